What follows belongs to an exercise in optimizing a design on an open flow for small area, a short achievable clock period and few clock cycles per item; a production flow would make more cautious choices. RTL that was checked went through simulation tests only; none was proved equivalent to the original. Order is by start time. A run may have started before the one above it ended, and the first run may already hold edits. Some runs may be left out. An edit can pass the tests and still lose a function that they never use. The RTL of runs 3, 8, 9 and 11 was laid out without a check of its function.

[flow/config.mk]
export PLATFORM = sky130hd
export DESIGN_NAME = JAM
export DESIGN_NICKNAME = JAM
export VERILOG_FILES = /design/flow/design.v
export SDC_FILE = /design/flow/constraint.sdc
export NUM_CORES = 4
export LEC_CHECK = 0
export CAP_MARGIN = 20
export CORE_MARGIN = 2
export CORE_UTILIZATION = 40
export SLEW_MARGIN = 20
[flow/constraint.sdc]
create_clock -name core_clock -period 10.0 [get_ports {CLK}]
set_input_delay 2.0000 -clock core_clock [delete_from_list [all_inputs] [get_ports {CLK}]]
set_output_delay 2.0000 -clock core_clock [all_outputs]
set_load 0.01 [all_outputs]
[flow/design.v]
module JAM (
input              CLK,
input              RST,
output logic [2:0] W,
output logic [2:0] J,
input        [6:0] Cost,
output logic [3:0] MatchCount,
output logic [8:0] MinCost,
output logic       Valid
);
logic [3:0] count_read;   
logic [2:0] arr [7:0];     
logic [9:0] roundCost;    
logic [2:0] P1;
logic [2:0] P2;
logic [2:0] P1_reg;
logic [2:0] P2_reg;
logic [2:0] beforeSort [7:0];
logic [2:0] afterSort [7:0];
logic [2:0] sortMin;
logic [9:0] roundCost_add_Cost;
logic LoopFinish;
assign roundCost_add_Cost = roundCost + Cost;
assign LoopFinish = (arr[0] == 3'd7) &&
                    (arr[1] == 3'd6) &&
                    (arr[2] == 3'd5) &&
                    (arr[3] == 3'd4) &&
                    (arr[4] == 3'd3) &&
                    (arr[5] == 3'd2) &&
                    (arr[6] == 3'd1) &&
                    (arr[7] == 3'd0) ;
genvar idx;
generate
    for(idx=0;idx<8;idx=idx+1)begin:instanceSomething
        setNumber setNumber(
            .selfIdx   (idx[2:0]),
            .self_value(arr[idx]),
            .P1_i      (P1),
            .P1_value  (arr[P1]),
            .number_o  (beforeSort[idx])
        );
    end
endgenerate
sort8 sort8(
  .in1 (beforeSort[0]),
  .in2 (beforeSort[1]),
  .in3 (beforeSort[2]),
  .in4 (beforeSort[3]),
  .in5 (beforeSort[4]),
  .in6 (beforeSort[5]),
  .in7 (beforeSort[6]),
  .in8 (beforeSort[7]),
  .out1( afterSort[0]),
  .out2( afterSort[1]),
  .out3( afterSort[2]),
  .out4( afterSort[3]),
  .out5( afterSort[4]),
  .out6( afterSort[5]),
  .out7( afterSort[6]),
  .out8( afterSort[7])
);
assign sortMin = afterSort[0];
typedef enum logic [2:0] {
    RESET, SWITCH, LIST, READ, FINISH
} fsm;
fsm state;
always_ff @(posedge CLK or posedge RST) begin
    if (RST) begin
        arr[0] <= 3'd0;
        arr[1] <= 3'd1;
        arr[2] <= 3'd2;
        arr[3] <= 3'd3;
        arr[4] <= 3'd4;
        arr[5] <= 3'd5;
        arr[6] <= 3'd6;
        arr[7] <= 3'd7;
    end
    else if (state == SWITCH) begin
        arr[P1] <= arr[P2];
        arr[P2] <= arr[P1];
    end
    else if (state == LIST) begin
        case (P1_reg)
            'd0: begin
                arr[1] <= arr[7];
                arr[7] <= arr[1];
                arr[2] <= arr[6];
                arr[6] <= arr[2];
                arr[3] <= arr[5];
                arr[5] <= arr[3];
            end
            'd1: begin
                arr[2] <= arr[7];
                arr[7] <= arr[2];
                arr[3] <= arr[6];
                arr[6] <= arr[3];
                arr[4] <= arr[5];
                arr[5] <= arr[4];
            end
            'd2: begin
                arr[3] <= arr[7];
                arr[7] <= arr[3];
                arr[4] <= arr[6];
                arr[6] <= arr[4];
            end
            'd3: begin
                arr[4] <= arr[7];
                arr[7] <= arr[4];
                arr[5] <= arr[6];
                arr[6] <= arr[5];
            end
            'd4: begin
                arr[5] <= arr[7];
                arr[7] <= arr[5];
            end
            'd5: begin
                arr[6] <= arr[7];
                arr[7] <= arr[6];
            end
        endcase
    end
    else begin
        arr[0] <= arr[0];
        arr[1] <= arr[1];
        arr[2] <= arr[2];
        arr[3] <= arr[3];
        arr[4] <= arr[4];
        arr[5] <= arr[5];
        arr[6] <= arr[6];
        arr[7] <= arr[7];
    end
end
always_comb begin
    if (arr[7] > arr[6])      P1 = 3'd6;
    else if (arr[6] > arr[5]) P1 = 3'd5;
    else if (arr[5] > arr[4]) P1 = 3'd4;
    else if (arr[4] > arr[3]) P1 = 3'd3;
    else if (arr[3] > arr[2]) P1 = 3'd2;
    else if (arr[2] > arr[1]) P1 = 3'd1;
    else if (arr[1] > arr[0]) P1 = 3'd0;
    else                      P1 = 3'd0;
end
always_comb begin
    if      (arr[7] == sortMin) P2 = 3'd7;
    else if (arr[6] == sortMin) P2 = 3'd6;
    else if (arr[5] == sortMin) P2 = 3'd5;
    else if (arr[4] == sortMin) P2 = 3'd4;
    else if (arr[3] == sortMin) P2 = 3'd3;
    else if (arr[2] == sortMin) P2 = 3'd2;
    else if (arr[1] == sortMin) P2 = 3'd1;
    else                        P2 = 3'd0;
end
always_ff @(posedge CLK or posedge RST) begin
    if (RST)
        state <= RESET;
    else begin
        case (state)
            RESET:
                state <= READ;
            SWITCH:
                state <= LIST;
            LIST:
                state <= READ;
            READ:
                if(count_read == 4'd8 || (roundCost_add_Cost > MinCost && count_read > 4'd1) )begin
                    if(LoopFinish)state <= FINISH;
                    else          state <= SWITCH;
                end
                else state <= READ;
            FINISH:
                state <= RESET;
            default:
                state <= RESET;
        endcase
    end
end
always_ff @(posedge CLK or posedge RST) begin
    if (RST)
        count_read <= 4'd0;
    else if (state == SWITCH)
        count_read <= 4'd0;
    else if (state == READ)
        count_read <= count_read + 4'd1;
    else
        count_read <= count_read;
end
always_ff @(posedge CLK or posedge RST) begin
    if (RST)P1_reg <= 3'd0;
    else if(state == SWITCH)P1_reg <= P1;
end
always_ff @(posedge CLK or posedge RST) begin
    if (RST)P2_reg <= 3'd0;
    else if(state == SWITCH)P2_reg <= P2;
end
always_comb begin
    if (state == READ) begin
        W = count_read;
        J = (count_read == 4'd8)?(3'd0):(arr[count_read]);
    end
    else begin
        W = 3'd0;
        J = 3'd0;
    end
end
always_ff @(posedge CLK or posedge RST) begin
    if (RST)
        roundCost <= 10'd0;
    else if (count_read == 4'd1 && state == READ)
        roundCost <= Cost;
    else if (state == READ)
        roundCost <= roundCost_add_Cost;
    else
        roundCost <= roundCost;
end
always_ff @(posedge CLK or posedge RST) begin
    if (RST)MinCost <= 9'd511;
    else if(state == RESET)MinCost <= 9'd511;
    else if (count_read == 4'd8 && state == READ && roundCost_add_Cost < MinCost)MinCost <= roundCost_add_Cost; 
end
always_ff @(posedge CLK or posedge RST) begin
    if (RST)MatchCount <= 4'd0;
    else if(state == RESET)MatchCount <= 4'd0;
    else if (count_read == 4'd8 && state == READ)begin
        if(roundCost_add_Cost < MinCost)MatchCount <= 4'd1;
        else if(roundCost_add_Cost == MinCost)MatchCount <= MatchCount + 4'd1;
    end 
end
assign Valid = (state == FINISH);
endmodule
module setNumber(
    input  [2:0] selfIdx,
    input  [2:0] self_value,
    input  [2:0] P1_i,
    input  [2:0] P1_value,
    output logic [2:0] number_o
);
always_comb begin
    if(selfIdx <= P1_i)number_o = 3'd7;
    else begin
        if(self_value > P1_value)number_o = self_value;
        else                     number_o = 3'd7;
    end
end
endmodule
module sort2(
  input         [2:0] in1 ,
  input         [2:0] in2 ,
  output logic  [2:0] out1,
  output logic  [2:0] out2
);
always_comb begin
    if(in1 < in2)begin
        out1 = in1;
        out2 = in2;
    end
    else begin
        out1 = in2;
        out2 = in1;
    end
end
endmodule
module sort4(
  input         [2:0] in1 ,
  input         [2:0] in2 ,
  input         [2:0] in3 ,
  input         [2:0] in4 ,
  output logic  [2:0] out1,
  output logic  [2:0] out2,
  output logic  [2:0] out3,
  output logic  [2:0] out4
);
logic  [2:0] stage1_1;
logic  [2:0] stage1_2;
logic  [2:0] stage1_3;
logic  [2:0] stage1_4;
sort2 S1_1(
    .in1 (in1),
    .in2 (in2),
    .out1(stage1_1),
    .out2(stage1_2)
);
sort2 S1_2(
    .in1 (in3),
    .in2 (in4),
    .out1(stage1_3),
    .out2(stage1_4)
);
logic  [2:0] stage2_1;
logic  [2:0] stage2_2;
logic  [2:0] stage2_3;
logic  [2:0] stage2_4;
sort2 S2_1(
    .in1 (stage1_1),
    .in2 (stage1_3),
    .out1(stage2_1),
    .out2(stage2_2)
);
sort2 S2_2(
    .in1 (stage1_2),
    .in2 (stage1_4),
    .out1(stage2_3),
    .out2(stage2_4)
);
logic  [2:0] stage3_1;
logic  [2:0] stage3_2;
sort2 S3_1(
    .in1 (stage2_2),
    .in2 (stage2_3),
    .out1(stage3_1),
    .out2(stage3_2)
);
assign out1 = stage2_1;
assign out2 = stage3_1;
assign out3 = stage3_2;
assign out4 = stage2_4;
endmodule
module sort8(
  input         [2:0] in1 ,
  input         [2:0] in2 ,
  input         [2:0] in3 ,
  input         [2:0] in4 ,
  input         [2:0] in5 ,
  input         [2:0] in6 ,
  input         [2:0] in7 ,
  input         [2:0] in8 ,
  output logic  [2:0] out1,
  output logic  [2:0] out2,
  output logic  [2:0] out3,
  output logic  [2:0] out4,
  output logic  [2:0] out5,
  output logic  [2:0] out6,
  output logic  [2:0] out7,
  output logic  [2:0] out8
);
logic  [2:0] stage1_1;
logic  [2:0] stage1_2;
logic  [2:0] stage1_3;
logic  [2:0] stage1_4;
logic  [2:0] stage1_5;
logic  [2:0] stage1_6;
logic  [2:0] stage1_7;
logic  [2:0] stage1_8;
sort2 S1_1(
    .in1 (in1),
    .in2 (in2),
    .out1(stage1_1),
    .out2(stage1_2)
);
sort2 S1_2(
    .in1 (in3),
    .in2 (in4),
    .out1(stage1_3),
    .out2(stage1_4)
);
sort2 S1_3(
    .in1 (in5),
    .in2 (in6),
    .out1(stage1_5),
    .out2(stage1_6)
);
sort2 S1_4(
    .in1 (in7),
    .in2 (in8),
    .out1(stage1_7),
    .out2(stage1_8)
);
logic  [2:0] stage2_1;
logic  [2:0] stage2_2;
logic  [2:0] stage2_3;
logic  [2:0] stage2_4;
logic  [2:0] stage2_5;
logic  [2:0] stage2_6;
logic  [2:0] stage2_7;
logic  [2:0] stage2_8;
sort4 S2_1(
    .in1 (stage1_1),
    .in2 (stage1_3),
    .in3 (stage1_5),
    .in4 (stage1_7),
    .out1(stage2_1),
    .out2(stage2_2),
    .out3(stage2_3),
    .out4(stage2_4)
);
sort4 S2_2(
    .in1 (stage1_2),
    .in2 (stage1_4),
    .in3 (stage1_6),
    .in4 (stage1_8),
    .out1(stage2_5),
    .out2(stage2_6),
    .out3(stage2_7),
    .out4(stage2_8)
);
logic  [2:0] stage3_1;
logic  [2:0] stage3_2;
logic  [2:0] stage3_3;
logic  [2:0] stage3_4;
logic  [2:0] stage3_5;
logic  [2:0] stage3_6;
sort2 S3_1(
    .in1 (stage2_2),
    .in2 (stage2_5),
    .out1(stage3_1),
    .out2(stage3_2)
);
sort2 S3_2(
    .in1 (stage2_3),
    .in2 (stage2_6),
    .out1(stage3_3),
    .out2(stage3_4)
);
sort2 S3_3(
    .in1 (stage2_4),
    .in2 (stage2_7),
    .out1(stage3_5),
    .out2(stage3_6)
);
logic  [2:0] stage4_1;
logic  [2:0] stage4_2;
logic  [2:0] stage4_3;
logic  [2:0] stage4_4;
sort4 S4_1(
    .in1 (stage2_2),
    .in2 (stage2_3),
    .in3 (stage2_4),
    .in4 (stage2_5),
    .out1(stage4_1),
    .out2(stage4_2),
    .out3(stage4_3),
    .out4(stage4_4)
);
assign out1 = stage2_1;
assign out2 = stage3_1;
assign out3 = stage4_1;
assign out4 = stage4_2;
assign out5 = stage4_3;
assign out6 = stage4_4;
assign out7 = stage3_6;
assign out8 = stage2_8;
endmodule
[flow/run.sh]
#!/bin/bash
# synth_recipe.tcl (not shown) runs the flow's synth.tcl, then flattens the netlist and writes it again
# the make line also repeats each setting of config.mk as NAME=value (left out here)
make -C /OpenROAD-flow-scripts/flow DESIGN_CONFIG=/design/flow/config.mk WORK_HOME=/design/flow/orfs CLKGATE_MAP_FILE= SYNTH_SCRIPT=/design/flow/synth_recipe.tcl finish
==> results of run 1 <==
[placed cells by master, fill, tap and decap left out, drive strengths merged, types with 10 or more instances in the layout]
cell type	n
o22ai	17
dfstp	21
buf	112
nand2b	14
dfrtp	36
clkbuf	11
o211ai	13
a31oi	16
or2	12
nor3	23
a21oi	56
or3	15
ha	84
o21ai	103
nor2b	12
nand3	26
nand2	83
a211oi	15
xnor2	16
inv	68
mux2i	24
o31ai	10
nor4	12
clkdlybuf4s50	28
nor2	89
[cell type report]
type                            instances  area [um2]  share of cell area, %
Antenna cell                            1        2.50                 0.0268
Clock buffer                           11         243                   2.60
Clock inverter                          5        78.8                  0.843
Inverter                               72         270                   2.89
Multi-Input combinational cell        815        5880                   62.9
Sequential cell                        57        1450                   15.5
Tap cell                              234         293                   3.13
Timing Repair Buffer                  140        1120                   12.0
[how the worst max path moves through the flow]
stage                    from        end  slack (ns)  cells after the start
floorplan           arr[3][1]  arr[6][0]        0.32                     42
global placement    arr[4][1]  arr[2][0]        0.14                     41
detailed placement  arr[4][1]  arr[6][0]       -0.08                     38
CTS                 arr[5][2]  arr[2][2]        0.04                     40
global route        arr[6][1]  arr[2][2]       -0.11                     44
finish              arr[6][1]  arr[6][0]        0.18                     43
[timing repair]
| action | CTS | global route |
|---|---|---|
| buffers inserted | 0 | 15 |
| pin swaps | 0 | 14 |
| gates cloned | 0 | 1 |
| endpoints found under the setup margin | 20 | 24 |
| gates resized for setup | 3 | 51 |
[layer usage]
layer  routed length [um]  up-vias  track usage [%]  share of wire [%]
li1                     -     3919                -                  -
met1                12700     4047             39.8                 44
met2                12400      407             42.0                 43
met3                 2930       82             7.15                 10
met4                 1010        0             11.2                3.5
met5                    0        -                0                  0
[cell families (layout without fill, tap and decap cells)]
logic type / count (synthesis) / after routing / share of synthesized area (%)
AO/OA/AOI/OAI: 339 / 339 / 30.5
AND/OR/NAND/NOR: 336 / 336 / 22.9
buffers and inverters: 125 / 228 / 6.41
adder cells (fa/ha/maj): 85 / 85 / 14.2
flip-flops: 57 / 57 / 19.3
multiplexers: 31 / 32 / 4.30
XOR/XNOR: 20 / 20 / 2.32
other: 1 / 4 / 0.0498
[metrics by stage]
step | utilization, % | hold WS [ns] | setup TNS, ns | cells | setup WS (ns)
3_5_place_dp | 46.5 | 0.489 | -0.320 | 1302 | -0.0819
4_1_cts | 48.3 | 0.501 | 0 | 1318 | 0.0379
3_3_place_gp | 46.5 | 0.474 | 0 | 1302 | 0.140
6_report | 50.3 | 0.497 | 0 | 1335 | 0.183
5_1_grt | 50.3 | 0.521 | -0.670 | 1334 | -0.113
2_1_floorplan | - | 0.454 | 0 | 996 | 0.318
[cell usage after synthesis, types with 10 or more instances]
cell	count
dfstp_2	21
clkbuf_1	45
a31oi_1	15
nor3_1	22
mux2i_1	22
nor4_1	10
nor2_1	86
xnor2_1	16
nand3_1	26
inv_1	68
o211ai_1	12
nand2_1	83
nand2b_1	14
o21ai_0	95
a21oi_1	54
ha_1	84
dfrtp_1	36
or3_1	15
o22ai_1	16
nor2b_1	12
a211oi_1	14
[worst min-delay path: stages, from the launching register on]
cell and delay [ns]:
dfrtp_1 0.34, nand2_1 0.05, o21ai_0 0.07
==> impl_metrics.tcl, run 1 <==
set metrics [dict create \
    outcome "finished clean" \
    synth.top_cells.by_area "ha_1, dfrtp_1, dfstp_2" \
    viasPerCell 6.33 \
    synth_warnings 7 \
    clock.fmax_mhz 102 \
    wl_um 29000 \
    synth.avg_cell_area_um2 7.58 \
    io_buffers 28 \
    maxSlewViolCount 0 \
    cts_tree "built" \
    path_common_cell "ha_1" \
    syn_inst 994 \
    path_buf_inv 5 \
    numCtsBuffers 9 \
    worst_pin_slew_ns 0.983 \
    cpPeakStageDelay_ns 0.59 \
    core_um2 18600 \
    antenna_found_initial 1 \
    critPathKind "reg2reg" \
    hold_viol_final 0 \
    dieArea_um2 20000 \
    regMostFlops "arr" \
    synth_ff_type "dfrtp_1" \
    synthArstFlopShare_pct 100 \
    h-tree-depth 3 \
    crit_path_start_kind "flop" \
    die_y_um 141 \
    required_ns 10.16 \
    grt_pass1_vias 7861 \
    track_usage_pct 28.4 \
    cts-root-buf "clkbuf_16" \
    synth_edf_count 0 \
    relSlewSlack_pct 34.5 \
    fp-row-count 50 \
    timing.final.crit_share_pct 98.2 \
    drc 0 \
    ff2ff_path_depth 43 \
    overflow 0 \
    gp_congestion 1.03 \
    hp-start "roundCost[3]" \
    timing.rr.end "arr[6][0]" \
    synth_seq_area_share_pct 19.3 \
    period_needed_ns 9.82 \
    setup-violations-final 0 \
    synth_cell_types 101 \
    path_clk_slew_ns 0.06 \
    dpl.hpwl_um 21500 \
    synth_top_area_share_pct 13.9 \
    whs_endpoint "roundCost[3]" \
    layout-drive-gt1-share_pct 21.1 \
    grt_max_degree 58 \
    critical-path-top-delay-family "compound AO/OA/AOI/OAI gates" \
    largest_register_ffs 24 \
    cp.arrival_ns 9.98 \
    min_path_type "reg2reg" \
    synth_area_um2 7540 \
    crit_fanout 7 \
    cts.path.max_buffers 2 \
    dieWidth_um 141 \
    firstDrtPassIters 9 \
    rrSetupSlack_ns 0.18 \
    avgRoutedWirePerCell_um 21.8 \
    drv_cap 0 \
    area_growth_pct 24.1 \
    min_delay_path_depth 2 \
    io_pins 29 \
    r2r-start "arr[6][1]" \
    final_area_um2 9350 \
    yosysTopAreaCell "ha_1" \
    fillers 1778 \
    vias 8455 \
    drt_iter0_markers 1002 \
    clk_latency_ns 0.34 \
    postCtsHoldBufs 0 \
    fin_skew_ns 0.00959 \
    placed_area_um2 8640 \
    start_util_pct 40.6 \
    grt_pass1_wl_um 44000 \
    ant_nets 0 \
    clock-sinks 57 \
    synth_seq_cells 57 \
    num-nets-final 1189 \
    cp-end-kind "flop" \
    cp_slowest_cell "dfstp_2" \
]
Testbench counts, summed over its fixed seeds: cycles 9,385,536, jobs 24.
Power of run 1 is not shown: default switching activity piles up to over one toggle a cycle in this logic, so the estimate is an artifact.
==> inputs of run 2 (changes only) <==
==> flow/design.v (replaced) <==
module JAM (
input              CLK,
input              RST,
output logic [2:0] W,
output logic [2:0] J,
input        [6:0] Cost,
output logic [3:0] MatchCount,
output logic [8:0] MinCost,
output logic       Valid
);
localparam logic [1:0] PRE  = 2'd0,
                       DFS  = 2'd1,
                       DONE = 2'd2;
logic [1:0] ph;
logic       p2;           
logic       ev_p2;        
logic       iv;
logic [7:0] mask;         
logic [2:0] col [0:6];    
logic [8:0] R   [1:7];    
logic       ev;
logic [2:0] ew, ej;
logic [9:0] T;            
logic [10:0] Kr;          
logic [6:0] u [0:7];
logic [6:0] v [0:7];
logic [6:0] m;            
logic [9:0] LB;           
logic [8:0] B;            
logic [9:0] nextB;
logic       found;
logic [3:0] cnt;
function automatic logic [2:0] ffs_above(input logic [7:0] used, input logic [2:0] aft, input logic incl);
    logic [2:0] r;
    r = 3'd0;
    for (int k = 7; k >= 0; k--)
        if (!used[k] && ((k > aft) || (incl && k == aft))) r = k;
    ffs_above = r;
endfunction
function automatic logic any_above(input logic [7:0] used, input logic [2:0] aft);
    logic r;
    r = 1'b0;
    for (int k = 0; k < 8; k++)
        if (!used[k] && k > aft) r = 1'b1;
    any_above = r;
endfunction
logic [8:0] Rcur;
assign Rcur = (W == 3'd0) ? 9'd0 : R[W];
logic [9:0] T_iss;
logic [10:0] Kr_iss;
assign T_iss  = {1'b0, B - Rcur} + {3'd0, u[W]} + {3'd0, v[J]};
assign Kr_iss = {2'b0, Rcur} - {4'b0, u[W]} - {4'b0, v[J]};
logic pass_e;
logic [9:0] ns;
assign pass_e = ({3'd0, Cost} <= T);
logic [10:0] ns_w;
assign ns_w   = Kr + {4'b0, Cost};
assign ns     = ns_w[9:0];
logic descend;
assign descend = ph == DFS && ev && pass_e && ew != 3'd7;
logic [7:0] mask_d;
assign mask_d = mask | (8'd1 << ej);
logic       sib_ok;
logic [2:0] sib;
assign sib_ok = any_above(mask, J);
assign sib    = ffs_above(mask, J, 1'b0);
logic [2:0] pcol;
logic [7:0] mask_p;
assign pcol   = col[W - 3'd1];
assign mask_p = mask & ~(8'd1 << pcol);
logic [6:0] rmin;
assign rmin = (ej == 3'd0 || Cost < m) ? Cost : m;
logic [6:0] cr;
assign cr = Cost - u[ew];
always_ff @(posedge CLK or posedge RST) begin
    if (RST) begin
        ph    <= PRE;
        p2    <= 1'b0;
        ev_p2 <= 1'b0;
        W     <= 3'd0;
        J     <= 3'd0;
        iv    <= 1'b1;
        mask  <= 8'd0;
        ev    <= 1'b0;
        ew    <= 3'd0;
        ej    <= 3'd0;
        T     <= 10'd0;
        Kr    <= 11'd0;
        m     <= 7'd0;
        LB    <= 10'd0;
        B     <= 9'd0;
        nextB <= 10'h3ff;
        found <= 1'b0;
        cnt   <= 4'd0;
        MinCost <= 9'd0;
        for (int k = 0; k < 7; k++) col[k] <= 3'd0;
        for (int k = 1; k < 8; k++) R[k] <= 9'd0;
        for (int k = 0; k < 8; k++) begin u[k] <= 7'd0; v[k] <= 7'd0; end
    end else begin
        case (ph)
        PRE: begin
            if (ev) begin
                if (!ev_p2) begin
                    m <= rmin;
                    if (ej == 3'd7) begin
                        u[ew] <= rmin;
                        LB    <= LB + {3'd0, rmin};
                    end
                end else begin
                    if (ew == 3'd0 || cr < v[ej]) v[ej] <= cr;
                    if (ew == 3'd7)
                        LB <= LB + {3'd0, (cr < v[ej]) ? cr : v[ej]};
                end
            end
            ev_p2 <= p2;
            ew    <= W;
            ej    <= J;
            if (p2 && W == 3'd7 && J == 3'd7) begin
                ph <= DFS;
                ev <= 1'b0;
                W  <= 3'd0;
                J  <= 3'd0;
                iv <= 1'b1;
            end else begin
                ev <= 1'b1;
                {W, J} <= {W, J} + 6'd1;
                if (W == 3'd7 && J == 3'd7) p2 <= 1'b1;
            end
        end
        DFS: begin
            if (ev_p2) begin
                ev_p2 <= 1'b0;
                if (cr < v[ej]) v[ej] <= cr;
                LB <= LB + {3'd0, (cr < v[ej]) ? cr : v[ej]};
            end
            if (ev && !ev_p2) begin
                if (pass_e) begin
                    if (ew == 3'd7) begin
                        found <= 1'b1;
                        cnt   <= cnt + 4'd1;
                    end
                end else if (ns < nextB) begin
                    nextB <= ns;
                end
            end
            if (descend) begin
                col[ew]      <= ej;
                R[ew + 3'd1] <= ns[8:0];
                mask         <= mask_d;
                W            <= ew + 3'd1;
                J            <= ffs_above(mask_d, 3'd0, 1'b1);
                iv           <= 1'b1;
                ev           <= 1'b0;
            end else if (iv) begin
                ev <= 1'b1;
                ew <= W;
                ej <= J;
                T  <= T_iss;
                Kr <= Kr_iss;
                iv <= sib_ok;
                J  <= sib;
            end else begin
                ev <= 1'b0;
                if (W != 3'd0) begin
                    W    <= W - 3'd1;
                    mask <= mask_p;
                    J    <= ffs_above(mask_p, pcol, 1'b0);
                    iv   <= any_above(mask_p, pcol);
                end else if (found || (ev && pass_e && ew == 3'd7)) begin
                    ph <= DONE;
                    MinCost <= 9'(LB + {1'b0, B});
                end else begin
                    B     <= ((!pass_e && ev && ns < nextB) ? ns[8:0] : nextB[8:0]);
                    nextB <= 10'h3ff;
                    mask  <= 8'd0;
                    J     <= 3'd0;
                    iv    <= 1'b1;
                end
            end
        end
        default: ;
        endcase
    end
end
assign Valid = (ph == DONE);
always_comb MatchCount = cnt;
endmodule
==> run 2 against run 1 <==
  * Still clean
  * Sequential cell count rose by 234
  * Count of clock-buffer cells in the layout rose by 37
  * Worst hold slack worse by 0.028 ns
  * Register-to-register slack improved by 2.1 ns
  * Cell area up 110%
  * Clock skew up 0.0088 ns
  * Maximum frequency grew 28%
  * Die area increased by 130%
  * Routed wire length is 75% higher
  * Utilization decreased by 5.4 points
  * Worst setup slack better by 2.1 ns
  * Final cell count grew 82%
==> impl_metrics.tcl, run 2 <==
set metrics [dict create \
    period_needed_ns 7.69 \
    ant_nets 0 \
    busiest_layer "met2" \
    setup_tns_ns 0 \
    num-nets-final 1947 \
    overflow 0 \
    ys_top_cells_by_count "dfrtp_1, nand2_1, o21ai_0, a21oi_1, mux2_2" \
    drt_iter0_markers 1267 \
    path_common_cell "ha_1" \
    regMostFlops "R" \
    antenna_found_initial 0 \
    ff2ff_path_depth 25 \
    diodes 0 \
    grt_use_met3_pct 3.01 \
    grtUsageMet1_pct 30.6 \
    min_path_type "reg2reg" \
    outcome "finished clean" \
    timing.final.crit_share_pct 76.9 \
    drv_cap 0 \
    required_ns 10.46 \
    ctsResizeCount 0 \
    cp.arrival_ns 8.15 \
    seqCellArea_um2 7300 \
    synth_ff_type "dfrtp_1" \
    post_cts_buffers 0 \
    firstDrtPassIters 7 \
    final_common_cell "dfrtp_1" \
    dpl.hpwl_um 35600 \
    fin_skew_ns 0.0184 \
    fp-row-count 77 \
    grt_pass1_wl_um 80700 \
    synth_top_area_share_pct 39.3 \
    postCtsHoldBufs 0 \
    drc 0 \
    setup-violations-final 0 \
    dieWidth_um 215 \
    gp_congestion 0.880 \
    worstSetupStartpoint "ew[2]" \
    h-tree-depth 2 \
    die_y_um 215 \
    synth_seq_cells 291 \
    crit_end "LB[7]" \
    wl_um 50900 \
    cts.path.max_buffers 3 \
    synth_edf_count 0 \
    cp-end-kind "flop" \
    yosysMostFrequentCell "dfrtp_1" \
    fillers 4234 \
    cp_slowest_cell "dfrtp_1" \
    path_clk_slew_ns 0.06 \
    synthArstFlopShare_pct 100 \
    synth_seq_area_share_pct 40.9 \
    numCtsBuffers 35 \
    avgRoutedWirePerCell_um 20.9 \
    io_pins 29 \
    clock.fmax_mhz 130 \
    grt_max_degree 143 \
    io_buffers 28 \
    core_um2 44100 \
    area_growth_pct 11.2 \
    multi_input_area_um2 9730 \
    grt_setup_unrepaired "false" \
    rrSetupSlack_ns 2.31 \
    viasPerCell 5.76 \
    vias 14003 \
    cts_tree "built" \
    crit_fanout 19 \
    syn_inst 1826 \
    critPathKind "reg2reg" \
    clock-sinks 291 \
    r2r-start "ew[2]" \
    layout_common_cells "dfrtp_1, nand2_1, o21ai_0, a21oi_1, mux2_2" \
    synth.avg_cell_area_um2 9.76 \
    grt_util_met2_pct 35.7 \
    maxSlewViolCount 0 \
    largest_register_ffs 63 \
    synth.top_cells.by_area "dfrtp_1, mux2_2, ha_1" \
    relSlewSlack_pct 24.2 \
    crit_path_start_kind "flop" \
    dieArea_um2 46300 \
    timing.rr.end "LB[7]" \
    cpPeakStageDelay_ns 0.69 \
    cts-root-buf "clkbuf_16" \
    synth_warnings 5 \
    grt_pass1_vias 13951 \
    clk_latency_ns 0.55 \
    hold_viol_final 0 \
    layout-drive-gt1-share_pct 14.2 \
    yosysTopAreaCell "dfrtp_1" \
    start_util_pct 40.4 \
    synth_cell_types 79 \
    track_usage_pct 22.0 \
    worst_pin_slew_ns 1.11 \
    synth_area_um2 17800 \
]
==> run 2: cell types whose count changed after synthesis, sizes merged, moves of 27 or more <==
cell,before,now
a21oi,56,138
nand2,83,162
a22oi,4,67
clkbuf,45,72
nor2,89,128
dfrtp,36,280
o21ai,103,153
inv,68,106
mux2,8,139
==> run 2: how the worst min path moves through the flow <==
stage | slack [ns] | endpoint | from | cells after the start
6_report | 0.47 | cnt[3] | cnt[3] | 1
3_5_place_dp | 0.46 | cnt[3] | cnt[3] | 1
4_1_cts | 0.47 | cnt[3] | cnt[3] | 1
5_1_grt | 0.50 | col[1][1] | col[1][1] | 2
2_1_floorplan | 0.44 | col[5][2] | col[5][2] | 2
3_3_place_gp | 0.46 | col[6][2] | col[6][2] | 2
==> run 2: kinds of logic after synthesis <==
logic type,Yosys count,synth area share [%]
multiplexers,178,11.4
XOR/XNOR,54,2.65
adder cells (fa/ha/maj),124,9.59
buffers and inverters,204,4.58
AO/OA/AOI/OAI,539,19.6
AND/OR/NAND/NOR,436,11.3
flip-flops,291,40.9
==> run 2: worst max-delay path, delay by kind of cell (launching register included) <==
| kind | cells | cell delay (ns) |
|---|---|---|
| XOR/XNOR | 2 | 0.82 |
| buffers and inverters | 1 | 0.35 |
| multiplexers | 2 | 0.70 |
| flip-flops | 1 | 0.69 |
| AND/OR/NAND/NOR | 3 | 0.68 |
| adder cells (fa/ha/maj) | 4 | 1.38 |
| AO/OA/AOI/OAI | 13 | 2.97 |
==> run 2: area by class of cell <==
cell class                      count  share of cell area [%]
Clock inverter                     16                    1.14
Clock buffer                       48                    4.97
Tap cell                          592                    3.74
Multi-Input combinational cell   1331                    49.1
Timing Repair Buffer               49                    2.27
Inverter                          106                    2.03
Sequential cell                   291                    36.8
==> run 2: per-stage QoR <==
stage | setup WS [ns] | utilization, % | instances | instance area [um2] | hold slack [ns]
after floorplan | 3.37 | - | 1826 | 17800 | 0.444
after global placement | 2.16 | 42.1 | 2369 | 18600 | 0.459
after detailed placement | 2.03 | 42.2 | 2369 | 18600 | 0.462
after CTS | 2.45 | 44.9 | 2433 | 19800 | 0.474
after global routing | 1.73 | 44.9 | 2433 | 19800 | 0.496
final | 2.31 | 44.9 | 2433 | 19800 | 0.469
==> run 2: metal layers <==
layer  wire (um)  part of all wire, %
met5           0                    0
met4        1290                  2.5
met3        2830                  5.6
met2       23500                   46
met1       23300                   46
Testbench counts for the RTL of run 2, summed over its fixed seeds: cycles 30,167, jobs 24.
Power of run 2 is not shown: the default activity estimate is doubtful for this run.
==> inputs of run 3 (changes only) <==
==> flow/design.v (replaced) <==
module JAM (
input              CLK,
input              RST,
output logic [2:0] W,
output logic [2:0] J,
input        [6:0] Cost,
output logic [3:0] MatchCount,
output logic [8:0] MinCost,
output logic       Valid
);
localparam logic [1:0] PRE  = 2'd0,
                       DFS  = 2'd1,
                       DONE = 2'd2;
logic [1:0] ph;
logic [7:0] c;            
logic [6:0] u  [0:7];
logic [6:0] v  [0:7];
logic [7:0] Z  [0:7];     
logic [3:0] S  [0:7];     
logic [7:0] Y  [0:7];     
logic [3:0] Tc [0:7];     
logic [6:0] dl [0:7];     
logic [6:0] m;            
logic [7:0] ya;           
logic [3:0] ta;           
logic       iv;           
logic [7:0] mask;         
logic [2:0] col [0:6];    
logic [8:0] D   [0:7];    
logic [7:0] minEx;        
logic       found;
logic [3:0] cnt;
logic       ev;
logic [2:0] ew, ej;
logic [7:0] em;
logic [9:0] E;            
logic [10:0] T;           
function automatic logic [2:0] ffs8(input logic [7:0] x);
    logic [2:0] r;
    r = 3'd0;
    for (int k = 7; k >= 0; k--)
        if (x[k]) r = k;
    ffs8 = r;
endfunction
function automatic logic [7:0] above(input logic [2:0] p);
    above = ~((8'd2 << p) - 8'd1);
endfunction
function automatic logic [3:0] sat4(input logic [6:0] x);
    sat4 = (x > 7'd15) ? 4'd15 : x[3:0];
endfunction
logic [7:0] ohJ, mc;
assign ohJ = 8'd1 << J;
assign mc  = mask | ohJ;
logic       cur_zero;
assign cur_zero = Z[W][J];
logic [7:0] rows_after;        
assign rows_after = above(W);
logic [6:0] lb_row, lb_col, LBc;
always_comb begin
    lb_row = 7'd0;
    lb_col = 7'd0;
    for (int i = 0; i < 8; i++) begin
        if (rows_after[i] && ((Z[i] & ~mc) == 8'd0)) lb_row = lb_row + {3'd0, S[i]};
        if (!mc[i] && ((Y[i] & rows_after) == 8'd0))  lb_col = lb_col + {3'd0, Tc[i]};
    end
    LBc = (lb_row > lb_col) ? lb_row : lb_col;
end
logic [8:0] Dw;
assign Dw = D[W];
logic pass0;
assign pass0 = ({2'd0, LBc} <= Dw);
logic [9:0]  E_iss;
logic [10:0] T_iss;
assign E_iss = {1'b0, Dw} + {3'd0, u[W]} + {3'd0, v[J]};
assign T_iss = {1'b0, E_iss} - {4'd0, LBc};
logic [7:0] sib_v;
assign sib_v = ~mask & above(J);
logic [2:0] pc;
logic [7:0] pmask, pop_v;
assign pc    = col[W - 3'd1];
assign pmask = mask & ~(8'd1 << pc);
assign pop_v = ~mask & above(pc);
logic pass_e;
assign pass_e = !T[10] && ({3'd0, Cost} <= T[9:0]);
logic [10:0] ex_e;
assign ex_e = {4'd0, Cost} - T;
logic [9:0] Dn;
assign Dn = E - {3'd0, Cost};
logic [7:0] emd;
assign emd = em | (8'd1 << ej);
logic e_desc, e_leaf;
assign e_desc = ph == DFS && ev && pass_e && ew != 3'd7;
assign e_leaf = ph == DFS && ev && pass_e && ew == 3'd7;
logic [6:0] rmin;      
logic [6:0] r;         
logic [6:0] cmin;
logic [6:0] red;       
logic [7:0] d1, d2, d3;
assign d1 = c - 8'd1;      
assign d2 = c - 8'd65;     
assign d3 = c - 8'd73;     
assign rmin = (d1[2:0] == 3'd0 || Cost < m) ? Cost : m;
assign r    = Cost - u[d2[2:0]];
assign cmin = (d2[2:0] == 3'd0 || r < m) ? r : m;
assign red  = dl[7] - v[d3[5:3]];
logic [7:0] ex_i, ex_ev, ex_min;
assign ex_i  = (ph == DFS && iv && !e_desc && cur_zero && !pass0) ? 8'(LBc - Dw[6:0]) : 8'hff;
assign ex_ev = (ph == DFS && ev && !pass_e) ? ((ex_e[10:8] != 3'd0) ? 8'hff : ex_e[7:0]) : 8'hff;
always_comb begin
    ex_min = minEx;
    if (ex_i  < ex_min) ex_min = ex_i;
    if (ex_ev < ex_min) ex_min = ex_ev;
end
always_ff @(posedge CLK or posedge RST) begin
    if (RST) begin
        ph      <= PRE;
        c       <= 8'd0;
        W       <= 3'd0;
        J       <= 3'd0;
        iv      <= 1'b0;
        ev      <= 1'b0;
        mask    <= 8'd0;
        minEx   <= 8'hff;
        found   <= 1'b0;
        cnt     <= 4'd0;
        MinCost <= 9'd0;
    end else begin
        case (ph)
        PRE: begin
            c <= c + 8'd1;
            if (c < 8'd63) begin
                {W, J} <= 6'(c + 8'd1);
            end else begin
                W <= 3'(c + 8'd1);
                J <= 3'((c + 8'd1) >> 3);
            end
            if (c >= 8'd1 && c <= 8'd64) begin
                m <= rmin;
                if (d1[2:0] == 3'd7) begin
                    u[d1[5:3]] <= rmin;
                    MinCost    <= MinCost + {2'd0, rmin};
                end
            end
            if (c >= 8'd65 && c <= 8'd128) begin
                m <= cmin;
                if (d2[2:0] == 3'd7) begin
                    v[d2[5:3]] <= cmin;
                    MinCost    <= MinCost + {2'd0, cmin};
                end
            end
            for (int k = 7; k > 0; k--) dl[k] <= dl[k-1];
            dl[0] <= r;
            if (c >= 8'd73) begin
                Z[d3[2:0]][d3[5:3]] <= (red == 7'd0);
                if (d3[5:3] == 3'd0)
                    S[d3[2:0]] <= (red == 7'd0) ? 4'd15 : sat4(red);
                else if (red != 7'd0 && sat4(red) < S[d3[2:0]])
                    S[d3[2:0]] <= sat4(red);
                ya[d3[2:0]] <= (red == 7'd0);
                if (d3[2:0] == 3'd0)
                    ta <= (red == 7'd0) ? 4'd15 : sat4(red);
                else if (red != 7'd0 && sat4(red) < ta)
                    ta <= sat4(red);
                if (d3[2:0] == 3'd7) begin
                    Y[d3[5:3]]  <= {(red == 7'd0), ya[6:0]};
                    Tc[d3[5:3]] <= (red != 7'd0 && sat4(red) < ta) ? sat4(red) : ta;
                end
            end
            if (c == 8'd136) begin
                ph    <= DFS;
                W     <= 3'd0;
                J     <= 3'd0;
                mask  <= 8'd0;
                iv    <= 1'b1;
                D[0]  <= 9'd0;
            end
        end
        DFS: begin
            minEx <= ex_min;
            if (e_leaf) begin
                found <= 1'b1;
                cnt   <= cnt + 4'd1;
            end
            if (e_desc) begin
                col[ew]      <= ej;
                D[ew + 3'd1] <= Dn[8:0];
                mask         <= emd;
                W            <= ew + 3'd1;
                J            <= ffs8(~emd);
                iv           <= 1'b1;
                ev           <= 1'b0;
            end else begin
                ev <= iv && !cur_zero;
                ew <= W;
                ej <= J;
                em <= mask;
                E  <= E_iss;
                T  <= T_iss;
                if (iv && cur_zero && pass0 && W != 3'd7) begin
                    col[W]      <= J;
                    D[W + 3'd1] <= Dw;
                    mask        <= mc;
                    W           <= W + 3'd1;
                    J           <= ffs8(~mc);
                end else begin
                    if (iv && cur_zero && pass0) begin
                        found <= 1'b1;
                        cnt   <= cnt + 4'd1;
                    end
                    if (iv && sib_v != 8'd0) begin
                        J <= ffs8(sib_v);
                    end else if (W != 3'd0) begin
                        W    <= W - 3'd1;
                        mask <= pmask;
                        J    <= ffs8(pop_v);
                        iv   <= (pop_v != 8'd0);
                    end else if (iv) begin
                        iv <= 1'b0;    
                    end else if (found || e_leaf) begin
                        ph <= DONE;
                    end else begin
                        MinCost <= MinCost + {1'b0, ex_min};
                        D[0]    <= D[0] + {1'b0, ex_min};
                        minEx   <= 8'hff;
                        mask    <= 8'd0;
                        J       <= 3'd0;
                        iv      <= 1'b1;
                    end
                end
            end
        end
        default: ;
        endcase
    end
end
assign Valid = (ph == DONE);
assign MatchCount = cnt;
endmodule
==> run 3 against run 2 <==
  * The layout now fails its checks (setup timing)
  * Non-clock buffer count rose by 512
  * Final cell count rose by 88%
  * Utilization rose by 6.9 points
  * Count of clock-buffer cells in the layout rose by 28
  * Critical endpoint is now D[0][8]
  * Critical path depth rose by 48
  * Largest cell class unchanged
  * Routed wire length rose by 120%
  * Cell area rose by 110%
==> impl_metrics.tcl, run 3 <==
set metrics [dict create \
    outcome "failed layout checks" \
    violatedChecks "setup timing" \
    maxSlewViolCount 0 \
    setup-violations-final 150 \
    cpPeakStageDelay_ns 0.44 \
    gp_congestion 0.961 \
    yosysTopAreaCell "edfxtp_1" \
    crit_path_start_kind "flop" \
    path_common_cell "a21o_1" \
    vias 27054 \
    timing.final.crit_share_pct 156 \
    diodes 0 \
    syn_inst 2975 \
    crit_fanout 5 \
    firstDrtPassIters 8 \
    start_util_pct 40.4 \
    dieArea_um2 83700 \
    required_ns 10.37 \
    preCtsSetupSlack_ns -6.00 \
    synth_area_um2 32600 \
    cp_slowest_cell "dfrtp_2" \
    layout-drive-gt1-share_pct 27.0 \
    worst_pin_slew_ns 1.17 \
    fillers 6920 \
    fp-row-count 104 \
    cp-end-kind "flop" \
    grt_pass1_wl_um 166000 \
    relSlewSlack_pct 20.8 \
    stdcell_count 4580 \
    synth_warnings 10 \
    cp.arrival_ns 15.98 \
    grt_max_degree 60 \
    grt_setup_unrepaired "true" \
    clock.fmax_mhz 64.0 \
    synth_seq_cells 544 \
    layout_common_cells "edfxtp_1, buf_4, nand2_1, inv_1, ha_1" \
    synth_seq_area_share_pct 49.5 \
    regMostFlops "D" \
    drc 0 \
    synth.avg_cell_area_um2 10.9 \
    die_y_um 289 \
    grt_pass1_vias 27053 \
    path_clk_slew_ns 0.06 \
    dpl.hpwl_um 82400 \
    viasPerCell 5.91 \
    min_path_type "reg2reg" \
    seqCellArea_um2 16100 \
    synthArstFlopShare_pct 8.82 \
    dieWidth_um 289 \
    drt_iter0_markers 2916 \
    setup_tns_ns -394.13 \
    synth_top_area_share_pct 45.7 \
    synth_edf_count 496 \
    largest_register_ffs 72 \
    dp.cells 4400 \
    core_um2 80500 \
    ant_nets 0 \
    io_buffers 28 \
    critPathKind "reg2reg" \
    avgRoutedWirePerCell_um 24.5 \
    whs_ns 0.418 \
    num-nets-final 3718 \
    yosysMostFrequentCell "edfxtp_1" \
    cts.path.max_buffers 3 \
    multi_input_area_um2 16700 \
    cts_tree "built" \
    clk_latency_ns 0.65 \
    fin_skew_ns 0.0331 \
    synth_cell_types 93 \
    setup_ws_ns -5.61 \
    hold_viol_final 0 \
    drv_cap 0 \
    period_needed_ns 15.61 \
    track_usage_pct 26.4 \
    h-tree-depth 2 \
    ys_top_cells_by_count "edfxtp_1, nand2_1, ha_1, inv_1, nor2_1" \
    synth.top_cells.by_area "edfxtp_1, ha_1, nand2_1" \
    clock-sinks 544 \
    antenna_found_initial 5 \
    synth_ff_type "edfxtp_1" \
    numCtsBuffers 59 \
    overflow 0 \
    io_pins 29 \
    cts-root-buf "clkbuf_16" \
    wl_um 112000 \
    final_common_cell "edfxtp_1" \
    area_growth_pct 28.1 \
]
==> run 3: cell types whose count changed in the layout (fill, tap and decap cells not counted), sizes merged, moves of 54 or more <==
cell | before | now
edfxtp | 0 | 496
mux2 | 139 | 75
xnor2 | 36 | 90
nor2 | 128 | 188
dfrtp | 280 | 40
inv | 106 | 201
nand2 | 162 | 268
a21o | 24 | 97
buf | 21 | 533
ha | 103 | 207
==> run 3: kinds of logic after synthesis <==
logic type,synth area share (%)
compound gates,17.9
simple gates,11.2
flops,49.5
buf+inv,3.80
fa+ha+maj,9.86
xor+xnor,3.51
mux,4.23
==> run 3: repair_timing <==
item,in CTS,in global routing
setup endpoints to repair,150,150
gates cloned,5,0
hold buffers,0,0
pin swaps,126,76
setup buffers,65,29
gates resized for setup,207,70
==> run 3: final cells by class <==
| class | count | share of cell area (%) |
|---|---|---|
| clock inverters | 34 | 1.02 |
| well taps | 1060 | 3.18 |
| flip-flops and latches | 544 | 38.6 |
| multi-input cells | 2106 | 40.1 |
| inverters | 199 | 1.82 |
| repair buffers | 561 | 11.5 |
| clock buffers | 76 | 3.76 |
==> run 3: final timing paths <==
path / startpoint / end / slack [ns] / depth (start not counted)
hold / removal: dl[4][5] / dl[5][5] / 0.42 / 0
setup / recovery: W[1] / D[0][8] / -5.61 / 73
hold reg to reg: dl[4][5] / dl[5][5] / 0.42 / 0
setup reg to reg: W[1] / D[0][8] / -5.61 / 73
min in group asynchronous: RST / cnt[0] / 2.55 / 3
max in group asynchronous: RST / W[0] / 6.87 / 3
==> run 3: layer usage <==
layer  part of all wire [%]  vias to the layer above  wire, um  track usage, %
met5                      0                        -         0               0
met4                    4.5                        0      5040            10.7
met3                    7.4                      275      8320            3.85
met2                     48                     1216     53800            44.9
met1                     40                    13366     44900            33.7
li1                       -                    12197         -               -
==> run 3: through the flow <==
| step | util, % | instance area, um2 |
|---|---|---|
| 2_1_floorplan | - | 33200 |
| 3_3_place_gp | 46.9 | 37800 |
| 3_5_place_dp | 46.9 | 37800 |
| 4_1_cts | 51.2 | 41300 |
| 5_1_grt | 51.8 | 41700 |
| 6_report | 51.8 | 41700 |
==> run 3: worst max-delay path: cells and delay by family (launching register included) <==
family / cells / cell delay, ns
xor+xnor: 5 / 0.65
mux: 5 / 1.50
fa+ha+maj: 15 / 4.37
compound gates: 30 / 5.28
simple gates: 9 / 1.89
buf+inv: 9 / 1.19
flops: 1 / 0.44
Power of run 3 is left out: the tool's default activity adds up to more than one toggle a clock period on the data nets, which glitch-free logic cannot reach.
==> inputs of run 4 (changes only) <==
==> flow/design.v (replaced) <==
module JAM (
input              CLK,
input              RST,
output logic [2:0] W,
output logic [2:0] J,
input        [6:0] Cost,
output logic [3:0] MatchCount,
output logic [8:0] MinCost,
output logic       Valid
);
localparam logic [1:0] PRE  = 2'd0,
                       DFS  = 2'd1,
                       DONE = 2'd2;
logic [1:0] ph;
logic [7:0] c;            
logic       srch;
assign srch = (ph == DFS);
logic [6:0] u  [0:7];
logic [6:0] v  [0:7];
logic [7:0] Z  [0:7];     
logic [3:0] S  [0:7];     
logic [3:0] Tc [0:7];     
logic [6:0] dl [0:7];     
logic [6:0] m;            
logic [3:0] ta;           
logic       iv;           
logic [7:0] mask;         
logic [2:0] col [0:6];    
logic [8:0] D   [0:7];    
logic [7:0] minEx;        
logic       found;
logic [3:0] cnt;
logic       ev;
logic [2:0] ew, ej;
logic [7:0] em;
logic [9:0] E;            
logic [6:0] LBr, LBk;     
function automatic logic [2:0] ffs8(input logic [7:0] x);
    logic [2:0] r;
    r = 3'd0;
    for (int k = 7; k >= 0; k--)
        if (x[k]) r = k;
    ffs8 = r;
endfunction
function automatic logic [7:0] above(input logic [2:0] p);
    above = ~((8'd2 << p) - 8'd1);
endfunction
function automatic logic [3:0] sat4(input logic [6:0] x);
    sat4 = (x > 7'd15) ? 4'd15 : x[3:0];
endfunction
logic [7:0] d1, d3;
assign d1 = c - 8'd1;      
assign d3 = c - 8'd73;     
logic [2:0] ui, vj;
logic [6:0] u_s, v_s;
assign u_s = u[ui];
assign v_s = v[vj];
logic [7:0] mc;
assign mc = mask | (8'd1 << J);
logic [7:0] Zt [0:7];          
always_comb
    for (int i = 0; i < 8; i++)
        for (int j = 0; j < 8; j++)
            Zt[j][i] = Z[i][j];
logic [7:0] rows_after;        
assign rows_after = above(W);
logic [3:0] gr [0:7];          
logic [3:0] gc [0:7];          
always_comb
    for (int i = 0; i < 8; i++) begin
        gr[i] = (rows_after[i] && ((Z[i] & ~mc) == 8'd0))  ? S[i]  : 4'd0;
        gc[i] = (!mc[i] && ((Zt[i] & rows_after) == 8'd0)) ? Tc[i] : 4'd0;
    end
logic [8:0] Dw;
assign Dw = D[W];
logic [9:0] E_iss;
logic [6:0] LBr_iss, LBk_iss;
logic [4:0] sr01, sr23, sr45, sr67, sk01, sk23, sk45, sk67;
logic [5:0] sr03, sr47, sk03, sk47;
assign E_iss = {1'b0, Dw} + {3'd0, u_s} + {3'd0, v_s};
assign sr01 = {1'b0, gr[0]} + {1'b0, gr[1]};
assign sr23 = {1'b0, gr[2]} + {1'b0, gr[3]};
assign sr45 = {1'b0, gr[4]} + {1'b0, gr[5]};
assign sr67 = {1'b0, gr[6]} + {1'b0, gr[7]};
assign sr03 = {1'b0, sr01} + {1'b0, sr23};
assign sr47 = {1'b0, sr45} + {1'b0, sr67};
assign LBr_iss = {1'b0, sr03} + {1'b0, sr47};
assign sk01 = {1'b0, gc[0]} + {1'b0, gc[1]};
assign sk23 = {1'b0, gc[2]} + {1'b0, gc[3]};
assign sk45 = {1'b0, gc[4]} + {1'b0, gc[5]};
assign sk67 = {1'b0, gc[6]} + {1'b0, gc[7]};
assign sk03 = {1'b0, sk01} + {1'b0, sk23};
assign sk47 = {1'b0, sk45} + {1'b0, sk67};
assign LBk_iss = {1'b0, sk03} + {1'b0, sk47};
logic       skipw, skipp;
logic [7:0] okw, okp;
assign skipw = ({5'd0, S[W]} > Dw);
assign okw   = skipw ? Z[W] : 8'hff;
logic [7:0] sib_v, skipped;
assign sib_v   = ~mask & above(J) & okw;
assign skipped = ~mask & above(J) & ~okw;
logic [2:0] pc, Wp;
logic [8:0] Dp;
logic [7:0] pmask, pop_v;
assign Wp    = W - 3'd1;
assign pc    = col[Wp];
assign Dp    = D[Wp];
assign skipp = ({5'd0, S[Wp]} > Dp);
assign okp   = 8'hff;
assign pmask = mask & ~(8'd1 << pc);
assign pop_v = ~mask & above(pc) & okp;
logic [10:0] Tr, Tk, Tm, ex_e;
assign Tr = {1'b0, E} - {4'd0, LBr};
assign Tk = {1'b0, E} - {4'd0, LBk};
assign Tm = (LBr > LBk) ? Tr : Tk;
logic pass_e;
assign pass_e = !Tr[10] && !Tk[10] && ({3'd0, Cost} <= Tr[9:0]) && ({3'd0, Cost} <= Tk[9:0]);
assign ex_e = {4'd0, Cost} - Tm;
logic [9:0] Dn;
assign Dn = E - {3'd0, Cost};
logic [7:0] emd;
assign emd = em | (8'd1 << ej);
logic e_desc, e_leaf;
assign e_desc = srch && ev && pass_e && ew != 3'd7;
assign e_leaf = srch && ev && pass_e && ew == 3'd7;
logic       p1;            
assign p1 = (c <= 8'd64);
logic [6:0] r;             
assign r = Cost - u_s;
logic [6:0] x, mn;
assign x  = p1 ? Cost : r;
assign mn = (d1[2:0] == 3'd0 || x < m) ? x : m;
logic [6:0] red;           
assign red = dl[7] - v_s;
logic       rz;
logic [3:0] rs;            
assign rz = (red == 7'd0);
assign rs = rz ? 4'd15 : sat4(red);
logic [7:0] ex_ev, exr, ex_s, exs, ex_min;
assign ex_ev = (srch && ev && !ex_e[10] && ex_e != 11'd0) ? ((ex_e[9:8] != 2'd0) ? 8'hff : ex_e[7:0]) : 8'hff;
assign ex_s  = (srch && iv && !e_desc && skipped != 8'd0) ? 8'({5'd0, S[W]} - Dw) : 8'hff;
always_comb begin
    ex_min = minEx;
    if (exr  < ex_min) ex_min = exr;
    if (exs  < ex_min) ex_min = exs;
end
logic pre_last, pass_end, fin, acc;
assign pre_last = (ph == PRE) && (c == 8'd136);
assign pass_end = srch && !iv && !ev && W == 3'd0;
assign fin      = pass_end && found;
assign acc      = (ph == PRE) && c >= 8'd9 && c <= 8'd129 && c[2:0] == 3'd1;
logic step_sib, step_pop;
assign step_sib = iv && sib_v != 8'd0;
assign step_pop = !step_sib && W != 3'd0;
logic [2:0] W_nx, J_nx;
always_comb begin
    W_nx = W;
    J_nx = J;
    if (ph == PRE) begin
        if (pre_last) begin
            W_nx = 3'd0;
            J_nx = 3'd0;
        end else if (c < 8'd63) begin
            {W_nx, J_nx} = 6'(c + 8'd1);
        end else begin
            W_nx = 3'(c + 8'd1);
            J_nx = 3'((c + 8'd1) >> 3);
        end
    end else if (srch) begin
        if (e_desc) begin
            W_nx = ew + 3'd1;
            J_nx = ffs8(~emd);
        end else if (step_sib) begin
            J_nx = ffs8(sib_v);
        end else if (step_pop) begin
            W_nx = Wp;
            J_nx = ffs8(pop_v);
        end else if (!iv && !ev && !found) begin
            J_nx = 3'd0;
        end
    end
end
always_ff @(posedge CLK) begin
    ui <= (ph == PRE && !pre_last) ? W : W_nx;
    vj <= (ph == PRE && !pre_last) ? 3'((d3 + 8'd1) >> 3) : J_nx;
end
always_ff @(posedge CLK or posedge RST) begin
    if (RST) begin
        ph      <= PRE;
        c       <= 8'd0;
        W       <= 3'd0;
        J       <= 3'd0;
        iv      <= 1'b0;
        ev      <= 1'b0;
        mask    <= 8'd0;
        minEx   <= 8'hff;
        exr     <= 8'hff;
        exs     <= 8'hff;
        found   <= 1'b0;
        cnt     <= 4'd0;
        MinCost <= 9'd0;
    end else begin
        W <= W_nx;
        J <= J_nx;
        if (acc || fin)
            MinCost <= MinCost + (fin ? D[0] : {2'd0, m});
        case (ph)
        PRE: begin
            c <= c + 8'd1;
            if (pre_last) begin
                ph   <= DFS;
                mask <= 8'd0;
                iv   <= 1'b1;
            end
        end
        DFS: begin
            minEx <= ex_min;
            exr   <= ex_ev;
            exs   <= ex_s;
            if (e_leaf) begin
                found <= 1'b1;
                cnt   <= cnt + 4'd1;
            end
            ev <= !e_desc && iv;
            if (e_desc) begin
                mask <= emd;
                iv   <= 1'b1;
            end else if (step_sib) begin
            end else if (step_pop) begin
                mask <= pmask;
                iv   <= (pop_v != 8'd0);
            end else if (iv || ev) begin
                iv <= 1'b0;    
            end else if (fin) begin
                ph <= DONE;
            end else begin
                minEx <= 8'hff;
                mask  <= 8'd0;
                iv    <= 1'b1;
            end
        end
        default: ;
        endcase
    end
end
always_ff @(posedge CLK) begin
    ew <= W;
    ej <= J;
    em <= mask;
    E  <= E_iss;
    LBr <= LBr_iss;
    LBk <= LBk_iss;
    m  <= mn;
    for (int k = 7; k > 0; k--) dl[k] <= dl[k-1];
    dl[0] <= r;
    if (ph == PRE && c <= 8'd128 && d1[2:0] == 3'd7) begin
        if (p1) u[d1[5:3]] <= mn;
        else    v[d1[5:3]] <= mn;
    end
    if (ph == PRE && c >= 8'd73) begin
        Z[d3[2:0]][d3[5:3]] <= rz;
        if (d3[5:3] == 3'd0 || rs < S[d3[2:0]])
            S[d3[2:0]] <= rs;
        if (d3[2:0] == 3'd7)
            Tc[d3[5:3]] <= (rs < ta) ? rs : ta;
    end
    ta <= (d3[2:0] == 3'd0 || rs < ta) ? rs : ta;
    if (pre_last)
        D[0] <= 9'd0;
    else if (pass_end && !fin)
        D[0] <= D[0] + {1'b0, ex_min};
    if (e_desc) begin
        col[ew]      <= ej;
        D[ew + 3'd1] <= Dn[8:0];
    end
end
assign Valid = (ph == DONE);
assign MatchCount = cnt;
endmodule
==> run 4 against run 3 <==
  * Now clean on timing, DRC and antenna
  * Utilization fell by 6.7 points
  * Clock skew rose by 0.0093 ns
  * Sequential share of layout area rose by 7.2 points
  * Synthesized cell count fell by 24%
  * Worst setup slack improved by 7.7 ns
  * Non-clock buffer count fell by 514
  * Global-route usage fell by 5.6 points
==> impl_metrics.tcl, run 4 <==
set metrics [dict create \
    final_common_cell "edfxtp_1" \
    largest_register_ffs 72 \
    path_buf_inv 4 \
    crit_path_start_kind "flop" \
    synth.avg_cell_area_um2 12.1 \
    ys_top_cells_by_count "edfxtp_1, nor2_1, inv_1, ha_1, nand2_1" \
    post_cts_buffers 0 \
    crit_fanout 21 \
    hp-start "dl[1][5]" \
    synth_edf_count 336 \
    synth_cell_types 86 \
    firstDrtPassIters 8 \
    start_util_pct 40.5 \
    regMostFlops "D" \
    io_buffers 28 \
    path_common_cell "fa_1" \
    synth_warnings 5 \
    yosysMostFrequentCell "edfxtp_1" \
    fin_skew_ns 0.0424 \
    grt_pass1_wl_um 112000 \
    viasPerCell 5.72 \
    drt_iter0_markers 1771 \
    area_growth_pct 11.3 \
    drc 0 \
    synth_top_area_share_pct 37.1 \
    grt_pass1_vias 18590 \
    fp-row-count 95 \
    timing.final.crit_share_pct 79.2 \
    worst_pin_slew_ns 1.15 \
    clock-sinks 507 \
    layout-drive-gt1-share_pct 11.5 \
    clock.fmax_mhz 126 \
    setup_tns_ns 0 \
    numCtsBuffers 56 \
    cp_slowest_cell "nor2b_1" \
    path_clk_slew_ns 0.07 \
    hold_viol_final 0 \
    cp-end-kind "flop" \
    synth.top_cells.by_area "edfxtp_1, dfxtp_1, ha_1" \
    grt_setup_unrepaired "false" \
    postCtsHoldBufs 0 \
    overflow 0 \
    critical-path-top-delay-family "adder cells" \
    worstSetupStartpoint "W[1]" \
    track_usage_pct 20.8 \
    io_pins 29 \
    h-tree-depth 2 \
    setup-violations-final 0 \
    num-nets-final 2503 \
    gp_congestion 0.945 \
    cts.path.max_buffers 3 \
    maxSlewViolCount 0 \
    core_um2 67300 \
    ant_nets 0 \
    path_cells "inv_1, ha_1, nor2b_1, clkinv_1, ha_1, xor2_1, a22oi_1, a221o_1, a221oi_1, and2_1, fa_1, fa_1, fa_1, inv_1, fa_1, inv_1, ha_1, fa_1, a21o_1, a21o_1" \
    outcome "finished clean" \
    vias 18341 \
    grt_max_degree 65 \
    yosysTopAreaCell "edfxtp_1" \
    dpl.hpwl_um 55000 \
    relSlewSlack_pct 22.8 \
    antenna_found_initial 2 \
    r2r-start "W[1]" \
    synth_area_um2 27200 \
    synth_seq_area_share_pct 50.9 \
    critPathKind "reg2reg" \
    dieWidth_um 265 \
    synth_seq_cells 507 \
    cts_tree "built" \
    die_y_um 265 \
    cp.arrival_ns 8.43 \
    syn_inst 2257 \
    cp_num_cells 20 \
    min_delay_path_depth 0 \
    layout_common_cells "edfxtp_1, nor2_1, inv_1, ha_1, nand2_1" \
    dieArea_um2 70200 \
    avgRoutedWirePerCell_um 22.7 \
    clk_latency_ns 0.66 \
    fillers 6081 \
    wl_um 72900 \
    cpPeakStageDelay_ns 0.81 \
    period_needed_ns 7.92 \
    ff2ff_path_depth 20 \
    synthArstFlopShare_pct 12.6 \
    diodes 0 \
    cts-root-buf "clkbuf_16" \
    drv_cap 0 \
    synth_ff_type "edfxtp_1" \
    required_ns 10.51 \
    ctsResizeCount 0 \
    min_path_type "reg2reg" \
]
-- run 4: final cells by class --
cell class | instances | area, um2 | share of cell area (%)
repair buffers | 47 | 423 | 1.40
clock buffers | 70 | 1470 | 4.86
multi-input cells | 1494 | 12400 | 40.8
inverters | 182 | 683 | 2.25
flip-flops and latches | 507 | 13900 | 45.8
well taps | 873 | 1090 | 3.60
clock inverters | 35 | 390 | 1.29
-- run 4: metrics by stage --
stage | hold WS (ns) | utilization [%] | cells | setup WS [ns] | area (um2)
floorplan | 0.310 | - | 2257 | 3.31 | 27200
global placement | 0.311 | 42.3 | 3103 | 2.39 | 28400
detailed placement | 0.312 | 42.3 | 3103 | 2.27 | 28400
CTS | 0.323 | 45.0 | 3208 | 2.26 | 30300
global route | 0.329 | 45.0 | 3208 | 1.70 | 30300
finish | 0.321 | 45.0 | 3208 | 2.08 | 30300
-- run 4: worst paths after layout --
kind                             to  slack (ns)
min reg2reg                dl[2][5]        0.32
min in group asynchronous    cnt[1]        1.94
max in group asynchronous      W[0]        7.34
max                          LBk[6]        2.08
max reg2reg                  LBk[6]        2.08
min                        dl[2][5]        0.32
-- run 4: worst reg2reg max path, delay by kind of cell, from the launching register on --
family | cells | cell delay (ns)
AOI/OAI and AO/OA | 5 | 1.70
buffers and inverters | 4 | 0.84
DFF | 1 | 0.60
xor gates and xnor gates | 1 | 0.18
adders and majority gates | 8 | 3.42
and+or+nand+nor | 2 | 1.06
-- run 4: routing by layer --
layer / vias to the layer above / share of wire, % / GRT usage [%]
met2: 601 / 47 / 34.4
met1: 9228 / 44 / 28.6
met3: 130 / 5.5 / 2.90
li1: 8380 / - / -
met4: 2 / 3.0 / 6.31
met5: - / 0.018 / 0
-- run 4: logic make-up after synthesis --
group           count (synthesis)  synth area share, %
buf+inv                       256                 3.65
mux                           175                 9.99
flops                         507                 50.9
xor+xnor                       94                 3.13
compound gates                426                 10.7
fa+ha+maj                     206                 11.1
simple gates                  593                 10.5
Testbench counts for the RTL of run 4, summed over its fixed seeds: cycles 8,151, jobs 24.
Power of run 4 is not shown: the default activity estimate is doubtful for this run.
==> inputs of run 5 (changes only) <==
==> flow/design.v (replaced) <==
module JAM (
input              CLK,
input              RST,
output logic [2:0] W,
output logic [2:0] J,
input        [6:0] Cost,
output logic [3:0] MatchCount,
output logic [8:0] MinCost,
output logic       Valid
);
localparam logic [1:0] PRE  = 2'd0,
                       DFS  = 2'd1,
                       DONE = 2'd2;
logic [1:0] ph;
logic [7:0] c;            
logic       srch;
assign srch = (ph == DFS);
logic [6:0] u  [0:7];     
logic [6:0] v  [0:7];     
logic [2:0] key [0:7];    
logic [2:0] perm [0:7];   
logic [7:0] rm;           
logic [7:0] Z  [0:7];     
logic [3:0] S  [0:7];     
logic [3:0] Tc [0:7];     
logic [6:0] dl [0:7];     
logic [6:0] m;            
logic [2:0] kc;           
logic [3:0] ta;           
logic [2:0] L;            
logic       iv;           
logic [7:0] mask;         
logic [2:0] col [0:6];    
logic [8:0] D   [0:7];    
logic [7:0] minEx;        
logic       found;
logic [3:0] cnt;
logic       ev;
logic [2:0] ew, ej;
logic [7:0] em;
logic [9:0] E;            
logic [6:0] LBr, LBk;     
function automatic logic [2:0] ffs8(input logic [7:0] x);
    logic [2:0] r;
    r = 3'd0;
    for (int k = 7; k >= 0; k--)
        if (x[k]) r = k;
    ffs8 = r;
endfunction
function automatic logic [7:0] above(input logic [2:0] p);
    above = ~((8'd2 << p) - 8'd1);
endfunction
function automatic logic [7:0] low1(input logic [7:0] x);
    low1 = x & ~(x - 8'd1);
endfunction
function automatic logic [3:0] sat4(input logic [6:0] x);
    sat4 = (x > 7'd15) ? 4'd15 : x[3:0];
endfunction
logic [6:0] Cost_r;
logic [2:0] wd;            
logic [5:0] a1, a2, a3;    
logic [7:0] i2;
assign i2 = c - 8'd66;     
logic p1d, p2d, dout;
assign p1d  = (c >= 8'd2)  && (c <= 8'd65);
assign p2d  = (c >= 8'd69) && (c <= 8'd132);
assign dout = (c >= 8'd77);
logic [2:0] ui, vj;
logic [6:0] u_s, v_s;
assign u_s = u[ui];
assign v_s = v[vj];
logic [3:0] kk [0:7];
always_comb
    for (int i = 0; i < 8; i++)
        kk[i] = rm[i] ? {1'b0, key[i]} : 4'd8;
logic [3:0] k01, k23, k45, k67, k03, k47;
logic [2:0] i01, i23, i45, i67, i03, i47, ipick;
assign {k01, i01} = (kk[1] < kk[0]) ? {kk[1], 3'd1} : {kk[0], 3'd0};
assign {k23, i23} = (kk[3] < kk[2]) ? {kk[3], 3'd3} : {kk[2], 3'd2};
assign {k45, i45} = (kk[5] < kk[4]) ? {kk[5], 3'd5} : {kk[4], 3'd4};
assign {k67, i67} = (kk[7] < kk[6]) ? {kk[7], 3'd7} : {kk[6], 3'd6};
assign {k03, i03} = (k23 < k01) ? {k23, i23} : {k01, i01};
assign {k47, i47} = (k67 < k45) ? {k67, i67} : {k45, i45};
assign ipick      = (k47 < k03) ? i47 : i03;
logic [7:0] Joh;               
logic [7:0] mc;
assign mc = mask | Joh;
logic [7:0] Zt [0:7];          
always_comb
    for (int i = 0; i < 8; i++)
        for (int j = 0; j < 8; j++)
            Zt[j][i] = Z[i][j];
logic [7:0] lv_after;          
logic [3:0] gr [0:7];          
logic [3:0] gc [0:7];          
always_comb
    for (int i = 0; i < 8; i++) begin
        gr[i] = (lv_after[i] && ((Z[i] & ~mc) == 8'd0))  ? S[i]  : 4'd0;
        gc[i] = (!mc[i] && ((Zt[i] & lv_after) == 8'd0)) ? Tc[i] : 4'd0;
    end
logic [8:0] Dw;
assign Dw = D[L];
logic [9:0] E_iss;
logic [6:0] LBr_iss, LBk_iss;
logic [4:0] sr01, sr23, sr45, sr67, sk01, sk23, sk45, sk67;
logic [5:0] sr03, sr47, sk03, sk47;
assign E_iss = {1'b0, Dw} + {3'd0, u_s} + {3'd0, v_s};
assign sr01 = {1'b0, gr[0]} + {1'b0, gr[1]};
assign sr23 = {1'b0, gr[2]} + {1'b0, gr[3]};
assign sr45 = {1'b0, gr[4]} + {1'b0, gr[5]};
assign sr67 = {1'b0, gr[6]} + {1'b0, gr[7]};
assign sr03 = {1'b0, sr01} + {1'b0, sr23};
assign sr47 = {1'b0, sr45} + {1'b0, sr67};
assign LBr_iss = {1'b0, sr03} + {1'b0, sr47};
assign sk01 = {1'b0, gc[0]} + {1'b0, gc[1]};
assign sk23 = {1'b0, gc[2]} + {1'b0, gc[3]};
assign sk45 = {1'b0, gc[4]} + {1'b0, gc[5]};
assign sk67 = {1'b0, gc[6]} + {1'b0, gc[7]};
assign sk03 = {1'b0, sk01} + {1'b0, sk23};
assign sk47 = {1'b0, sk45} + {1'b0, sk67};
assign LBk_iss = {1'b0, sk03} + {1'b0, sk47};
logic       skipw;
logic [7:0] okw;
assign skipw = ({5'd0, S[L]} > Dw);
assign okw   = skipw ? Z[L] : 8'hff;
logic [7:0] sib_v, skipped;
assign sib_v   = ~mask & above(J) & okw;
assign skipped = ~mask & above(J) & ~okw;
logic [2:0] pc, Lp;
logic [7:0] pmask, pop_v;
assign Lp    = L - 3'd1;
assign pc    = col[Lp];
assign pmask = mask & ~(8'd1 << pc);
assign pop_v = ~mask & above(pc);
logic [10:0] Tr, Tk, Tm, ex_e;
assign Tr = {1'b0, E} - {4'd0, LBr};
assign Tk = {1'b0, E} - {4'd0, LBk};
assign Tm = (LBr > LBk) ? Tr : Tk;
logic pass_e;
assign pass_e = !Tr[10] && !Tk[10] && ({3'd0, Cost} <= Tr[9:0]) && ({3'd0, Cost} <= Tk[9:0]);
assign ex_e = {4'd0, Cost} - Tm;
logic [9:0] Dn;
assign Dn = E - {3'd0, Cost};
logic [7:0] emd;
assign emd = em | (8'd1 << ej);
logic e_desc, e_leaf;
assign e_desc = srch && ev && pass_e && ew != 3'd7;
assign e_leaf = srch && ev && pass_e && ew == 3'd7;
logic [6:0] r;             
assign r = Cost_r - u_s;
logic [6:0] x, mn;
logic       first;
logic [2:0] kn;
assign x     = p1d ? Cost_r : r;
assign first = p1d ? (a1[2:0] == 3'd0) : (a2[2:0] == 3'd0);
assign mn    = (first || x < m) ? x : m;
assign kn    = (first || x < m) ? 3'd1 : (x == m && kc != 3'd7) ? kc + 3'd1 : kc;
logic [6:0] red;           
assign red = dl[7] - v_s;
logic       rz;
logic [3:0] rs;            
assign rz = (red == 7'd0);
assign rs = rz ? 4'd15 : sat4(red);
logic [7:0] ex_ev, exr, ex_s, exs, ex_min;
assign ex_ev = (srch && ev && !ex_e[10] && ex_e != 11'd0) ? ((ex_e[9:8] != 2'd0) ? 8'hff : ex_e[7:0]) : 8'hff;
assign ex_s  = (srch && iv && !e_desc && skipped != 8'd0) ? 8'({5'd0, S[L]} - Dw) : 8'hff;
always_comb begin
    ex_min = minEx;
    if (exr < ex_min) ex_min = exr;
    if (exs < ex_min) ex_min = exs;
end
logic pre_last, pass_end, fin, acc;
assign pre_last = (ph == PRE) && (c == 8'd140);
assign pass_end = srch && !iv && !ev && L == 3'd0;
assign fin      = pass_end && found;
logic pe;                  
assign acc      = (ph == PRE) && ((c >= 8'd10 && c <= 8'd66  && c[2:0] == 3'd2) ||
                                  (c >= 8'd77 && c <= 8'd133 && c[2:0] == 3'd5));
logic step_sib, step_pop;
assign step_sib = iv && sib_v != 8'd0;
assign step_pop = !step_sib && L != 3'd0;
logic [2:0] L_nx, J_nx, W_nx;
logic [7:0] Joh_nx, la_nx;
always_comb begin
    L_nx   = L;
    J_nx   = J;
    Joh_nx = Joh;
    la_nx  = lv_after;
    if (ph == PRE) begin
        if (pre_last) begin
            L_nx = 3'd0;
            J_nx = 3'd0;
        end else if (c < 8'd63) begin
            {L_nx, J_nx} = 6'(c + 8'd1);
        end else begin
            L_nx = i2[2:0];
            J_nx = i2[5:3];
        end
        Joh_nx = 8'd1 << J_nx;
        la_nx  = 8'hfe;
    end else if (srch) begin
        if (e_desc) begin
            L_nx   = ew + 3'd1;
            J_nx   = ffs8(~emd);
            Joh_nx = low1(~emd);
            la_nx  = above(ew + 3'd1);
        end else if (step_sib) begin
            J_nx   = ffs8(sib_v);
            Joh_nx = low1(sib_v);
        end else if (step_pop) begin
            L_nx   = Lp;
            J_nx   = ffs8(pop_v);
            Joh_nx = low1(pop_v);
            la_nx  = above(Lp);
        end else if (!iv && !ev && !found) begin
            J_nx   = 3'd0;
            Joh_nx = 8'd1;
        end
    end
    if (ph == PRE && c < 8'd63)
        W_nx = L_nx;
    else if (ph == PRE && c >= 8'd66 && c <= 8'd73)
        W_nx = ipick;            
    else
        W_nx = perm[L_nx];
end
always_ff @(posedge CLK) begin
    ui  <= (ph == PRE && !pre_last) ? wd : W_nx;
    wd  <= W;
    Cost_r <= Cost;
    Joh <= Joh_nx;
    lv_after <= la_nx;
    vj <= (ph == PRE && !pre_last) ? 3'((a3 + 6'd1) >> 3) : J_nx;
end
always_ff @(posedge CLK or posedge RST) begin
    if (RST) begin
        ph      <= PRE;
        c       <= 8'd0;
        a1      <= 6'd62;
        a2      <= 6'd59;
        a3      <= 6'd51;
        pe      <= 1'b0;
        L       <= 3'd0;
        W       <= 3'd0;
        J       <= 3'd0;
        iv      <= 1'b0;
        ev      <= 1'b0;
        mask    <= 8'd0;
        minEx   <= 8'hff;
        exr     <= 8'hff;
        exs     <= 8'hff;
        found   <= 1'b0;
        cnt     <= 4'd0;
        MinCost <= 9'd0;
    end else begin
        L <= L_nx;
        W <= W_nx;
        J <= J_nx;
        if (acc || fin)
            MinCost <= MinCost + (fin ? D[0] : {2'd0, m});
        case (ph)
        PRE: begin
            c  <= c + 8'd1;
            a1 <= a1 + 6'd1;
            a2 <= a2 + 6'd1;
            a3 <= a3 + 6'd1;
            if (pre_last) begin
                ph   <= DFS;
                mask <= 8'd0;
                iv   <= 1'b1;
            end
        end
        DFS: begin
            pe    <= pass_end && !pe;
            minEx <= ex_min;
            exr   <= ex_ev;
            exs   <= ex_s;
            if (e_leaf) begin
                found <= 1'b1;
                cnt   <= cnt + 4'd1;
            end
            ev <= !e_desc && iv;
            if (e_desc) begin
                mask <= emd;
                iv   <= 1'b1;
            end else if (step_sib) begin
            end else if (step_pop) begin
                mask <= pmask;
                iv   <= (pop_v != 8'd0);
            end else if (iv || ev) begin
                iv <= 1'b0;    
            end else if (fin) begin
                ph <= DONE;
            end else if (pe) begin
                minEx <= 8'hff;
                mask  <= 8'd0;
                iv    <= 1'b1;
            end
        end
        default: ;
        endcase
    end
end
always_ff @(posedge CLK) begin
    ew  <= L;
    ej  <= J;
    em  <= mask;
    E   <= E_iss;
    LBr <= LBr_iss;
    LBk <= LBk_iss;
    m  <= mn;
    kc <= kn;
    for (int k = 7; k > 0; k--) dl[k] <= dl[k-1];
    dl[0] <= r;
    if (p1d && a1[2:0] == 3'd7) begin
        u[a1[5:3]]   <= mn;
        key[a1[5:3]] <= kn;
    end
    if (p2d && a2[2:0] == 3'd7)
        v[a2[5:3]] <= mn;
    if (c == 8'd65)
        rm <= 8'hff;
    if (ph == PRE && c >= 8'd66 && c <= 8'd73) begin
        perm[i2[2:0]] <= ipick;
        rm[ipick]     <= 1'b0;
    end
    if (ph == PRE && dout) begin
        Z[a3[2:0]][a3[5:3]] <= rz;
        if (a3[5:3] == 3'd0 || rs < S[a3[2:0]])
            S[a3[2:0]] <= rs;
        if (a3[2:0] == 3'd7)
            Tc[a3[5:3]] <= (rs < ta) ? rs : ta;
    end
    ta <= (a3[2:0] == 3'd0 || rs < ta) ? rs : ta;
    if (pre_last)
        D[0] <= 9'd0;
    else if (pass_end && pe && !fin)
        D[0] <= D[0] + {1'b0, minEx};
    if (e_desc) begin
        col[ew]      <= ej;
        D[ew + 3'd1] <= Dn[8:0];
    end
end
assign Valid = (ph == DONE);
assign MatchCount = cnt;
endmodule
==> run 5 against run 4 <==
  * Non-clock buffer count grew 8
  * Critical path depth shrank 4
  * Register-to-register slack gained 1.6 ns
  * Synthesized cell count grew 25%
  * Maximum frequency grew 25%
  * Clock skew shrank 0.016 ns
  * First-iteration DRC count grew 34%
  * Cell area grew 21%
==> impl_metrics.tcl, run 5 <==
set metrics [dict create \
    viasPerCell 5.71 \
    synth_edf_count 392 \
    io_pins 29 \
    regMostFlops "D" \
    synthXorXnorAreaFrac_pct 2.90 \
    cp.arrival_ns 6.58 \
    clk_latency_ns 0.62 \
    dpl.hpwl_um 67700 \
    largest_register_ffs 72 \
    grt_setup_unrepaired "false" \
    worst_pin_slew_ns 1.16 \
    setup_tns_ns 0 \
    critical-path-top-delay-family "simple AND/OR/NAND/NOR gates" \
    dieWidth_um 290 \
    firstDrtPassIters 6 \
    antenna_found_initial 0 \
    timing.final.crit_share_pct 63.2 \
    period_needed_ns 6.32 \
    relSlewSlack_pct 22.4 \
    overflow 0 \
    synth_seq_cells 613 \
    layout-drive-gt1-share_pct 11.8 \
    crit_fanout 14 \
    synth_cell_types 93 \
    avgRoutedWirePerCell_um 22.8 \
    yosysMostFrequentCell "edfxtp_1" \
    setup-violations-final 0 \
    die_y_um 290 \
    track_usage_pct 21.3 \
    synth_ff_type "edfxtp_1" \
    preCtsSetupSlack_ns 3.57 \
    critPathKind "reg2reg" \
    synth.avg_cell_area_um2 11.6 \
    maxSlewViolCount 0 \
    h-tree-depth 3 \
    final_common_cell "edfxtp_1" \
    crit_path_start_kind "flop" \
    ctsResizeCount 0 \
    postCtsHoldBufs 0 \
    synth.top_cells.by_area "edfxtp_1, dfxtp_1, ha_1" \
    synth-simple-area-share_pct 11.8 \
    cpPeakStageDelay_ns 0.94 \
    post_cts_buffers 0 \
    cp_slowest_cell "dfxtp_1" \
    start_util_pct 40.5 \
    dieArea_um2 84200 \
    clock-sinks 613 \
    synth_top_area_share_pct 35.9 \
    synth_compound_area_share_pct 11.5 \
    cts.path.max_buffers 3 \
    fp-row-count 104 \
    core_um2 80800 \
    num-nets-final 3129 \
    clock.fmax_mhz 158 \
    cp-end-kind "flop" \
    synth_top_family_by_area "simple AND/OR/NAND/NOR gates" \
    path_cells "mux4_2, mux2i_1, ha_1, a21o_1, a21oi_1, o21bai_1, a21oi_1, xor3_1, or2_2, nor3b_1, nand2_1, ha_1, o211ai_1, a31oi_1, o41a_1, nor2_1" \
    layout_common_cells "edfxtp_1, nor2_1, nand2_1, inv_1, ha_1" \
    required_ns 10.27 \
    outcome "finished clean" \
    fin_skew_ns 0.0268 \
    vias 22738 \
    synth_seq_area_share_pct 50.9 \
    diodes 0 \
    setup_ws_ns 3.68 \
    synth_area_um2 32800 \
    cts_tree "built" \
    synth-adder-area-share_pct 11.2 \
    path_clk_slew_ns 0.06 \
    yosysTopAreaCell "edfxtp_1" \
    grt_pass1_wl_um 138000 \
    grt_max_degree 58 \
    area_growth_pct 11.8 \
    io_buffers 28 \
    hold_viol_final 0 \
    synth_warnings 6 \
    drv_cap 0 \
    cts-root-buf "clkbuf_16" \
    gp_congestion 0.919 \
    finish.utilization_pct 45.3 \
    ys_top_cells_by_count "edfxtp_1, nor2_1, nand2_1, inv_1, ha_1" \
    drt_iter0_markers 2374 \
    synth_mux_area_share_pct 7.98 \
    syn_inst 2829 \
    ant_nets 0 \
    wl_um 90600 \
    drc 0 \
    hp-start "dl[4][4]" \
    grt_pass1_vias 23104 \
    path_buf_inv 0 \
    synthArstFlopShare_pct 14.0 \
    min_path_type "reg2reg" \
    numCtsBuffers 70 \
]
run 5: changes by cell type after synthesis, moves of 17 or more:
cell / before / now
inv_1: 178 / 216
and3_1: 8 / 30
nor3_1: 34 / 51
a21oi_1: 83 / 123
nor2_1: 197 / 258
nand2_1: 142 / 231
clkbuf_1: 48 / 70
edfxtp_1: 336 / 392
dfxtp_1: 107 / 135
ha_1: 147 / 199
o21ai_0: 71 / 98
run 5: cell families after synthesis:
kind of cell	count (synthesis)
and+or+nand+nor	810
adders and majority gates	258
AOI/OAI and AO/OA	557
DFF	613
xor gates and xnor gates	105
buffers and inverters	316
muxes	170
run 5: worst paths after layout:
check / depth (start not counted) / slack (ns) / endpoint
worst min register to register: 0 / 0.32 / dl[5][4]
worst max register to register: 16 / 3.68 / S[6][0]
worst max-delay path: 16 / 3.68 / S[6][0]
max in group asynchronous: 3 / 7.03 / L[1]
min in group asynchronous: 2 / 1.75 / c[1]
worst min-delay path: 0 / 0.32 / dl[5][4]
run 5: area by class of cell:
cell class	count	area, um2
tap	1060	1330
fill	7277	44200
multi-input combinational	1900	14900
clock inverter	43	546
clock buffer	86	1860
inverter	222	836
sequential	613	16700
timing repair buffer	55	483
run 5: per-layer routing:
layer	vias to the layer above	track usage, %	share of wire (%)	routed length, um
met5	-	0	0	0
met2	829	34.7	47	42400
met1	11338	29.3	44	40100
li1	10406	-	-	-
met3	165	3.15	6.1	5560
met4	0	6.47	2.8	2510
run 5: worst reg2reg max path, stage by stage, from the launching register on:
cell	delay [ns]
dfxtp_1	0.94
mux4_2	0.61
mux2i_1	0.27
ha_1	0.33
a21o_1	0.19
a21oi_1	0.24
o21bai_1	0.09
a21oi_1	0.18
xor3_1	0.27
or2_2	0.28
nor3b_1	0.61
nand2_1	0.49
ha_1	0.45
o211ai_1	0.10
a31oi_1	0.06
o41a_1	0.51
nor2_1	0.36
run 5: stage by stage:
stage / hold WS [ns] / cells / area [um2]
final: 0.322 / 3979 / 36600
after global routing: 0.318 / 3979 / 36600
after CTS: 0.313 / 3979 / 36600
after detailed placement: 0.312 / 3850 / 34200
after global placement: 0.310 / 3850 / 34200
after floorplan: 0.310 / 2829 / 32800
Testbench counts for the RTL of run 5, summed over its fixed seeds: cycles 6,631, jobs 24.
Power of run 5 is not shown: the default activity estimate is doubtful for this run.
==> inputs of run 6 (changes only) <==
--- a/flow/config.mk
+++ b/flow/config.mk
@@ -8,4 +8,5 @@
 export CAP_MARGIN = 20
 export CORE_MARGIN = 2
 export CORE_UTILIZATION = 40
+export SETUP_SLACK_MARGIN = 5
 export SLEW_MARGIN = 20
==> run 6 against run 5 <==
  * Non-clock buffer count grew 70
  * Global-route usage grew 0.38 points
  * Maximum frequency grew 30%
  * Count of clock-buffer cells in the layout grew 7
  * Area after synthesis is the same
  * Still clean on timing, DRC and antenna
  * Critical endpoint is now u[1][2]
==> impl_metrics.tcl, run 6 <==
set metrics [dict create \
    synth_warnings 6 \
    fp-row-count 104 \
    whs_endpoint "dl[4][5]" \
    required_ns 10.31 \
    setup-violations-final 0 \
    cts.path.max_buffers 3 \
    setup_tns_ns 0 \
    io_buffers 28 \
    crit_fanout 17 \
    die_y_um 290 \
    layout_common_cells "edfxtp_1, nand2_1, nor2_1, inv_1, ha_1" \
    postCtsHoldBufs 0 \
    firstDrtPassIters 6 \
    ys_top_cells_by_count "edfxtp_1, nor2_1, nand2_1, inv_1, ha_1" \
    fillers 7173 \
    synth.avg_cell_area_um2 11.6 \
    multi_input_area_um2 15500 \
    fin_skew_ns 0.0303 \
    regMostFlops "D" \
    io_pins 29 \
    min_delay_path_depth 0 \
    synth_cell_types 93 \
    synth.top_cells.by_area "edfxtp_1, dfxtp_1, ha_1" \
    synth_ff_type "edfxtp_1" \
    avgRoutedWirePerCell_um 23.3 \
    crit_path_start_kind "flop" \
    grt_setup_unrepaired "true" \
    synth_top_area_share_pct 35.9 \
    yosysMostFrequentCell "edfxtp_1" \
    clock.fmax_mhz 206 \
    drt_iter0_markers 2195 \
    grt_pass1_wl_um 140000 \
    dieWidth_um 290 \
    wl_um 94300 \
    syn_inst 2829 \
    vias 23210 \
    path_cells "mux4_2, mux2i_1, ha_1, a21o_1, a21o_1, a21o_1, a21oi_1, xnor2_1, nand2_1, nand2_1, ha_1, o21ai_0, nand2b_1, a21oi_1, a311oi_4, buf_4, mux2_2" \
    diodes 0 \
    seqCellArea_um2 16700 \
    num-nets-final 3200 \
    period_needed_ns 4.85 \
    ant_nets 0 \
    maxSlewViolCount 0 \
    overflow 0 \
    track_usage_pct 21.7 \
    cp-end-kind "flop" \
    timing.rr.end "u[1][2]" \
    gp_congestion 0.911 \
    cpPeakStageDelay_ns 0.53 \
    relSlewSlack_pct 30.1 \
    clk_latency_ns 0.63 \
    final_common_cell "edfxtp_1" \
    synthArstFlopShare_pct 14.0 \
    cts-root-buf "clkbuf_16" \
    whs_ns 0.324 \
    worst_pin_slew_ns 1.05 \
    layout-drive-gt1-share_pct 17.6 \
    h-tree-depth 3 \
    rrSetupSlack_ns 5.15 \
    drc 0 \
    path_common_cell "a21o_1" \
    largest_register_ffs 72 \
    antenna_found_initial 0 \
    grt_pass1_vias 22952 \
    yosysTopAreaCell "edfxtp_1" \
    area_growth_pct 16.2 \
    core_um2 80800 \
    path_clk_slew_ns 0.06 \
    min_path_type "reg2reg" \
    synth_edf_count 392 \
    hp-start "dl[3][5]" \
    hold_viol_final 0 \
    placed_area_um2 34200 \
    critPathKind "reg2reg" \
    clock-sinks 613 \
    synth_seq_area_share_pct 50.9 \
    dpl.hpwl_um 68700 \
    grt_max_degree 54 \
    outcome "finished clean" \
    drv_cap 0 \
    cp.arrival_ns 5.16 \
    final_area_um2 38100 \
    cp_slowest_cell "mux4_2" \
    numCtsBuffers 70 \
    viasPerCell 5.73 \
    cts_tree "built" \
    dieArea_um2 84200 \
    synth_area_um2 32800 \
    timing.final.crit_share_pct 48.5 \
    start_util_pct 40.5 \
    synth_seq_cells 613 \
    ff2ff_path_depth 17 \
]
-- run 6: cell counts after synthesis --
Identical to the previous run, type by type.
-- run 6: worst max path at each step --
stage	endpoint	slack, ns	cells past startpoint
after CTS	flop	5.01	17
final	u[1][2]	5.15	17
after detailed placement	S[2][0]	3.64	16
after global placement	exs[2]	3.77	11
after floorplan	u[0][3]	5.02	23
after global routing	W[0]	4.92	26
-- run 6: cell type report --
class / count / area share (%)
flip-flops and latches: 613 / 43.9
multi-input cells: 1901 / 40.8
clock buffers: 93 / 5.18
well taps: 1060 / 3.48
repair buffers: 125 / 3.22
inverters: 222 / 2.24
clock inverters: 36 / 1.15
-- run 6: through the flow --
stage	setup WS (ns)	cells	util, %
2_1_floorplan	5.02	2829	-
3_3_place_gp	3.77	3850	42.3
3_5_place_dp	3.64	3852	42.3
4_1_cts	5.01	3993	45.9
5_1_grt	4.92	4050	47.1
6_report	5.15	4050	47.1
-- run 6: cells by family after synthesis --
family | share of synthesized area (%)
simple gates | 11.8
flops | 50.9
compound gates | 11.5
buf+inv | 3.77
fa+ha+maj | 11.2
mux | 7.98
xor+xnor | 2.90
-- run 6: metal layers --
metal	track usage, %	wire [um]	up-vias
li1	-	-	10551
met1	30.1	41000	11575
met2	35.5	44500	916
met3	3.03	6380	168
met4	6.11	2470	0
met5	0	0	-
-- run 6: timing repair --
item,in CTS,in global routing
gates cloned,0,5
buffers inserted,12,52
resized for setup,87,115
pin swaps,9,30
setup endpoints to repair,398,320
hold endpoints to repair,0,0
-- run 6: worst max-delay path, delay by kind of cell, from the launching register on --
family | cells | cell delay, ns
buffers and inverters | 1 | 0.21
AND/OR/NAND/NOR | 3 | 0.27
multiplexers | 3 | 1.57
AO/OA/AOI/OAI | 7 | 1.22
adder cells (fa/ha/maj) | 2 | 0.67
flip-flops | 1 | 0.49
XOR/XNOR | 1 | 0.11
Power of run 6 is not shown: the default activity estimate is doubtful for this run.
==> inputs of run 7 (changes only) <==
--- a/flow/config.mk
+++ b/flow/config.mk
@@ -7,6 +7,6 @@
 export LEC_CHECK = 0
 export CAP_MARGIN = 20
 export CORE_MARGIN = 2
-export CORE_UTILIZATION = 40
+export CORE_UTILIZATION = 65
 export SETUP_SLACK_MARGIN = 5
 export SLEW_MARGIN = 20
==> run 7 against run 6 <==
  * Still clean on timing, DRC and antenna
  * Clock skew down 0.011 ns
  * Count of clock-buffer cells in the layout shrank 10
  * Critical path type unchanged
  * Non-clock buffer count is 8 lower
  * Final cell count decreased by 10%
==> impl_metrics.tcl, run 7 <==
set metrics [dict create \
    setup_tns_ns 0 \
    start_util_pct 65.6 \
    required_ns 10.57 \
    grt_setup_unrepaired "false" \
    yosysMostFrequentCell "edfxtp_1" \
    ant_nets 0 \
    synth_warnings 6 \
    synth_edf_count 392 \
    fp-row-count 82 \
    overflow 0 \
    finish.utilization_pct 74.7 \
    gp_congestion 0.955 \
    dieWidth_um 229 \
    layout-drive-gt1-share_pct 17.7 \
    crit_fanout 8 \
    regMostFlops "D" \
    cts.path.max_buffers 3 \
    synth_seq_cells 613 \
    cts-root-buf "clkbuf_16" \
    preCtsSetupSlack_ns 3.44 \
    whs_ns 0.322 \
    cp.arrival_ns 5.45 \
    synth.avg_cell_area_um2 11.6 \
    dieArea_um2 52200 \
    clk_latency_ns 0.65 \
    synthArstFlopShare_pct 14.0 \
    hold_viol_final 0 \
    synth_area_um2 32800 \
    critPathKind "reg2reg" \
    yosysTopAreaCell "edfxtp_1" \
    drt_iter0_markers 2646 \
    area_growth_pct 13.9 \
    grt_max_degree 62 \
    die_y_um 229 \
    clock-sinks 613 \
    drv_cap 0 \
    worst_pin_slew_ns 1.05 \
    crit_path_start_kind "flop" \
    path_clk_slew_ns 0.06 \
    setup-violations-final 0 \
    maxSlewViolCount 0 \
    period_needed_ns 4.87 \
    setup_ws_ns 5.13 \
    layout_common_cells "edfxtp_1, nor2_1, nand2_1, inv_1, ha_1" \
    viasPerCell 6.53 \
    synth_top_area_share_pct 35.9 \
    outcome "finished clean" \
    io_buffers 28 \
    synth_ff_type "edfxtp_1" \
    ys_top_cells_by_count "edfxtp_1, nor2_1, nand2_1, inv_1, ha_1" \
    cts_tree "built" \
    fin_skew_ns 0.0190 \
    avgRoutedWirePerCell_um 24.8 \
    postCtsHoldBufs 0 \
    num-nets-final 3183 \
    min_path_type "reg2reg" \
    diodes 0 \
    cp-end-kind "flop" \
    numCtsBuffers 61 \
    track_usage_pct 34.2 \
    grt_pass1_vias 23506 \
    grt_pass1_wl_um 137000 \
    firstDrtPassIters 7 \
    antenna_found_initial 0 \
    syn_inst 2829 \
    io_pins 29 \
    synth_cell_types 93 \
    synth_seq_area_share_pct 50.9 \
    final_common_cell "edfxtp_1" \
    vias 23759 \
    drc 0 \
    synth.top_cells.by_area "edfxtp_1, dfxtp_1, ha_1" \
    dpl.hpwl_um 64400 \
    timing.final.crit_share_pct 48.7 \
    relSlewSlack_pct 29.5 \
    core_um2 50000 \
    largest_register_ffs 72 \
    h-tree-depth 2 \
    wl_um 90200 \
    clock.fmax_mhz 205 \
]
[run 7: cell count changes in the layout (fill, tap and decap cells not counted), moves of 5 or more]
cell       previous run  this run
ha_1                196       191
buf_12                9         4
clkbuf_16            77        67
clkbuf_1             12         6
nor3_2                5         0
[run 7: worst paths after layout]
kind                               start       end  slack (ns)  cells past startpoint
worst max-delay path               rm[1]     rm[3]        5.13                     22
worst min-delay path            dl[0][4]  dl[1][4]        0.32                      0
worst max register to register     rm[1]     rm[3]        5.13                     22
worst min register to register  dl[0][4]  dl[1][4]        0.32                      0
max in group asynchronous            RST     a3[3]        7.07                      3
min in group asynchronous            RST      W[2]        1.72                      2
[run 7: cell type report]
type                            count  area (um2)
Timing Repair Buffer              117        1030
Tap cell                          672         841
Inverter                          222         858
Sequential cell                   613       16700
Clock buffer                       83        1810
Multi-Input combinational cell   1901       15700
Fill cell                        3315       12600
Clock inverter                     31         340
[run 7: logic make-up after synthesis]
group / synth area share (%)
muxes: 7.98
buffers and inverters: 3.77
xor gates and xnor gates: 2.90
DFF: 50.9
adders and majority gates: 11.2
and+or+nand+nor: 11.8
AOI/OAI and AO/OA: 11.5
[run 7: what timing repair did]
action | in CTS | in global routing
endpoints found under the setup margin | 450 | 305
endpoints found under the hold margin | 0 | 0
gates cloned | 1 | 1
setup buffers | 21 | 40
resized for setup | 108 | 120
pin swaps | 8 | 39
[run 7: per-stage QoR]
stage	instance area (um2)	instances
6_report	37300	3639
5_1_grt	37300	3639
4_1_cts	36500	3598
3_5_place_dp	33700	3462
3_3_place_gp	33700	3462
2_1_floorplan	32800	2829
[run 7: worst max-delay path, stage by stage (launching register included)]
cell and delay (ns):
dfxtp_1 0.42, and2_1 0.19, ha_1 0.23, inv_1 0.06
a31oi_1 0.04, o21ai_0 0.25, a21oi_2 0.12, nor2_4 0.17
buf_4 0.16, mux2_2 0.33, o21ai_0 0.39, a21oi_4 0.12
a21o_1 0.21, ha_1 0.30, a211o_1 0.27, nor3b_2 0.18
a41oi_2 0.22, a211oi_2 0.24, a31o_2 0.21, clkinvlp_4 0.26
ha_4 0.24, nand2_2 0.06, o22a_1 0.13
[run 7: layer usage]
layer	vias to the layer above	track usage [%]	wire length [um]
li1	10533	-	-
met1	11668	48.0	36200
met2	1327	54.2	41700
met3	231	6.79	8910
met4	0	11.0	3400
met5	-	0	0
Power of run 7 is not shown: the default activity estimate is doubtful for this run.
==> inputs of run 8 (changes only) <==
--- a/flow/design.v
+++ b/flow/design.v
@@ -40,6 +40,7 @@
 logic [7:0] em;
 logic [9:0] E;            
 logic [6:0] LBr, LBk;     
+logic [3:0] Sn;           
 function automatic logic [2:0] ffs8(input logic [7:0] x);
     logic [2:0] r;
     r = 3'd0;
@@ -57,14 +58,13 @@
     sat4 = (x > 7'd15) ? 4'd15 : x[3:0];
 endfunction
 logic [6:0] Cost_r;
-logic [2:0] wd;            
 logic [5:0] a1, a2, a3;    
 logic [7:0] i2;
 assign i2 = c - 8'd66;     
 logic p1d, p2d, dout;
 assign p1d  = (c >= 8'd2)  && (c <= 8'd65);
 assign p2d  = (c >= 8'd69) && (c <= 8'd132);
-assign dout = (c >= 8'd77);
+assign dout = (c >= 8'd78);
 logic [2:0] ui, vj;
 logic [6:0] u_s, v_s;
 assign u_s = u[ui];
@@ -119,10 +119,9 @@
 assign sk03 = {1'b0, sk01} + {1'b0, sk23};
 assign sk47 = {1'b0, sk45} + {1'b0, sk67};
 assign LBk_iss = {1'b0, sk03} + {1'b0, sk47};
-logic       skipw;
+logic [7:0] skb;
 logic [7:0] okw;
-assign skipw = ({5'd0, S[L]} > Dw);
-assign okw   = skipw ? Z[L] : 8'hff;
+assign okw = skb[L] ? Z[L] : 8'hff;
 logic [7:0] sib_v, skipped;
 assign sib_v   = ~mask & above(J) & okw;
 assign skipped = ~mask & above(J) & ~okw;
@@ -141,26 +140,31 @@
 assign ex_e = {4'd0, Cost} - Tm;
 logic [9:0] Dn;
 assign Dn = E - {3'd0, Cost};
+logic [9:0] Tsk;
+logic       sk_e;
+assign Tsk  = E - {6'd0, Sn};
+assign sk_e = Tsk[9] || ({3'd0, Cost} > Tsk);
+logic [8:0] D0n;
+assign D0n = D[0] + {1'b0, minEx};
 logic [7:0] emd;
 assign emd = em | (8'd1 << ej);
 logic e_desc, e_leaf;
 assign e_desc = srch && ev && pass_e && ew != 3'd7;
 assign e_leaf = srch && ev && pass_e && ew == 3'd7;
-logic [6:0] r;             
-assign r = Cost_r - u_s;
+logic [6:0] rr;            
 logic [6:0] x, mn;
 logic       first;
 logic [2:0] kn;
-assign x     = p1d ? Cost_r : r;
+assign x     = p1d ? Cost_r : rr;
 assign first = p1d ? (a1[2:0] == 3'd0) : (a2[2:0] == 3'd0);
 assign mn    = (first || x < m) ? x : m;
 assign kn    = (first || x < m) ? 3'd1 : (x == m && kc != 3'd7) ? kc + 3'd1 : kc;
-logic [6:0] red;           
+logic [6:0] red, redr;     
 assign red = dl[7] - v_s;
 logic       rz;
 logic [3:0] rs;            
-assign rz = (red == 7'd0);
-assign rs = rz ? 4'd15 : sat4(red);
+assign rz = (redr == 7'd0);
+assign rs = rz ? 4'd15 : sat4(redr);
 logic [7:0] ex_ev, exr, ex_s, exs, ex_min;
 assign ex_ev = (srch && ev && !ex_e[10] && ex_e != 11'd0) ? ((ex_e[9:8] != 2'd0) ? 8'hff : ex_e[7:0]) : 8'hff;
 assign ex_s  = (srch && iv && !e_desc && skipped != 8'd0) ? 8'({5'd0, S[L]} - Dw) : 8'hff;
@@ -170,7 +174,7 @@
     if (exs < ex_min) ex_min = exs;
 end
 logic pre_last, pass_end, fin, acc;
-assign pre_last = (ph == PRE) && (c == 8'd140);
+assign pre_last = (ph == PRE) && (c == 8'd141);
 assign pass_end = srch && !iv && !ev && L == 3'd0;
 assign fin      = pass_end && found;
 logic pe;                  
@@ -179,6 +183,9 @@
 logic step_sib, step_pop;
 assign step_sib = iv && sib_v != 8'd0;
 assign step_pop = !step_sib && L != 3'd0;
+logic [2:0] pw_d, pw_p;
+assign pw_d = perm[ew + 3'd1];
+assign pw_p = perm[Lp];
 logic [2:0] L_nx, J_nx, W_nx;
 logic [7:0] Joh_nx, la_nx;
 always_comb begin
@@ -222,15 +229,15 @@
     else if (ph == PRE && c >= 8'd66 && c <= 8'd73)
         W_nx = ipick;            
     else
-        W_nx = perm[L_nx];
+        W_nx = (srch && e_desc) ? pw_d : (srch && step_pop && !step_sib) ? pw_p : perm[L_nx];
 end
 always_ff @(posedge CLK) begin
-    ui  <= (ph == PRE && !pre_last) ? wd : W_nx;
-    wd  <= W;
+    ui  <= (ph == PRE && !pre_last) ? W : W_nx;
+    rr  <= Cost - u_s;
     Cost_r <= Cost;
     Joh <= Joh_nx;
     lv_after <= la_nx;
-    vj <= (ph == PRE && !pre_last) ? 3'((a3 + 6'd1) >> 3) : J_nx;
+    vj <= (ph == PRE && !pre_last) ? 3'((a3 + 6'd2) >> 3) : J_nx;
 end
 always_ff @(posedge CLK or posedge RST) begin
     if (RST) begin
@@ -238,7 +245,7 @@
         c       <= 8'd0;
         a1      <= 6'd62;
         a2      <= 6'd59;
-        a3      <= 6'd51;
+        a3      <= 6'd50;
         pe      <= 1'b0;
         L       <= 3'd0;
         W       <= 3'd0;
@@ -257,7 +264,7 @@
         W <= W_nx;
         J <= J_nx;
         if (acc || fin)
-            MinCost <= MinCost + (fin ? D[0] : {2'd0, m});
+            MinCost <= MinCost + ((ph == PRE) ? {2'd0, m} : D[0]);
         case (ph)
         PRE: begin
             c  <= c + 8'd1;
@@ -307,11 +314,13 @@
     em  <= mask;
     E   <= E_iss;
     LBr <= LBr_iss;
+    Sn  <= S[L + 3'd1];
     LBk <= LBk_iss;
     m  <= mn;
+    redr <= red;
     kc <= kn;
     for (int k = 7; k > 0; k--) dl[k] <= dl[k-1];
-    dl[0] <= r;
+    dl[0] <= rr;
     if (p1d && a1[2:0] == 3'd7) begin
         u[a1[5:3]]   <= mn;
         key[a1[5:3]] <= kn;
@@ -332,13 +341,19 @@
             Tc[a3[5:3]] <= (rs < ta) ? rs : ta;
     end
     ta <= (a3[2:0] == 3'd0 || rs < ta) ? rs : ta;
-    if (pre_last)
-        D[0] <= 9'd0;
-    else if (pass_end && pe && !fin)
-        D[0] <= D[0] + {1'b0, minEx};
-    if (e_desc) begin
-        col[ew]      <= ej;
-        D[ew + 3'd1] <= Dn[8:0];
+    if (pre_last) begin
+        D[0]   <= 9'd0;
+        skb[0] <= 1'b1;
+    end else if (pass_end && pe && !fin) begin
+        D[0]   <= D0n;
+        skb[0] <= ({5'd0, S[0]} > D0n);
+    end
+    if (srch && ev) begin
+        col[ew] <= ej;
+        if (ew != 3'd7) begin
+            D[ew + 3'd1]   <= Dn[8:0];
+            skb[ew + 3'd1] <= sk_e;
+        end
     end
 end
 assign Valid = (ph == DONE);
--- a/flow/config.mk
+++ b/flow/config.mk
@@ -7,6 +7,6 @@
 export LEC_CHECK = 0
 export CAP_MARGIN = 20
 export CORE_MARGIN = 2
-export CORE_UTILIZATION = 65
+export CORE_UTILIZATION = 40
 export SETUP_SLACK_MARGIN = 5
 export SLEW_MARGIN = 20
==> run 8 against run 7 <==
  * Utilization shrank 29 points
  * Still clean on timing, DRC and antenna
  * Sequential share of layout area fell by 0.98 points
  * Sequential cell count rose by 23
  * Worst hold slack worse by 0.0027 ns
  * First-iteration DRC count decreased by 7.4%
  * Largest cell class unchanged
  * Non-clock buffer count fell by 20
  * Worst setup slack worse by 0.028 ns
  * Routed wire length increased by 1.4%
==> impl_metrics.tcl, run 8 <==
set metrics [dict create \
    gp_congestion 0.889 \
    clock-sinks 636 \
    fillers 7715 \
    grt_max_degree 52 \
    setup_tns_ns 0 \
    clock.fmax_mhz 204 \
    diodes 0 \
    avgRoutedWirePerCell_um 21.4 \
    cts.path.max_buffers 3 \
    synthArstFlopShare_pct 13.5 \
    cp.arrival_ns 5.47 \
    crit_path_start_kind "flop" \
    die_y_um 298 \
    crit_fanout 8 \
    firstDrtPassIters 6 \
    dpl.hpwl_um 67100 \
    cpPeakStageDelay_ns 0.55 \
    syn_inst 3007 \
    path_cells "nor2_2, a22o_1, a221oi_1, and4_1, and2_1, ha_1, fa_1, inv_1, fa_1, inv_1, fa_1, ha_1, inv_1, fa_1, nor2b_1, o21ai_0, nand2b_1" \
    antenna_found_initial 1 \
    cp-end-kind "flop" \
    synth_cell_types 89 \
    num-nets-final 3361 \
    synth_top_area_share_pct 34.7 \
    yosysMostFrequentCell "edfxtp_1" \
    io_pins 29 \
    synth_area_um2 34500 \
    overflow 0 \
    fin_skew_ns 0.0231 \
    layout_common_cells "edfxtp_1, nor2_1, inv_1, ha_1, nand2_1" \
    cts_tree "built" \
    grt_pass1_vias 23324 \
    synth_edf_count 399 \
    outcome "finished clean" \
    clk_latency_ns 0.64 \
    hold_viol_final 0 \
    period_needed_ns 4.90 \
    critPathKind "reg2reg" \
    synth_seq_cells 636 \
    grt_setup_unrepaired "true" \
    timing.final.crit_share_pct 49.0 \
    largest_register_ffs 72 \
    drc 0 \
    grt_pass1_wl_um 140000 \
    final_common_cell "edfxtp_1" \
    track_usage_pct 20.4 \
    yosysTopAreaCell "edfxtp_1" \
    ant_nets 0 \
    start_util_pct 40.4 \
    synth_ff_type "edfxtp_1" \
    ys_top_cells_by_count "edfxtp_1, nor2_1, inv_1, ha_1, nand2_1" \
    setup-violations-final 0 \
    path_clk_slew_ns 0.06 \
    cts-root-buf "clkbuf_16" \
    dieArea_um2 88600 \
    synth.top_cells.by_area "edfxtp_1, dfxtp_1, ha_1" \
    worst_pin_slew_ns 1.08 \
    layout-drive-gt1-share_pct 13.8 \
    synth.avg_cell_area_um2 11.5 \
    io_buffers 28 \
    drv_cap 0 \
    synth_seq_area_share_pct 49.9 \
    numCtsBuffers 74 \
    dp.cells 4117 \
    fp-row-count 107 \
    path_common_cell "fa_1" \
    core_um2 85300 \
    cp_slowest_cell "dfrtp_1" \
    vias 23772 \
    drt_iter0_markers 2449 \
    h-tree-depth 3 \
    wl_um 91500 \
    viasPerCell 5.56 \
    synth_warnings 6 \
    area_growth_pct 14.0 \
    required_ns 10.57 \
    maxSlewViolCount 0 \
    stdcell_count 4279 \
    regMostFlops "D" \
    setup_ws_ns 5.10 \
    preCtsSetupSlack_ns 3.77 \
    min_path_type "reg2reg" \
    dieWidth_um 298 \
    relSlewSlack_pct 25.9 \
]
[run 8: cell count changes after synthesis, moves of 12 or more]
cell / previous run / this run
inv_1: 216 / 236
clkbuf_1: 70 / 87
a21o_1: 45 / 33
mux2i_1: 50 / 70
mux2_2: 50 / 33
a21oi_1: 123 / 136
nor2_1: 258 / 280
nor2b_1: 30 / 46
ha_1: 199 / 219
mux4_2: 65 / 84
dfxtp_1: 135 / 151
nand2_1: 231 / 217
a22oi_1: 38 / 26
o21ai_0: 98 / 123
[run 8: worst paths after layout]
| path | start | to | slack [ns] | depth (start not counted) |
|---|---|---|---|---|
| min in group asynchronous | RST | MinCost[8] | 1.73 | 2 |
| worst max register to register | mask[6] | LBr[6] | 5.10 | 17 |
| worst min register to register | dl[3][3] | dl[4][3] | 0.32 | 0 |
| worst max-delay path | mask[6] | LBr[6] | 5.10 | 17 |
| max in group asynchronous | RST | ph[1] | 7.15 | 3 |
| worst min-delay path | dl[3][3] | dl[4][3] | 0.32 | 0 |
[run 8: routing by layer]
metal  share of wire [%]  wire length, um  GRT usage (%)
met4                 2.8             2580           6.28
met1                  46            42400           29.5
met5                   0                0              0
met3                 6.5             5920           3.21
met2                  44            40600           31.5
[run 8: cell type report]
| type | count | area, um2 | area share [%] |
|---|---|---|---|
| multi-input cells | 2023 | 16200 | 41.3 |
| repair buffers | 97 | 818 | 2.08 |
| flip-flops and latches | 636 | 17200 | 43.8 |
| clock inverters | 40 | 602 | 1.53 |
| well taps | 1144 | 1430 | 3.64 |
| clock buffers | 98 | 2090 | 5.31 |
| inverters | 241 | 920 | 2.34 |
[run 8: timing repair]
item                                   CTS  global route
buffers inserted                         8            16
resized for setup                       22            56
endpoints found under the hold margin    0             0
setup endpoints to repair               94           200
hold buffers                             0             0
pin swaps                                6            13
[run 8: metrics by stage]
| stage | hold slack (ns) | utilization (%) | area [um2] |
|---|---|---|---|
| 2_1_floorplan | 0.310 | - | 34500 |
| 3_3_place_gp | 0.311 | 42.4 | 36100 |
| 3_5_place_dp | 0.312 | 42.4 | 36200 |
| 4_1_cts | 0.323 | 45.7 | 39000 |
| 5_1_grt | 0.333 | 46.1 | 39300 |
| 6_report | 0.320 | 46.1 | 39300 |
[run 8: kinds of logic after synthesis]
logic type	Yosys count	synth area share [%]
XOR/XNOR	112	2.93
flip-flops	636	49.9
multiplexers	187	8.59
adder cells (fa/ha/maj)	279	11.4
AND/OR/NAND/NOR	853	11.9
AO/OA/AOI/OAI	592	11.4
buffers and inverters	348	3.89
[run 8: worst max-delay path: cells and delay by family, from the launching register on]
family	cells	cell delay, ns
buffers and inverters	3	0.16
adders and majority gates	6	2.41
DFF	1	0.55
AOI/OAI and AO/OA	3	0.71
and+or+nand+nor	5	0.99
Power of run 8 is not shown: the default activity estimate is doubtful for this run.
==> inputs of run 9 (changes only) <==
==> flow/flow/run.sh (new file) <==
#!/bin/bash
set -euo pipefail
bash standard.sh SETUP_SLACK_MARGIN=6 finish > layout.log 2>&1
==> flow/standard.sh (new file) <==
#!/bin/bash
# synth_recipe.tcl (not shown) runs the flow's synth.tcl, then flattens the netlist and writes it again
# the make line also repeats each setting of config.mk as NAME=value (left out here)
make -C /OpenROAD-flow-scripts/flow DESIGN_CONFIG=/design/flow/config.mk WORK_HOME=/design/flow/orfs CLKGATE_MAP_FILE= SYNTH_SCRIPT=/design/flow/synth_recipe.tcl "${@:-finish}"
removed: flow/run.sh
==> run 9 against run 8 <==
  * Clock skew rose by 0.0045 ns
  * Area after synthesis is the same
  * Sequential cell count stayed put
  * Register-to-register slack improved by 0.44 ns
  * Maximum frequency grew 9.8%
  * Via count up 6.5%
  * First-iteration DRC count is 11% lower
  * Sequential share of layout area is 3.3 points lower
  * Non-clock buffer count grew 156
  * Critical path depth grew 6
  * Routed wire length rose by 11%
==> impl_metrics.tcl, run 9 <==
set metrics [dict create \
    grt_max_degree 59 \
    io_buffers 28 \
    start_util_pct 40.4 \
    synth.avg_cell_area_um2 11.5 \
    syn_inst 3007 \
    track_usage_pct 22.2 \
    min_path_type "reg2reg" \
    rrSetupSlack_ns 5.53 \
    fp-row-count 107 \
    relSlewSlack_pct 22.8 \
    synth_warnings 6 \
    io_pins 29 \
    yosysTopAreaCell "edfxtp_1" \
    num-nets-final 3518 \
    synth_seq_cells 636 \
    crit_fanout 6 \
    largest_register_ffs 72 \
    setup_tns_ns 0 \
    path_buf_inv 2 \
    core_um2 85300 \
    preCtsSetupSlack_ns 3.75 \
    yosysMostFrequentCell "edfxtp_1" \
    die_y_um 298 \
    synth_seq_area_share_pct 49.9 \
    path_cells "nand2_4, ha_4, inv_2, a31oi_1, o41a_1, a31oi_2, ha_2, o21ai_2, a21oi_2, a21oi_2, inv_2, nor2_2, a21o_1, ha_4, a21oi_4, nor2b_4, o2111ai_2, and2_4, o31ai_4, ha_4, xnor2_4, nand3_2, o22a_1" \
    drv_cap 0 \
    setup_ws_ns 5.53 \
    cp-end-kind "flop" \
    grt_setup_unrepaired "true" \
    critPathKind "reg2reg" \
    synthArstFlopShare_pct 13.5 \
    layout_common_cells "edfxtp_1, nor2_1, inv_1, nand2_1, ha_1" \
    wl_um 102000 \
    cts.path.max_buffers 3 \
    final_common_cell "edfxtp_1" \
    period_needed_ns 4.47 \
    dpl.hpwl_um 71300 \
    regMostFlops "D" \
    drt_iter0_markers 2169 \
    clk_latency_ns 0.63 \
    maxSlewViolCount 0 \
    grt_pass1_wl_um 152000 \
    synth_area_um2 34500 \
    cp_slowest_cell "o41a_1" \
    firstDrtPassIters 8 \
    h-tree-depth 3 \
    clock.fmax_mhz 224 \
    timing.rr.end "rm[4]" \
    cp_num_cells 23 \
    grt_pass1_vias 25558 \
    avgRoutedWirePerCell_um 23.0 \
    cts-root-buf "clkbuf_16" \
    cpPeakStageDelay_ns 0.55 \
    cts_tree "built" \
    synth_edf_count 399 \
    timing.final.crit_share_pct 44.7 \
    ys_top_cells_by_count "edfxtp_1, nor2_1, inv_1, ha_1, nand2_1" \
    r2r-start "key[0][1]" \
    ff2ff_path_depth 23 \
    synth.top_cells.by_area "edfxtp_1, dfxtp_1, ha_1" \
    diodes 0 \
    worstSetupStartpoint "key[0][1]" \
    area_growth_pct 23.8 \
    critical-path-top-delay-family "compound AO/OA/AOI/OAI gates" \
    cp.arrival_ns 4.97 \
    drc 0 \
    outcome "finished clean" \
    synth_ff_type "edfxtp_1" \
    hold_viol_final 0 \
    dieArea_um2 88600 \
    worst_pin_slew_ns 1.16 \
    setup-violations-final 0 \
    dieWidth_um 298 \
    numCtsBuffers 72 \
    fin_skew_ns 0.0276 \
    crit_path_start_kind "flop" \
    crit_end "rm[4]" \
    vias 25314 \
    path_clk_slew_ns 0.06 \
    ant_nets 0 \
    gp_congestion 0.939 \
    clock-sinks 636 \
    path_common_cell "ha_4" \
    synth_top_area_share_pct 34.7 \
    required_ns 10.50 \
    layout-drive-gt1-share_pct 27.3 \
    viasPerCell 5.71 \
    antenna_found_initial 0 \
    overflow 0 \
    synth_cell_types 89 \
]
## run 9: cell type report
type                       instances  area [um2]
fill                            7319       42600
multi-input combinational       2026       18000
sequential                       636       17300
timing repair buffer             253        2510
clock buffer                      93        2000
tap                             1144        1430
inverter                         241         967
clock inverter                    38         500
## run 9: timing repair
item | CTS | global route
cloned | 6 | 6
endpoints found under the setup margin | 331 | 304
resized for setup | 293 | 224
pin swaps | 115 | 106
hold buffers | 0 | 0
buffers inserted | 121 | 63
## run 9: worst min path at each step
stage / from / endpoint / slack, ns / cells after the start
floorplan: dl[0][0] / dl[1][0] / 0.31 / 0
global placement: dl[5][6] / dl[6][6] / 0.31 / 0
detailed placement: dl[1][3] / dl[2][3] / 0.31 / 0
CTS: dl[4][0] / dl[5][0] / 0.32 / 0
global route: dl[3][4] / dl[4][4] / 0.33 / 0
finish: dl[4][0] / dl[5][0] / 0.32 / 0
## run 9: routing by layer
metal,track usage (%),vias up,wire [um]
li1,-,11443,-
met1,29.6,12758,43100
met2,36.7,895,48600
met3,3.37,218,6460
met4,8.41,0,3530
met5,0,-,0
## run 9: per-stage QoR
stage	hold slack (ns)	std cells	area (um2)	utilization [%]
after floorplan	0.310	3007	35300	-
final	0.322	4431	42700	50.0
after global routing	0.330	4431	42700	50.0
after CTS	0.320	4362	41100	48.2
after global placement	0.310	4103	36600	42.9
after detailed placement	0.312	4104	36600	43.0
## run 9: logic make-up after synthesis
| kind of cell | count (synthesis) | synth area share, % |
|---|---|---|
| compound gates | 592 | 11.4 |
| xor+xnor | 112 | 2.93 |
| fa+ha+maj | 279 | 11.4 |
| buf+inv | 348 | 3.89 |
| flops | 636 | 49.9 |
| mux | 187 | 8.59 |
| simple gates | 853 | 11.9 |
Power of run 9 is not shown: the default activity estimate is doubtful for this run.
==> inputs of run 10 (changes only) <==
==> flow/design.v (replaced) <==
module JAM (
input              CLK,
input              RST,
output logic [2:0] W,
output logic [2:0] J,
input        [6:0] Cost,
output logic [3:0] MatchCount,
output logic [8:0] MinCost,
output logic       Valid
);
localparam logic [1:0] PRE  = 2'd0,
                       DFS  = 2'd1,
                       DONE = 2'd2;
logic [1:0] ph;
logic [7:0] c;            
logic       srch;
assign srch = (ph == DFS);
logic [6:0] u  [0:7];     
logic [6:0] v  [0:7];     
logic [7:0] Z  [0:7];     
logic [3:0] S  [0:7];     
logic [2:0] perm [0:7];   
logic [7:0] rm;           
logic [6:0] dl [0:7];     
logic [6:0] m;            
logic [6:0] xr;           
logic [6:0] uf;           
logic [6:0] Cost_r;
logic [5:0] a1, a3, a4;   
logic p1, p3, p4;
assign p1 = (c >= 8'd2)  && (c <= 8'd65);
assign p3 = (c >= 8'd10) && (c <= 8'd73);
assign p4 = (c >= 8'd11) && (c <= 8'd74);
logic [2:0] L;            
logic       iv;           
logic [7:0] mask;         
logic [7:0] rmask;        
logic [7:0] Joh;          
logic [2:0] col [0:7];    
logic [8:0] D   [0:7];    
logic [7:0] minEx;        
logic       found;
logic [3:0] cnt;
logic       ev;
logic [2:0] ew, ej;
logic [7:0] em, erm;
logic [2:0] eW;
logic [9:0] E;            
logic [6:0] LBr;          
function automatic logic [2:0] ffs8(input logic [7:0] x);
    logic [2:0] r;
    r = 3'd0;
    for (int k = 7; k >= 0; k--)
        if (x[k]) r = k;
    ffs8 = r;
endfunction
function automatic logic [7:0] above(input logic [2:0] p);
    above = ~((8'd2 << p) - 8'd1);
endfunction
function automatic logic [7:0] low1(input logic [7:0] x);
    low1 = x & ~(x - 8'd1);
endfunction
function automatic logic [3:0] sat4(input logic [6:0] x);
    sat4 = (x > 7'd15) ? 4'd15 : x[3:0];
endfunction
function automatic logic [3:0] pop8(input logic [7:0] x);
    logic [3:0] r;
    r = 4'd0;
    for (int k = 0; k < 8; k++)
        r = r + {3'd0, x[k]};
    pop8 = r;
endfunction
logic [2:0] ui, vj;
logic [6:0] u_s, v_s;
assign u_s = u[ui];
assign v_s = v[vj];
logic [2:0] kz [0:7];
logic [3:0] kk [0:7];
always_comb
    for (int i = 0; i < 8; i++)
        kk[i] = rm[i] ? {1'b0, kz[i]} : 4'd15;
logic [3:0] k01, k23, k45, k67, k03, k47;
logic [2:0] i01, i23, i45, i67, i03, i47, ipick;
assign {k01, i01} = (kk[1] < kk[0]) ? {kk[1], 3'd1} : {kk[0], 3'd0};
assign {k23, i23} = (kk[3] < kk[2]) ? {kk[3], 3'd3} : {kk[2], 3'd2};
assign {k45, i45} = (kk[5] < kk[4]) ? {kk[5], 3'd5} : {kk[4], 3'd4};
assign {k67, i67} = (kk[7] < kk[6]) ? {kk[7], 3'd7} : {kk[6], 3'd6};
assign {k03, i03} = (k23 < k01) ? {k23, i23} : {k01, i01};
assign {k47, i47} = (k67 < k45) ? {k67, i67} : {k45, i45};
assign ipick      = (k47 < k03) ? i47 : i03;
logic [7:0] mc, ra;
assign mc = mask | Joh;
assign ra = ~(rmask | (8'd1 << W));    
logic [3:0] gr [0:7];                 
always_comb
    for (int i = 0; i < 8; i++)
        gr[i] = (ra[i] && ((Z[i] & ~mc) == 8'd0)) ? S[i] : 4'd0;
logic [8:0] Dw;
assign Dw = D[L];
logic [9:0] E_iss;
logic [6:0] LBr_iss;
logic [4:0] sr01, sr23, sr45, sr67;
logic [5:0] sr03, sr47;
assign E_iss = {1'b0, Dw} + {3'd0, u_s} + {3'd0, v_s};
assign sr01 = {1'b0, gr[0]} + {1'b0, gr[1]};
assign sr23 = {1'b0, gr[2]} + {1'b0, gr[3]};
assign sr45 = {1'b0, gr[4]} + {1'b0, gr[5]};
assign sr67 = {1'b0, gr[6]} + {1'b0, gr[7]};
assign sr03 = {1'b0, sr01} + {1'b0, sr23};
assign sr47 = {1'b0, sr45} + {1'b0, sr67};
assign LBr_iss = {1'b0, sr03} + {1'b0, sr47};
logic       skipw;
logic [7:0] okw;
assign skipw = ({5'd0, S[W]} > Dw);
assign okw   = skipw ? Z[W] : 8'hff;
logic [7:0] sib_v, skipped;
assign sib_v   = ~mask & above(J) & okw;
assign skipped = ~mask & above(J) & ~okw;
logic [2:0] pc, Lp;
logic [7:0] pmask, pop_v;
assign Lp    = L - 3'd1;
assign pc    = col[Lp];
assign pmask = mask & ~(8'd1 << pc);
assign pop_v = ~mask & above(pc);
logic [10:0] Tr, ex_e;
assign Tr = {1'b0, E} - {4'd0, LBr};
logic pass_e;
assign pass_e = !Tr[10] && ({3'd0, Cost} <= Tr[9:0]);
assign ex_e = {4'd0, Cost} - Tr;
logic [9:0] Dn;
assign Dn = E - {3'd0, Cost};
logic [7:0] emd;
assign emd = em | (8'd1 << ej);
logic e_desc, e_leaf;
assign e_desc = srch && ev && pass_e && ew != 3'd7;
assign e_leaf = srch && ev && pass_e && ew == 3'd7;
logic [6:0] mn;
assign mn = (a1[2:0] == 3'd0 || Cost_r < m) ? Cost_r : m;
logic lt, eq;
assign lt = (xr < u_s);
assign eq = (xr == u_s);
logic [7:0] ex_ev, exr, ex_s, exs, ex_min;
assign ex_ev = (srch && ev && !ex_e[10] && ex_e != 11'd0) ? ((ex_e[9:8] != 2'd0) ? 8'hff : ex_e[7:0]) : 8'hff;
assign ex_s  = (srch && iv && !e_desc && skipped != 8'd0) ? 8'({5'd0, S[W]} - Dw) : 8'hff;
always_comb begin
    ex_min = minEx;
    if (exr < ex_min) ex_min = exr;
    if (exs < ex_min) ex_min = exs;
end
logic pre_last, pass_end, fin, acc;
assign pre_last = (ph == PRE) && (c == 8'd77);
assign pass_end = srch && !iv && !ev && L == 3'd0;
assign fin      = pass_end && found;
logic pe;                  
assign acc      = (ph == PRE) && ((c >= 8'd10 && c <= 8'd66 && c[2:0] == 3'd2) ||
                                  (c >= 8'd68 && c <= 8'd75));
logic step_sib, step_pop;
assign step_sib = iv && sib_v != 8'd0;
assign step_pop = !step_sib && L != 3'd0;
logic [2:0] L_nx, J_nx, W_nx;
logic [7:0] Joh_nx;
always_comb begin
    L_nx   = L;
    J_nx   = J;
    W_nx   = W;
    Joh_nx = Joh;
    if (ph == PRE) begin
        if (pre_last) begin
            L_nx = 3'd0;
            J_nx = 3'd0;
            W_nx = perm[0];
        end else begin
            W_nx = 3'(c + 8'd1);
            J_nx = 3'((c + 8'd1) >> 3);
        end
        Joh_nx = 8'd1 << J_nx;
    end else if (srch) begin
        if (e_desc) begin
            L_nx   = ew + 3'd1;
            W_nx   = perm[ew + 3'd1];
            J_nx   = ffs8(~emd);
            Joh_nx = low1(~emd);
        end else if (step_sib) begin
            J_nx   = ffs8(sib_v);
            Joh_nx = low1(sib_v);
        end else if (step_pop) begin
            L_nx   = Lp;
            W_nx   = perm[Lp];
            J_nx   = ffs8(pop_v);
            Joh_nx = low1(pop_v);
        end else if (!iv && !ev && !found) begin
            J_nx   = 3'd0;
            W_nx   = perm[0];
            Joh_nx = 8'd1;
        end
    end
end
always_ff @(posedge CLK) begin
    ui     <= (ph == PRE && !pre_last) ? 3'(a4 + 6'd1) : W_nx;
    vj     <= (ph == PRE && !pre_last) ? 3'((a3 + 6'd1) >> 3) : J_nx;
    Cost_r <= Cost;
    Joh    <= Joh_nx;
    for (int i = 0; i < 8; i++)
        kz[i] <= (Z[i] == 8'hff) ? 3'd7 : 3'(pop8(Z[i]));
end
always_ff @(posedge CLK or posedge RST) begin
    if (RST) begin
        ph      <= PRE;
        c       <= 8'd0;
        a1      <= 6'd62;
        a3      <= 6'd54;
        a4      <= 6'd53;
        pe      <= 1'b0;
        L       <= 3'd0;
        W       <= 3'd0;
        J       <= 3'd0;
        iv      <= 1'b0;
        ev      <= 1'b0;
        mask    <= 8'd0;
        rmask   <= 8'd0;
        minEx   <= 8'hff;
        exr     <= 8'hff;
        exs     <= 8'hff;
        found   <= 1'b0;
        cnt     <= 4'd0;
        MinCost <= 9'd0;
    end else begin
        L <= L_nx;
        W <= W_nx;
        J <= J_nx;
        if (c != 8'd84) begin
            c  <= c + 8'd1;
            a1 <= a1 + 6'd1;
            a3 <= a3 + 6'd1;
            a4 <= a4 + 6'd1;
        end
        if (acc || fin)
            MinCost <= MinCost + ((ph == PRE) ? {2'd0, (c <= 8'd66) ? m : uf} : D[0]);
        case (ph)
        PRE: begin
            if (pre_last) begin
                ph    <= DFS;
                mask  <= 8'd0;
                rmask <= 8'd0;
                iv    <= 1'b1;
            end
        end
        DFS: begin
            pe    <= pass_end && !pe;
            minEx <= ex_min;
            exr   <= ex_ev;
            exs   <= ex_s;
            if (e_leaf) begin
                found <= 1'b1;
                cnt   <= cnt + 4'd1;
            end
            ev <= !e_desc && iv;
            if (e_desc) begin
                mask  <= emd;
                rmask <= erm | (8'd1 << eW);
                iv    <= 1'b1;
            end else if (step_sib) begin
            end else if (step_pop) begin
                mask  <= pmask;
                rmask <= rmask & ~(8'd1 << perm[Lp]);
                iv    <= (pop_v != 8'd0);
            end else if (iv || ev) begin
                iv <= 1'b0;    
            end else if (fin) begin
                ph <= DONE;
            end else if (pe) begin
                minEx <= 8'hff;
                mask  <= 8'd0;
                rmask <= 8'd0;
                iv    <= 1'b1;
            end
        end
        default: ;
        endcase
    end
end
always_ff @(posedge CLK) begin
    ew  <= L;
    ej  <= J;
    eW  <= W;
    em  <= mask;
    erm <= rmask;
    E   <= E_iss;
    LBr <= LBr_iss;
    m <= mn;
    if (p1 && a1[2:0] == 3'd7)
        v[a1[5:3]] <= mn;
    for (int k = 7; k > 0; k--) dl[k] <= dl[k-1];
    dl[0] <= Cost_r;
    xr <= dl[7] - v_s;
    if (p4) begin
        if (a4[5:3] == 3'd0 || lt) begin
            u[a4[2:0]] <= xr;
            S[a4[2:0]] <= (a4[5:3] == 3'd0) ? 4'd15 : sat4(u_s - xr);
            Z[a4[2:0]] <= 8'd1 << a4[5:3];
        end else if (eq) begin
            Z[a4[2:0]][a4[5:3]] <= 1'b1;
        end else if (sat4(xr - u_s) < S[a4[2:0]]) begin
            S[a4[2:0]] <= sat4(xr - u_s);
        end
    end
    uf <= lt ? xr : u_s;
    if (c == 8'd75)
        rm <= 8'hff;
    if (c >= 8'd76 && c <= 8'd83) begin
        perm[c[2:0] - 3'd4] <= ipick;
        rm[ipick]           <= 1'b0;
    end
    if (pre_last)
        D[0] <= 9'd0;
    else if (pass_end && pe && !fin)
        D[0] <= D[0] + {1'b0, minEx};
    if (srch && ev) begin
        col[ew] <= ej;
        if (ew != 3'd7)
            D[ew + 3'd1] <= Dn[8:0];
    end
end
assign Valid = (ph == DONE);
assign MatchCount = cnt;
endmodule
==> flow/run.sh (new file) <==
#!/bin/bash
# synth_recipe.tcl (not shown) runs the flow's synth.tcl, then flattens the netlist and writes it again
# the make line also repeats each setting of config.mk as NAME=value (left out here)
make -C /OpenROAD-flow-scripts/flow DESIGN_CONFIG=/design/flow/config.mk WORK_HOME=/design/flow/orfs CLKGATE_MAP_FILE= SYNTH_SCRIPT=/design/flow/synth_recipe.tcl finish
removed: flow/flow/run.sh
removed: flow/standard.sh
==> run 10 against run 9 <==
  * Still clean
  * Non-clock buffer count fell by 145
  * Cell area fell by 16%
  * Final cell count fell by 14%
  * Sequential share of layout area rose by 3.4 points
  * Worst setup slack got worse by 0.47 ns
  * Worst hold slack barely moved
  * Synthesized cell count fell by 12%
  * Maximum frequency fell by 9.5%
  * Global-route usage fell by 0.76 points
  * Routed wire length fell by 14%
  * Count of clock-buffer cells in the layout fell by 6
  * Critical endpoint is now LBr[6]
==> impl_metrics.tcl, run 10 <==
set metrics [dict create \
    h-tree-depth 3 \
    setup_tns_ns 0 \
    yosysTopAreaCell "edfxtp_1" \
    ys_top_cells_by_count "edfxtp_1, inv_1, nor2_1, ha_1, dfxtp_1" \
    dieWidth_um 283 \
    io_buffers 28 \
    placed_area_um2 32600 \
    synth_top_area_share_pct 32.4 \
    grt_pass1_wl_um 133000 \
    timing.final.crit_share_pct 49.3 \
    viasPerCell 5.66 \
    layout-drive-gt1-share_pct 17.6 \
    clk_latency_ns 0.63 \
    final_area_um2 36000 \
    cts_tree "built" \
    dieArea_um2 80100 \
    min_path_type "reg2reg" \
    grt_pass1_vias 21706 \
    num-nets-final 2989 \
    drv_cap 0 \
    largest_register_ffs 72 \
    syn_inst 2646 \
    path_clk_slew_ns 0.06 \
    layout_common_cells "edfxtp_1, inv_1, nor2_1, ha_1, dfxtp_1" \
    synth.top_cells.by_area "edfxtp_1, dfxtp_1, ha_1" \
    outcome "finished clean" \
    relSlewSlack_pct 30.5 \
    wl_um 87700 \
    clock-sinks 594 \
    critPathKind "reg2reg" \
    drt_iter0_markers 2173 \
    track_usage_pct 21.5 \
    firstDrtPassIters 8 \
    period_needed_ns 4.93 \
    regMostFlops "D" \
    avgRoutedWirePerCell_um 22.9 \
    synth.avg_cell_area_um2 11.8 \
    start_util_pct 40.3 \
    grt_max_degree 63 \
    synth_cell_types 81 \
    hold_viol_final 0 \
    maxSlewViolCount 0 \
    ant_nets 0 \
    cts.path.max_buffers 3 \
    dp.cells 3655 \
    die_y_um 283 \
    setup-violations-final 0 \
    synth_edf_count 336 \
    yosysMostFrequentCell "edfxtp_1" \
    fin_skew_ns 0.0261 \
    numCtsBuffers 66 \
    area_growth_pct 15.5 \
    fp-row-count 102 \
    drc 0 \
    crit_path_start_kind "flop" \
    whs_ns 0.323 \
    cpPeakStageDelay_ns 0.60 \
    path_common_cell "fa_1" \
    cp.arrival_ns 5.44 \
    grt_setup_unrepaired "false" \
    required_ns 10.51 \
    synthArstFlopShare_pct 15.8 \
    fillers 6861 \
    gp_congestion 0.929 \
    crit_fanout 8 \
    core_um2 77200 \
    cp-end-kind "flop" \
    synth_warnings 5 \
    dpl.hpwl_um 64900 \
    antenna_found_initial 0 \
    clock.fmax_mhz 203 \
    io_pins 29 \
    overflow 0 \
    worst_pin_slew_ns 1.04 \
    synth_area_um2 31100 \
    cts-root-buf "clkbuf_16" \
    stdcell_count 3832 \
    vias 21704 \
    path_cells "nor2_2, a22o_1, a221oi_1, nand3_1, nor3_4, and2_1, fa_1, fa_1, inv_1, fa_1, fa_1, inv_1, ha_1, fa_2, a21o_1, a21o_1" \
    synth_ff_type "edfxtp_1" \
    synth_seq_area_share_pct 50.6 \
    cp_slowest_cell "nor2_2" \
    diodes 0 \
    synth_seq_cells 594 \
    final_common_cell "edfxtp_1" \
]
## run 10: changes by cell type after synthesis, sizes merged, moves of 20 or more
| cell | previous run | this run |
|---|---|---|
| nand2 | 218 | 158 |
| edfxtp | 399 | 336 |
| ha | 219 | 170 |
| clkbuf | 87 | 67 |
| nor2 | 280 | 208 |
| and2 | 47 | 23 |
| a21oi | 136 | 105 |
| xnor2 | 72 | 52 |
| o21ai | 130 | 73 |
| inv | 238 | 264 |
| nor2b | 46 | 25 |
## run 10: cells by family after synthesis
group | Yosys count | share of synthesized area (%)
AO/OA/AOI/OAI | 489 | 10.6
XOR/XNOR | 95 | 2.72
adder cells (fa/ha/maj) | 242 | 11.5
buffers and inverters | 351 | 4.29
flip-flops | 594 | 50.6
multiplexers | 180 | 9.32
AND/OR/NAND/NOR | 695 | 10.9
## run 10: layout make-up
cell class | count | area, um2 | area share [%]
Clock buffer | 87 | 1790 | 4.98
Clock inverter | 35 | 418 | 1.16
Inverter | 266 | 1020 | 2.83
Multi-Input combinational cell | 1701 | 14600 | 40.6
Sequential cell | 594 | 15800 | 43.9
Tap cell | 1040 | 1300 | 3.62
Timing Repair Buffer | 108 | 1030 | 2.86
Timing Repair inverter | 1 | 7.51 | 0.0209
## run 10: critical path: cells and delay by family, from the launching register on
kind	cells	cell delay, ns
AOI/OAI and AO/OA	4	0.59
adders and majority gates	6	2.59
buffers and inverters	2	0.10
DFF	1	0.42
and+or+nand+nor	4	1.11
## run 10: worst paths after layout
kind | start | end | slack, ns | cells past startpoint
max | Joh[6] | LBr[6] | 5.07 | 16
min | dl[4][5] | dl[5][5] | 0.32 | 0
max reg2reg | Joh[6] | LBr[6] | 5.07 | 16
min reg2reg | dl[4][5] | dl[5][5] | 0.32 | 0
max in group asynchronous | RST | mask[6] | 6.83 | 3
min in group asynchronous | RST | a4[3] | 1.78 | 2
## run 10: per-stage QoR
stage          worst slack [ns]  util, %
3_5_place_dp               4.00     42.3
5_1_grt                    4.96     46.6
3_3_place_gp               4.13     42.3
6_report                   5.07     46.6
2_1_floorplan              4.89        -
4_1_cts                    4.92     45.7
## run 10: what timing repair did
action                     4_1_cts  5_1_grt
setup endpoints to repair      253      221
hold endpoints to repair         0        0
setup buffers                   15       36
hold buffers                     0        0
pin swaps                        7       38
resized for setup               85       88
cloned                           1        3
## run 10: metal layers
| layer | GRT usage, % | vias to the layer above | part of all wire [%] |
|---|---|---|---|
| met5 | 0 | - | 0 |
| met4 | 6.45 | 0 | 2.9 |
| met3 | 2.79 | 154 | 5.6 |
| met2 | 35.6 | 775 | 48 |
| met1 | 29.5 | 10978 | 44 |
| li1 | - | 9797 | - |
Testbench counts for the RTL of run 10, summed over its fixed seeds: cycles 5,407, jobs 24.
Power of run 10 is not shown: the default activity estimate is doubtful for this run.
==> inputs of run 11 (changes only) <==
--- a/flow/design.v
+++ b/flow/design.v
@@ -74,11 +74,10 @@
 logic [6:0] u_s, v_s;
 assign u_s = u[ui];
 assign v_s = v[vj];
-logic [2:0] kz [0:7];
 logic [3:0] kk [0:7];
 always_comb
     for (int i = 0; i < 8; i++)
-        kk[i] = rm[i] ? {1'b0, kz[i]} : 4'd15;
+        kk[i] = rm[i] ? pop8(Z[i]) : 4'd15;
 logic [3:0] k01, k23, k45, k67, k03, k47;
 logic [2:0] i01, i23, i45, i67, i03, i47, ipick;
 assign {k01, i01} = (kk[1] < kk[0]) ? {kk[1], 3'd1} : {kk[0], 3'd0};
@@ -148,7 +147,7 @@
     if (exs < ex_min) ex_min = exs;
 end
 logic pre_last, pass_end, fin, acc;
-assign pre_last = (ph == PRE) && (c == 8'd77);
+assign pre_last = (ph == PRE) && (c == 8'd76);
 assign pass_end = srch && !iv && !ev && L == 3'd0;
 assign fin      = pass_end && found;
 logic pe;                  
@@ -200,8 +199,6 @@
     vj     <= (ph == PRE && !pre_last) ? 3'((a3 + 6'd1) >> 3) : J_nx;
     Cost_r <= Cost;
     Joh    <= Joh_nx;
-    for (int i = 0; i < 8; i++)
-        kz[i] <= (Z[i] == 8'hff) ? 3'd7 : 3'(pop8(Z[i]));
 end
 always_ff @(posedge CLK or posedge RST) begin
     if (RST) begin
@@ -228,7 +225,7 @@
         L <= L_nx;
         W <= W_nx;
         J <= J_nx;
-        if (c != 8'd84) begin
+        if (c != 8'd83) begin
             c  <= c + 8'd1;
             a1 <= a1 + 6'd1;
             a3 <= a3 + 6'd1;
@@ -305,10 +302,10 @@
         end
     end
     uf <= lt ? xr : u_s;
-    if (c == 8'd75)
+    if (c == 8'd74)
         rm <= 8'hff;
-    if (c >= 8'd76 && c <= 8'd83) begin
-        perm[c[2:0] - 3'd4] <= ipick;
+    if (c >= 8'd75 && c <= 8'd82) begin
+        perm[c[2:0] - 3'd3] <= ipick;
         rm[ipick]           <= 1'b0;
     end
     if (pre_last)
==> run 11 against run 10 <==
  * Worst setup slack got worse by 1.6 ns
  * Routed wire length decreased by 1.9%
  * Global-route usage increased by 0.26 points
==> impl_metrics.tcl, run 11 <==
set metrics [dict create \
    relSlewSlack_pct 23.0 \
    synth_cell_types 92 \
    synth_compound_area_share_pct 11.7 \
    period_needed_ns 6.54 \
    drv_cap 0 \
    cts.path.max_buffers 3 \
    synth_top_area_share_pct 32.8 \
    dieArea_um2 79000 \
    hold_viol_final 0 \
    setup_tns_ns 0 \
    grt_use_met3_pct 2.72 \
    setup_ws_ns 3.46 \
    avgRoutedWirePerCell_um 22.5 \
    synth-simple-area-share_pct 10.3 \
    final_common_cell "edfxtp_1" \
    grt_setup_unrepaired "true" \
    synthArstFlopShare_pct 16.5 \
    fin_skew_ns 0.0459 \
    track_usage_pct 21.7 \
    synth_mux_area_share_pct 9.16 \
    synth_seq_area_share_pct 49.8 \
    ys_top_cells_by_count "edfxtp_1, inv_1, nor2_1, ha_1, nand2_1" \
    dieWidth_um 281 \
    cpPeakStageDelay_ns 0.52 \
    clk_latency_ns 0.66 \
    grt_max_degree 62 \
    maxSlewViolCount 0 \
    drt_iter0_markers 2071 \
    path_common_cell "fa_1" \
    antenna_found_initial 1 \
    cts_tree "built" \
    crit_fanout 6 \
    busiest_layer "met2" \
    yosysMostFrequentCell "edfxtp_1" \
    synth.avg_cell_area_um2 11.6 \
    io_buffers 28 \
    numCtsBuffers 60 \
    core_um2 75900 \
    cts-root-buf "clkbuf_16" \
    seqCellArea_um2 15300 \
    synth_top_family_by_area "compound AO/OA/AOI/OAI gates" \
    synth_warnings 4 \
    ant_nets 0 \
    clock-sinks 570 \
    clock.fmax_mhz 153 \
    area_growth_pct 15.9 \
    fp-row-count 101 \
    synth_ff_type "edfxtp_1" \
    synthXorXnorAreaFrac_pct 2.87 \
    num-nets-final 2982 \
    gp_congestion 0.923 \
    placed_area_um2 32200 \
    drc 0 \
    critPathKind "reg2reg" \
    final_area_um2 35600 \
    grt_pass1_wl_um 131000 \
    outcome "finished clean" \
    viasPerCell 5.67 \
    grt_util_met2_pct 36.3 \
    preCtsSetupSlack_ns 3.03 \
    synth_edf_count 336 \
    fillers 6770 \
    grt_pass1_vias 21847 \
    start_util_pct 40.4 \
    wl_um 86000 \
    die_y_um 281 \
    overflow 0 \
    cp.arrival_ns 7.09 \
    h-tree-depth 2 \
    min_path_type "reg2reg" \
    largest_register_ffs 72 \
    syn_inst 2653 \
    synth-adder-area-share_pct 11.5 \
    path_clk_slew_ns 0.06 \
    regMostFlops "D" \
    layout_common_cells "edfxtp_1, inv_1, nor2_1, nand2_1, ha_1" \
    dpl.hpwl_um 62900 \
    crit_path_start_kind "flop" \
    synth.top_cells.by_area "edfxtp_1, dfxtp_1, ha_1" \
    io_pins 29 \
    multi_input_area_um2 14800 \
    whs_ns 0.323 \
    worst_pin_slew_ns 1.15 \
    timing.final.crit_share_pct 65.4 \
    vias 21659 \
    required_ns 10.54 \
    grtUsageMet1_pct 29.5 \
    cp_slowest_cell "fa_1" \
    layout-drive-gt1-share_pct 19.4 \
    synth_area_um2 30700 \
    yosysTopAreaCell "edfxtp_1" \
    firstDrtPassIters 6 \
    synth_seq_cells 570 \
    cp-end-kind "flop" \
    setup-violations-final 0 \
]
run 11: cell types whose count changed after synthesis, moves of 10 or more:
| cell | change |
|---|---|
| nand2b_1 | -29 |
| a21o_1 | -13 |
| o21ai_0 | +14 |
| nor2_1 | +33 |
| o211ai_1 | -13 |
| mux2i_1 | -16 |
| nor4_1 | -10 |
| dfxtp_1 | -24 |
| o22ai_1 | -11 |
| clkbuf_1 | +12 |
| a21oi_1 | +32 |
| a211oi_1 | +12 |
run 11: per-layer routing:
layer  share of wire [%]  up-vias
li1                    -     9796
met1                  43    10836
met2                  48      858
met3                 6.2      169
met4                 3.3        0
met5                   0        -
run 11: kinds of logic (layout without fill, tap and decap cells):
group | after synthesis | count (layout)
other | 0 | 2
multiplexers | 169 | 169
AO/OA/AOI/OAI | 533 | 533
adder cells (fa/ha/maj) | 239 | 239
flip-flops | 570 | 570
buffers and inverters | 375 | 507
AND/OR/NAND/NOR | 669 | 669
XOR/XNOR | 98 | 98
run 11: final timing paths:
path                       startpoint         end  slack [ns]  depth (start not counted)
min reg2reg                  dl[5][6]    dl[6][6]        0.32                          0
min in group asynchronous         RST  MinCost[2]        1.78                          2
max reg2reg                   Z[4][3]       rm[0]        3.46                         27
min                          dl[5][6]    dl[6][6]        0.32                          0
max in group asynchronous         RST     mask[4]        6.89                          3
max                           Z[4][3]       rm[0]        3.46                         27
run 11: timing repair:
item                       CTS  global route
pin swaps                   30            35
hold buffers                 0             0
resized for setup           86            75
buffers inserted            54            14
setup endpoints to repair  192           130
run 11: final cells by class:
type	instances	share of cell area, %
Timing Repair Buffer	122	3.01
Sequential cell	570	43.0
Inverter	272	2.89
Multi-Input combinational cell	1708	41.6
Tap cell	1030	3.62
Clock inverter	39	1.16
Antenna cell	2	0.0141
Clock buffer	74	4.69
run 11: worst max-delay path: cells and delay by family, from the launching register on:
family | cells | cell delay, ns
flops | 1 | 0.50
compound gates | 10 | 1.74
simple gates | 4 | 0.82
fa+ha+maj | 9 | 2.97
buf+inv | 3 | 0.16
mux | 1 | 0.26
run 11: stage by stage:
step                std cells  util [%]
CTS                      3800      46.3
global placement         3633      42.4
global route             3815      46.9
floorplan                2653         -
detailed placement       3633      42.4
finish                   3817      46.9
Power of run 11 is not shown: the default activity estimate is doubtful for this run.
==> inputs of run 12 (changes only) <==
--- a/flow/design.v
+++ b/flow/design.v
@@ -74,10 +74,11 @@
 logic [6:0] u_s, v_s;
 assign u_s = u[ui];
 assign v_s = v[vj];
+logic [2:0] kz [0:7];
 logic [3:0] kk [0:7];
 always_comb
     for (int i = 0; i < 8; i++)
-        kk[i] = rm[i] ? pop8(Z[i]) : 4'd15;
+        kk[i] = rm[i] ? {1'b0, kz[i]} : 4'd15;
 logic [3:0] k01, k23, k45, k67, k03, k47;
 logic [2:0] i01, i23, i45, i67, i03, i47, ipick;
 assign {k01, i01} = (kk[1] < kk[0]) ? {kk[1], 3'd1} : {kk[0], 3'd0};
@@ -147,7 +148,7 @@
     if (exs < ex_min) ex_min = exs;
 end
 logic pre_last, pass_end, fin, acc;
-assign pre_last = (ph == PRE) && (c == 8'd76);
+assign pre_last = (ph == PRE) && (c == 8'd77);
 assign pass_end = srch && !iv && !ev && L == 3'd0;
 assign fin      = pass_end && found;
 logic pe;                  
@@ -199,6 +200,8 @@
     vj     <= (ph == PRE && !pre_last) ? 3'((a3 + 6'd1) >> 3) : J_nx;
     Cost_r <= Cost;
     Joh    <= Joh_nx;
+    for (int i = 0; i < 8; i++)
+        kz[i] <= (Z[i] == 8'hff) ? 3'd7 : 3'(pop8(Z[i]));
 end
 always_ff @(posedge CLK or posedge RST) begin
     if (RST) begin
@@ -225,7 +228,7 @@
         L <= L_nx;
         W <= W_nx;
         J <= J_nx;
-        if (c != 8'd83) begin
+        if (c != 8'd84) begin
             c  <= c + 8'd1;
             a1 <= a1 + 6'd1;
             a3 <= a3 + 6'd1;
@@ -302,10 +305,10 @@
         end
     end
     uf <= lt ? xr : u_s;
-    if (c == 8'd74)
+    if (c == 8'd75)
         rm <= 8'hff;
-    if (c >= 8'd75 && c <= 8'd82) begin
-        perm[c[2:0] - 3'd3] <= ipick;
+    if (c >= 8'd76 && c <= 8'd83) begin
+        perm[c[2:0] - 3'd4] <= ipick;
         rm[ipick]           <= 1'b0;
     end
     if (pre_last)
--- a/flow/config.mk
+++ b/flow/config.mk
@@ -5,6 +5,7 @@
 export SDC_FILE = /design/flow/constraint.sdc
 export NUM_CORES = 4
 export LEC_CHECK = 0
+export ABC_AREA = 1
 export CAP_MARGIN = 20
 export CORE_MARGIN = 2
 export CORE_UTILIZATION = 40
==> run 12 against run 11 <==
  * First-iteration DRC count grew 7.5%
  * Highest routed layer unchanged
  * Worst hold slack lost 0.014 ns
  * Sequential cell count up 24
  * Register-to-register slack improved by 1.7 ns
  * Maximum frequency grew 34%
  * Still clean on timing, DRC and antenna
  * Global-route usage fell by 0.89 points
  * Final cell count is 19% higher
  * Clock skew down 0.0088 ns
  * Worst setup slack improved by 1.7 ns
  * Cell area decreased by 0.35%
  * Synthesized cell count is 29% higher
  * Critical endpoint is now LBr[4]
==> impl_metrics.tcl, run 12 <==
set metrics [dict create \
    outcome "finished clean" \
    synth.top_cells.by_area "edfxtp_1, dfxtp_1, ha_1" \
    hp-start "dl[2][2]" \
    syn_inst 3435 \
    layout-drive-gt1-share_pct 7.99 \
    drv_cap 0 \
    min_path_type "reg2reg" \
    io_buffers 28 \
    setup_tns_ns 0 \
    track_usage_pct 20.8 \
    cp-end-kind "flop" \
    min_delay_path_depth 0 \
    viasPerCell 5.26 \
    dieArea_um2 80700 \
    dp.cells 4428 \
    stdcell_count 4559 \
    hold_viol_final 0 \
    synthArstFlopShare_pct 15.8 \
    critPathKind "reg2reg" \
    r2r-start "W[1]" \
    relSlewSlack_pct 27.2 \
    period_needed_ns 4.87 \
    wl_um 85500 \
    dieWidth_um 284 \
    rrSetupSlack_ns 5.13 \
    maxSlewViolCount 0 \
    core_um2 77600 \
    yosysMostFrequentCell "nand2_1" \
    avgRoutedWirePerCell_um 18.7 \
    num-nets-final 3715 \
    antenna_found_initial 0 \
    synth.avg_cell_area_um2 9.14 \
    synth_cell_types 62 \
    synth_seq_cells 594 \
    ff2ff_path_depth 14 \
    largest_register_ffs 72 \
    synth_ff_type "edfxtp_1" \
    regMostFlops "D" \
    fin_skew_ns 0.0372 \
    drt_iter0_markers 2226 \
    cts.path.max_buffers 3 \
    vias 23993 \
    ant_nets 0 \
    grt_pass1_wl_um 132000 \
    io_pins 29 \
    dpl.hpwl_um 61800 \
    clk_latency_ns 0.64 \
    layout_common_cells "nand2_1, inv_1, nor2_1, edfxtp_1, o21ai_0" \
    grt_max_degree 69 \
    worst_pin_slew_ns 1.09 \
    postCtsHoldBufs 0 \
    synth_compound_area_share_pct 11.3 \
    synth_mux_area_share_pct 0.108 \
    yosysTopAreaCell "edfxtp_1" \
    required_ns 10.51 \
    synth-simple-area-share_pct 17.6 \
    path_clk_slew_ns 0.06 \
    clock.fmax_mhz 205 \
    firstDrtPassIters 7 \
    synth_top_family_by_area "simple AND/OR/NAND/NOR gates" \
    die_y_um 284 \
    synth-adder-area-share_pct 11.4 \
    timing.final.crit_share_pct 48.7 \
    synth_seq_area_share_pct 50.2 \
    fp-row-count 102 \
    timing.rr.end "LBr[4]" \
    cp.arrival_ns 5.38 \
    fillers 7422 \
    numCtsBuffers 67 \
    grt_pass1_vias 23008 \
    grt_setup_unrepaired "true" \
    clock-sinks 594 \
    synth_area_um2 31400 \
    crit_fanout 15 \
    finish.utilization_pct 45.7 \
    area_growth_pct 13.0 \
    start_util_pct 40.5 \
    crit_path_start_kind "flop" \
    h-tree-depth 3 \
    synth_warnings 5 \
    gp_congestion 0.939 \
    synthXorXnorAreaFrac_pct 2.23 \
    cts-root-buf "clkbuf_16" \
    ys_top_cells_by_count "nand2_1, nor2_1, inv_1, edfxtp_1, o21ai_0" \
    whs_endpoint "dl[3][2]" \
    setup-violations-final 0 \
    synth_top_area_share_pct 32.1 \
    cts_tree "built" \
    overflow 0 \
    final_common_cell "nand2_1" \
    synth_edf_count 336 \
    drc 0 \
]
==> run 12: worst max path at each step <==
stage                       start  endpoint  slack (ns)
after detailed placement  Cost[0]  rmask[3]        3.69
after global placement    Cost[0]  rmask[3]        3.79
after CTS                    flop   S[0][1]        5.00
after floorplan              flop   S[0][1]        5.32
final                        W[1]    LBr[4]        5.13
after global routing         flop   S[0][1]        4.93
==> run 12: cells by family after synthesis <==
kind of cell	after synthesis
muxes	3
adders and majority gates	242
buffers and inverters	589
and+or+nand+nor	1327
DFF	594
AOI/OAI and AO/OA	600
xor gates and xnor gates	80
==> run 12: metal layers <==
metal  vias up  track usage [%]  wire [um]
li1      11533                -          -
met1     11369             29.3      38100
met2       948             33.1      38600
met3       143             3.02       6210
met4         0             6.84       2470
met5         -                0          0
==> run 12: what timing repair did <==
item / CTS / global route
resized for setup: 32 / 64
setup endpoints to repair: 240 / 211
pin swaps: 0 / 5
cloned: 0 / 1
setup buffers: 4 / 2
==> run 12: critical path, cell delays in order, from the launching register on <==
cell and delay (ns):
dfrtp_2 0.49, nand2_2 0.35, clkinv_2 0.30, a211oi_1 0.30, nand2_1 0.16, inv_1 0.15
nand2_1 0.09, fa_1 0.56, fa_1 0.46, fa_1 0.52, fa_1 0.55, inv_1 0.04
ha_1 0.21, fa_1 0.40, xor2_1 0.17
==> run 12: cell type report <==
class,instances,area [um2],area share [%]
Inverter,496,1890,5.31
Tap cell,1040,1300,3.67
Antenna cell,1,2.50,0.00705
Clock buffer,82,1830,5.15
Timing Repair Buffer,52,484,1.36
Clock inverter,41,582,1.64
Multi-Input combinational cell,2253,13600,38.4
Sequential cell,594,15800,44.5
==> run 12: metrics by stage <==
stage | hold WS (ns) | cell area [um2] | setup slack, ns
6_report | 0.309 | 35500 | 5.13
5_1_grt | 0.316 | 35500 | 4.93
4_1_cts | 0.311 | 35200 | 5.00
3_5_place_dp | 0.312 | 32700 | 3.69
3_3_place_gp | 0.310 | 32700 | 3.79
2_1_floorplan | 0.310 | 31400 | 5.32
Testbench counts for the RTL of run 12, summed over its fixed seeds: cycles 5,407, jobs 24.
Power of run 12 is not shown: the default activity estimate is doubtful for this run.
==> inputs of run 13 (changes only) <==
--- a/flow/design.v
+++ b/flow/design.v
@@ -47,6 +47,11 @@
 logic [2:0] eW;
 logic [9:0] E;            
 logic [6:0] LBr;          
+logic       espec;        
+logic [2:0] aJ;           
+logic [7:0] aJoh;
+logic       aiv;          
+logic       apop;         
 function automatic logic [2:0] ffs8(input logic [7:0] x);
     logic [2:0] r;
     r = 3'd0;
@@ -95,8 +100,10 @@
 always_comb
     for (int i = 0; i < 8; i++)
         gr[i] = (ra[i] && ((Z[i] & ~mc) == 8'd0)) ? S[i] : 4'd0;
-logic [8:0] Dw;
-assign Dw = D[L];
+logic       fwd;
+logic [8:0] Dw, Dw_r;
+assign fwd = srch && ev && espec && L == ew + 3'd1;
+assign Dw  = fwd ? Dw_r : D[L];
 logic [9:0] E_iss;
 logic [6:0] LBr_iss;
 logic [4:0] sr01, sr23, sr45, sr67;
@@ -119,7 +126,7 @@
 logic [2:0] pc, Lp;
 logic [7:0] pmask, pop_v;
 assign Lp    = L - 3'd1;
-assign pc    = col[Lp];
+assign pc    = fwd ? ej : col[Lp];
 assign pmask = mask & ~(8'd1 << pc);
 assign pop_v = ~mask & above(pc);
 logic [10:0] Tr, ex_e;
@@ -131,9 +138,16 @@
 assign Dn = E - {3'd0, Cost};
 logic [7:0] emd;
 assign emd = em | (8'd1 << ej);
-logic e_desc, e_leaf;
-assign e_desc = srch && ev && pass_e && ew != 3'd7;
+logic e_desc, e_leaf, e_rest;
+assign e_desc = srch && ev && pass_e && !espec && ew != 3'd7;
 assign e_leaf = srch && ev && pass_e && ew == 3'd7;
+assign e_rest = srch && ev && !pass_e && espec;
+logic       sq;            
+assign sq = e_desc || e_rest;
+logic [2:0] ewp, pcw, pWe;
+assign ewp = ew - 3'd1;
+assign pcw = col[ewp];
+assign pWe = perm[ewp];
 logic [6:0] mn;
 assign mn = (a1[2:0] == 3'd0 || Cost_r < m) ? Cost_r : m;
 logic lt, eq;
@@ -141,7 +155,7 @@
 assign eq = (xr == u_s);
 logic [7:0] ex_ev, exr, ex_s, exs, ex_min;
 assign ex_ev = (srch && ev && !ex_e[10] && ex_e != 11'd0) ? ((ex_e[9:8] != 2'd0) ? 8'hff : ex_e[7:0]) : 8'hff;
-assign ex_s  = (srch && iv && !e_desc && skipped != 8'd0) ? 8'({5'd0, S[W]} - Dw) : 8'hff;
+assign ex_s  = (srch && iv && !sq && skipped != 8'd0) ? 8'({5'd0, S[W]} - Dw) : 8'hff;
 always_comb begin
     ex_min = minEx;
     if (exr < ex_min) ex_min = exr;
@@ -157,18 +171,47 @@
 logic step_sib, step_pop;
 assign step_sib = iv && sib_v != 8'd0;
 assign step_pop = !step_sib && L != 3'd0;
+logic cur_zero, spec;
+assign cur_zero = Z[W][J];
+assign spec     = srch && iv && cur_zero && L != 3'd7;    
 logic [2:0] L_nx, J_nx, W_nx;
-logic [7:0] Joh_nx;
+logic [7:0] Joh_nx, mask_nx, rmask_nx;
+logic       iv_nx;
+logic [2:0] J_alt;
+logic [7:0] Joh_alt;
+logic       iv_alt, pop_alt;
 always_comb begin
-    L_nx   = L;
-    J_nx   = J;
-    W_nx   = W;
-    Joh_nx = Joh;
+    J_alt   = J;
+    Joh_alt = Joh;
+    iv_alt  = 1'b0;
+    pop_alt = 1'b0;
+    if (step_sib) begin
+        J_alt   = ffs8(sib_v);
+        Joh_alt = low1(sib_v);
+        iv_alt  = 1'b1;
+    end else if (step_pop) begin
+        J_alt   = ffs8(pop_v);
+        Joh_alt = low1(pop_v);
+        iv_alt  = (pop_v != 8'd0);
+        pop_alt = 1'b1;
+    end
+end
+always_comb begin
+    L_nx     = L;
+    J_nx     = J;
+    W_nx     = W;
+    Joh_nx   = Joh;
+    mask_nx  = mask;
+    rmask_nx = rmask;
+    iv_nx    = iv;
     if (ph == PRE) begin
         if (pre_last) begin
-            L_nx = 3'd0;
-            J_nx = 3'd0;
-            W_nx = perm[0];
+            L_nx     = 3'd0;
+            J_nx     = 3'd0;
+            W_nx     = perm[0];
+            mask_nx  = 8'd0;
+            rmask_nx = 8'd0;
+            iv_nx    = 1'b1;
         end else begin
             W_nx = 3'(c + 8'd1);
             J_nx = 3'((c + 8'd1) >> 3);
@@ -176,22 +219,55 @@
         Joh_nx = 8'd1 << J_nx;
     end else if (srch) begin
         if (e_desc) begin
-            L_nx   = ew + 3'd1;
-            W_nx   = perm[ew + 3'd1];
-            J_nx   = ffs8(~emd);
-            Joh_nx = low1(~emd);
+            L_nx     = ew + 3'd1;
+            W_nx     = perm[ew + 3'd1];
+            J_nx     = ffs8(~emd);
+            Joh_nx   = low1(~emd);
+            mask_nx  = emd;
+            rmask_nx = erm | (8'd1 << eW);
+            iv_nx    = 1'b1;
+        end else if (e_rest) begin
+            J_nx   = aJ;
+            Joh_nx = aJoh;
+            iv_nx  = aiv;
+            if (apop) begin
+                L_nx     = ewp;
+                W_nx     = pWe;
+                mask_nx  = em & ~(8'd1 << pcw);
+                rmask_nx = erm & ~(8'd1 << pWe);
+            end else begin
+                L_nx     = ew;
+                W_nx     = eW;
+                mask_nx  = em;
+                rmask_nx = erm;
+            end
+        end else if (spec) begin
+            L_nx     = L + 3'd1;
+            W_nx     = perm[L + 3'd1];
+            J_nx     = ffs8(~mc);
+            Joh_nx   = low1(~mc);
+            mask_nx  = mc;
+            rmask_nx = rmask | (8'd1 << W);
         end else if (step_sib) begin
-            J_nx   = ffs8(sib_v);
-            Joh_nx = low1(sib_v);
+            J_nx   = J_alt;
+            Joh_nx = Joh_alt;
         end else if (step_pop) begin
-            L_nx   = Lp;
-            W_nx   = perm[Lp];
-            J_nx   = ffs8(pop_v);
-            Joh_nx = low1(pop_v);
-        end else if (!iv && !ev && !found) begin
-            J_nx   = 3'd0;
-            W_nx   = perm[0];
-            Joh_nx = 8'd1;
+            L_nx     = Lp;
+            W_nx     = perm[Lp];
+            J_nx     = J_alt;
+            Joh_nx   = Joh_alt;
+            mask_nx  = pmask;
+            rmask_nx = rmask & ~(8'd1 << perm[Lp]);
+            iv_nx    = iv_alt;
+        end else if (iv || ev) begin
+            iv_nx = 1'b0;    
+        end else if (!found && pe) begin
+            J_nx     = 3'd0;
+            W_nx     = perm[0];
+            Joh_nx   = 8'd1;
+            mask_nx  = 8'd0;
+            rmask_nx = 8'd0;
+            iv_nx    = 1'b1;
         end
     end
 end
@@ -236,44 +312,26 @@
         end
         if (acc || fin)
             MinCost <= MinCost + ((ph == PRE) ? {2'd0, (c <= 8'd66) ? m : uf} : D[0]);
+        mask  <= mask_nx;
+        rmask <= rmask_nx;
+        iv    <= iv_nx;
         case (ph)
         PRE: begin
-            if (pre_last) begin
-                ph    <= DFS;
-                mask  <= 8'd0;
-                rmask <= 8'd0;
-                iv    <= 1'b1;
-            end
+            if (pre_last)
+                ph <= DFS;
         end
         DFS: begin
             pe    <= pass_end && !pe;
-            minEx <= ex_min;
+            minEx <= (pass_end && pe && !found) ? 8'hff : ex_min;
             exr   <= ex_ev;
             exs   <= ex_s;
             if (e_leaf) begin
                 found <= 1'b1;
                 cnt   <= cnt + 4'd1;
             end
-            ev <= !e_desc && iv;
-            if (e_desc) begin
-                mask  <= emd;
-                rmask <= erm | (8'd1 << eW);
-                iv    <= 1'b1;
-            end else if (step_sib) begin
-            end else if (step_pop) begin
-                mask  <= pmask;
-                rmask <= rmask & ~(8'd1 << perm[Lp]);
-                iv    <= (pop_v != 8'd0);
-            end else if (iv || ev) begin
-                iv <= 1'b0;    
-            end else if (fin) begin
+            ev <= !sq && iv;
+            if (fin)
                 ph <= DONE;
-            end else if (pe) begin
-                minEx <= 8'hff;
-                mask  <= 8'd0;
-                rmask <= 8'd0;
-                iv    <= 1'b1;
-            end
         end
         default: ;
         endcase
@@ -287,6 +345,11 @@
     erm <= rmask;
     E   <= E_iss;
     LBr <= LBr_iss;
+    espec <= spec;
+    aJ    <= J_alt;
+    aJoh  <= Joh_alt;
+    aiv   <= iv_alt;
+    apop  <= pop_alt;
     m <= mn;
     if (p1 && a1[2:0] == 3'd7)
         v[a1[5:3]] <= mn;
@@ -320,6 +383,7 @@
         if (ew != 3'd7)
             D[ew + 3'd1] <= Dn[8:0];
     end
+    Dw_r <= Dw;
 end
 assign Valid = (ph == DONE);
 assign MatchCount = cnt;
==> run 13 against run 12 <==
  * Utilization rose by 0.80 points
  * Die area rose by 6.6%
  * Highest routed layer is now met5
  * Global-route usage rose by 1.8 points
  * Critical endpoint unchanged
  * Maximum frequency fell by 0.26%
  * Critical path type unchanged
==> impl_metrics.tcl, run 13 <==
set metrics [dict create \
    synth_ff_type "edfxtp_1" \
    cp.arrival_ns 5.41 \
    dpl.hpwl_um 72500 \
    required_ns 10.52 \
    period_needed_ns 4.88 \
    setup-violations-final 0 \
    critPathKind "reg2reg" \
    min_path_type "reg2reg" \
    r2r-start "mask[1]" \
    regMostFlops "D" \
    dieArea_um2 86100 \
    viasPerCell 5.37 \
    num-nets-final 4125 \
    grt_pass1_vias 25612 \
    clk_latency_ns 0.64 \
    path_buf_inv 4 \
    firstDrtPassIters 6 \
    numCtsBuffers 70 \
    synth.avg_cell_area_um2 8.85 \
    hp-start "dl[4][6]" \
    path_clk_slew_ns 0.06 \
    cts-root-buf "clkbuf_16" \
    gp_congestion 0.989 \
    setup_tns_ns 0 \
    overflow 0 \
    synth_warnings 5 \
    synth_top_area_share_pct 30.1 \
    io_pins 29 \
    yosysMostFrequentCell "nand2_1" \
    vias 26914 \
    fin_skew_ns 0.0451 \
    hold_viol_final 0 \
    cts.path.max_buffers 3 \
    maxSlewViolCount 0 \
    die_y_um 293 \
    area_growth_pct 15.7 \
    h-tree-depth 3 \
    drt_iter0_markers 2523 \
    ant_nets 0 \
    track_usage_pct 22.6 \
    clock-sinks 617 \
    cp_slowest_cell "nor2_1" \
    layout-drive-gt1-share_pct 10.6 \
    antenna_found_initial 2 \
    crit_path_start_kind "flop" \
    synth_area_um2 33500 \
    dieWidth_um 293 \
    synth_edf_count 336 \
    start_util_pct 40.2 \
    synth_cell_types 67 \
    path_common_cell "fa_1" \
    outcome "finished clean" \
    wl_um 99500 \
    path_cells "nor2_1, buf_4, a221oi_1, nand2_1, nor2_1, fa_1, fa_1, inv_1, fa_1, fa_1, inv_1, ha_1, inv_1, fa_1, xnor2_1" \
    syn_inst 3785 \
    ys_top_cells_by_count "nand2_1, inv_1, nor2_1, edfxtp_1, o21ai_0" \
    critical-path-top-delay-family "adder cells" \
    worstSetupStartpoint "mask[1]" \
    diodes 0 \
    worst_pin_slew_ns 1.12 \
    core_um2 83300 \
    synth.top_cells.by_area "edfxtp_1, dfxtp_1, nand2_1" \
    synth_seq_area_share_pct 48.5 \
    clock.fmax_mhz 205 \
    drc 0 \
    fillers 7903 \
    synthArstFlopShare_pct 15.2 \
    grt_max_degree 74 \
    cpPeakStageDelay_ns 0.70 \
    avgRoutedWirePerCell_um 19.9 \
    largest_register_ffs 72 \
    final_common_cell "nand2_1" \
    grt_setup_unrepaired "true" \
    timing.final.crit_share_pct 48.8 \
    fp-row-count 106 \
    io_buffers 28 \
    crit_fanout 7 \
    yosysTopAreaCell "edfxtp_1" \
    cts_tree "built" \
    relSlewSlack_pct 24.6 \
    cp-end-kind "flop" \
    postCtsHoldBufs 0 \
    grt_pass1_wl_um 150000 \
    layout_common_cells "nand2_1, inv_1, nor2_1, edfxtp_1, o21ai_0" \
    finish.utilization_pct 46.5 \
    drv_cap 0 \
    synth_seq_cells 617 \
]
[run 13: cell count changes after synthesis, sizes merged, moves of 18 or more]
cell / before / now
a21oi: 116 / 155
nand3: 104 / 192
inv: 492 / 556
dfxtp: 164 / 187
clkbuf: 64 / 92
nor2: 511 / 427
o21ai: 284 / 329
o22ai: 52 / 70
nand2: 583 / 673
o211ai: 20 / 53
[run 13: per-layer routing]
| metal | track usage, % | vias up | wire (um) |
|---|---|---|---|
| li1 | - | 12906 | - |
| met1 | 31.0 | 12754 | 43100 |
| met2 | 35.3 | 1052 | 44700 |
| met3 | 5.02 | 200 | 8370 |
| met4 | 7.91 | 2 | 3400 |
| met5 | 0 | - | 13 |
[run 13: final cells by class]
class	instances	area, um2	share of cell area, %
Clock buffer	100	2030	5.23
Timing Repair inverter	2	11.3	0.0291
Timing Repair Buffer	127	1310	3.37
Clock inverter	30	414	1.07
Tap cell	1080	1350	3.49
Multi-Input combinational cell	2492	15200	39.3
Sequential cell	617	16200	41.9
Inverter	563	2170	5.61
[run 13: cells by family (layout without fill, tap and decap cells)]
family / after synthesis / count (layout) / synth area share [%]
AO/OA/AOI/OAI: 745 / 745 / 13.1
XOR/XNOR: 80 / 80 / 2.11
adder cells (fa/ha/maj): 243 / 243 / 10.7
buffers and inverters: 678 / 822 / 7.73
flip-flops: 617 / 617 / 48.5
multiplexers: 6 / 6 / 0.191
AND/OR/NAND/NOR: 1416 / 1418 / 17.7
[run 13: final timing paths]
check | endpoint | slack (ns) | cells past startpoint
max | LBr[4] | 5.12 | 15
min reg2reg | dl[5][6] | 0.32 | 0
min in group asynchronous | MinCost[6] | 1.77 | 2
max in group asynchronous | mask[7] | 6.91 | 3
min | dl[5][6] | 0.32 | 0
max reg2reg | LBr[4] | 5.12 | 15
[run 13: timing repair]
action / CTS / global route
gates cloned: 4 / 7
resized for setup: 81 / 108
buffers inserted: 19 / 32
pin swaps: 9 / 25
setup endpoints to repair: 202 / 183
[run 13: through the flow]
| step | cell area (um2) | hold WS [ns] | setup slack, ns | std cells |
|---|---|---|---|---|
| CTS | 38000 | 0.321 | 5.00 | 4971 |
| finish | 38800 | 0.321 | 5.12 | 5011 |
| global placement | 35000 | 0.310 | 3.54 | 4818 |
| detailed placement | 35000 | 0.312 | 3.40 | 4818 |
| global route | 38800 | 0.330 | 4.96 | 5011 |
| floorplan | 33500 | 0.310 | 5.10 | 3785 |
Testbench counts for the RTL of run 13, summed over its fixed seeds: cycles 4,803, jobs 24.
Power of run 13 is not shown: the default activity estimate is doubtful for this run.
==> inputs of run 14 (changes only) <==
--- a/flow/config.mk
+++ b/flow/config.mk
@@ -6,8 +6,8 @@
 export NUM_CORES = 4
 export LEC_CHECK = 0
 export ABC_AREA = 1
-export CAP_MARGIN = 20
+export CAP_MARGIN = 0
 export CORE_MARGIN = 2
 export CORE_UTILIZATION = 40
 export SETUP_SLACK_MARGIN = 5
-export SLEW_MARGIN = 20
+export SLEW_MARGIN = 0
==> run 14 against run 13 <==
  * Still clean
  * Global-route usage unchanged
  * Register-to-register slack better by 0.04 ns
  * Worst setup slack improved by 0.037 ns
  * Via count barely moved
  * Die area unchanged
  * Synthesized cell count unchanged
  * Largest cell class unchanged
==> impl_metrics.tcl, run 14 <==
set metrics [dict create \
    core_um2 83300 \
    synthXorXnorAreaFrac_pct 2.11 \
    final_common_cell "nand2_1" \
    path_clk_slew_ns 0.06 \
    top_layer "met5" \
    synth_seq_cells 617 \
    layout-drive-gt1-share_pct 10.6 \
    synth_seq_area_share_pct 48.5 \
    cts-root-buf "clkbuf_16" \
    required_ns 10.52 \
    wl_met3_um 8460 \
    outcome "finished clean" \
    regMostFlops "D" \
    preCtsSetupSlack_ns 3.40 \
    cts.path.max_buffers 3 \
    drv_cap 0 \
    syn_inst 3785 \
    synth-adder-area-share_pct 10.7 \
    synth.avg_cell_area_um2 8.85 \
    wl_met2_um 44400 \
    synth.top_cells.by_area "edfxtp_1, dfxtp_1, nand2_1" \
    cp.arrival_ns 5.37 \
    ys_top_cells_by_count "nand2_1, inv_1, nor2_1, edfxtp_1, o21ai_0" \
    track_usage_pct 22.6 \
    fp-row-count 106 \
    grt_setup_unrepaired "true" \
    crit_fanout 10 \
    synth_compound_area_share_pct 13.1 \
    fin_skew_ns 0.0433 \
    setup_tns_ns 0 \
    area_growth_pct 15.6 \
    clk_latency_ns 0.64 \
    synth_top_family_by_area "simple AND/OR/NAND/NOR gates" \
    vias 26938 \
    crit_path_start_kind "flop" \
    min_path_type "reg2reg" \
    io_pins 29 \
    synth_mux_area_share_pct 0.191 \
    start_util_pct 40.2 \
    timing.final.crit_share_pct 48.5 \
    synth_cell_types 67 \
    grt_pass1_wl_um 150000 \
    layout_common_cells "nand2_1, inv_1, nor2_1, edfxtp_1, o21ai_0" \
    critPathKind "reg2reg" \
    cpPeakStageDelay_ns 0.59 \
    drc 0 \
    dpl.hpwl_um 72500 \
    firstDrtPassIters 7 \
    numCtsBuffers 70 \
    viasPerCell 5.37 \
    rrSetupSlack_ns 5.15 \
    placed_area_um2 35000 \
    setup-violations-final 0 \
    cp_slowest_cell "fa_1" \
    synth-simple-area-share_pct 17.7 \
    dieArea_um2 86100 \
    yosysTopAreaCell "edfxtp_1" \
    synth_area_um2 33500 \
    die_y_um 293 \
    io_buffers 28 \
    hold_viol_final 0 \
    grt_max_degree 74 \
    path_common_cell "fa_1" \
    postCtsHoldBufs 0 \
    antenna_found_initial 2 \
    period_needed_ns 4.85 \
    yosysMostFrequentCell "nand2_1" \
    num-nets-final 4125 \
    grt_pass1_vias 25612 \
    relSlewSlack_pct 19.9 \
    synthArstFlopShare_pct 15.2 \
    maxSlewViolCount 0 \
    worst_pin_slew_ns 1.19 \
    synth_edf_count 336 \
    synth_ff_type "edfxtp_1" \
    clock-sinks 617 \
    cts_tree "built" \
    cp-end-kind "flop" \
    h-tree-depth 3 \
    final_area_um2 38700 \
    synth_warnings 5 \
    dieWidth_um 293 \
    synth_top_area_share_pct 30.1 \
    ant_nets 0 \
    path_cells "nand2_4, buf_12, clkinvlp_4, a21oi_4, o21ai_1, a211oi_2, nand2_1, inv_1, nand2_1, fa_1, inv_1, fa_1, fa_1, fa_1, inv_1, fa_1, xnor2_1" \
    largest_register_ffs 72 \
    setup_ws_ns 5.15 \
    overflow 0 \
    wl_um 99500 \
    clock.fmax_mhz 206 \
    gp_congestion 0.989 \
    drt_iter0_markers 2526 \
    wl_met1_um 43000 \
    avgRoutedWirePerCell_um 19.9 \
]
run 14: changes by cell type in the layout (fill, tap and decap cells not counted), sizes merged:
| cell | delta |
|---|---|
| clkbuf | -1 |
| buf | +1 |
| diode | +1 |
run 14: final cells by class:
class | instances | area, um2
Antenna cell | 1 | 2.50
Clock buffer | 100 | 2030
Clock inverter | 30 | 414
Fill cell | 7908 | 44600
Inverter | 563 | 2170
Multi-Input combinational cell | 2492 | 15200
Sequential cell | 617 | 16200
Tap cell | 1080 | 1350
Timing Repair Buffer | 127 | 1310
Timing Repair inverter | 2 | 11.3
run 14: routing by layer:
| layer | up-vias | GRT usage, % |
|---|---|---|
| met4 | 2 | 7.91 |
| met2 | 1068 | 35.3 |
| li1 | 12902 | - |
| met5 | - | 0 |
| met1 | 12744 | 31.0 |
| met3 | 222 | 5.02 |
run 14: worst max-delay path, delay by kind of cell (launching register included):
family,cells,cell delay (ns)
simple gates,3,0.39
flops,1,0.49
xor+xnor,1,0.13
buf+inv,5,0.58
fa+ha+maj,5,2.54
compound gates,3,0.60
run 14: worst paths after layout:
path	from	cells past startpoint	endpoint
worst max register to register	W[1]	17	LBr[4]
max in group asynchronous	RST	3	mask[7]
min in group asynchronous	RST	2	MinCost[6]
worst min-delay path	dl[4][6]	0	dl[5][6]
worst max-delay path	W[1]	17	LBr[4]
worst min register to register	dl[4][6]	0	dl[5][6]
run 14: what timing repair did:
action	in CTS	in global routing
pin swaps	9	24
cloned	4	7
buffers inserted	19	33
resized for setup	81	104
endpoints found under the setup margin	202	183
run 14: logic make-up after synthesis:
logic type,count (synthesis)
muxes,6
buffers and inverters,678
adders and majority gates,243
and+or+nand+nor,1416
AOI/OAI and AO/OA,745
xor gates and xnor gates,80
DFF,617
run 14: per-stage QoR:
step	hold WS (ns)	util, %	std cells
floorplan	0.310	-	3785
global placement	0.310	42.0	4818
detailed placement	0.312	42.0	4818
CTS	0.321	45.6	4971
global route	0.330	46.5	5011
finish	0.321	46.5	5012
Power of run 14 is not shown: the default activity estimate is doubtful for this run.
==> inputs of run 15 (changes only) <==
--- a/flow/config.mk
+++ b/flow/config.mk
@@ -6,8 +6,10 @@
 export NUM_CORES = 4
 export LEC_CHECK = 0
 export ABC_AREA = 1
-export CAP_MARGIN = 0
+export CAP_MARGIN = 20
 export CORE_MARGIN = 2
 export CORE_UTILIZATION = 40
+export CTS_BUF_LIST = sky130_fd_sc_hd__clkbuf_8
+export CTS_CLUSTER_SIZE = 30
 export SETUP_SLACK_MARGIN = 5
-export SLEW_MARGIN = 0
+export SLEW_MARGIN = 20
==> run 15 against run 14 <==
  * Still clean on timing, DRC and antenna
  * Utilization down 0.37 points
  * Worst hold slack gained 0.0031 ns
  * Synthesized cell count is the same
  * Final cell count is 1.1% higher
  * Sequential cell count stayed put
  * Die area stayed put
  * Highest routed layer is now met4
==> impl_metrics.tcl, run 15 <==
set metrics [dict create \
    outcome "finished clean" \
    yosysMostFrequentCell "nand2_1" \
    regMostFlops "D" \
    firstDrtPassIters 6 \
    fin_skew_ns 0.0558 \
    clk_latency_ns 0.75 \
    final_common_cell "nand2_1" \
    drt_iter0_markers 2442 \
    dieWidth_um 293 \
    yosysTopAreaCell "edfxtp_1" \
    synth_mux_area_share_pct 0.191 \
    grt_setup_unrepaired "true" \
    dpl.hpwl_um 72500 \
    cp.arrival_ns 5.51 \
    grt_util_met2_pct 35.8 \
    postCtsHoldBufs 0 \
    grt_pass1_vias 25931 \
    synth.avg_cell_area_um2 8.85 \
    cts.path.max_buffers 3 \
    hold_viol_final 0 \
    crit_path_start_kind "flop" \
    largest_register_ffs 72 \
    critPathKind "reg2reg" \
    area_growth_pct 14.7 \
    setup_tns_ns 0 \
    worstSetupStartpoint "mask[6]" \
    antenna_found_initial 2 \
    synth_cell_types 67 \
    multi_input_area_um2 15100 \
    layout-drive-gt1-share_pct 10.9 \
    stdcell_count 5066 \
    synthXorXnorAreaFrac_pct 2.11 \
    viasPerCell 5.33 \
    die_y_um 293 \
    fp-row-count 106 \
    relSlewSlack_pct 26.4 \
    synth_top_family_by_area "simple AND/OR/NAND/NOR gates" \
    cts_tree "built" \
    synth_compound_area_share_pct 13.1 \
    drc 0 \
    layout_common_cells "nand2_1, inv_1, nor2_1, edfxtp_1, o21ai_0" \
    grt_use_met3_pct 4.58 \
    cp-end-kind "flop" \
    num-nets-final 4146 \
    io_buffers 28 \
    io_pins 29 \
    timing.final.crit_share_pct 48.5 \
    gp_congestion 0.989 \
    clock-sinks 617 \
    grt_pass1_wl_um 151000 \
    ant_nets 0 \
    grt_max_degree 74 \
    hp-start "dl[3][2]" \
    synth_edf_count 336 \
    rrSetupSlack_ns 5.15 \
    busiest_layer "met2" \
    crit_fanout 7 \
    synth_area_um2 33500 \
    drv_cap 0 \
    synth_seq_cells 617 \
    synth-simple-area-share_pct 17.7 \
    preCtsSetupSlack_ns 3.40 \
    worst_pin_slew_ns 1.10 \
    synth_ff_type "edfxtp_1" \
    synth_seq_area_share_pct 48.5 \
    r2r-start "mask[6]" \
    maxSlewViolCount 0 \
    setup-violations-final 0 \
    synth-adder-area-share_pct 10.7 \
    setup_ws_ns 5.15 \
    required_ns 10.66 \
    numCtsBuffers 102 \
    cts-root-buf "clkbuf_8" \
    synth_top_area_share_pct 30.1 \
    core_um2 83300 \
    vias 26998 \
    overflow 0 \
    synthArstFlopShare_pct 15.2 \
    clock.fmax_mhz 206 \
    track_usage_pct 22.7 \
    min_path_type "reg2reg" \
    start_util_pct 40.2 \
    syn_inst 3785 \
    ys_top_cells_by_count "nand2_1, inv_1, nor2_1, edfxtp_1, o21ai_0" \
    avgRoutedWirePerCell_um 19.5 \
    synth_warnings 5 \
    grtUsageMet1_pct 31.1 \
    seqCellArea_um2 16200 \
    path_clk_slew_ns 0.06 \
    dp.cells 4818 \
    fillers 8002 \
    period_needed_ns 4.85 \
    h-tree-depth 3 \
    wl_um 98900 \
    dieArea_um2 86100 \
    synth.top_cells.by_area "edfxtp_1, dfxtp_1, nand2_1" \
]
## run 15: cell counts after synthesis
No cell type changed its count.
## run 15: cell type report
cell class,count,area share (%)
multi-input combinational,2491,39.3
antenna,3,0.0195
timing repair buffer,117,3.01
clock buffer,127,4.55
clock inverter,66,1.62
sequential,617,42.3
timing repair inverter,2,0.0293
inverter,563,5.64
tap,1080,3.52
## run 15: layer usage
layer | up-vias | routed length, um
met5 | - | 0
met4 | 0 | 3190
met3 | 206 | 7660
met2 | 1038 | 44700
met1 | 12781 | 43400
li1 | 12973 | -
## run 15: kinds of logic after synthesis
kind of cell | count (synthesis)
AND/OR/NAND/NOR | 1416
AO/OA/AOI/OAI | 745
buffers and inverters | 678
flip-flops | 617
adder cells (fa/ha/maj) | 243
XOR/XNOR | 80
multiplexers | 6
## run 15: per-stage QoR
step / area, um2 / hold slack, ns / util [%]
after floorplan: 33500 / 0.310 / -
after global placement: 35000 / 0.310 / 42.0
after detailed placement: 35000 / 0.312 / 42.0
after CTS: 37900 / 0.324 / 45.5
after global routing: 38400 / 0.328 / 46.1
final: 38400 / 0.324 / 46.1
## run 15: what timing repair did
item,in CTS,in global routing
endpoints found under the setup margin,206,243
resized for setup,82,81
pin swaps,9,19
gates cloned,3,3
setup buffers,23,21
## run 15: final timing paths
check / cells after the start / end
worst max-delay path: 15 / LBr[6]
worst min-delay path: 0 / dl[4][2]
worst max register to register: 15 / LBr[6]
worst min register to register: 0 / dl[4][2]
max in group asynchronous: 3 / mask[7]
min in group asynchronous: 2 / MinCost[6]
## run 15: critical path, cell delays in order (launching register included)
cell and delay, ns:
dfrtp_1 0.48, nor2_1 0.16, inv_1 0.29, o22ai_1 0.16, a2111oi_2 0.38, buf_4 0.21
buf_12 0.10, nand2_1 0.06, fa_1 0.56, inv_1 0.06, fa_1 0.50, fa_1 0.51
fa_1 0.59, inv_1 0.07, fa_1 0.44, o21ai_0 0.17
Power of run 15 is not shown: the default activity estimate is doubtful for this run.
==> inputs of run 16 (changes only) <==
--- a/flow/config.mk
+++ b/flow/config.mk
@@ -9,7 +9,7 @@
 export CAP_MARGIN = 20
 export CORE_MARGIN = 2
 export CORE_UTILIZATION = 40
-export CTS_BUF_LIST = sky130_fd_sc_hd__clkbuf_8
-export CTS_CLUSTER_SIZE = 30
+export CTS_BUF_LIST = sky130_fd_sc_hd__clkbuf_4
+export CTS_CLUSTER_SIZE = 20
 export SETUP_SLACK_MARGIN = 5
 export SLEW_MARGIN = 20
==> run 16 against run 15 <==
  * Still clean on timing, DRC and antenna
  * Global-route usage rose by 0.20 points
  * Final cell count grew 2.5%
  * Clock skew up 0.050 ns
  * Maximum frequency up 0.56%
  * Cell area is 0.11% lower
  * Sequential share of layout area barely moved
  * Utilization decreased by 0.051 points
  * Worst setup slack improved by 0.027 ns
  * Via count grew 2.4%
  * Highest routed layer unchanged
==> impl_metrics.tcl, run 16 <==
set metrics [dict create \
    outcome "finished clean" \
    synth-adder-area-share_pct 10.7 \
    drv_cap 0 \
    synth-simple-area-share_pct 17.7 \
    io_pins 29 \
    busiest_layer "met2" \
    critPathKind "reg2reg" \
    clock-sinks 617 \
    path_clk_slew_ns 0.07 \
    worst_pin_slew_ns 1.09 \
    rrSetupSlack_ns 5.18 \
    timing.final.crit_share_pct 48.2 \
    required_ns 10.93 \
    synth_area_um2 33500 \
    fin_skew_ns 0.106 \
    maxSlewViolCount 0 \
    clk_latency_ns 1.12 \
    fillers 8082 \
    grt_use_met3_pct 5.21 \
    ys_top_cells_by_count "nand2_1, inv_1, nor2_1, edfxtp_1, o21ai_0" \
    synthArstFlopShare_pct 15.2 \
    grt_util_met2_pct 35.9 \
    synth_top_area_share_pct 30.1 \
    regMostFlops "D" \
    synth_ff_type "edfxtp_1" \
    avgRoutedWirePerCell_um 19.2 \
    h-tree-depth 4 \
    grt_setup_unrepaired "true" \
    relSlewSlack_pct 26.5 \
    min_path_type "reg2reg" \
    crit_path_start_kind "flop" \
    whs_ns 0.319 \
    period_needed_ns 4.82 \
    gp_congestion 0.989 \
    dieWidth_um 293 \
    yosysMostFrequentCell "nand2_1" \
    largest_register_ffs 72 \
    hold_viol_final 0 \
    cts-root-buf "clkbuf_4" \
    antenna_found_initial 3 \
    final_common_cell "nand2_1" \
    syn_inst 3785 \
    synth.avg_cell_area_um2 8.85 \
    setup_tns_ns 0 \
    grt_max_degree 74 \
    io_buffers 28 \
    viasPerCell 5.32 \
    yosysTopAreaCell "edfxtp_1" \
    synth_top_family_by_area "simple AND/OR/NAND/NOR gates" \
    ant_nets 0 \
    cp-end-kind "flop" \
    synth_compound_area_share_pct 13.1 \
    synth_warnings 5 \
    layout_common_cells "nand2_1, inv_1, nor2_1, edfxtp_1, o21ai_0" \
    synth_mux_area_share_pct 0.191 \
    num-nets-final 4220 \
    track_usage_pct 22.9 \
    numCtsBuffers 166 \
    grtUsageMet1_pct 30.9 \
    r2r-start "W[1]" \
    cp.arrival_ns 5.75 \
    core_um2 83300 \
    hp-start "dl[3][1]" \
    whs_endpoint "dl[4][1]" \
    cts.path.max_buffers 3 \
    min_delay_path_depth 0 \
    worstSetupStartpoint "W[1]" \
    drt_iter0_markers 2469 \
    area_growth_pct 14.6 \
    synth_edf_count 336 \
    fp-row-count 106 \
    synth_cell_types 67 \
    synth_seq_cells 617 \
    layout-drive-gt1-share_pct 13.7 \
    clock.fmax_mhz 207 \
    start_util_pct 40.2 \
    synthXorXnorAreaFrac_pct 2.11 \
    overflow 0 \
    timing.rr.end "mask[2]" \
    vias 27640 \
    setup-violations-final 0 \
    cts_tree "built" \
    dpl.hpwl_um 72500 \
    ff2ff_path_depth 25 \
    firstDrtPassIters 8 \
    grt_pass1_wl_um 152000 \
    drc 0 \
    wl_um 99600 \
    dieArea_um2 86100 \
    synth_seq_area_share_pct 48.5 \
    synth.top_cells.by_area "edfxtp_1, dfxtp_1, nand2_1" \
    crit_fanout 14 \
    die_y_um 293 \
    grt_pass1_vias 26386 \
]
-- run 16: cell counts after synthesis --
Identical to the previous run, type by type.
-- run 16: routing by layer --
| layer | routed length [um] | vias up | share of wire, % |
|---|---|---|---|
| met5 | 0 | - | 0 |
| met4 | 3380 | 0 | 3.4 |
| met3 | 8110 | 235 | 8.1 |
| met2 | 44900 | 1083 | 45 |
| met1 | 43300 | 13102 | 43 |
| li1 | - | 13220 | - |
-- run 16: worst max path at each step --
stage | to | slack, ns | cells past startpoint
after CTS | S[4][1] | 4.97 | 24
final | mask[2] | 5.18 | 25
after global routing | Joh[6] | 4.94 | 32
after detailed placement | rmask[7] | 3.40 | 26
after floorplan | LBr[4] | 5.10 | 20
after global placement | rmask[7] | 3.54 | 23
-- run 16: logic make-up (layout without fill, tap and decap cells) --
family          after synthesis  count (layout)
mux                           6               6
compound gates              745             745
simple gates               1416            1418
fa+ha+maj                   243             243
xor+xnor                     80              80
other cells                   0               7
buf+inv                     678             997
flops                       617             617
-- run 16: cell type report --
class                      count  area [um2]  share of cell area, %
multi-input combinational   2492       15200                   39.7
tap                         1080        1350                   3.52
clock buffer                 236        1770                   4.62
timing repair inverter         2        11.3                 0.0293
clock inverter                70         410                   1.07
inverter                     563        2180                   5.67
timing repair buffer         126        1180                   3.08
sequential                   617       16200                   42.3
antenna                        7        17.5                 0.0456
-- run 16: repair_timing --
item,in CTS,in global routing
cloned,2,4
setup endpoints to repair,207,242
resized for setup,68,116
buffers inserted,24,30
hold buffers,0,0
pin swaps,8,22
-- run 16: stage by stage --
stage	cell area, um2	setup WS, ns	util, %	std cells
6_report	38400	5.18	46.1	5193
5_1_grt	38400	4.94	46.1	5193
4_1_cts	37600	4.97	45.2	5150
3_5_place_dp	35000	3.40	42.0	4818
3_3_place_gp	35000	3.54	42.0	4818
2_1_floorplan	33500	5.10	-	3785
-- run 16: critical path, cell delays in order, from the launching register on --
cell and delay (ns):
dfrtp_2 0.48, buf_4 0.17, nor2_1 0.28, buf_4 0.32
clkinvlp_4 0.23, o221ai_1 0.28, o32ai_2 0.20, ha_1 0.33
nand3_1 0.08, nand2_1 0.10, a21oi_1 0.07, nor2_1 0.13
nand2_2 0.16, nor2_8 0.21, nand3_2 0.11, nand2_2 0.09
nand2_2 0.09, o21ai_4 0.23, nand3_4 0.21, buf_4 0.21
nand2_4 0.10, o31ai_4 0.08, buf_12 0.17, buf_4 0.15
nand2_1 0.05, o21ai_0 0.07
Power of run 16 is not shown: the default activity estimate is doubtful for this run.
==> inputs of run 17 (changes only) <==
--- a/flow/design.v
+++ b/flow/design.v
@@ -27,6 +27,7 @@
 logic [6:0] uf;           
 logic [6:0] Cost_r;
 logic [5:0] a1, a3, a4;   
+assign a3 = {a1[5:3] - 3'd1, a1[2:0]};
 logic p1, p3, p4;
 assign p1 = (c >= 8'd2)  && (c <= 8'd65);
 assign p3 = (c >= 8'd10) && (c <= 8'd73);
@@ -35,10 +36,9 @@
 logic       iv;           
 logic [7:0] mask;         
 logic [7:0] rmask;        
-logic [7:0] Joh;          
 logic [2:0] col [0:7];    
 logic [8:0] D   [0:7];    
-logic [7:0] minEx;        
+logic [5:0] minEx;        
 logic       found;
 logic [3:0] cnt;
 logic       ev;
@@ -49,7 +49,6 @@
 logic [6:0] LBr;          
 logic       espec;        
 logic [2:0] aJ;           
-logic [7:0] aJoh;
 logic       aiv;          
 logic       apop;         
 function automatic logic [2:0] ffs8(input logic [7:0] x);
@@ -94,7 +93,7 @@
 assign {k47, i47} = (k67 < k45) ? {k67, i67} : {k45, i45};
 assign ipick      = (k47 < k03) ? i47 : i03;
 logic [7:0] mc, ra;
-assign mc = mask | Joh;
+assign mc = mask | (8'd1 << J);
 assign ra = ~(rmask | (8'd1 << W));    
 logic [3:0] gr [0:7];                 
 always_comb
@@ -153,9 +152,9 @@
 logic lt, eq;
 assign lt = (xr < u_s);
 assign eq = (xr == u_s);
-logic [7:0] ex_ev, exr, ex_s, exs, ex_min;
-assign ex_ev = (srch && ev && !ex_e[10] && ex_e != 11'd0) ? ((ex_e[9:8] != 2'd0) ? 8'hff : ex_e[7:0]) : 8'hff;
-assign ex_s  = (srch && iv && !sq && skipped != 8'd0) ? 8'({5'd0, S[W]} - Dw) : 8'hff;
+logic [5:0] ex_ev, exr, ex_s, exs, ex_min;
+assign ex_ev = (srch && ev && !ex_e[10] && ex_e != 11'd0) ? ((ex_e[9:6] != 4'd0) ? 6'h3f : ex_e[5:0]) : 6'h3f;
+assign ex_s  = (srch && iv && !sq && skipped != 8'd0) ? 6'({5'd0, S[W]} - Dw) : 6'h3f;
 always_comb begin
     ex_min = minEx;
     if (exr < ex_min) ex_min = exr;
@@ -175,23 +174,19 @@
 assign cur_zero = Z[W][J];
 assign spec     = srch && iv && cur_zero && L != 3'd7;    
 logic [2:0] L_nx, J_nx, W_nx;
-logic [7:0] Joh_nx, mask_nx, rmask_nx;
+logic [7:0] mask_nx, rmask_nx;
 logic       iv_nx;
 logic [2:0] J_alt;
-logic [7:0] Joh_alt;
 logic       iv_alt, pop_alt;
 always_comb begin
     J_alt   = J;
-    Joh_alt = Joh;
     iv_alt  = 1'b0;
     pop_alt = 1'b0;
     if (step_sib) begin
         J_alt   = ffs8(sib_v);
-        Joh_alt = low1(sib_v);
         iv_alt  = 1'b1;
     end else if (step_pop) begin
         J_alt   = ffs8(pop_v);
-        Joh_alt = low1(pop_v);
         iv_alt  = (pop_v != 8'd0);
         pop_alt = 1'b1;
     end
@@ -200,7 +195,6 @@
     L_nx     = L;
     J_nx     = J;
     W_nx     = W;
-    Joh_nx   = Joh;
     mask_nx  = mask;
     rmask_nx = rmask;
     iv_nx    = iv;
@@ -216,19 +210,16 @@
             W_nx = 3'(c + 8'd1);
             J_nx = 3'((c + 8'd1) >> 3);
         end
-        Joh_nx = 8'd1 << J_nx;
     end else if (srch) begin
         if (e_desc) begin
             L_nx     = ew + 3'd1;
             W_nx     = perm[ew + 3'd1];
             J_nx     = ffs8(~emd);
-            Joh_nx   = low1(~emd);
             mask_nx  = emd;
             rmask_nx = erm | (8'd1 << eW);
             iv_nx    = 1'b1;
         end else if (e_rest) begin
             J_nx   = aJ;
-            Joh_nx = aJoh;
             iv_nx  = aiv;
             if (apop) begin
                 L_nx     = ewp;
@@ -245,17 +236,14 @@
             L_nx     = L + 3'd1;
             W_nx     = perm[L + 3'd1];
             J_nx     = ffs8(~mc);
-            Joh_nx   = low1(~mc);
             mask_nx  = mc;
             rmask_nx = rmask | (8'd1 << W);
         end else if (step_sib) begin
             J_nx   = J_alt;
-            Joh_nx = Joh_alt;
         end else if (step_pop) begin
             L_nx     = Lp;
             W_nx     = perm[Lp];
             J_nx     = J_alt;
-            Joh_nx   = Joh_alt;
             mask_nx  = pmask;
             rmask_nx = rmask & ~(8'd1 << perm[Lp]);
             iv_nx    = iv_alt;
@@ -264,7 +252,6 @@
         end else if (!found && pe) begin
             J_nx     = 3'd0;
             W_nx     = perm[0];
-            Joh_nx   = 8'd1;
             mask_nx  = 8'd0;
             rmask_nx = 8'd0;
             iv_nx    = 1'b1;
@@ -272,10 +259,10 @@
     end
 end
 always_ff @(posedge CLK) begin
-    ui     <= (ph == PRE && !pre_last) ? 3'(a4 + 6'd1) : W_nx;
+    ui     <= (ph == PRE && !pre_last) ? a3[2:0] : W_nx;
+    a4     <= a3;
     vj     <= (ph == PRE && !pre_last) ? 3'((a3 + 6'd1) >> 3) : J_nx;
     Cost_r <= Cost;
-    Joh    <= Joh_nx;
     for (int i = 0; i < 8; i++)
         kz[i] <= (Z[i] == 8'hff) ? 3'd7 : 3'(pop8(Z[i]));
 end
@@ -284,8 +271,6 @@
         ph      <= PRE;
         c       <= 8'd0;
         a1      <= 6'd62;
-        a3      <= 6'd54;
-        a4      <= 6'd53;
         pe      <= 1'b0;
         L       <= 3'd0;
         W       <= 3'd0;
@@ -294,9 +279,9 @@
         ev      <= 1'b0;
         mask    <= 8'd0;
         rmask   <= 8'd0;
-        minEx   <= 8'hff;
-        exr     <= 8'hff;
-        exs     <= 8'hff;
+        minEx   <= 6'h3f;
+        exr     <= 6'h3f;
+        exs     <= 6'h3f;
         found   <= 1'b0;
         cnt     <= 4'd0;
         MinCost <= 9'd0;
@@ -307,8 +292,6 @@
         if (c != 8'd84) begin
             c  <= c + 8'd1;
             a1 <= a1 + 6'd1;
-            a3 <= a3 + 6'd1;
-            a4 <= a4 + 6'd1;
         end
         if (acc || fin)
             MinCost <= MinCost + ((ph == PRE) ? {2'd0, (c <= 8'd66) ? m : uf} : D[0]);
@@ -322,7 +305,7 @@
         end
         DFS: begin
             pe    <= pass_end && !pe;
-            minEx <= (pass_end && pe && !found) ? 8'hff : ex_min;
+            minEx <= (pass_end && pe && !found) ? 6'h3f : ex_min;
             exr   <= ex_ev;
             exs   <= ex_s;
             if (e_leaf) begin
@@ -347,7 +330,6 @@
     LBr <= LBr_iss;
     espec <= spec;
     aJ    <= J_alt;
-    aJoh  <= Joh_alt;
     aiv   <= iv_alt;
     apop  <= pop_alt;
     m <= mn;
@@ -377,7 +359,7 @@
     if (pre_last)
         D[0] <= 9'd0;
     else if (pass_end && pe && !fin)
-        D[0] <= D[0] + {1'b0, minEx};
+        D[0] <= D[0] + {3'd0, minEx};
     if (srch && ev) begin
         col[ew] <= ej;
         if (ew != 3'd7)
==> run 17 against run 16 <==
  * Maximum frequency shrank 1.7%
  * Via count shrank 5.1%
  * Routed wire length shrank 4.4%
==> impl_metrics.tcl, run 17 <==
set metrics [dict create \
    synth_warnings 5 \
    drv_cap 0 \
    rrSetupSlack_ns 5.09 \
    vias 26241 \
    clock-sinks 589 \
    numCtsBuffers 158 \
    fin_skew_ns 0.105 \
    whs_ns 0.317 \
    clock.fmax_mhz 204 \
    drc 0 \
    layout_common_cells "nand2_1, inv_1, nor2_1, edfxtp_1, o21ai_0" \
    wl_um 95300 \
    syn_inst 3605 \
    outcome "finished clean" \
    required_ns 10.94 \
    relSlewSlack_pct 24.7 \
    cts_tree "built" \
    synth_seq_area_share_pct 48.3 \
    clk_latency_ns 1.06 \
    ff2ff_path_depth 20 \
    maxSlewViolCount 0 \
    yosysTopAreaCell "edfxtp_1" \
    synth.top_cells.by_area "edfxtp_1, dfxtp_1, nand2_1" \
    synth_seq_cells 589 \
    ant_nets 0 \
    final_area_um2 36900 \
    grt_setup_unrepaired "true" \
    r2r-start "J[1]" \
    firstDrtPassIters 6 \
    dieArea_um2 82400 \
    die_y_um 287 \
    area_growth_pct 15.0 \
    grt_pass1_vias 25233 \
    setup_tns_ns 0 \
    gp_congestion 0.933 \
    timing.rr.end "LBr[3]" \
    synthArstFlopShare_pct 12.9 \
    num-nets-final 4027 \
    crit_end "LBr[3]" \
    h-tree-depth 4 \
    drt_iter0_markers 2591 \
    min_path_type "reg2reg" \
    placed_area_um2 33300 \
    final_common_cell "nand2_1" \
    core_um2 79100 \
    start_util_pct 40.5 \
    dieWidth_um 287 \
    synth_cell_types 66 \
    path_clk_slew_ns 0.06 \
    cp.arrival_ns 5.85 \
    synth_area_um2 32100 \
    ys_top_cells_by_count "nand2_1, inv_1, nor2_1, o21ai_0, edfxtp_1" \
    setup-violations-final 0 \
    synth_top_area_share_pct 30.7 \
    cts.path.max_buffers 3 \
    regMostFlops "D" \
    layout-drive-gt1-share_pct 14.3 \
    io_pins 29 \
    hold_viol_final 0 \
    worstSetupStartpoint "J[1]" \
    crit_fanout 9 \
    largest_register_ffs 72 \
    track_usage_pct 22.8 \
    grt_pass1_wl_um 144000 \
    synth_edf_count 328 \
    dpl.hpwl_um 67300 \
    overflow 0 \
    grt_max_degree 72 \
    worst_pin_slew_ns 1.12 \
    crit_path_start_kind "flop" \
    yosysMostFrequentCell "nand2_1" \
    viasPerCell 5.28 \
    synth_ff_type "edfxtp_1" \
    io_buffers 28 \
    cp-end-kind "flop" \
    cts-root-buf "clkbuf_4" \
    fp-row-count 103 \
    avgRoutedWirePerCell_um 19.2 \
    timing.final.crit_share_pct 49.1 \
    period_needed_ns 4.91 \
    antenna_found_initial 3 \
    critPathKind "reg2reg" \
    synth.avg_cell_area_um2 8.89 \
]
-- run 17: cell count changes after synthesis, sizes merged, moves of 11 or more --
| cell | change |
|---|---|
| a21oi | -15 |
| buf | +11 |
| clkbuf | -18 |
| dfstp | -14 |
| inv | +11 |
| nand2 | -41 |
| nand3 | -51 |
| nor2 | -27 |
| nor3 | -18 |
| o211ai | -17 |
| o22ai | +14 |
-- run 17: cells by family after synthesis --
group           count (synthesis)  share of synthesized area [%]
simple gates                 1287                           16.9
buf+inv                       680                           8.29
xor+xnor                       71                           1.94
compound gates                733                           13.3
mux                             7                          0.226
flops                         589                           48.3
fa+ha+maj                     238                           11.0
-- run 17: worst min path at each step --
stage                   from       end  depth (start not counted)
finish              dl[6][6]  dl[7][6]                          0
global placement    dl[3][6]  dl[4][6]                          0
floorplan           dl[0][0]  dl[1][0]                          0
CTS                 dl[0][5]  dl[1][5]                          0
detailed placement  dl[2][6]  dl[3][6]                          0
global route        dl[0][5]  dl[1][5]                          0
-- run 17: repair_timing --
item | CTS | global route
gates resized for setup | 85 | 113
cloned | 4 | 3
pin swaps | 8 | 25
endpoints found under the setup margin | 192 | 180
hold buffers | 0 | 0
setup buffers | 22 | 43
-- run 17: metal layers --
layer / vias to the layer above / global-route usage, % / share of wire, %
li1: 12544 / - / -
met1: 12347 / 30.6 / 43
met2: 1111 / 36.0 / 45
met3: 237 / 5.06 / 8.3
met4: 2 / 8.62 / 3.1
met5: - / 0 / 0.014
-- run 17: final cells by class --
| cell class | instances | area (um2) |
|---|---|---|
| inverters | 572 | 2240 |
| diodes | 6 | 15.0 |
| repair buffers | 118 | 1070 |
| fillers | 7681 | 42300 |
| flip-flops and latches | 589 | 15500 |
| well taps | 1050 | 1310 |
| multi-input cells | 2339 | 14500 |
| repair inverters | 2 | 12.5 |
| clock inverters | 55 | 385 |
| clock buffers | 237 | 1780 |
-- run 17: stage by stage --
stage                     util (%)  std cells  setup slack [ns]
after floorplan                  -       3605              5.03
after detailed placement      42.1       4598              3.36
after global placement        42.1       4598              3.56
final                         46.6       4968              5.09
after CTS                     45.5       4916              5.01
after global routing          46.6       4965              4.93
-- run 17: worst max-delay path: stages (launching register included) --
cell and delay (ns):
dfrtp_2 0.49, nor2_4 0.14, inv_1 0.09, nor2_2 0.13, nor2_2 0.09, bufinv_8 0.26, o22ai_1 0.10, a221oi_1 0.24
and3_4 0.29, nand2_1 0.09, fa_2 0.57, inv_1 0.05, fa_1 0.50, inv_1 0.06, fa_1 0.53, inv_1 0.05
fa_1 0.41, ha_1 0.20, inv_1 0.08, fa_2 0.42, inv_1 0.05
Testbench counts for the RTL of run 17, summed over its fixed seeds: cycles 4,803, jobs 24.
Power of run 17 is not shown: the default activity estimate is doubtful for this run.
==> inputs of run 18 (changes only) <==
--- a/flow/config.mk
+++ b/flow/config.mk
@@ -8,8 +8,9 @@
 export ABC_AREA = 1
 export CAP_MARGIN = 20
 export CORE_MARGIN = 2
-export CORE_UTILIZATION = 40
+export CORE_UTILIZATION = 60
 export CTS_BUF_LIST = sky130_fd_sc_hd__clkbuf_4
 export CTS_CLUSTER_SIZE = 20
+export GPL_TIMING_DRIVEN = 1
 export SETUP_SLACK_MARGIN = 5
 export SLEW_MARGIN = 20
==> run 18 against run 17 <==
  * Count of clock-buffer cells in the layout shrank 19
  * Clock skew shrank 0.036 ns
  * Worst setup slack gained 0.035 ns
  * Sequential cell count is the same
  * Worst hold slack lost 0.011 ns
  * Largest cell class unchanged
  * Via count grew 3.5%
  * Non-clock buffer count shrank 25
  * Register-to-register slack gained 0.04 ns
  * Critical endpoint unchanged
  * Area after synthesis is the same
  * Critical path depth shrank 2
  * First-iteration DRC count grew 13%
  * Final cell count shrank 8.1%
==> impl_metrics.tcl, run 18 <==
set metrics [dict create \
    avgRoutedWirePerCell_um 21.3 \
    fp-row-count 84 \
    core_um2 52700 \
    cts-root-buf "clkbuf_4" \
    cp.arrival_ns 5.82 \
    required_ns 10.94 \
    gp_congestion 0.998 \
    critical-path-top-delay-family "adder cells" \
    worst_pin_slew_ns 1.17 \
    num-nets-final 3999 \
    wl_um 97100 \
    synth_seq_area_share_pct 48.3 \
    path_clk_slew_ns 0.07 \
    synth_warnings 5 \
    path_cells "buf_4, nor2_2, nor2_2, inv_2, o22ai_1, a221o_1, nor4_4, buf_4, nand2_1, fa_1, inv_1, fa_1, fa_1, fa_1, ha_2, inv_1, fa_2, inv_1" \
    setup_tns_ns 0 \
    io_pins 29 \
    start_util_pct 60.9 \
    synth.top_cells.by_area "edfxtp_1, dfxtp_1, nand2_1" \
    firstDrtPassIters 8 \
    drc 0 \
    min_path_type "reg2reg" \
    fin_skew_ns 0.0691 \
    overflow 0 \
    synthArstFlopShare_pct 12.9 \
    synth_cell_types 66 \
    clock.fmax_mhz 205 \
    crit_fanout 11 \
    final_common_cell "nand2_1" \
    dieWidth_um 235 \
    clock-sinks 589 \
    path_common_cell "fa_1" \
    die_y_um 235 \
    relSlewSlack_pct 21.1 \
    cts_tree "built" \
    layout_common_cells "nand2_1, inv_1, nor2_1, edfxtp_1, o21ai_0" \
    r2r-start "J[2]" \
    h-tree-depth 4 \
    ff2ff_path_depth 18 \
    io_buffers 28 \
    cp-end-kind "flop" \
    critPathKind "reg2reg" \
    area_growth_pct 12.1 \
    numCtsBuffers 155 \
    dieArea_um2 55300 \
    grt_pass1_vias 25994 \
    whs_ns 0.306 \
    whs_endpoint "dl[5][5]" \
    outcome "finished clean" \
    grt_pass1_wl_um 147000 \
    yosysMostFrequentCell "nand2_1" \
    hold_viol_final 0 \
    period_needed_ns 4.87 \
    setup-violations-final 0 \
    cp_slowest_cell "fa_1" \
    synth_area_um2 32100 \
    min_delay_path_depth 0 \
    synth_seq_cells 589 \
    synth-adder-area-share_pct 11.0 \
    track_usage_pct 34.5 \
    dpl.hpwl_um 69900 \
    layout-drive-gt1-share_pct 13.0 \
    vias 27170 \
    postCtsHoldBufs 0 \
    synth_edf_count 328 \
    finish.utilization_pct 68.3 \
    hp-start "dl[4][5]" \
    largest_register_ffs 72 \
    grt_setup_unrepaired "false" \
    fillers 4261 \
    synth_top_area_share_pct 30.7 \
    timing.final.crit_share_pct 48.7 \
    yosysTopAreaCell "edfxtp_1" \
    path_buf_inv 6 \
    viasPerCell 5.95 \
    regMostFlops "D" \
    drt_iter0_markers 2918 \
    synth_compound_area_share_pct 13.3 \
    ant_nets 0 \
    grt_max_degree 71 \
    synth_top_family_by_area "simple AND/OR/NAND/NOR gates" \
    synth-simple-area-share_pct 16.9 \
    drv_cap 0 \
    cpPeakStageDelay_ns 0.55 \
    crit_path_start_kind "flop" \
    synth_mux_area_share_pct 0.226 \
    timing.rr.end "LBr[3]" \
    antenna_found_initial 2 \
    ys_top_cells_by_count "nand2_1, inv_1, nor2_1, o21ai_0, edfxtp_1" \
    synth_ff_type "edfxtp_1" \
    synthXorXnorAreaFrac_pct 1.94 \
    rrSetupSlack_ns 5.13 \
    maxSlewViolCount 0 \
    cts.path.max_buffers 3 \
    clk_latency_ns 1.05 \
    syn_inst 3605 \
    synth.avg_cell_area_um2 8.89 \
]
## run 18: worst max-delay path by stage
stage                       start  cells past startpoint  slack (ns)  endpoint
after floorplan              J[0]                     19        5.03    LBr[4]
final                        J[2]                     18        5.13    LBr[3]
after detailed placement    ew[0]                     27        3.25   mask[1]
after global placement    Cost[0]                     22        3.46   mask[1]
after CTS                    flop                     26        4.99   S[5][1]
after global routing         L[2]                     33        4.92      J[1]
## run 18: layer usage
| metal | track usage, % | share of wire (%) | wire (um) | up-vias |
|---|---|---|---|---|
| met5 | 0 | 0 | 0 | - |
| met4 | 16.8 | 4.5 | 4410 | 0 |
| met3 | 7.12 | 9.5 | 9270 | 280 |
| met2 | 53.7 | 46 | 44500 | 1522 |
| met1 | 46.2 | 40 | 38900 | 12891 |
| li1 | - | - | - | 12477 |
## run 18: cell type report
type / count / area [um2] / area share (%)
timing repair inverter: 2 / 10.0 / 0.0278
antenna: 5 / 12.5 / 0.0348
multi-input combinational: 2339 / 14500 / 40.2
sequential: 589 / 15500 / 43.1
clock inverter: 60 / 365 / 1.02
inverter: 572 / 2230 / 6.19
timing repair buffer: 93 / 886 / 2.46
clock buffer: 218 / 1640 / 4.55
tap: 688 / 861 / 2.39
## run 18: repair_timing
action,4_1_cts,5_1_grt
gates cloned,4,3
resized for setup,97,85
pin swaps,8,19
setup endpoints to repair,221,167
setup buffers,16,27
## run 18: kinds of logic after synthesis
logic type      count (synthesis)
simple gates                 1287
mux                             7
xor+xnor                       71
compound gates                733
fa+ha+maj                     238
flops                         589
buf+inv                       680
## run 18: through the flow
step	worst slack (ns)	cell area [um2]	instances
CTS	4.99	35300	4531
finish	5.13	35900	4566
global route	4.92	35900	4562
floorplan	5.03	32100	3605
detailed placement	3.25	32800	4233
global placement	3.46	32800	4233
Power of run 18 is not shown: the default activity estimate is doubtful for this run.
==> inputs of run 19 (changes only) <==
==> flow/flow/run.sh (new file) <==
#!/bin/bash
set -euo pipefail
bash standard.sh SETUP_SLACK_MARGIN=6 finish > layout.log 2>&1
==> flow/standard.sh (new file) <==
#!/bin/bash
# synth_recipe.tcl (not shown) runs the flow's synth.tcl, then flattens the netlist and writes it again
# the make line also repeats each setting of config.mk as NAME=value (left out here)
make -C /OpenROAD-flow-scripts/flow DESIGN_CONFIG=/design/flow/config.mk WORK_HOME=/design/flow/orfs CLKGATE_MAP_FILE= SYNTH_SCRIPT=/design/flow/synth_recipe.tcl "${@:-finish}"
--- a/flow/config.mk
+++ b/flow/config.mk
@@ -8,9 +8,8 @@
 export ABC_AREA = 1
 export CAP_MARGIN = 20
 export CORE_MARGIN = 2
-export CORE_UTILIZATION = 60
+export CORE_UTILIZATION = 40
 export CTS_BUF_LIST = sky130_fd_sc_hd__clkbuf_4
 export CTS_CLUSTER_SIZE = 20
-export GPL_TIMING_DRIVEN = 1
 export SETUP_SLACK_MARGIN = 5
 export SLEW_MARGIN = 20
removed: flow/run.sh
==> run 19 against run 18 <==
  * Clock skew up 0.028 ns
  * Sequential share of layout area down 3.5 points
  * First-iteration DRC count down 15%
  * Routed wire length up 2.6%
  * Still clean on timing, DRC and antenna
  * Non-clock buffer count up 131
  * Sequential cell count unchanged
  * Synthesized cell count unchanged
  * Maximum frequency up 0.51%
  * Global-route usage down 11 points
  * Highest routed layer unchanged
  * Largest cell class is now multi-input combinational cells
  * Register-to-register slack better by 0.02 ns
==> impl_metrics.tcl, run 19 <==
set metrics [dict create \
    postCtsHoldBufs 0 \
    outcome "finished clean" \
    cts.path.max_buffers 3 \
    relSlewSlack_pct 27.3 \
    drt_iter0_markers 2481 \
    drv_cap 0 \
    fin_skew_ns 0.0968 \
    grt_pass1_wl_um 150000 \
    regMostFlops "D" \
    wl_um 99600 \
    worst_pin_slew_ns 1.08 \
    path_cells "buf_4, nor2_4, nand2_4, nand2_4, buf_4, inv_2, a221o_1, nor4_4, buf_6, nand2_2, fa_1, inv_2, fa_2, fa_1, fa_1, ha_4, inv_2, fa_2, inv_1" \
    finish.utilization_pct 49.6 \
    yosysMostFrequentCell "nand2_1" \
    cp-end-kind "flop" \
    final_common_cell "nand2_1" \
    clock.fmax_mhz 206 \
    overflow 0 \
    crit_fanout 5 \
    synth.avg_cell_area_um2 8.89 \
    io_buffers 28 \
    io_pins 29 \
    grt_use_met3_pct 5.40 \
    ant_nets 0 \
    synth_area_um2 32100 \
    final_area_um2 39200 \
    path_clk_slew_ns 0.07 \
    synth_warnings 5 \
    antenna_found_initial 3 \
    critPathKind "reg2reg" \
    die_y_um 287 \
    gp_congestion 0.936 \
    area_growth_pct 22.4 \
    cts_tree "built" \
    start_util_pct 40.5 \
    grt_max_degree 60 \
    setup_tns_ns 0 \
    numCtsBuffers 161 \
    critical-path-top-delay-family "adder cells" \
    clk_latency_ns 1.12 \
    yosysTopAreaCell "edfxtp_1" \
    placed_area_um2 33600 \
    avgRoutedWirePerCell_um 19.6 \
    hold_viol_final 0 \
    vias 27183 \
    dpl.hpwl_um 67300 \
    track_usage_pct 23.8 \
    required_ns 10.96 \
    dieWidth_um 287 \
    setup-violations-final 0 \
    busiest_layer "met2" \
    grtUsageMet1_pct 31.7 \
    synth_ff_type "edfxtp_1" \
    cp_slowest_cell "fa_2" \
    min_path_type "reg2reg" \
    synth_seq_area_share_pct 48.3 \
    num-nets-final 4138 \
    synth.top_cells.by_area "edfxtp_1, dfxtp_1, nand2_1" \
    largest_register_ffs 72 \
    cp.arrival_ns 5.81 \
    synth_seq_cells 589 \
    path_buf_inv 7 \
    clock-sinks 589 \
    core_um2 79100 \
    grt_pass1_vias 25885 \
    synth_edf_count 328 \
    synth_top_area_share_pct 30.7 \
    synth_cell_types 66 \
    syn_inst 3605 \
    maxSlewViolCount 0 \
    period_needed_ns 4.85 \
    cts-root-buf "clkbuf_4" \
    firstDrtPassIters 6 \
    timing.final.crit_share_pct 48.5 \
    dieArea_um2 82400 \
    layout-drive-gt1-share_pct 22.3 \
    cpPeakStageDelay_ns 0.60 \
    synthArstFlopShare_pct 12.9 \
    crit_path_start_kind "flop" \
    drc 0 \
    grt_util_met2_pct 37.2 \
    h-tree-depth 4 \
    fillers 7358 \
    viasPerCell 5.36 \
    layout_common_cells "nand2_1, inv_1, nor2_1, edfxtp_1, o21ai_0" \
    fp-row-count 103 \
    grt_setup_unrepaired "true" \
    ys_top_cells_by_count "nand2_1, inv_1, nor2_1, o21ai_0, edfxtp_1" \
]
[run 19: metrics by stage]
step,hold slack [ns],worst slack [ns],std cells
final,0.313,5.15,5076
after global routing,0.331,5.05,5076
after CTS,0.318,5.16,5016
after detailed placement,0.312,3.44,4596
after global placement,0.310,3.56,4596
after floorplan,0.310,5.49,3605
[run 19: layer usage]
| metal | part of all wire (%) | routed length, um | up-vias |
|---|---|---|---|
| li1 | - | - | 12802 |
| met1 | 42 | 41900 | 12937 |
| met2 | 46 | 45500 | 1191 |
| met3 | 8.3 | 8270 | 253 |
| met4 | 4.0 | 3940 | 0 |
| met5 | 0 | 0 | - |
[run 19: worst register-to-register path, cell delays in order (launching register included)]
cell,delay (ns)
dfrtp_2,0.44
buf_4,0.17
nor2_4,0.15
nand2_4,0.08
nand2_4,0.11
buf_4,0.13
inv_2,0.06
a221o_1,0.35
nor4_4,0.23
buf_6,0.17
nand2_2,0.06
fa_1,0.49
inv_2,0.04
fa_2,0.60
fa_1,0.42
fa_1,0.53
ha_4,0.14
inv_2,0.03
fa_2,0.50
inv_1,0.03
[run 19: logic make-up after synthesis]
kind of cell	synth area share (%)
mux	0.226
compound gates	13.3
simple gates	16.9
xor+xnor	1.94
flops	48.3
fa+ha+maj	11.0
buf+inv	8.29
[run 19: worst paths after layout]
kind,startpoint,endpoint,slack (ns),cells after the start
max,J[0],LBr[3],5.15,19
max reg2reg,J[0],LBr[3],5.15,19
max in group asynchronous,RST,J[2],7.46,3
min in group asynchronous,RST,MinCost[0],1.23,2
min,dl[6][0],dl[7][0],0.31,0
min reg2reg,dl[6][0],dl[7][0],0.31,0
[run 19: area by class of cell]
cell class	count	area, um2	area share (%)
multi-input cells	2339	15700	40.0
flip-flops and latches	589	15500	39.6
inverters	572	2280	5.81
repair buffers	224	2250	5.75
clock buffers	237	1780	4.54
well taps	1050	1310	3.35
clock inverters	56	362	0.922
repair inverters	4	28.8	0.0734
diodes	5	12.5	0.0319
[run 19: timing repair]
action	in CTS	in global routing
gates resized for setup	299	232
setup endpoints to repair	327	256
gates cloned	12	1
pin swaps	65	121
setup buffers	115	54
Power of run 19 is not shown: the default activity estimate is doubtful for this run.
==> inputs of run 20 (changes only) <==
--- a/flow/design.v
+++ b/flow/design.v
@@ -24,9 +24,9 @@
 logic [6:0] dl [0:7];     
 logic [6:0] m;            
 logic [6:0] xr;           
-logic [6:0] uf;           
 logic [6:0] Cost_r;
 logic [5:0] a1, a3, a4;   
+assign a4 = a1 - 6'd9;
 assign a3 = {a1[5:3] - 3'd1, a1[2:0]};
 logic p1, p3, p4;
 assign p1 = (c >= 8'd2)  && (c <= 8'd65);
@@ -36,7 +36,7 @@
 logic       iv;           
 logic [7:0] mask;         
 logic [7:0] rmask;        
-logic [2:0] col [0:7];    
+logic [2:0] col [0:6];    
 logic [8:0] D   [0:7];    
 logic [5:0] minEx;        
 logic       found;
@@ -46,7 +46,7 @@
 logic [7:0] em, erm;
 logic [2:0] eW;
 logic [9:0] E;            
-logic [6:0] LBr;          
+logic [6:0] LBp, LBq;     
 logic       espec;        
 logic [2:0] aJ;           
 logic       aiv;          
@@ -104,17 +104,23 @@
 assign fwd = srch && ev && espec && L == ew + 3'd1;
 assign Dw  = fwd ? Dw_r : D[L];
 logic [9:0] E_iss;
-logic [6:0] LBr_iss;
-logic [4:0] sr01, sr23, sr45, sr67;
-logic [5:0] sr03, sr47;
+logic [6:0] LBp_iss, LBq_iss;
+function automatic logic [13:0] csa(input logic [6:0] a, input logic [6:0] b, input logic [6:0] c);
+    csa = {a ^ b ^ c, 7'(((a & b) | (a & c) | (b & c)) << 1)};
+endfunction
+logic [6:0] g7 [0:7];
+logic [6:0] s1, c1, s2, c2, s3, c3, s4, c4, s5, c5;
+always_comb begin
+    for (int i = 0; i < 8; i++)
+        g7[i] = {3'd0, gr[i]};
+    {s1, c1} = csa(g7[0], g7[1], g7[2]);
+    {s2, c2} = csa(g7[3], g7[4], g7[5]);
+    {s3, c3} = csa(s1, c1, s2);
+    {s4, c4} = csa(c2, g7[6], g7[7]);
+    {s5, c5} = csa(s3, c3, s4);
+    {LBp_iss, LBq_iss} = csa(s5, c5, c4);
+end
 assign E_iss = {1'b0, Dw} + {3'd0, u_s} + {3'd0, v_s};
-assign sr01 = {1'b0, gr[0]} + {1'b0, gr[1]};
-assign sr23 = {1'b0, gr[2]} + {1'b0, gr[3]};
-assign sr45 = {1'b0, gr[4]} + {1'b0, gr[5]};
-assign sr67 = {1'b0, gr[6]} + {1'b0, gr[7]};
-assign sr03 = {1'b0, sr01} + {1'b0, sr23};
-assign sr47 = {1'b0, sr45} + {1'b0, sr67};
-assign LBr_iss = {1'b0, sr03} + {1'b0, sr47};
 logic       skipw;
 logic [7:0] okw;
 assign skipw = ({5'd0, S[W]} > Dw);
@@ -129,6 +135,8 @@
 assign pmask = mask & ~(8'd1 << pc);
 assign pop_v = ~mask & above(pc);
 logic [10:0] Tr, ex_e;
+logic [6:0] LBr;
+assign LBr = LBp + LBq;    
 assign Tr = {1'b0, E} - {4'd0, LBr};
 logic pass_e;
 assign pass_e = !Tr[10] && ({3'd0, Cost} <= Tr[9:0]);
@@ -166,7 +174,7 @@
 assign fin      = pass_end && found;
 logic pe;                  
 assign acc      = (ph == PRE) && ((c >= 8'd10 && c <= 8'd66 && c[2:0] == 3'd2) ||
-                                  (c >= 8'd68 && c <= 8'd75));
+                                  (c >= 8'd67 && c <= 8'd74));
 logic step_sib, step_pop;
 assign step_sib = iv && sib_v != 8'd0;
 assign step_pop = !step_sib && L != 3'd0;
@@ -260,7 +268,6 @@
 end
 always_ff @(posedge CLK) begin
     ui     <= (ph == PRE && !pre_last) ? a3[2:0] : W_nx;
-    a4     <= a3;
     vj     <= (ph == PRE && !pre_last) ? 3'((a3 + 6'd1) >> 3) : J_nx;
     Cost_r <= Cost;
     for (int i = 0; i < 8; i++)
@@ -294,7 +301,7 @@
             a1 <= a1 + 6'd1;
         end
         if (acc || fin)
-            MinCost <= MinCost + ((ph == PRE) ? {2'd0, (c <= 8'd66) ? m : uf} : D[0]);
+            MinCost <= MinCost + ((ph == PRE) ? {2'd0, (c <= 8'd66) ? m : (lt ? xr : u_s)} : D[0]);
         mask  <= mask_nx;
         rmask <= rmask_nx;
         iv    <= iv_nx;
@@ -327,7 +334,8 @@
     em  <= mask;
     erm <= rmask;
     E   <= E_iss;
-    LBr <= LBr_iss;
+    LBp <= LBp_iss;
+    LBq <= LBq_iss;
     espec <= spec;
     aJ    <= J_alt;
     aiv   <= iv_alt;
@@ -349,7 +357,6 @@
             S[a4[2:0]] <= sat4(xr - u_s);
         end
     end
-    uf <= lt ? xr : u_s;
     if (c == 8'd75)
         rm <= 8'hff;
     if (c >= 8'd76 && c <= 8'd83) begin
@@ -361,7 +368,8 @@
     else if (pass_end && pe && !fin)
         D[0] <= D[0] + {3'd0, minEx};
     if (srch && ev) begin
-        col[ew] <= ej;
+        if (ew != 3'd7)
+            col[ew] <= ej;
         if (ew != 3'd7)
             D[ew + 3'd1] <= Dn[8:0];
     end
==> flow/run.sh (new file) <==
#!/bin/bash
# synth_recipe.tcl (not shown) runs the flow's synth.tcl, then flattens the netlist and writes it again
# the make line also repeats each setting of config.mk as NAME=value (left out here)
make -C /OpenROAD-flow-scripts/flow DESIGN_CONFIG=/design/flow/config.mk WORK_HOME=/design/flow/orfs CLKGATE_MAP_FILE= SYNTH_SCRIPT=/design/flow/synth_recipe.tcl finish
removed: flow/flow/run.sh
removed: flow/standard.sh
==> run 20 against run 19 <==
  * Via count is 4.9% lower
  * Maximum frequency shrank 0.49%
  * Sequential cell count shrank 13
  * Clock skew fell by 0.0059 ns
  * Count of clock-buffer cells in the layout is 14 lower
  * Final cell count is 4.5% lower
  * Critical path type unchanged
  * Critical endpoint is now LBp[1]
==> impl_metrics.tcl, run 20 <==
set metrics [dict create \
    outcome "finished clean" \
    track_usage_pct 22.5 \
    cp.arrival_ns 5.75 \
    synth_seq_area_share_pct 47.9 \
    relSlewSlack_pct 26.6 \
    syn_inst 3556 \
    wl_um 93600 \
    synth_warnings 6 \
    grt_use_met3_pct 4.56 \
    dpl.hpwl_um 66900 \
    numCtsBuffers 153 \
    hold_viol_final 0 \
    clock-sinks 576 \
    synth_compound_area_share_pct 12.9 \
    synth_top_family_by_area "simple AND/OR/NAND/NOR gates" \
    grt_util_met2_pct 34.7 \
    ys_top_cells_by_count "nand2_1, inv_1, nor2_1, edfxtp_1, o21ai_0" \
    io_pins 29 \
    synth_seq_cells 576 \
    die_y_um 286 \
    crit_fanout 9 \
    synthXorXnorAreaFrac_pct 2.21 \
    overflow 0 \
    synth_area_um2 31700 \
    ant_nets 0 \
    largest_register_ffs 72 \
    path_common_cell "fa_1" \
    maxSlewViolCount 0 \
    core_um2 78700 \
    dieWidth_um 286 \
    clock.fmax_mhz 205 \
    postCtsHoldBufs 0 \
    critPathKind "reg2reg" \
    synth_top_area_share_pct 30.8 \
    cpPeakStageDelay_ns 0.57 \
    period_needed_ns 4.87 \
    fin_skew_ns 0.0909 \
    synthArstFlopShare_pct 13.2 \
    grt_max_degree 67 \
    path_cells "inv_1, nor2_1, nand2_1, nand2_1, clkinv_1, a221oi_1, o2111ai_1, nor2_1, fa_1, fa_1, inv_1, fa_1, inv_1, fa_1" \
    antenna_found_initial 2 \
    required_ns 10.88 \
    cp-end-kind "flop" \
    layout-drive-gt1-share_pct 11.8 \
    io_buffers 28 \
    grt_pass1_vias 24330 \
    fillers 7691 \
    yosysMostFrequentCell "nand2_1" \
    yosysTopAreaCell "edfxtp_1" \
    timing.final.crit_share_pct 48.7 \
    drt_iter0_markers 2795 \
    cts-root-buf "clkbuf_4" \
    fp-row-count 103 \
    synth-simple-area-share_pct 17.9 \
    gp_congestion 0.966 \
    synth_edf_count 325 \
    synth_mux_area_share_pct 0.201 \
    worst_pin_slew_ns 1.09 \
    grt_setup_unrepaired "true" \
    synth_cell_types 67 \
    synth_ff_type "edfxtp_1" \
    cp_slowest_cell "fa_1" \
    drc 0 \
    avgRoutedWirePerCell_um 19.3 \
    num-nets-final 3923 \
    regMostFlops "D" \
    path_buf_inv 4 \
    synth-adder-area-share_pct 11.2 \
    grtUsageMet1_pct 31.2 \
    firstDrtPassIters 6 \
    clk_latency_ns 1.03 \
    layout_common_cells "nand2_1, inv_1, nor2_1, edfxtp_1, o21ai_0" \
    path_clk_slew_ns 0.07 \
    vias 25861 \
    viasPerCell 5.33 \
    setup-violations-final 0 \
    min_path_type "reg2reg" \
    setup_tns_ns 0 \
    synth.top_cells.by_area "edfxtp_1, dfxtp_1, nand2_1" \
    final_common_cell "nand2_1" \
    area_growth_pct 12.4 \
    cts.path.max_buffers 3 \
    busiest_layer "met2" \
    synth.avg_cell_area_um2 8.92 \
    dieArea_um2 81600 \
    h-tree-depth 4 \
    crit_path_start_kind "flop" \
    cts_tree "built" \
    grt_pass1_wl_um 142000 \
    start_util_pct 40.3 \
    critical-path-top-delay-family "adder cells" \
    drv_cap 0 \
]
## run 20: cell types whose count changed after synthesis, moves of 12 or more
cell / before / now
inv_1: 556 / 494
nand2_1: 621 / 595
nand3_1: 131 / 171
nand4_1: 42 / 29
nor2_1: 392 / 438
o21ai_0: 329 / 288
o21ai_1: 7 / 23
o221ai_1: 7 / 19
o22ai_1: 84 / 54
o32ai_1: 18 / 31
## run 20: cell type report
class | count | area, um2 | share of cell area, %
Clock inverter | 53 | 304 | 0.853
Multi-Input combinational cell | 2355 | 14500 | 40.6
Inverter | 514 | 1960 | 5.51
Timing Repair Buffer | 73 | 724 | 2.03
Tap cell | 1050 | 1310 | 3.68
Clock buffer | 223 | 1670 | 4.69
Antenna cell | 3 | 7.51 | 0.0210
Timing Repair inverter | 1 | 5.00 | 0.0140
Sequential cell | 576 | 15200 | 42.6
## run 20: kinds of logic (layout without fill, tap and decap cells)
group	Yosys count	in the layout
buf+inv	627	864
compound gates	693	693
fa+ha+maj	240	240
flops	576	576
mux	6	6
other cells	0	3
xor+xnor	77	77
simple gates	1337	1339
## run 20: timing repair
item                       CTS  global route
pin swaps                    4            12
resized for setup           48            75
buffers inserted             4            15
setup endpoints to repair  234           178
cloned                       2             3
## run 20: final timing paths
| kind | start | slack [ns] | to | depth (start not counted) |
|---|---|---|---|---|
| worst max-delay path | J[1] | 5.13 | LBp[1] | 14 |
| worst min-delay path | dl[2][1] | 0.32 | dl[3][1] | 0 |
| worst max register to register | J[1] | 5.13 | LBp[1] | 14 |
| worst min register to register | dl[2][1] | 0.32 | dl[3][1] | 0 |
| max in group asynchronous | RST | 7.40 | J[1] | 3 |
| min in group asynchronous | RST | 1.30 | cnt[3] | 2 |
## run 20: layer usage
metal	vias up	routed length, um	part of all wire, %
met5	-	0	0
met4	0	3250	3.5
met3	210	7390	7.9
met2	1141	41600	44
met1	12214	41400	44
li1	12296	-	-
## run 20: through the flow
step	std cells	setup WS (ns)	instance area, um2	utilization [%]	hold slack [ns]
floorplan	3556	5.14	31700	-	0.310
global placement	4544	3.45	33000	41.9	0.310
detailed placement	4544	3.33	33000	41.9	0.312
CTS	4826	4.99	35200	44.7	0.315
global route	4847	4.84	35700	45.3	0.326
finish	4848	5.13	35700	45.3	0.318
Testbench counts for the RTL of run 20, summed over its fixed seeds: cycles 4,803, jobs 24.
Power of run 20 is not shown: the default activity estimate is doubtful for this run.
==> inputs of run 21 (changes only) <==
--- a/flow/config.mk
+++ b/flow/config.mk
@@ -9,7 +9,8 @@
 export CAP_MARGIN = 20
 export CORE_MARGIN = 2
 export CORE_UTILIZATION = 40
-export CTS_BUF_LIST = sky130_fd_sc_hd__clkbuf_4
-export CTS_CLUSTER_SIZE = 20
+export CTS_BUF_LIST = sky130_fd_sc_hd__clkbuf_16
+export CTS_CLUSTER_DIAMETER = 60
+export CTS_CLUSTER_SIZE = 32
 export SETUP_SLACK_MARGIN = 5
 export SLEW_MARGIN = 20
==> run 21 against run 20 <==
  * Still clean on timing, DRC and antenna
  * Sequential cell count stayed put
  * First-iteration DRC count grew 0.68%
  * Area after synthesis did not move
  * Largest cell class unchanged
  * Highest routed layer unchanged
==> impl_metrics.tcl, run 21 <==
set metrics [dict create \
    path_common_cell "fa_1" \
    layout_common_cells "nand2_1, inv_1, nor2_1, edfxtp_1, o21ai_0" \
    cts.path.max_buffers 3 \
    clk_latency_ns 0.64 \
    die_y_um 286 \
    overflow 0 \
    timing.rr.end "LBp[1]" \
    dieWidth_um 286 \
    hold_viol_final 0 \
    regMostFlops "D" \
    core_um2 78700 \
    r2r-start "J[1]" \
    io_pins 29 \
    path_clk_slew_ns 0.08 \
    grt_setup_unrepaired "true" \
    cp-end-kind "flop" \
    drv_cap 0 \
    relSlewSlack_pct 24.1 \
    setup_tns_ns 0 \
    fin_skew_ns 0.0290 \
    crit_end "LBp[1]" \
    synth_seq_area_share_pct 47.9 \
    crit_fanout 9 \
    cp_slowest_cell "fa_1" \
    postCtsHoldBufs 0 \
    cpPeakStageDelay_ns 0.57 \
    timing.final.crit_share_pct 48.9 \
    syn_inst 3556 \
    required_ns 10.49 \
    cts_tree "built" \
    wl_um 92100 \
    ys_top_cells_by_count "nand2_1, inv_1, nor2_1, edfxtp_1, o21ai_0" \
    crit_path_start_kind "flop" \
    maxSlewViolCount 0 \
    worstSetupStartpoint "J[1]" \
    vias 25219 \
    h-tree-depth 2 \
    critPathKind "reg2reg" \
    num-nets-final 3817 \
    cts-root-buf "clkbuf_16" \
    largest_register_ffs 72 \
    area_growth_pct 11.9 \
    min_path_type "reg2reg" \
    dieArea_um2 81600 \
    fp-row-count 103 \
    numCtsBuffers 48 \
    yosysTopAreaCell "edfxtp_1" \
    gp_congestion 0.966 \
    synth_edf_count 325 \
    grt_max_degree 67 \
    avgRoutedWirePerCell_um 19.8 \
    outcome "finished clean" \
    synth_top_area_share_pct 30.8 \
    viasPerCell 5.41 \
    synthArstFlopShare_pct 13.2 \
    antenna_found_initial 0 \
    firstDrtPassIters 6 \
    dpl.hpwl_um 66900 \
    grt_pass1_vias 23443 \
    cp.arrival_ns 5.38 \
    synth_warnings 6 \
    period_needed_ns 4.89 \
    rrSetupSlack_ns 5.11 \
    start_util_pct 40.3 \
    path_cells "inv_1, nor2_1, nand2_1, nand2_1, clkinv_1, a221oi_1, o2111ai_1, nor2_1, fa_1, fa_1, inv_1, fa_1, inv_1, fa_1" \
    track_usage_pct 21.9 \
    synth.avg_cell_area_um2 8.92 \
    synth.top_cells.by_area "edfxtp_1, dfxtp_1, nand2_1" \
    yosysMostFrequentCell "nand2_1" \
    final_common_cell "nand2_1" \
    synth_ff_type "edfxtp_1" \
    clock-sinks 576 \
    drt_iter0_markers 2814 \
    setup-violations-final 0 \
    worst_pin_slew_ns 1.13 \
    io_buffers 28 \
    ant_nets 0 \
    layout-drive-gt1-share_pct 8.29 \
    grt_pass1_wl_um 139000 \
    synth_seq_cells 576 \
    synth_area_um2 31700 \
    synth_cell_types 67 \
    clock.fmax_mhz 204 \
    ff2ff_path_depth 14 \
    drc 0 \
]
==> run 21: timing repair <==
item | 4_1_cts | 5_1_grt
pin swaps | 3 | 13
setup endpoints to repair | 238 | 172
gates cloned | 2 | 3
buffers inserted | 3 | 16
gates resized for setup | 52 | 79
==> run 21: worst max-delay path, delay by kind of cell (launching register included) <==
| kind | cells | cell delay [ns] |
|---|---|---|
| AO/OA/AOI/OAI | 2 | 0.85 |
| adder cells (fa/ha/maj) | 4 | 2.11 |
| buffers and inverters | 4 | 0.55 |
| flip-flops | 1 | 0.52 |
| AND/OR/NAND/NOR | 4 | 0.72 |
==> run 21: cell type report <==
type | instances | area (um2)
well taps | 1050 | 1310
repair inverters | 1 | 5.00
clock buffers | 50 | 1250
inverters | 514 | 1960
repair buffers | 72 | 706
diodes | 1 | 2.50
flip-flops and latches | 576 | 15200
clock inverters | 40 | 597
multi-input cells | 2355 | 14500
fillers | 7585 | 43200
==> run 21: metal layers <==
metal,routed length [um],up-vias,global-route usage (%)
met5,0,-,0
met4,2970,0,6.54
met3,6800,194,2.97
met2,41100,1078,34.6
met1,41200,11974,31.3
li1,-,11973,-
==> run 21: metrics by stage <==
step	cells	worst slack, ns	instance area, um2	util, %	hold WS [ns]
floorplan	3556	5.14	31700	-	0.310
global placement	4544	3.45	33000	41.9	0.310
detailed placement	4544	3.33	33000	41.9	0.312
CTS	4639	5.03	35000	44.5	0.317
global route	4658	4.88	35500	45.1	0.322
finish	4659	5.11	35500	45.1	0.315
==> run 21: cell families after synthesis <==
logic type | after synthesis | synth area share [%]
mux | 6 | 0.201
flops | 576 | 47.9
fa+ha+maj | 240 | 11.2
simple gates | 1337 | 17.9
xor+xnor | 77 | 2.21
compound gates | 693 | 12.9
buf+inv | 627 | 7.71
==> run 21: how the worst min path moves through the flow <==
stage | to | from | slack (ns) | cells after the start
final | dl[2][2] | dl[1][2] | 0.31 | 0
after global routing | dl[2][2] | dl[1][2] | 0.32 | 0
after CTS | dl[2][2] | dl[1][2] | 0.32 | 0
after detailed placement | dl[3][0] | dl[2][0] | 0.31 | 0
after global placement | dl[3][2] | dl[2][2] | 0.31 | 0
after floorplan | dl[1][0] | dl[0][0] | 0.31 | 0
Power of run 21 is not shown: the default activity estimate is doubtful for this run.
==> inputs of run 22 (changes only) <==
--- a/flow/config.mk
+++ b/flow/config.mk
@@ -10,7 +10,7 @@
 export CORE_MARGIN = 2
 export CORE_UTILIZATION = 40
 export CTS_BUF_LIST = sky130_fd_sc_hd__clkbuf_16
-export CTS_CLUSTER_DIAMETER = 60
-export CTS_CLUSTER_SIZE = 32
+export CTS_CLUSTER_DIAMETER = 100
+export CTS_CLUSTER_SIZE = 30
 export SETUP_SLACK_MARGIN = 5
 export SLEW_MARGIN = 20
==> run 22 against run 21 <==
  * Routed wire length decreased by 1.0%
  * Via count decreased by 1.3%
  * Largest cell class unchanged
  * Highest routed layer unchanged
  * Critical path type unchanged
  * Sequential cell count unchanged
  * Area after synthesis unchanged
  * Register-to-register slack improved by 0.08 ns
  * Cell area decreased by 2.4%
  * First-iteration DRC count decreased by 1.7%
  * Maximum frequency increased by 1.7%
==> impl_metrics.tcl, run 22 <==
set metrics [dict create \
    outcome "finished clean" \
    cp-end-kind "flop" \
    cts-root-buf "clkbuf_16" \
    seqCellArea_um2 15200 \
    hp-start "dl[4][5]" \
    numCtsBuffers 29 \
    synth_top_area_share_pct 30.8 \
    path_common_cell "fa_1" \
    dpl.hpwl_um 66900 \
    crit_fanout 9 \
    synth_mux_area_share_pct 0.201 \
    cts.path.max_buffers 3 \
    cpPeakStageDelay_ns 0.57 \
    io_buffers 28 \
    clock-sinks 576 \
    final_area_um2 34700 \
    drv_cap 0 \
    crit_path_start_kind "flop" \
    ys_top_cells_by_count "nand2_1, inv_1, nor2_1, edfxtp_1, o21ai_0" \
    r2r-start "J[1]" \
    fp-row-count 103 \
    synth_area_um2 31700 \
    die_y_um 286 \
    num-nets-final 3797 \
    critPathKind "reg2reg" \
    path_buf_inv 4 \
    antenna_found_initial 0 \
    path_cells "inv_1, nor2_1, nand2_1, nand2_1, clkinvlp_4, a221oi_1, o2111ai_2, nor2_1, fa_1, fa_1, inv_1, fa_1, inv_1, fa_1" \
    largest_register_ffs 72 \
    timing.rr.end "LBp[1]" \
    fin_skew_ns 0.0325 \
    clk_latency_ns 0.63 \
    min_path_type "reg2reg" \
    layout_common_cells "nand2_1, inv_1, nor2_1, edfxtp_1, o21ai_0" \
    relSlewSlack_pct 27.5 \
    firstDrtPassIters 8 \
    dp.cells 4544 \
    setup-violations-final 0 \
    synth_warnings 6 \
    io_pins 29 \
    synth.top_cells.by_area "edfxtp_1, dfxtp_1, nand2_1" \
    synth_ff_type "edfxtp_1" \
    synth_seq_cells 576 \
    maxSlewViolCount 0 \
    setup_tns_ns 0 \
    required_ns 10.47 \
    grt_pass1_vias 23032 \
    core_um2 78700 \
    diodes 0 \
    min_delay_path_depth 0 \
    stdcell_count 4620 \
    cp.arrival_ns 5.28 \
    synth-simple-area-share_pct 17.9 \
    synth.avg_cell_area_um2 8.92 \
    cp_slowest_cell "fa_1" \
    drt_iter0_markers 2767 \
    wl_um 91200 \
    fillers 7666 \
    clock.fmax_mhz 208 \
    gp_congestion 0.966 \
    track_usage_pct 21.6 \
    synth_top_family_by_area "simple AND/OR/NAND/NOR gates" \
    regMostFlops "D" \
    whs_endpoint "dl[5][5]" \
    path_clk_slew_ns 0.11 \
    avgRoutedWirePerCell_um 19.7 \
    yosysTopAreaCell "edfxtp_1" \
    synth_cell_types 67 \
    yosysMostFrequentCell "nand2_1" \
    area_growth_pct 9.30 \
    synth_compound_area_share_pct 12.9 \
    layout-drive-gt1-share_pct 7.11 \
    period_needed_ns 4.81 \
    cts_tree "built" \
    ff2ff_path_depth 14 \
    grt_pass1_wl_um 138000 \
    synth_seq_area_share_pct 47.9 \
    whs_ns 0.315 \
    syn_inst 3556 \
    worst_pin_slew_ns 1.09 \
    dieArea_um2 81600 \
    h-tree-depth 1 \
    ant_nets 0 \
    viasPerCell 5.39 \
    rrSetupSlack_ns 5.19 \
    overflow 0 \
    synth_edf_count 325 \
    synthXorXnorAreaFrac_pct 2.21 \
    dieWidth_um 286 \
    placed_area_um2 33000 \
    drc 0 \
    synth-adder-area-share_pct 11.2 \
    synthArstFlopShare_pct 13.2 \
    multi_input_area_um2 14500 \
    grt_max_degree 67 \
    vias 24881 \
    critical-path-top-delay-family "adder cells" \
    final_common_cell "nand2_1" \
    timing.final.crit_share_pct 48.1 \
    start_util_pct 40.3 \
    hold_viol_final 0 \
    grt_setup_unrepaired "true" \
]
run 22: cell counts after synthesis:
No cell type changed its count.
run 22: kinds of logic (layout without fill, tap and decap cells):
| kind of cell | after synthesis | count (layout) |
|---|---|---|
| simple gates | 1337 | 1339 |
| xor+xnor | 77 | 77 |
| compound gates | 693 | 693 |
| fa+ha+maj | 240 | 240 |
| flops | 576 | 576 |
| buf+inv | 627 | 639 |
| mux | 6 | 6 |
run 22: worst max path at each step:
| stage | startpoint | to | slack (ns) | depth (start not counted) |
|---|---|---|---|---|
| after floorplan | flop | MinCost[8] | 5.14 | 30 |
| after global placement | ew[0] | mask[4] | 3.45 | 29 |
| after detailed placement | ew[0] | rmask[7] | 3.33 | 29 |
| after CTS | flop | S[7][2] | 4.96 | 27 |
| after global routing | flop | MinCost[8] | 4.87 | 30 |
| final | J[1] | LBp[1] | 5.19 | 14 |
run 22: routing by layer:
layer | wire (um) | track usage (%) | vias up
met5 | 0 | 0 | -
met4 | 2530 | 5.03 | 0
met3 | 6230 | 2.49 | 147
met2 | 41300 | 34.6 | 918
met1 | 41100 | 31.4 | 11897
li1 | - | - | 11919
run 22: stage by stage:
step	util, %	setup slack (ns)
final	44.0	5.19
after global routing	44.0	4.87
after CTS	43.4	4.96
after detailed placement	41.9	3.33
after global placement	41.9	3.45
after floorplan	-	5.14
run 22: layout make-up:
type / count / area share [%]
Clock buffer: 29 / 2.09
Inverter: 514 / 5.68
Clock inverter: 24 / 0.787
Tap cell: 1050 / 3.79
Sequential cell: 576 / 43.9
Multi-Input combinational cell: 2355 / 41.7
Timing Repair inverter: 1 / 0.0144
Timing Repair Buffer: 71 / 2.06
run 22: timing repair:
| item | in CTS | in global routing |
|---|---|---|
| pin swaps | 3 | 10 |
| endpoints found under the setup margin | 219 | 172 |
| hold buffers | 0 | 0 |
| gates cloned | 2 | 3 |
| setup buffers | 3 | 15 |
| resized for setup | 47 | 82 |
Power of run 22 is not shown: the default activity estimate is doubtful for this run.
==> inputs of run 23 (changes only) <==
--- a/flow/config.mk
+++ b/flow/config.mk
@@ -14,3 +14,4 @@
 export CTS_CLUSTER_SIZE = 30
 export SETUP_SLACK_MARGIN = 5
 export SLEW_MARGIN = 20
+export TNS_END_PERCENT = 0
==> run 23 against run 22 <==
  * Count of clock-buffer cells in the layout unchanged
  * First-iteration DRC count down 3.1%
  * Utilization down 0.095 points
  * Global-route usage down 0.095 points
  * Area after synthesis unchanged
  * Register-to-register slack worse by 0.18 ns
  * Still clean on timing, DRC and antenna
  * Worst hold slack about the same
  * Non-clock buffer count unchanged
  * Synthesized cell count unchanged
  * Largest cell class unchanged
  * Final cell count about the same
  * Critical path type unchanged
  * Clock skew up 0.0055 ns
==> impl_metrics.tcl, run 23 <==
set metrics [dict create \
    gp_congestion 0.966 \
    synth_seq_cells 576 \
    layout-drive-gt1-share_pct 6.69 \
    cp.arrival_ns 5.46 \
    ant_nets 0 \
    synth_warnings 6 \
    fillers 7687 \
    num-nets-final 3797 \
    core_um2 78700 \
    cp-end-kind "flop" \
    crit_path_start_kind "flop" \
    setup-violations-final 0 \
    outcome "finished clean" \
    cpPeakStageDelay_ns 0.57 \
    yosysTopAreaCell "edfxtp_1" \
    min_path_type "reg2reg" \
    vias 24968 \
    overflow 0 \
    clock-sinks 576 \
    ys_top_cells_by_count "nand2_1, inv_1, nor2_1, edfxtp_1, o21ai_0" \
    maxSlewViolCount 0 \
    drt_iter0_markers 2681 \
    largest_register_ffs 72 \
    cp_slowest_cell "dfrtp_1" \
    numCtsBuffers 29 \
    synth.top_cells.by_area "edfxtp_1, dfxtp_1, nand2_1" \
    io_buffers 28 \
    seqCellArea_um2 15200 \
    synth_area_um2 31700 \
    io_pins 29 \
    start_util_pct 40.3 \
    track_usage_pct 21.5 \
    path_cells "nor2_1, inv_1, nor2_1, nor2_1, inv_2, o22ai_1, a221oi_1, o2111ai_1, nor2_1, fa_1, fa_1, inv_1, fa_1, inv_1, fa_1" \
    grt_pass1_vias 22939 \
    firstDrtPassIters 6 \
    dieWidth_um 286 \
    period_needed_ns 4.99 \
    required_ns 10.47 \
    fin_skew_ns 0.0380 \
    wl_um 91200 \
    yosysMostFrequentCell "nand2_1" \
    synth_ff_type "edfxtp_1" \
    regMostFlops "D" \
    preCtsSetupSlack_ns 3.33 \
    timing.final.crit_share_pct 49.9 \
    viasPerCell 5.40 \
    synth.avg_cell_area_um2 8.92 \
    dpl.hpwl_um 66900 \
    crit_fanout 8 \
    grt_pass1_wl_um 138000 \
    critical-path-top-delay-family "adder cells" \
    hold_viol_final 0 \
    grt_max_degree 67 \
    syn_inst 3556 \
    drc 0 \
    antenna_found_initial 0 \
    area_growth_pct 9.07 \
    synth_top_area_share_pct 30.8 \
    wl_met2_um 41300 \
    path_buf_inv 4 \
    setup_ws_ns 5.01 \
    final_common_cell "nand2_1" \
    setup_tns_ns 0 \
    drv_cap 0 \
    synth_edf_count 325 \
    relSlewSlack_pct 27.0 \
    clock.fmax_mhz 200 \
    cts.path.max_buffers 3 \
    clk_latency_ns 0.63 \
    cts_tree "built" \
    cts-root-buf "clkbuf_16" \
    wl_met3_um 6330 \
    critPathKind "reg2reg" \
    synth_cell_types 67 \
    fp-row-count 103 \
    dieArea_um2 81600 \
    whs_ns 0.315 \
    synth_seq_area_share_pct 47.9 \
    worst_pin_slew_ns 1.09 \
    synthArstFlopShare_pct 13.2 \
    h-tree-depth 1 \
    path_clk_slew_ns 0.11 \
    multi_input_area_um2 14400 \
    top_layer "met4" \
    die_y_um 286 \
    avgRoutedWirePerCell_um 19.7 \
    wl_met1_um 41200 \
    grt_setup_unrepaired "true" \
    layout_common_cells "nand2_1, inv_1, nor2_1, edfxtp_1, o21ai_0" \
]
[run 23: cell counts after synthesis]
No cell type changed its count.
[run 23: final cells by class]
cell class,count,share of cell area [%]
tap,1050,3.80
multi-input combinational,2355,41.7
antenna,1,0.00723
timing repair buffer,71,2.01
inverter,514,5.68
clock inverter,24,0.789
timing repair inverter,1,0.0145
sequential,576,44.0
clock buffer,29,2.10
[run 23: cell families after synthesis]
logic type      after synthesis  synth area share [%]
compound gates              693                  12.9
xor+xnor                     77                  2.21
fa+ha+maj                   240                  11.2
buf+inv                     627                  7.71
flops                       576                  47.9
mux                           6                 0.201
simple gates               1337                  17.9
[run 23: final timing paths]
check	end	slack, ns	start	depth (start not counted)
max	LBp[1]	5.01	J[0]	15
min	dl[5][5]	0.31	dl[4][5]	0
max reg2reg	LBp[1]	5.01	J[0]	15
min reg2reg	dl[5][5]	0.31	dl[4][5]	0
max in group asynchronous	W[0]	7.04	RST	3
min in group asynchronous	cnt[0]	1.70	RST	2
[run 23: routing by layer]
| metal | up-vias | track usage (%) |
|---|---|---|
| met1 | 11926 | 31.3 |
| met2 | 988 | 34.4 |
| met4 | 0 | 4.93 |
| met5 | - | 0 |
| li1 | 11916 | - |
| met3 | 138 | 2.42 |
[run 23: through the flow]
step,instances,util (%),instance area (um2)
floorplan,3556,-,31700
global placement,4544,41.9,33000
global route,4620,43.9,34600
detailed placement,4544,41.9,33000
CTS,4601,43.3,34100
finish,4621,43.9,34600
[run 23: what timing repair did]
action                     CTS  global route
resized for setup           31            80
buffers inserted             3            15
pin swaps                    2            10
hold buffers                 0             0
gates cloned                 1             4
setup endpoints to repair  219           178
[run 23: worst register-to-register path, cell delays in order, from the launching register on]
cell and delay, ns:
dfrtp_1 0.57, nor2_1 0.29, inv_1 0.08, nor2_1 0.13, nor2_1 0.16, inv_2 0.28, o22ai_1 0.11, a221oi_1 0.36
o2111ai_1 0.38, nor2_1 0.26, fa_1 0.45, fa_1 0.57, inv_1 0.06, fa_1 0.53, inv_1 0.06, fa_1 0.53
Power of run 23 is not shown: the default activity estimate is doubtful for this run.
==> inputs of run 24 (changes only) <==
--- a/flow/config.mk
+++ b/flow/config.mk
@@ -14,4 +14,4 @@
 export CTS_CLUSTER_SIZE = 30
 export SETUP_SLACK_MARGIN = 5
 export SLEW_MARGIN = 20
-export TNS_END_PERCENT = 0
+export TNS_END_PERCENT = 20
==> run 24 against run 23 <==
  * Routed wire length hardly changed
  * Highest routed layer unchanged
  * Worst hold slack barely moved
  * Non-clock buffer count decreased by 1
  * Sequential share of layout area barely moved
==> impl_metrics.tcl, run 24 <==
set metrics [dict create \
    outcome "finished clean" \
    synth_seq_cells 576 \
    start_util_pct 40.3 \
    synth_top_family_by_area "simple AND/OR/NAND/NOR gates" \
    relSlewSlack_pct 26.5 \
    cts.path.max_buffers 3 \
    worst_pin_slew_ns 1.10 \
    overflow 0 \
    path_clk_slew_ns 0.11 \
    min_delay_path_depth 0 \
    synth.top_cells.by_area "edfxtp_1, dfxtp_1, nand2_1" \
    viasPerCell 5.38 \
    synth_mux_area_share_pct 0.201 \
    grt_pass1_wl_um 138000 \
    clock-sinks 576 \
    drv_cap 0 \
    num-nets-final 3796 \
    drt_iter0_markers 2788 \
    synth_area_um2 31700 \
    diodes 0 \
    crit_path_start_kind "flop" \
    io_buffers 28 \
    crit_fanout 8 \
    preCtsSetupSlack_ns 3.33 \
    whs_endpoint "dl[5][5]" \
    setup_ws_ns 5.04 \
    core_um2 78700 \
    ys_top_cells_by_count "nand2_1, inv_1, nor2_1, edfxtp_1, o21ai_0" \
    maxSlewViolCount 0 \
    synth.avg_cell_area_um2 8.92 \
    timing.final.crit_share_pct 49.6 \
    fin_skew_ns 0.0343 \
    ff2ff_path_depth 14 \
    dieArea_um2 81600 \
    critPathKind "reg2reg" \
    yosysMostFrequentCell "nand2_1" \
    synth_warnings 6 \
    fp-row-count 103 \
    grt_setup_unrepaired "true" \
    layout-drive-gt1-share_pct 6.84 \
    track_usage_pct 21.6 \
    die_y_um 286 \
    io_pins 29 \
    regMostFlops "D" \
    synth_cell_types 67 \
    synth_ff_type "edfxtp_1" \
    clock.fmax_mhz 202 \
    rrSetupSlack_ns 5.04 \
    path_buf_inv 4 \
    timing.rr.end "LBp[1]" \
    hold_viol_final 0 \
    gp_congestion 0.966 \
    synth_compound_area_share_pct 12.9 \
    syn_inst 3556 \
    synthArstFlopShare_pct 13.2 \
    firstDrtPassIters 8 \
    whs_ns 0.315 \
    layout_common_cells "nand2_1, inv_1, nor2_1, edfxtp_1, o21ai_0" \
    h-tree-depth 1 \
    cp.arrival_ns 5.43 \
    min_path_type "reg2reg" \
    cp-end-kind "flop" \
    hp-start "dl[4][5]" \
    cts-root-buf "clkbuf_16" \
    period_needed_ns 4.96 \
    wl_um 91300 \
    synth_seq_area_share_pct 47.9 \
    numCtsBuffers 29 \
    final_common_cell "nand2_1" \
    drc 0 \
    antenna_found_initial 0 \
    dieWidth_um 286 \
    path_cells "inv_1, nor2_1, nand2_1, nand2_1, inv_1, a221oi_1, o2111ai_1, nor2_1, fa_1, fa_1, inv_1, fa_1, inv_1, fa_1" \
    synth_top_area_share_pct 30.8 \
    area_growth_pct 9.16 \
    cp_slowest_cell "dfrtp_1" \
    synth-simple-area-share_pct 17.9 \
    r2r-start "J[0]" \
    synth_edf_count 325 \
    avgRoutedWirePerCell_um 19.8 \
    vias 24873 \
    required_ns 10.47 \
    grt_max_degree 67 \
    ant_nets 0 \
    synth-adder-area-share_pct 11.2 \
    critical-path-top-delay-family "adder cells" \
    largest_register_ffs 72 \
    yosysTopAreaCell "edfxtp_1" \
    setup-violations-final 0 \
    synthXorXnorAreaFrac_pct 2.21 \
    finish.utilization_pct 44.0 \
    setup_tns_ns 0 \
    clk_latency_ns 0.62 \
    cts_tree "built" \
    grt_pass1_vias 23032 \
    dpl.hpwl_um 66900 \
    cpPeakStageDelay_ns 0.65 \
]
-- run 24: cell counts after synthesis --
No cell type changed its count.
-- run 24: how the worst max path moves through the flow --
stage / from / to / slack [ns] / cells after the start
detailed placement: ew[0] / rmask[7] / 3.33 / 29
global route: flop / S[3][2] / 4.87 / 24
finish: J[0] / LBp[1] / 5.04 / 14
CTS: flop / S[7][2] / 4.96 / 27
global placement: ew[0] / mask[4] / 3.45 / 29
floorplan: flop / MinCost[8] / 5.14 / 30
-- run 24: stage by stage --
| step | instance area [um2] | cells |
|---|---|---|
| 6_report | 34600 | 4619 |
| 5_1_grt | 34600 | 4619 |
| 4_1_cts | 34200 | 4602 |
| 3_5_place_dp | 33000 | 4544 |
| 3_3_place_gp | 33000 | 4544 |
| 2_1_floorplan | 31700 | 3556 |
-- run 24: cell type report --
| class | instances | area, um2 |
|---|---|---|
| clock buffer | 29 | 726 |
| clock inverter | 24 | 273 |
| fill | 7673 | 44100 |
| inverter | 514 | 1960 |
| multi-input combinational | 2355 | 14400 |
| sequential | 576 | 15200 |
| tap | 1050 | 1310 |
| timing repair buffer | 70 | 708 |
| timing repair inverter | 1 | 5.00 |
-- run 24: what timing repair did --
item | CTS | global route
gates cloned | 2 | 3
buffers inserted | 3 | 14
hold endpoints to repair | 0 | 0
pin swaps | 3 | 8
setup endpoints to repair | 219 | 172
hold buffers | 0 | 0
resized for setup | 47 | 73
-- run 24: metal layers --
layer  wire (um)  vias to the layer above  global-route usage [%]
li1            -                    11919                       -
met1       41500                    11892                    31.4
met2       41200                      916                    34.6
met3        6100                      146                    2.49
met4        2460                        0                    5.03
met5           0                        -                       0
-- run 24: worst reg2reg max path, stage by stage (launching register included) --
cell and delay (ns):
dfrtp_1 0.65, inv_1 0.12, nor2_1 0.20, nand2_1 0.11, nand2_1 0.19, inv_1 0.22, a221oi_1 0.46, o2111ai_1 0.37
nor2_1 0.26, fa_1 0.45, fa_1 0.57, inv_1 0.06, fa_1 0.53, inv_1 0.06, fa_1 0.54
-- run 24: kinds of logic after synthesis --
group,Yosys count
AO/OA/AOI/OAI,693
XOR/XNOR,77
adder cells (fa/ha/maj),240
buffers and inverters,627
flip-flops,576
multiplexers,6
AND/OR/NAND/NOR,1337
Power of run 24 is not shown: the default activity estimate is doubtful for this run.
==> inputs of run 25 (changes only) <==
--- a/flow/design.v
+++ b/flow/design.v
@@ -67,13 +67,6 @@
 function automatic logic [3:0] sat4(input logic [6:0] x);
     sat4 = (x > 7'd15) ? 4'd15 : x[3:0];
 endfunction
-function automatic logic [3:0] pop8(input logic [7:0] x);
-    logic [3:0] r;
-    r = 4'd0;
-    for (int k = 0; k < 8; k++)
-        r = r + {3'd0, x[k]};
-    pop8 = r;
-endfunction
 logic [2:0] ui, vj;
 logic [6:0] u_s, v_s;
 assign u_s = u[ui];
@@ -270,8 +263,6 @@
     ui     <= (ph == PRE && !pre_last) ? a3[2:0] : W_nx;
     vj     <= (ph == PRE && !pre_last) ? 3'((a3 + 6'd1) >> 3) : J_nx;
     Cost_r <= Cost;
-    for (int i = 0; i < 8; i++)
-        kz[i] <= (Z[i] == 8'hff) ? 3'd7 : 3'(pop8(Z[i]));
 end
 always_ff @(posedge CLK or posedge RST) begin
     if (RST) begin
@@ -351,8 +342,11 @@
             u[a4[2:0]] <= xr;
             S[a4[2:0]] <= (a4[5:3] == 3'd0) ? 4'd15 : sat4(u_s - xr);
             Z[a4[2:0]] <= 8'd1 << a4[5:3];
+            kz[a4[2:0]] <= 3'd1;
         end else if (eq) begin
             Z[a4[2:0]][a4[5:3]] <= 1'b1;
+            if (kz[a4[2:0]] != 3'd7)
+                kz[a4[2:0]] <= kz[a4[2:0]] + 3'd1;
         end else if (sat4(xr - u_s) < S[a4[2:0]]) begin
             S[a4[2:0]] <= sat4(xr - u_s);
         end
--- a/flow/config.mk
+++ b/flow/config.mk
@@ -14,4 +14,3 @@
 export CTS_CLUSTER_SIZE = 30
 export SETUP_SLACK_MARGIN = 5
 export SLEW_MARGIN = 20
-export TNS_END_PERCENT = 20
==> run 25 against run 24 <==
  * Still clean
  * Count of clock-buffer cells in the layout rose by 2
  * Die area is 3.1% lower
  * Final cell count down 1.6%
  * Worst hold slack better by 0.013 ns
  * Largest cell class unchanged
==> impl_metrics.tcl, run 25 <==
set metrics [dict create \
    min_path_type "reg2reg" \
    yosysMostFrequentCell "nand2_1" \
    crit_fanout 7 \
    antenna_found_initial 2 \
    avgRoutedWirePerCell_um 19.8 \
    ant_nets 0 \
    largest_register_ffs 72 \
    cp.arrival_ns 5.30 \
    clk_latency_ns 0.64 \
    regMostFlops "D" \
    synthArstFlopShare_pct 13.2 \
    fp-row-count 101 \
    r2r-start "J[0]" \
    synth_top_area_share_pct 34.1 \
    drv_cap 0 \
    diodes 0 \
    period_needed_ns 4.82 \
    worst_pin_slew_ns 1.13 \
    grt_pass1_wl_um 136000 \
    clock.fmax_mhz 207 \
    cpPeakStageDelay_ns 0.55 \
    die_y_um 281 \
    cts-root-buf "clkbuf_16" \
    cts_tree "built" \
    hold_viol_final 0 \
    synth.top_cells.by_area "edfxtp_1, dfxtp_1, nand2_1" \
    grt_pass1_vias 22792 \
    io_pins 29 \
    hp-start "dl[6][2]" \
    dpl.hpwl_um 66000 \
    required_ns 10.48 \
    clock-sinks 576 \
    min_delay_path_depth 0 \
    synth_warnings 5 \
    final_common_cell "nand2_1" \
    grt_max_degree 66 \
    fillers 7309 \
    gp_congestion 0.939 \
    yosysTopAreaCell "edfxtp_1" \
    crit_path_start_kind "flop" \
    firstDrtPassIters 5 \
    dieArea_um2 79000 \
    synth_seq_cells 576 \
    track_usage_pct 22.2 \
    cts.path.max_buffers 3 \
    synth.avg_cell_area_um2 8.83 \
    outcome "finished clean" \
    synth_area_um2 30700 \
    path_clk_slew_ns 0.11 \
    numCtsBuffers 29 \
    critPathKind "reg2reg" \
    synth_edf_count 349 \
    h-tree-depth 1 \
    relSlewSlack_pct 24.2 \
    synth_ff_type "edfxtp_1" \
    path_cells "inv_1, nor2_2, nand2_1, nand2_1, inv_1, nand2_1, o21ai_0, a221oi_1, nand3_1, nor2_1, fa_1, fa_1, inv_1, fa_1, inv_1, fa_1" \
    start_util_pct 40.4 \
    ys_top_cells_by_count "nand2_1, inv_1, nor2_1, edfxtp_1, o21ai_0" \
    area_growth_pct 10.9 \
    timing.rr.end "LBp[1]" \
    overflow 0 \
    num-nets-final 3690 \
    drt_iter0_markers 2431 \
    drc 0 \
    whs_endpoint "dl[7][2]" \
    setup_tns_ns 0 \
    layout_common_cells "nand2_1, inv_1, nor2_1, edfxtp_1, o21ai_0" \
    syn_inst 3479 \
    layout-drive-gt1-share_pct 7.79 \
    synth_seq_area_share_pct 50.2 \
    wl_um 89900 \
    rrSetupSlack_ns 5.18 \
    setup_ws_ns 5.18 \
    cp_slowest_cell "fa_1" \
    maxSlewViolCount 0 \
    core_um2 75900 \
    preCtsSetupSlack_ns 3.47 \
    synth_cell_types 68 \
    io_buffers 28 \
    setup-violations-final 0 \
    timing.final.crit_share_pct 48.2 \
    vias 24465 \
    dieWidth_um 281 \
    cp-end-kind "flop" \
    grt_setup_unrepaired "true" \
    ff2ff_path_depth 16 \
    fin_skew_ns 0.0441 \
    viasPerCell 5.38 \
]
==> run 25: repair_timing <==
item	4_1_cts	5_1_grt
buffers inserted	3	27
gates resized for setup	46	106
setup endpoints to repair	211	136
hold buffers	0	0
pin swaps	2	23
cloned	1	11
==> run 25: final cells by class <==
class / instances / area [um2] / share of cell area, %
clock buffer: 31 / 776 / 2.28
clock inverter: 22 / 280 / 0.823
inverter: 493 / 1910 / 5.61
multi-input combinational: 2305 / 13500 / 39.6
sequential: 576 / 15400 / 45.3
tap: 1030 / 1290 / 3.78
timing repair buffer: 89 / 870 / 2.55
timing repair inverter: 1 / 5.00 / 0.0147
==> run 25: how the worst max path moves through the flow <==
stage | startpoint | endpoint | slack, ns
after floorplan | flop | MinCost[8] | 5.03
after global placement | ew[0] | mask[0] | 3.61
after detailed placement | ew[0] | rmask[2] | 3.47
after CTS | Cost[0] | rmask[2] | 4.93
after global routing | flop | MinCost[8] | 4.94
final | J[0] | LBp[1] | 5.18
==> run 25: per-stage QoR <==
step | utilization [%] | cell area [um2] | instances | hold slack (ns)
4_1_cts | 43.8 | 33300 | 4509 | 0.325
2_1_floorplan | - | 30700 | 3479 | 0.310
3_3_place_gp | 42.2 | 32000 | 4452 | 0.310
5_1_grt | 44.9 | 34100 | 4547 | 0.340
3_5_place_dp | 42.2 | 32000 | 4452 | 0.312
6_report | 44.9 | 34100 | 4547 | 0.328
==> run 25: kinds of logic (layout without fill, tap and decap cells) <==
family	after synthesis	in the layout	share of synthesized area, %
and+or+nand+nor	1329	1336	17.7
AOI/OAI and AO/OA	709	709	13.7
buffers and inverters	605	636	7.63
DFF	576	576	50.2
adders and majority gates	186	186	8.55
xor gates and xnor gates	69	69	1.97
muxes	5	5	0.175
==> run 25: critical path, delay by kind of cell (launching register included) <==
family                   cells  cell delay (ns)
buffers and inverters        4             0.48
AND/OR/NAND/NOR              6             1.22
adder cells (fa/ha/maj)      4             2.09
flip-flops                   1             0.53
AO/OA/AOI/OAI                2             0.32
==> run 25: per-layer routing <==
layer / track usage (%) / part of all wire [%]
met2: 36.2 / 46
met1: 31.1 / 45
met4: 6.47 / 3.1
met3: 2.33 / 5.8
met5: 0 / 0
Testbench counts for the RTL of run 25, summed over its fixed seeds: cycles 4,803, jobs 24.
Power of run 25 is not shown: the default activity estimate is doubtful for this run.
==> inputs of run 26 (changes only) <==
--- a/flow/config.mk
+++ b/flow/config.mk
@@ -10,7 +10,7 @@
 export CORE_MARGIN = 2
 export CORE_UTILIZATION = 40
 export CTS_BUF_LIST = sky130_fd_sc_hd__clkbuf_16
-export CTS_CLUSTER_DIAMETER = 100
-export CTS_CLUSTER_SIZE = 30
+export CTS_CLUSTER_DIAMETER = 80
+export CTS_CLUSTER_SIZE = 34
 export SETUP_SLACK_MARGIN = 5
 export SLEW_MARGIN = 20
==> run 26 against run 25 <==
  * Final cell count increased by 0.31%
  * Global-route usage increased by 0.15 points
  * Non-clock buffer count increased by 5
  * Area after synthesis unchanged
  * Cell area increased by 0.95%
  * Highest routed layer unchanged
  * Die area unchanged
==> impl_metrics.tcl, run 26 <==
set metrics [dict create \
    clock.fmax_mhz 208 \
    preCtsSetupSlack_ns 3.47 \
    fin_skew_ns 0.0562 \
    finish.utilization_pct 45.3 \
    dieArea_um2 79000 \
    period_needed_ns 4.82 \
    synth_cell_types 68 \
    synth_area_um2 30700 \
    synthXorXnorAreaFrac_pct 1.97 \
    track_usage_pct 22.3 \
    maxSlewViolCount 0 \
    layout-drive-gt1-share_pct 8.27 \
    setup_ws_ns 5.18 \
    final_common_cell "nand2_1" \
    num-nets-final 3700 \
    synth_ff_type "edfxtp_1" \
    synth_mux_area_share_pct 0.175 \
    fillers 7267 \
    synth_top_family_by_area "simple AND/OR/NAND/NOR gates" \
    synth-adder-area-share_pct 8.55 \
    yosysMostFrequentCell "nand2_1" \
    fp-row-count 101 \
    synth_edf_count 349 \
    worst_pin_slew_ns 1.13 \
    cts_tree "built" \
    synth_seq_cells 576 \
    setup-violations-final 0 \
    die_y_um 281 \
    syn_inst 3479 \
    grt_setup_unrepaired "true" \
    area_growth_pct 12.0 \
    yosysTopAreaCell "edfxtp_1" \
    avgRoutedWirePerCell_um 19.7 \
    cp.arrival_ns 5.28 \
    required_ns 10.47 \
    synth_compound_area_share_pct 13.7 \
    setup_tns_ns 0 \
    synth_seq_area_share_pct 50.2 \
    min_path_type "reg2reg" \
    drt_iter0_markers 2604 \
    outcome "finished clean" \
    h-tree-depth 2 \
    relSlewSlack_pct 24.6 \
    core_um2 75900 \
    ys_top_cells_by_count "nand2_1, inv_1, nor2_1, edfxtp_1, o21ai_0" \
    synth_top_area_share_pct 34.1 \
    numCtsBuffers 34 \
    clk_latency_ns 0.61 \
    drv_cap 0 \
    grt_pass1_vias 22782 \
    gp_congestion 0.939 \
    overflow 0 \
    wl_um 90000 \
    crit_fanout 11 \
    timing.final.crit_share_pct 48.2 \
    dpl.hpwl_um 66000 \
    viasPerCell 5.38 \
    synthArstFlopShare_pct 13.2 \
    antenna_found_initial 2 \
    largest_register_ffs 72 \
    hold_viol_final 0 \
    cts-root-buf "clkbuf_16" \
    cts.path.max_buffers 3 \
    clock-sinks 576 \
    regMostFlops "D" \
    grt_max_degree 66 \
    synth.avg_cell_area_um2 8.83 \
    io_pins 29 \
    synth_warnings 5 \
    drc 0 \
    dieWidth_um 281 \
    start_util_pct 40.4 \
    grt_pass1_wl_um 136000 \
    vias 24558 \
    critPathKind "reg2reg" \
    path_clk_slew_ns 0.12 \
    ant_nets 0 \
    io_buffers 28 \
    cp-end-kind "flop" \
    synth-simple-area-share_pct 17.7 \
    crit_path_start_kind "flop" \
    synth.top_cells.by_area "edfxtp_1, dfxtp_1, nand2_1" \
    firstDrtPassIters 8 \
    layout_common_cells "nand2_1, inv_1, nor2_1, edfxtp_1, o21ai_0" \
]
## run 26: changes by cell type in the layout (fill, tap and decap cells not counted), sizes merged
cell      before  now
buf           57   62
clkbuf        35   39
bufinv         0    1
clkinv        14   15
clkinvlp       4    5
diode          0    1
inv          498  499
## run 26: logic make-up (layout without fill, tap and decap cells)
| family | Yosys count | in the layout |
|---|---|---|
| AO/OA/AOI/OAI | 709 | 709 |
| XOR/XNOR | 69 | 69 |
| adder cells (fa/ha/maj) | 186 | 186 |
| buffers and inverters | 605 | 649 |
| flip-flops | 576 | 576 |
| multiplexers | 5 | 5 |
| other | 0 | 1 |
| AND/OR/NAND/NOR | 1329 | 1336 |
## run 26: worst max-delay path: stages, from the launching register on
cell and delay (ns):
dfrtp_2 0.56, inv_1 0.10, nor2_1 0.25, inv_1 0.15, nor2_1 0.11, inv_1 0.07
nand2_1 0.06, inv_1 0.18, a221oi_1 0.59, nand3_1 0.30, nor2_1 0.22, fa_1 0.43
fa_1 0.49, inv_1 0.06, fa_1 0.55, inv_1 0.06, fa_1 0.51
## run 26: path summary, 6_finish.rpt
kind,cells past startpoint,slack (ns),from,end
max,16,5.18,J[1],LBp[1]
max reg2reg,16,5.18,J[1],LBp[1]
min reg2reg,0,0.33,dl[3][3],dl[4][3]
min in group asynchronous,2,1.78,RST,MinCost[1]
min,0,0.33,dl[3][3],dl[4][3]
max in group asynchronous,3,7.15,RST,J[1]
## run 26: area by class of cell
| type | instances | area, um2 | area share (%) |
|---|---|---|---|
| sequential | 576 | 15400 | 44.9 |
| multi-input combinational | 2305 | 13500 | 39.3 |
| inverter | 493 | 1910 | 5.56 |
| tap | 1030 | 1290 | 3.75 |
| timing repair buffer | 94 | 920 | 2.67 |
| clock buffer | 35 | 876 | 2.55 |
| clock inverter | 26 | 432 | 1.25 |
| timing repair inverter | 1 | 5.00 | 0.0146 |
| antenna | 1 | 2.50 | 0.00728 |
## run 26: metal layers
metal  up-vias  GRT usage, %  part of all wire, %
met3       144          2.82                  6.0
met5         -             0                    0
met4         0          6.83                  3.0
met1     11812          31.2                   45
met2       842          36.1                   46
li1      11760             -                    -
## run 26: what timing repair did
action | 4_1_cts | 5_1_grt
endpoints found under the setup margin | 209 | 144
pin swaps | 2 | 23
cloned | 1 | 11
setup buffers | 3 | 32
hold buffers | 0 | 0
hold endpoints to repair | 0 | 0
resized for setup | 47 | 104
## run 26: stage by stage
| step | std cells | hold slack [ns] | instance area, um2 |
|---|---|---|---|
| 6_report | 4561 | 0.326 | 34400 |
| 4_1_cts | 4517 | 0.325 | 33500 |
| 3_3_place_gp | 4452 | 0.310 | 32000 |
| 2_1_floorplan | 3479 | 0.310 | 30700 |
| 3_5_place_dp | 4452 | 0.312 | 32000 |
| 5_1_grt | 4560 | 0.329 | 34400 |
Power of run 26 is not shown: the default activity estimate is doubtful for this run.

-- afterwards: timing with drivers on the ports --
How much do the figures lean on ideal ports? The routed layouts below were timed once more, with nothing changed but the port constraints. Step 1, drivers: a clkbuf_16 drives CLK and a buf_2 each remaining input, both assumed. Step 2, shift: input delay + t, output delay - t, t = (earliest + latest rising clock arrival at the registers) / 2. This alone moves slack from input paths to output paths. Three values: ideal ports, drivers, drivers and shift; two values: the first two.
run | shift t [ns] | setup WS [ns] | worst hold slack (ns) | worst setup path at the end | pins driven straight from the clock port
run 1 | 0.382 | 0.183 / 0.183 / 0.183 | 0.497 / 0.497 / 0.497 | register to register | 1
run 2 | 0.591 | 2.308 / 2.308 / 1.929 | 0.469 / 0.469 / 0.469 | input to register | 1
run 3 | 0.699 | -5.615 / -5.615 / -5.615 | 0.418 / 0.418 / 0.418 | register to register | 1
run 4 | 0.701 | 2.082 / 2.082 / 2.082 | 0.321 / 0.321 / 0.321 | register to register | 1
run 5 | 0.669 | 3.684 / 3.684 / 3.581 | 0.322 / 0.322 / 0.322 | input to register | 1
run 6 | 0.683 | 5.146 / 5.146 / 4.524 | 0.324 / 0.324 / 0.324 | input to register | 1
run 7 | 0.700 | 5.126 / 5.126 / 4.569 | 0.322 / 0.322 / 0.322 | input to register | 1
run 8 | 0.697 | 5.098 / 5.098 / 4.546 | 0.320 / 0.320 / 0.320 | input to register | 1
run 9 | 0.683 | 5.535 / 5.535 / 4.954 | 0.322 / 0.322 / 0.322 | input to register | 1
run 10 | 0.683 | 5.067 / 5.067 / 4.539 | 0.323 / 0.323 / 0.323 | input to register | 1
run 11 | 0.700 | 3.457 / 3.457 / 3.457 | 0.323 / 0.323 / 0.323 | register to register | 1
run 12 | 0.676 | 5.129 / 5.129 / 4.591 | 0.309 / 0.309 / 0.309 | input to register | 1
run 13 | 0.685 | 5.117 / 5.117 / 4.612 | 0.321 / 0.321 / 0.321 | input to register | 1
run 14 | 0.685 | 5.154 / 5.154 / 4.606 | 0.321 / 0.321 / 0.321 | input to register | 1
run 15 | 0.786 | 5.152 / 5.152 / 4.448 | 0.324 / 0.324 / 0.324 | input to register | 1
run 16 | 1.123 | 5.178 / 5.178 / 4.165 | 0.319 / 0.319 / 0.319 | input to register | 1
run 17 | 1.058 | 5.093 / 5.093 / 4.246 | 0.317 / 0.317 / 0.317 | input to register | 1
run 18 | 1.078 | 5.128 / 5.128 / 4.213 | 0.306 / 0.306 / 0.306 | input to register | 1
run 19 | 1.127 | 5.153 / 5.153 / 4.624 | 0.313 / 0.313 / 0.313 | input to register | 1
run 20 | 1.047 | 5.129 / 5.129 / 4.511 | 0.318 / 0.318 / 0.318 | input to register | 1
run 21 | 0.691 | 5.108 / 5.108 / 4.735 | 0.315 / 0.315 / 0.315 | input to register | 1
run 22 | 0.678 | 5.191 / 5.191 / 4.735 | 0.315 / 0.315 / 0.315 | input to register | 1
run 23 | 0.676 | 5.012 / 5.012 / 4.581 | 0.315 / 0.315 / 0.315 | input to register | 1
run 24 | 0.678 | 5.041 / 5.041 / 4.741 | 0.315 / 0.315 / 0.315 | input to register | 1
run 25 | 0.687 | 5.179 / 5.179 / 4.590 | 0.328 / 0.328 / 0.328 | input to register | 1
run 26 | 0.649 | 5.184 / 5.184 / 4.612 | 0.326 / 0.326 / 0.326 | input to register | 1
For run 16, which loses most, drivers alone change the setup slack by 0.000 ns; drivers and shift together by -1.013 ns.
